Source: an optimization exercise on an open RTL-to-GDS flow (aim: small area). Production flows keep margins and buffers that such runs may drop.
In this exercise RTL edits were held to simulation tests only and were not proved equivalent to the original.
Order is by start time. A run may have started before the one above it ended, and the first run may already hold edits.
Some runs may be left out. An edit can pass the tests and still lose a function that they never use.

<file path="design/flow/config.mk">
export PLATFORM = sky130hd
export DESIGN_NAME = router_top
export DESIGN_NICKNAME = router_top
export VERILOG_FILES = /design/flow/design.v
export SDC_FILE = /design/flow/constraint.sdc
export NUM_CORES = 4
export LEC_CHECK = 0
export CAP_MARGIN = 20
export CORE_MARGIN = 2
export CORE_UTILIZATION = 40
export SLEW_MARGIN = 20
</file>
<file path="design/flow/constraint.sdc">
create_clock -name core_clock -period 4.0 [get_ports {clk}]
set_input_delay 0.8000 -clock core_clock [delete_from_list [all_inputs] [get_ports {clk}]]
set_output_delay 0.8000 -clock core_clock [all_outputs]
set_load 0.01 [all_outputs]
</file>
<file path="design/flow/design.v">
module router_fifo(clk,rst,rd_en,we,din,dout,full,empty,sft_rst,lfd_state);
input clk,rst,rd_en,we,sft_rst,lfd_state;
input [7:0]din;
output reg [7:0]dout;
output full,empty;
reg [8:0]mem[15:0];
reg [4:0]wrp,rdp;
reg [6:0]count;
reg lfd_state_t;
always@(posedge clk)
begin
	if(!rst)
		lfd_state_t<=0;
	else
		lfd_state_t<=lfd_state;
end
always@(posedge clk)
begin
	if(!rst)
		count<=7'h0;
	else if(sft_rst)
		count<=7'h0;
	else if(rd_en && !empty)
		begin
			if(mem[rdp[3:0]][8]==1)
				count<=mem[rdp[3:0]][7:2]+1'b1;
		else if(count!=0)
		count<=count-1'b1;
end
end
always@(posedge clk)
begin
	if(!rst)
		dout<=8'h0;
	else if(sft_rst)
		dout<=8'h0;
	else if(rd_en&&!empty)
		dout<=mem[rdp[3:0]][7:0];
		else 
		dout<=8'h0;
end
always@(posedge clk)
begin
	if(!rst)
		mem[wrp[3:0]][8:0]<=9'h0;
	else if(sft_rst)
		mem[wrp[3:0]][8:0]<=9'h0;
	else if(we&&!full)
	begin
	if(lfd_state_t)
	begin
	mem[wrp[3:0]][8]<=1;
	mem[wrp[3:0]][7:0]<=din;
	end
	else
	begin
	mem[wrp[3:0]][8]<=0;
	mem[wrp[3:0]][7:0]<=din;
	end
	end
end
always@(posedge clk)
begin
	if(!rst)
		wrp<=5'h0;
	else if(sft_rst)
		wrp<=5'h0;
	else if(we &&!full)
		wrp<=wrp+1'b1;
end
always@(posedge clk)
begin
	if(!rst)
		rdp<=5'h0;
	else if(sft_rst)
		rdp<=5'h0;
	else if (rd_en && !empty)
		rdp<=rdp+1'b1;
end
assign full=((wrp=={~rdp[4],rdp[3:0]}))? 1'b1:1'b0;
assign empty =(wrp==rdp)||(sft_rst==1)? 1'b1:1'b0;
endmodule
module rfsm(clk,rst,parity_done,pkt_vld,sft_rst0,sft_rst1,sft_rst2,fifo_full,low_pkt_vld,fifo_empty0,fifo_empty1,fifo_empty2,din,busy,detect_add,ld_state,laf_state,full_state,write_enb_reg,rst_int_reg,lfd_state);
input clk,rst,parity_done,pkt_vld,sft_rst0,sft_rst1,sft_rst2,fifo_full,low_pkt_vld,fifo_empty0,fifo_empty1,fifo_empty2;
input [1:0]din;
output busy,detect_add,ld_state,laf_state,full_state,write_enb_reg,rst_int_reg,lfd_state;
parameter DECODE_ADDRESS = 3'b000,
	  WAIT_TILL_EMPTY=3'b001,
	  LOAD_FIRST_DATA = 3'b010,
	  LOAD_DATA = 3'b011,
	  LOAD_PARITY=3'b100,
	  FIFO_FULL_STATE=3'b101,
	  LOAD_AFTER_FULL=3'b110,
	  CHECK_PARITY_ERROR=3'b111;
reg [1:0] addr;
reg [2:0] state,next;
always @(posedge clk)
begin
	if(!rst)
		addr<=0;
	else if(state==DECODE_ADDRESS)
		addr<=din;
end
always@(posedge clk)
begin
	if(!rst)
		state<=DECODE_ADDRESS;
		else if(sft_rst0||sft_rst1||sft_rst2)
		state<=DECODE_ADDRESS;
	else
		state<=next;
end
always@(*)
begin
next=DECODE_ADDRESS;
	case(state)
		DECODE_ADDRESS:
		begin
			if((pkt_vld & din[1:0]==0 & fifo_empty0)|(pkt_vld & din[1:0]==1 & fifo_empty1)|(pkt_vld & din[1:0]==2 & fifo_empty2))
				next=LOAD_FIRST_DATA;
			else if((pkt_vld & din[1:0]==0 & ~fifo_empty0)|(pkt_vld & din[1:0]==1 & ~fifo_empty1)|(pkt_vld & din[1:0]==2 & ~fifo_empty2))
				next=WAIT_TILL_EMPTY;
			else
				next=DECODE_ADDRESS;
				end
		WAIT_TILL_EMPTY:
		begin
			if(fifo_empty0 &&(addr==2'd0)||fifo_empty1&&(addr==2'd1)||fifo_empty2&&(addr==2'd2))
				next=LOAD_FIRST_DATA;
			else
				next=WAIT_TILL_EMPTY;
				end
		LOAD_FIRST_DATA:
			next=LOAD_DATA;
		LOAD_DATA:
		begin
			if(!fifo_full && !pkt_vld)
				next=LOAD_PARITY;
			else if(fifo_full)
				next=FIFO_FULL_STATE;
			else
				next=LOAD_DATA;
				end
		LOAD_PARITY:
			next=CHECK_PARITY_ERROR;
		FIFO_FULL_STATE:
		begin
			if(fifo_full)
				next=FIFO_FULL_STATE;
			else 
				next=LOAD_AFTER_FULL;
				end
		LOAD_AFTER_FULL:
			begin
		   if(!parity_done && low_pkt_vld)
				next=LOAD_PARITY;
			else if(!parity_done && !low_pkt_vld)
				next=LOAD_DATA;
	   		else if(parity_done)
				next=DECODE_ADDRESS;
				end
		CHECK_PARITY_ERROR:
		begin
			if(fifo_full)
				next=FIFO_FULL_STATE;
			else if(!fifo_full)
				next=DECODE_ADDRESS;
				end
	endcase
end
assign lfd_state=(state==LOAD_FIRST_DATA)? 1'b1:1'b0;
assign detect_add=(state==DECODE_ADDRESS)? 1'b1:1'b0;
assign ld_state=(state==LOAD_DATA)? 1'b1:1'b0;
assign full_state=(state==FIFO_FULL_STATE)? 1'b1:1'b0;
assign laf_state=(state==LOAD_AFTER_FULL)? 1'b1:1'b0;
assign write_enb_reg=((state==LOAD_DATA)||(state==LOAD_PARITY)||(state==LOAD_AFTER_FULL))? 1'b1:1'b0;
assign rst_int_reg=(state==CHECK_PARITY_ERROR)? 1'b1:1'b0;
assign busy=((state==DECODE_ADDRESS)||(state==LOAD_DATA))? 1'b0:1'b1;
endmodule
module router_reg(clk,rst,pkt_vld,din,fifo_full,rst_int_reg,detect_add,ld_state,laf_state,full_state,lfd_state,parity_done,low_pkt_vld,err,dout);
input clk,rst,pkt_vld,fifo_full,rst_int_reg,detect_add,ld_state,laf_state,full_state,lfd_state;
input [7:0]din;
output reg parity_done,low_pkt_vld,err;
output reg [7:0]dout;
reg [7:0] packet_parity,header,internal_parity,fifo_full_state;
always@(posedge clk)
begin
	if(!rst)
		dout<=0;
	else if(lfd_state)
		dout<=header;
	else if(pkt_vld&&ld_state&&!fifo_full)
		dout<=din;
	else if(ld_state&&fifo_full)
	begin
	  fifo_full_state<=din;
	    if(laf_state)
			dout<=fifo_full_state;
			end
		else if(~pkt_vld)
	dout<=din;
	else
		dout<=dout;
end
always@(posedge clk)
begin
	if(!rst)
		header<=0;
	else if(detect_add && pkt_vld&&din[1:0]!=2'b11)
		header<=din;
	else
		header<=header;
end
always@(posedge clk)
begin
	if(!rst)
		low_pkt_vld<=0;
	else if(rst_int_reg)
		low_pkt_vld<=0;
	else if(ld_state && !pkt_vld)
		low_pkt_vld<=1;
	else
		low_pkt_vld<=low_pkt_vld;
end
always@(posedge clk)
begin
	if(!rst)
		packet_parity<=8'd0;
	else if(detect_add)
		packet_parity<=8'd0;
	else if((ld_state&&!pkt_vld&&!fifo_full)||(laf_state&&!parity_done&&low_pkt_vld))
		packet_parity<=din;
		else
		packet_parity<=packet_parity;
end
always@(posedge clk)
begin
	if(!rst)
		internal_parity<=8'd0;
	else if(detect_add)
		internal_parity<=8'd0;
	else if(lfd_state&&pkt_vld)
		internal_parity<=internal_parity^header;
	else if(ld_state && pkt_vld&&!full_state)
		internal_parity<=internal_parity^din;
        else
	 internal_parity<=internal_parity;
 end
always@(posedge clk)
begin
	if(!rst)
		parity_done<=1'b0;
	else if(detect_add)
		parity_done<=1'b0;
	else if((ld_state&&!pkt_vld&&!fifo_full)||(laf_state&&!parity_done&&low_pkt_vld))
		parity_done<=1'b1;
		else
		parity_done<=parity_done;
end
always@(posedge clk)
begin
	if(!rst)
		err<=0;
	else if(parity_done)
	begin
		if(internal_parity==packet_parity)
			err<=1'b0;
		else
			err<=1'b1;
	end
	else
		err<=0;
end
endmodule
module rsynch(detect_add,data_in,wrt_enb_reg,clk,rst,rd_en0,rd_en1,rd_en2,empty_0,empty_1,empty_2,full0,full1,full2,sft_rst0,sft_rst1,sft_rst2,vld_out0,vld_out1,vld_out2,fifo_full,wrt_enb);
input detect_add,wrt_enb_reg,clk,rst,rd_en0,rd_en1,rd_en2,empty_0,empty_1,empty_2,full0,full1,full2;
input [1:0] data_in;
output reg sft_rst0,sft_rst1,sft_rst2,fifo_full;
output vld_out0,vld_out1,vld_out2;
output reg [2:0]wrt_enb;
reg [1:0]fifo_add;
reg [4:0] count_sft_rst0,count_sft_rst1,count_sft_rst2;
wire w0,w1,w2;
always @(posedge clk)
begin
	if(!rst)
		fifo_add<=2'd0;
	else if(detect_add)
		fifo_add<=data_in;
end
always@(*)
begin
	if(wrt_enb_reg)
	begin
		case (fifo_add)
			2'b00:wrt_enb=3'b001;
			2'b01:wrt_enb=3'b010;
			2'b10:wrt_enb=3'b100;
			2'b11:wrt_enb=3'b000;
		endcase
	end
	else
		wrt_enb=3'b000;
end
always@(*)
begin
	case(fifo_add)
		2'b00:fifo_full=full0;
		2'b01:fifo_full=full1;
		2'b10:fifo_full=full2;
		2'b11:fifo_full=1'b0;
	endcase
end
assign vld_out0=!empty_0;
assign vld_out1=!empty_1;
assign vld_out2=!empty_2;
always @(posedge clk)
begin
	if(!rst)
	begin
	count_sft_rst0<=1;
	sft_rst0<=0;
        end
	else if(!vld_out0)
	begin
		count_sft_rst0<=1;
		sft_rst0<=0;
	end
	else if(rd_en0)
	begin
		count_sft_rst0<=1;
		sft_rst0<=0;
	end
        else if(w0)
	begin
		count_sft_rst0<=1;
		sft_rst0<=1;
	end
        else
	begin
		count_sft_rst0<=count_sft_rst0+1;
		sft_rst0<=0;
	end
end
always @(posedge clk)
begin
	if(!rst)
	begin
	count_sft_rst1<=1;
	sft_rst1<=0;
        end
	else if(!vld_out1)
	begin
		count_sft_rst1<=1;
		sft_rst1<=0;
	end
	else if(rd_en1)
	begin
		count_sft_rst1<=1;
		sft_rst1<=0;
	end
        else if(w1)
	begin
		count_sft_rst1<=1;
		sft_rst1<=1;
	end
        else
	begin
		count_sft_rst1<=count_sft_rst1+1;
		sft_rst1<=0;
	end
end
always @(posedge clk)
begin
	if(!rst)
	begin
	count_sft_rst2<=1;
	sft_rst2<=0;
        end
	else if(!vld_out2)
	begin
		count_sft_rst2<=1;
		sft_rst2<=0;
	end
	else if(rd_en2)
	begin
		count_sft_rst2<=1;
	sft_rst2<=0;
	end
        else if(w2)
	begin
		count_sft_rst2<=5'b1;
		sft_rst2<=1'b1;
	end
        else
	begin
		count_sft_rst2<=count_sft_rst2+1;
		sft_rst2<=1'b0;
	end
end
assign w0=(count_sft_rst0==5'd30)? 1'b1:1'b0;
assign w1=(count_sft_rst1==5'd30)? 1'b1:1'b0;
assign w2=(count_sft_rst2==5'd30)? 1'b1:1'b0;
endmodule
module router_top(clk,rst,din,rd_en0,rd_en1,rd_en2,pkt_vld,vld_out0,vld_out1,vld_out2,dout0,dout1,dout2,busy,err);
input clk,rst,rd_en0,rd_en1,rd_en2,pkt_vld;
input [7:0] din;
output vld_out0,vld_out1,vld_out2,busy,err;
output [7:0]dout0,dout1,dout2;
wire [2:0]write_enb;
wire [7:0]dout;
wire empty0,empty1,empty2,full0,full1,full2,sft_rst0,sft_rst1,sft_rst2,lfd_state,detect_add,ld_state,laf_state,full_state,write_enb_reg,rst_int_reg,low_pkt_vld,parity_done,fifo_full;
rfsm FSM(clk,rst,parity_done,pkt_vld,sft_rst0,sft_rst1,sft_rst2,fifo_full,low_pkt_vld,empty0,empty1,empty2,din[1:0],busy,detect_add,ld_state,laf_state,full_state,write_enb_reg,rst_int_reg,lfd_state);
rsynch SYN(detect_add,din[1:0],write_enb_reg,clk,rst,rd_en0,rd_en1,rd_en2,empty0,empty1,empty2,full0,full1,full2,sft_rst0,sft_rst1,sft_rst2,vld_out0,vld_out1,vld_out2,fifo_full,write_enb);
router_reg REG(clk,rst,pkt_vld,din,fifo_full,rst_int_reg,detect_add,ld_state,laf_state,full_state,lfd_state,parity_done,low_pkt_vld,err,dout);
router_fifo FIFO_0(clk,rst,rd_en0,write_enb[0],dout,dout0,full0,empty0,sft_rst0,lfd_state);
router_fifo FIFO_1(clk,rst,rd_en1,write_enb[1],dout,dout1,full1,empty1,sft_rst1,lfd_state);
router_fifo FIFO_2(clk,rst,rd_en2,write_enb[2],dout,dout2,full2,empty2,sft_rst2,lfd_state);
endmodule
</file>
<file path="design/flow/run.sh">
#!/bin/bash
# synth_recipe.tcl (not shown) runs the flow's synth.tcl, then flattens the netlist and writes it again
# the make line also repeats each setting of config.mk as NAME=value (left out here)
make -C /OpenROAD-flow-scripts/flow DESIGN_CONFIG=/design/flow/config.mk WORK_HOME=/design/flow/orfs CLKGATE_MAP_FILE= SYNTH_SCRIPT=/design/flow/synth_recipe.tcl finish
</file>
==> impl_results.md, run 1 <==
* Status: finished clean
* Synth area leaders: edfxtp_1 57%, mux4_2 13%, dfxtp_1 11%, and2_1 1.8%, xor2_1 1.6%
* Syn Nets at 1,218
* CTS tree: built
* Synthesized area at just over 20,000 sq um
* Post-synth EDFFs at between 300 and 400
* Number of global-route vias before repair at between 10,000 and 15,000
* Num CTS Buffers at 51
* Relative slew slack at 0.361
* Layout cells sized above 1 at 0.198
* Yosys warning count at 4
* Routed wire length at between 40,000 and 50,000 microns
* Min Tclk post-route at around 3.4 ns
* Top sig layer: met4
* Max-cap violations at 0
* Asr flop ratio synth at 0
* Synth top area share at 0.573
* Die H at 228 microns
* Fillers at about 4,300
* DRC Markers at 0
* Required @ worst endpoint at around 3.2 ns
* Via density per instance at roughly 5.3
* Max incr delay on CP at between 0.6 and 0.7 ns
* Number of synthesized register bits at 496
* Worst Path Max Fanout at 12
* Commonest register cell after synthesis: edfxtp_1
* Met3 WL at 2080 microns
* Post-Layout Cell Count at about 2,000
* Port Buffers at 42
* Metal-1 WL at approximately 18,000 microns
* Slowest stage cell, crit path: clkdlybuf4s50_1
* DP Cell Count at around 1,900
* I/O pin count at between 40 and 50
* Most frequent cells in the layout: 384 x edfxtp_1, 120 x mux4_2, 109 x dfxtp_1
* Antenna fix cells at 0
* CTS Hold Bufs at 0
* Slew at the pin with the worst max-slew slack at 0.956 ns
* Clock Path Buffers at 3
* Hold_ws at 0.476 ns
* Dominant cell type by area after synthesis: edfxtp_1
* Multi-input logic area at approximately 6000 sq um
* DRT iter0 DRCs at around 630
* Remaining antenna violation count at 0
* Max-slew violation count at 0
* Post-synth cell types at 60
* Crit path kind: flop to output pin
* Post-CTS sizing at 0
* Sequential fraction of the synthesis area at 0.684
* Post-CTS Setup Bufs at 0
* Final setup TNS at 0 ns
* Tot GR Track Use at 0.163
* Reg clk slew, reported paths at around 0.050 ns
* Critical Path End Type: output pin
* Metal2 WL at 20,700 microns
* First-pass GRT wire length at between 60,000 and 70,000 microns
* Dpl hpwl at 26,900 microns
* RePlAce Congestion at just under 0.8
* Layout Skew at roughly 0.012 ns
* Final setup violation count at 0
* Effective utilization at floorplan at 0.403
* Root buf cell: clkbuf_16
* Cells after Synth at roughly 1,200
* CP Cell Sequence: buf_4, xor2_1, nor4_4, a21oi_1, clkdlybuf4s50_1
* Rows at approximately 80
* Crit share post-route at 0.848
* Reg area at roughly 14,000 sq um
* Initial antenna violation count at 0
* Worst-skew pair later-pin latency at ~0.58 ns
* DIE AREA at around 52,000 sq um
* WL/cell at 21.4 microns
* CP Launch Type: flop
* Mean Syn Cell Area at roughly 17 sq um
* Pre-Repair DR Iteration Count at 5
* Hold Crit Class: flop to flop
* Arrival @ worst endpoint at around 2.6 ns
* Grt ovf at 0
* TritonCTS sink count at ~500
* Area Overhead vs Synth at 13.9%
* Peak Freq at 295 MHz
* Final design utilization at 0.459
* Most common cell after layout, fill and taps aside: edfxtp_1
* Core ar. at approximately 50,000 sq um
* DR vias at a little over 10,000
* H-tree depth at 2
* RSZ-0062 raised after global routing: false
* Largest net degree at the start of global routing at 36
* Final hold viol count at 0
* Die width at ~230 microns
* Nets at ~1,300
==> stage by stage <==
stage / worst slack (ns) / instance area (sq um)
CTS: 0.559 / 22900
finish: 0.606 / 22900
floorplan: 1.57 / 20100
global placement: 1.12 / 21300
detailed placement: 1.09 / 21300
global route: 0.457 / 22900
==> final cells by class <==
cell class / count / share of cell area
Clock buffer: 70 / 0.0605
Sequential cell: 496 / 0.601
Clock inverter: 23 / 0.00976
Tap cell: 672 / 0.0367
Inverter: 12 / 0.00196
Multi-Input combinational cell: 611 / 0.261
Timing Repair Buffer: 78 / 0.0299
==> worst paths after layout <==
kind	startpoint	endpoint	slack, ns	depth (start not counted)
worst max-delay path	FIFO_0.rdp[2]	vld_out0	0.61	5
worst max register to register	FSM.state[0]	FIFO_0.mem[4][3]	1.17	6
worst min-delay path	REG.packet_parity[5]	REG.packet_parity[5]	0.48	2
worst min register to register	REG.packet_parity[5]	REG.packet_parity[5]	0.48	2
==> per-layer routing <==
metal | GRT usage | vias up
li1 | - | 4723
met1 | 0.220 | 5329
met2 | 0.272 | 230
met3 | 0.0344 | 46
met4 | 0.0392 | 0
met5 | 0 | -
==> cells by family (layout without fill, tap and decap cells) <==
logic type / Yosys count / count (layout) / synth area share
AO/OA/AOI/OAI: 74 / 74 / 0.0239
adder cells (fa/ha/maj): 21 / 21 / 0.0130
flip-flops: 496 / 496 / 0.684
AND/OR/NAND/NOR: 311 / 311 / 0.0867
multiplexers: 147 / 147 / 0.148
buffers and inverters: 76 / 183 / 0.0193
XOR/XNOR: 58 / 58 / 0.0256
==> state kept, by name, summed over array words and instances (netlist names), 2 cells and up <==
signal and count:
REG.dout 8, FIFO_0.dout 8, REG.header 8, FIFO_0.rdp 5
FSM.addr 2, FIFO_0.mem 128, FIFO_2.dout 8, REG.internal_parity 8
FIFO_0.wrp 5, FIFO_1.dout 8, SYN.count_sft_rst1 5, FIFO_1.wrp 5
FIFO_1.mem 128, FIFO_2.mem 128, REG.packet_parity 8, FIFO_2.wrp 5
SYN.count_sft_rst0 5, SYN.count_sft_rst2 5, FSM.state 3, FIFO_1.rdp 5
FIFO_2.rdp 5
==> worst max-delay path, delay by kind of cell, from the launching register on <==
kind,cells,cell delay [ns]
buffers and inverters,2,0.91
AND/OR/NAND/NOR,1,0.10
XOR/XNOR,1,0.27
AO/OA/AOI/OAI,1,0.44
flip-flops,1,0.30
==> cells in the mapped netlist (2+ instances only) <==
cell	count
edfxtp_1	384
mux4_2	120
dfxtp_1	112
nor2_1	85
and2_1	59
xor2_1	37
a21oi_1	31
clkbuf_1	30
nand2_1	29
mux2i_1	27
ha_1	21
xnor2_1	20
or3_1	19
nand3_1	17
and3_1	16
nand4_1	15
nand2b_1	13
inv_1	12
buf_2	10
buf_4	10
nor3_1	10
o21ai_0	10
nor2b_1	9
o211ai_1	9
o21ai_1	8
buf_1	7
buf_6	7
and4_1	5
nor3b_2	5
or2_2	4
nand3b_1	3
a21o_1	2
a221oi_4	2
nand3b_2	2
nor3_2	2
nor3b_1	2
nor4_1	2
nor4b_1	2
o22ai_1	2
or2_1	2
or4_1	2
Power of run 1 is not shown: the default activity estimate is doubtful for this run.
==> run 2: changes to the inputs <==
==> design/flow/design.v (replaced) <==
module router_fifo(clk,rst,rd_en,we,din,dout,full,cnt_nz,sft_rst,rd_eff);
input clk,rst,rd_en,we,sft_rst;
input [7:0]din;
output [7:0]dout;
output full,cnt_nz,rd_eff;
reg [7:0]mem[15:0];
reg [4:0]cnt;
reg rd_q;
integer i;
wire wr_eff;
assign full=cnt[4];
assign cnt_nz=|cnt;
assign rd_eff=rd_en&cnt_nz&!sft_rst;
assign wr_eff=we&!full&!sft_rst;
always@(posedge clk)
begin
	if(wr_eff)
	begin
		mem[0]<=din;
		for(i=1;i<16;i=i+1)
			mem[i]<=mem[i-1];
	end
end
always@(posedge clk)
begin
	if(!rst||sft_rst)
		cnt<=5'd0;
	else if(wr_eff&&!rd_eff)
		cnt<=cnt+1'b1;
	else if(rd_eff&&!wr_eff)
		cnt<=cnt-1'b1;
end
always@(posedge clk)
begin
	if(!rst)
		rd_q<=1'b0;
	else
		rd_q<=rd_eff;
end
assign dout=rd_q?mem[cnt[3:0]]:8'h00;
endmodule
module rfsm(clk,rst,pkt_vld,din,sft_any,cnt_nz0,cnt_nz1,cnt_nz2,fifo_full,parity_done,low_pkt_vld,addr,busy,detect_add,lfd_state,ld_state,laf_state,cpe_state,write_enb_reg);
input clk,rst,pkt_vld,sft_any,cnt_nz0,cnt_nz1,cnt_nz2,fifo_full,parity_done,low_pkt_vld;
input [1:0]din;
output reg [1:0]addr;
output busy,detect_add,lfd_state,ld_state,laf_state,cpe_state,write_enb_reg;
parameter DECODE_ADDRESS = 3'b000,
	  WAIT_TILL_EMPTY=3'b001,
	  LOAD_FIRST_DATA = 3'b010,
	  LOAD_DATA = 3'b011,
	  LOAD_PARITY=3'b100,
	  FIFO_FULL_STATE=3'b101,
	  LOAD_AFTER_FULL=3'b110,
	  CHECK_PARITY_ERROR=3'b111;
reg [2:0] state,next;
reg din_empty,addr_empty;
always@(posedge clk)
begin
	if(!rst)
		addr<=2'd0;
	else if(state==DECODE_ADDRESS)
		addr<=din;
end
always@(posedge clk)
begin
	if(!rst||sft_any)
		state<=DECODE_ADDRESS;
	else
		state<=next;
end
always@(*)
begin
	case(din)
		2'd0:din_empty=!cnt_nz0;
		2'd1:din_empty=!cnt_nz1;
		default:din_empty=!cnt_nz2;
	endcase
	case(addr)
		2'd0:addr_empty=!cnt_nz0;
		2'd1:addr_empty=!cnt_nz1;
		2'd2:addr_empty=!cnt_nz2;
		default:addr_empty=1'b0;
	endcase
end
always@(*)
begin
	next=DECODE_ADDRESS;
	case(state)
		DECODE_ADDRESS:
			if(pkt_vld&&din!=2'd3)
				next=din_empty?LOAD_FIRST_DATA:WAIT_TILL_EMPTY;
		WAIT_TILL_EMPTY:
			next=addr_empty?LOAD_FIRST_DATA:WAIT_TILL_EMPTY;
		LOAD_FIRST_DATA:
			next=LOAD_DATA;
		LOAD_DATA:
			if(fifo_full)
				next=FIFO_FULL_STATE;
			else if(!pkt_vld)
				next=LOAD_PARITY;
			else
				next=LOAD_DATA;
		LOAD_PARITY:
			next=CHECK_PARITY_ERROR;
		FIFO_FULL_STATE:
			next=fifo_full?FIFO_FULL_STATE:LOAD_AFTER_FULL;
		LOAD_AFTER_FULL:
			if(parity_done)
				next=DECODE_ADDRESS;
			else if(low_pkt_vld)
				next=LOAD_PARITY;
			else
				next=LOAD_DATA;
		CHECK_PARITY_ERROR:
			next=fifo_full?FIFO_FULL_STATE:DECODE_ADDRESS;
	endcase
end
assign detect_add=(state==DECODE_ADDRESS);
assign lfd_state=(state==LOAD_FIRST_DATA);
assign ld_state=(state==LOAD_DATA);
assign laf_state=(state==LOAD_AFTER_FULL);
assign cpe_state=(state==CHECK_PARITY_ERROR);
assign write_enb_reg=(state==LOAD_DATA)||(state==LOAD_PARITY)||(state==LOAD_AFTER_FULL);
assign busy=!((state==DECODE_ADDRESS)||(state==LOAD_DATA));
endmodule
module router_reg(clk,rst,pkt_vld,din,addr,fifo_full,detect_add,lfd_state,ld_state,laf_state,cpe_state,parity_done,low_pkt_vld,err,dout);
input clk,rst,pkt_vld,fifo_full,detect_add,lfd_state,ld_state,laf_state,cpe_state;
input [7:0]din;
input [1:0]addr;
output reg parity_done,low_pkt_vld,err;
output reg [7:0]dout;
reg [7:2]header;
reg [7:0]par;
wire [7:0]hdr={header,addr};
wire load_parity=(ld_state&&!pkt_vld&&!fifo_full)||(laf_state&&!parity_done&&low_pkt_vld);
always@(posedge clk)
begin
	if(!rst)
		dout<=8'd0;
	else if(lfd_state)
		dout<=hdr;
	else if(ld_state&&fifo_full)
		dout<=dout;
	else if(ld_state||!pkt_vld)
		dout<=din;
end
always@(posedge clk)
begin
	if(!rst)
		header<=6'd0;
	else if(detect_add&&pkt_vld&&din[1:0]!=2'b11)
		header<=din[7:2];
end
always@(posedge clk)
begin
	if(!rst||cpe_state)
		low_pkt_vld<=1'b0;
	else if(ld_state&&!pkt_vld)
		low_pkt_vld<=1'b1;
end
always@(posedge clk)
begin
	if(!rst||detect_add)
		par<=8'd0;
	else if(lfd_state&&pkt_vld)
		par<=par^hdr;
	else if((ld_state&&pkt_vld)||load_parity)
		par<=par^din;
end
always@(posedge clk)
begin
	if(!rst||detect_add)
		parity_done<=1'b0;
	else if(load_parity)
		parity_done<=1'b1;
end
always@(posedge clk)
begin
	if(!rst)
		err<=1'b0;
	else
		err<=parity_done&&(par!=8'd0);
end
endmodule
module rsynch(clk,rst,rd_en,vld_out,sft_rst);
input clk,rst,rd_en,vld_out;
output reg sft_rst;
reg [4:0]count;
always@(posedge clk)
begin
	if(!rst||!vld_out||rd_en)
	begin
		count<=5'd1;
		sft_rst<=1'b0;
	end
	else if(count==5'd30)
	begin
		count<=5'd1;
		sft_rst<=1'b1;
	end
	else
	begin
		count<=count+1'b1;
		sft_rst<=1'b0;
	end
end
endmodule
module router_top(clk,rst,din,rd_en0,rd_en1,rd_en2,pkt_vld,vld_out0,vld_out1,vld_out2,dout0,dout1,dout2,busy,err);
input clk,rst,rd_en0,rd_en1,rd_en2,pkt_vld;
input [7:0] din;
output vld_out0,vld_out1,vld_out2,busy,err;
output [7:0]dout0,dout1,dout2;
wire [7:0]data;
wire [1:0]addr;
wire full0,full1,full2,nz0,nz1,nz2,sft_rst0,sft_rst1,sft_rst2,rde0,rde1,rde2;
wire detect_add,lfd_state,ld_state,laf_state,cpe_state,write_enb_reg,parity_done,low_pkt_vld;
reg fifo_full;
always@(*)
begin
	case(addr)
		2'd0:fifo_full=full0;
		2'd1:fifo_full=full1;
		2'd2:fifo_full=full2;
		default:fifo_full=1'b0;
	endcase
end
assign vld_out0=nz0&!sft_rst0;
assign vld_out1=nz1&!sft_rst1;
assign vld_out2=nz2&!sft_rst2;
rfsm FSM(clk,rst,pkt_vld,din[1:0],sft_rst0|sft_rst1|sft_rst2,nz0,nz1,nz2,fifo_full,parity_done,low_pkt_vld,addr,busy,detect_add,lfd_state,ld_state,laf_state,cpe_state,write_enb_reg);
router_reg REG(clk,rst,pkt_vld,din,addr,fifo_full,detect_add,lfd_state,ld_state,laf_state,cpe_state,parity_done,low_pkt_vld,err,data);
rsynch SYN0(clk,rst,rd_en0,vld_out0,sft_rst0);
rsynch SYN1(clk,rst,rd_en1,vld_out1,sft_rst1);
rsynch SYN2(clk,rst,rd_en2,vld_out2,sft_rst2);
router_fifo FIFO_0(clk,rst,rd_en0,write_enb_reg&&addr==2'd0,data,dout0,full0,nz0,sft_rst0,rde0);
router_fifo FIFO_1(clk,rst,rd_en1,write_enb_reg&&addr==2'd1,data,dout1,full1,nz1,sft_rst1,rde1);
router_fifo FIFO_2(clk,rst,rd_en2,write_enb_reg&&addr==2'd2,data,dout2,full2,nz2,sft_rst2,rde2);
endmodule
==> impl_results.md, run 2 <==
* Final worst slack at 0.129 ns
* Via density per instance at between 5 and 6
* Mean Syn Cell Area at 14.1 sq um
* Grt ovf at 0
* Worst reg2reg path depth at 5
* Synth area leaders: edfxtp_1 62%, dfxtp_1 7.1%, mux2i_1 3.5%, mux2_2 2.3%, a21oi_1 1.8%
* Max-slew violation count at 0
* CTS tree: built
* RSZ-0062 raised after global routing: false
* Synth top area share at 0.617
* Peak Freq at 258 MHz
* Most common cell after layout, fill and taps aside: edfxtp_1
* Synthesized area at around 19,000 sq um
* Most frequent cell after synthesis: edfxtp_1
* Layout Skew at 0.0204 ns
* Remaining antenna violation count at 0
* Required @ worst endpoint at between 3 and 4 ns
* Clock Path Buffers at 3
* Area Overhead vs Synth at 15.7%
* Final hold viol count at 0
* Hold Path Depth at 0
* Hold path endpoint: FIFO_0.mem[10][4]
* Most common library cells after synthesis: 384 x edfxtp_1, 72 x nor2_1, 66 x a21oi_1, 66 x dfxtp_1, 66 x mux2i_1
* Crit path kind: flop to output pin
* Layout cells sized above 1 at 0.143
* Cells after Synth at about 1,300
* Antenna fix cells at 0
* CP Launch Type: flop
* Dpl hpwl at around 27,000 microns
* Die H at approximately 220 microns
* H-tree depth at 2
* Slew at the pin with the worst max-slew slack at 0.964 ns
* Status: finished clean
* Initial antenna violation count at 0
* Min Tclk post-route at between 3 and 4 ns
* Tot GR Track Use at 0.175
* Core ar. at approximately 46,000 sq um
* Post-synth EDFFs at 384
* Hold_sp: FIFO_0.mem[9][4]
* R2R Path End: FIFO_0.mem[12][2]
* Effective utilization at floorplan at 0.403
* Nets at 1,426
* DRC Markers at 0
* Number of global-route vias before repair at 11,226
* Routed wire length at around 42,000 microns
* Worst-skew pair later-pin latency at a little under 0.6 ns
* Arrival @ worst endpoint at between 3 and 4 ns
* Post-Layout Cell Count at about 2,000
* I/O pin count at 43
* DP Cell Count at slightly below 2,000
* Crit share post-route at 0.968
* TritonCTS sink count at 450
* WL/cell at about 21 microns
* Rows at 79
* First-pass GRT wire length at between 60,000 and 70,000 microns
* Most frequent cells in the layout: 384 x edfxtp_1, 72 x nor2_1, 65 x mux2i_1
* DRT iter0 DRCs at ~1,000
* Number of synthesized register bits at 450
* Root buf cell: clkbuf_16
* Port Buffers at 42
* Worst Path Max Fanout at 25
* DR vias at 11,426
* Syn Nets at between 1,000 and 1,500
* Sequential fraction of the synthesis area at 0.688
* Asr flop ratio synth at 0
* Dpl ws at 0.596 ns
* Pre-Repair DR Iteration Count at 5
* Final setup violation count at 0
* Yosys warning count at 6
* DIE AREA at a little under 50,000 sq um
* Relative slew slack at 0.356
* Critical Path End Type: output pin
* Fillers at roughly 3,900
* Hold Crit Class: flop to flop
* Die width at ~220 microns
* Num CTS Buffers at 49
* Dominant cell type by area after synthesis: edfxtp_1
* Largest net degree at the start of global routing at roughly 130
* Max-cap violations at 0
* RePlAce Congestion at between 0.8 and 0.9
* R2R Setup Slk at about 0.6 ns
* Origin of the critical flop-to-flop path: FSM.state[2]
* Commonest register cell after synthesis: edfxtp_1
* Final design utilization at 0.466
* Reg clk slew, reported paths at about 0.060 ns
* Post-synth cell types at 71
## run 2: changes by cell type in the layout (fill, tap and decap cells not counted), sizes merged, moves of 39 or more
cell / previous run / this run
nor2b: 9 / 48
mux2i: 27 / 66
and2: 59 / 8
o21ai: 18 / 61
dfxtp: 112 / 66
mux4: 120 / 4
## run 2: repair_timing
item | 4_1_cts | 5_1_grt
resized for setup | 3 | 5
cloned | 0 | 0
hold buffers | 0 | 0
buffers inserted | 0 | 3
setup endpoints to repair | 3 | 14
## run 2: final cells by class
cell class | instances | area (sq um) | area share
clock buffer | 72 | 1410 | 0.0654
inverter | 23 | 90.1 | 0.00417
multi-input combinational | 772 | 5510 | 0.255
sequential | 450 | 12900 | 0.595
clock inverter | 19 | 123 | 0.00567
timing repair buffer | 95 | 843 | 0.0390
tap | 607 | 759 | 0.0351
## run 2: per-layer routing
layer | global-route usage | vias to the layer above | routed length, microns
li1 | - | 5282 | -
met1 | 0.255 | 5699 | 19600
met2 | 0.264 | 376 | 18900
met5 | 0 | - | 0
met4 | 0.0600 | 0 | 1120
met3 | 0.0294 | 69 | 2300
## run 2: stage by stage
step           area (sq um)  setup TNS, ns  hold WS [ns]
5_1_grt               21600              0         0.453
6_report              21600              0         0.441
2_1_floorplan         18800        -383.40         0.417
3_3_place_gp          20000              0         0.425
4_1_cts               21600              0         0.443
3_5_place_dp          20000              0         0.428
## run 2: worst max path at each step
stage / from / end / slack (ns) / cells after the start
floorplan: FSM.state[0] / FIFO_2.cnt[4] / -2.68 / 11
global placement: FIFO_0.cnt[1] / dout0[2] / 0.66 / 6
detailed placement: FSM.state[2] / FIFO_0.mem[12][2] / 0.60 / 5
CTS: FIFO_1.cnt[3] / dout1[2] / 0.004 / 6
global route: FIFO_2.cnt[1] / dout2[7] / 0.007 / 7
finish: FIFO_2.cnt[1] / dout2[7] / 0.13 / 7
## run 2: cell families (layout without fill, tap and decap cells)
kind of cell / after synthesis / after routing / synth area share
xor gates and xnor gates: 29 / 29 / 0.0136
AOI/OAI and AO/OA: 299 / 299 / 0.110
DFF: 450 / 450 / 0.688
buffers and inverters: 102 / 209 / 0.0222
and+or+nand+nor: 315 / 315 / 0.0882
adders and majority gates: 21 / 21 / 0.0153
muxes: 108 / 108 / 0.0631
## run 2: critical path, stage by stage (launching register included)
cell,delay [ns]
dfxtp_1,0.39
buf_12,0.20
nor2_1,0.50
nand2_1,0.26
o32ai_1,0.16
nor4_1,0.08
a21oi_1,0.27
clkdlybuf4s50_1,0.59
Power of run 2 is not shown: the default activity estimate is doubtful for this run.
==> run 3: changes to the inputs <==
--- a/design/flow/config.mk
+++ b/design/flow/config.mk
@@ -9,3 +9,4 @@
 export CORE_MARGIN = 2
 export CORE_UTILIZATION = 40
+export CTS_BUF_LIST = sky130_fd_sc_hd__clkbuf_4 sky130_fd_sc_hd__clkbuf_8
 export SLEW_MARGIN = 20
==> impl_results.md, run 3 <==
* CTS tree: built
* RSZ-0062 raised after global routing: false
* Core ar. at ~46,000 sq um
* Dpl hpwl at between 20,000 and 30,000 microns
* Synthesized area at about 19,000 sq um
* Multi-input logic area at 5510 sq um
* Final hold viol count at 0
* Grt ovf at 0
* Nets at around 1,500
* Hold_sp: FIFO_0.mem[9][6]
* Commonest register cell after synthesis: edfxtp_1
* H-tree depth at 3
* Rows at around 80
* Effective utilization at floorplan at 0.403
* Clock Path Buffers at 3
* Post-Layout Cell Count at 2,088
* Max-slew violation count at 0
* Root buf cell: clkbuf_8
* Remaining antenna violation count at 0
* Reg clk slew, reported paths at around 0.06 ns
* Final setup violation count at 0
* DIE AREA at around 48,000 sq um
* Required @ worst endpoint at 3.20 ns
* Syn Nets at about 1,400
* DP Cell Count at 1,944
* Via density per instance at approximately 5.5
* Number of synthesized register bits at 450
* Arrival @ worst endpoint at roughly 3.0 ns
* Asr flop ratio synth at 0
* RePlAce Congestion at ~0.84
* Post-synth EDFFs at 384
* Dominant cell type by area after synthesis: edfxtp_1
* DR vias at ~12,000
* Post-synth cell types at 71
* Status: finished clean
* Peak Freq at ~260 MHz
* Synth Area in Adders at 0.0153
* Max-cap violations at 0
* Synth Area in Simple Gates at 0.0882
* Cells after Synth at 1,324
* Number of global-route vias before repair at between 10,000 and 15,000
* Die width at approximately 220 microns
* Routed wire length at 42,200 microns
* Most frequent cell after synthesis: edfxtp_1
* R2R Setup Slk at roughly 0.60 ns
* Fillers at slightly below 4,000
* Num CTS Buffers at slightly below 80
* Largest net degree at the start of global routing at about 130
* Synth top area share at 0.617
* Area Overhead vs Synth at 15.8%
* Origin of the critical flop-to-flop path: FSM.state[2]
* Initial antenna violation count at 0
* Slew at the pin with the worst max-slew slack at roughly 1 ns
* DRC Markers at 0
* Layout cells sized above 1 at 0.174
* I/O pin count at 43
* Sequential fraction of the synthesis area at 0.688
* Worst Path Max Fanout at 17
* Synth area leaders: edfxtp_1 62%, dfxtp_1 7.1%, mux2i_1 3.5%, mux2_2 2.3%, a21oi_1 1.8%
* CP Launch Type: flop
* Critical Path Start: FIFO_1.cnt[1]
* Pre-Repair DR Iteration Count at 5
* Critical Path End Type: output pin
* Crit share post-route at 0.960
* Compound-gate portion of the synthesized area at 0.110
* Port Buffers at 42
* Layout Skew at between 0.02 and 0.025 ns
* Relative slew slack at 0.351
* Mean Syn Cell Area at 14.1 sq um
* Reg area at 12,900 sq um
* Main combinational cell family by area after synthesis: compound AO/OA/AOI/OAI gates
* Hold Crit Class: flop to flop
* XOR/XNOR share of the synthesized area at 0.0136
* Worst-skew pair later-pin latency at ~0.64 ns
* Tot GR Track Use at 0.177
* Min Tclk post-route at a little under 4 ns
* Most frequent cells in the layout: 384 x edfxtp_1, 85 x clkbuf_8, 71 x nor2_1
* First-pass GRT wire length at approximately 66,000 microns
* Antenna fix cells at 0
* Multiplexer share of the synthesized area at 0.0631
* Most common library cells after synthesis: 384 x edfxtp_1, 72 x nor2_1, 66 x a21oi_1, 66 x dfxtp_1, 66 x mux2i_1
* DRT iter0 DRCs at around 960
* WL/cell at approximately 20 microns
* Yosys warning count at 6
* TritonCTS sink count at between 400 and 500
* Most common cell after layout, fill and taps aside: edfxtp_1
* Crit path kind: flop to output pin
* Die H at around 220 microns
[run 3: changes by cell type in the layout (fill, tap and decap cells not counted), moves of 2 or more]
cell	previous run	this run
clkbuf_8	8	85
inv_8	0	2
clkinv_1	5	19
clkbuf_1	14	0
clkbuf_16	50	0
clkinv_2	10	5
clkinvlp_4	1	4
clkbuf_4	0	24
[run 3: kinds of logic (layout without fill, tap and decap cells)]
logic type,Yosys count,in the layout
buf+inv,102,259
simple gates,315,315
fa+ha+maj,21,21
flops,450,450
compound gates,299,299
mux,108,108
xor+xnor,29,29
[run 3: layout make-up]
| type | instances | area share |
|---|---|---|
| Tap cell | 607 | 0.0351 |
| Clock inverter | 32 | 0.00908 |
| Sequential cell | 450 | 0.595 |
| Inverter | 23 | 0.00417 |
| Clock buffer | 109 | 0.0624 |
| Multi-Input combinational cell | 772 | 0.255 |
| Timing Repair Buffer | 95 | 0.0390 |
[run 3: per-layer routing]
metal / wire (microns) / vias to the layer above / track usage / part of all wire
li1: - / 5357 / - / -
met1: 19700 / 5744 / 0.256 / 0.47
met2: 19000 / 395 / 0.264 / 0.45
met3: 2450 / 73 / 0.0329 / 0.058
met4: 1090 / 0 / 0.0700 / 0.026
met5: 0 / - / 0 / 0
[run 3: through the flow]
stage / utilization / cell area, sq um / hold slack, ns / worst slack (ns) / setup TNS (ns)
after global placement: 0.432 / 20000 / 0.425 / 0.658 / 0
after floorplan: - / 18800 / 0.417 / -2.68 / -383.40
after CTS: 0.466 / 21600 / 0.423 / 0.00459 / 0
after global routing: 0.466 / 21600 / 0.444 / 0.00273 / 0
final: 0.466 / 21600 / 0.426 / 0.159 / 0
after detailed placement: 0.432 / 20000 / 0.428 / 0.596 / 0
[run 3: path summary, 6_finish.rpt]
check                                          to  cells past startpoint
worst max-delay path                     dout1[0]                      7
worst min-delay path            FIFO_0.mem[10][6]                      0
worst max register to register  FIFO_0.mem[14][1]                      5
worst min register to register  FIFO_0.mem[10][6]                      0
[run 3: worst max-delay path, stage by stage (launching register included)]
cell and delay (ns):
dfxtp_1 0.40, buf_4 0.24, nor2b_1 0.36, a22oi_1 0.13, nand2_1 0.09, or4b_1 0.43
a21oi_1 0.19, clkdlybuf4s50_1 0.57
[run 3: timing repair]
| action | CTS | global route |
|---|---|---|
| gates cloned | 0 | 0 |
| setup endpoints to repair | 10 | 6 |
| hold buffers | 0 | 0 |
| setup buffers | 0 | 3 |
| resized for setup | 5 | 5 |
Power of run 3 is not shown: the default activity estimate is doubtful for this run.
==> run 4: changes to the inputs <==
--- a/design/flow/design.v
+++ b/design/flow/design.v
@@ -38,11 +38,18 @@
 		rd_q<=rd_eff;
 end
-assign dout=rd_q?mem[cnt[3:0]]:8'h00;
-endmodule
-module rfsm(clk,rst,pkt_vld,din,sft_any,cnt_nz0,cnt_nz1,cnt_nz2,fifo_full,parity_done,low_pkt_vld,addr,busy,detect_add,lfd_state,ld_state,laf_state,cpe_state,write_enb_reg);
+reg [7:0]mo;
+always@(*)
+begin
+	mo=8'h00;
+	for(i=0;i<16;i=i+1)
+		mo=mo|({8{rd_q&&cnt[3:0]==i}}&mem[i]);
+end
+assign dout=mo;
+endmodule
+module rfsm(clk,rst,pkt_vld,din,sft_any,cnt_nz0,cnt_nz1,cnt_nz2,fifo_full,parity_done,low_pkt_vld,addr,busy,detect_add,wait_state,lfd_state,ld_state,laf_state,cpe_state,write_enb_reg);
 input clk,rst,pkt_vld,sft_any,cnt_nz0,cnt_nz1,cnt_nz2,fifo_full,parity_done,low_pkt_vld;
 input [1:0]din;
 output reg [1:0]addr;
-output busy,detect_add,lfd_state,ld_state,laf_state,cpe_state,write_enb_reg;
+output busy,detect_add,wait_state,lfd_state,ld_state,laf_state,cpe_state,write_enb_reg;
 parameter DECODE_ADDRESS = 3'b000,
 	  WAIT_TILL_EMPTY=3'b001,
@@ -117,4 +124,5 @@
 end
 assign detect_add=(state==DECODE_ADDRESS);
+assign wait_state=(state==WAIT_TILL_EMPTY);
 assign lfd_state=(state==LOAD_FIRST_DATA);
 assign ld_state=(state==LOAD_DATA);
@@ -124,31 +132,15 @@
 assign busy=!((state==DECODE_ADDRESS)||(state==LOAD_DATA));
 endmodule
-module router_reg(clk,rst,pkt_vld,din,addr,fifo_full,detect_add,lfd_state,ld_state,laf_state,cpe_state,parity_done,low_pkt_vld,err,dout);
-input clk,rst,pkt_vld,fifo_full,detect_add,lfd_state,ld_state,laf_state,cpe_state;
+module router_reg(clk,rst,pkt_vld,din,fifo_full,detect_add,wait_state,lfd_state,ld_state,laf_state,cpe_state,parity_done,low_pkt_vld,err,dout);
+input clk,rst,pkt_vld,fifo_full,detect_add,wait_state,lfd_state,ld_state,laf_state,cpe_state;
 input [7:0]din;
-input [1:0]addr;
 output reg parity_done,low_pkt_vld,err;
 output reg [7:0]dout;
-reg [7:2]header;
 reg [7:0]par;
-wire [7:0]hdr={header,addr};
 wire load_parity=(ld_state&&!pkt_vld&&!fifo_full)||(laf_state&&!parity_done&&low_pkt_vld);
 always@(posedge clk)
 begin
-	if(!rst)
-		dout<=8'd0;
-	else if(lfd_state)
-		dout<=hdr;
-	else if(ld_state&&fifo_full)
-		dout<=dout;
-	else if(ld_state||!pkt_vld)
+	if(detect_add||(ld_state&&!fifo_full)||(!pkt_vld&&!ld_state&&!wait_state&&!lfd_state))
 		dout<=din;
-end
-always@(posedge clk)
-begin
-	if(!rst)
-		header<=6'd0;
-	else if(detect_add&&pkt_vld&&din[1:0]!=2'b11)
-		header<=din[7:2];
 end
 always@(posedge clk)
@@ -161,8 +153,8 @@
 always@(posedge clk)
 begin
-	if(!rst||detect_add)
+	if(detect_add)
+		par<=din;
+	else if(lfd_state&&!pkt_vld)
 		par<=8'd0;
-	else if(lfd_state&&pkt_vld)
-		par<=par^hdr;
 	else if((ld_state&&pkt_vld)||load_parity)
 		par<=par^din;
@@ -183,25 +175,16 @@
 end
 endmodule
-module rsynch(clk,rst,rd_en,vld_out,sft_rst);
-input clk,rst,rd_en,vld_out;
-output reg sft_rst;
+module rsynch(clk,rst,rd_en,cnt_nz,vld_out,sft_rst);
+input clk,rst,rd_en,cnt_nz;
+output vld_out,sft_rst;
 reg [4:0]count;
+assign sft_rst=&count;
+assign vld_out=cnt_nz&!sft_rst;
 always@(posedge clk)
 begin
 	if(!rst||!vld_out||rd_en)
-	begin
-		count<=5'd1;
-		sft_rst<=1'b0;
-	end
-	else if(count==5'd30)
-	begin
-		count<=5'd1;
-		sft_rst<=1'b1;
-	end
-	else
-	begin
-		count<=count+1'b1;
-		sft_rst<=1'b0;
-	end
+		count<=5'b11110;
+	else
+		count<={count[3:0],count[4]^count[2]};
 end
 endmodule
@@ -214,5 +197,5 @@
 wire [1:0]addr;
 wire full0,full1,full2,nz0,nz1,nz2,sft_rst0,sft_rst1,sft_rst2,rde0,rde1,rde2;
-wire detect_add,lfd_state,ld_state,laf_state,cpe_state,write_enb_reg,parity_done,low_pkt_vld;
+wire detect_add,wait_state,lfd_state,ld_state,laf_state,cpe_state,write_enb_reg,parity_done,low_pkt_vld;
 reg fifo_full;
 always@(*)
@@ -225,12 +208,9 @@
 	endcase
 end
-assign vld_out0=nz0&!sft_rst0;
-assign vld_out1=nz1&!sft_rst1;
-assign vld_out2=nz2&!sft_rst2;
-rfsm FSM(clk,rst,pkt_vld,din[1:0],sft_rst0|sft_rst1|sft_rst2,nz0,nz1,nz2,fifo_full,parity_done,low_pkt_vld,addr,busy,detect_add,lfd_state,ld_state,laf_state,cpe_state,write_enb_reg);
-router_reg REG(clk,rst,pkt_vld,din,addr,fifo_full,detect_add,lfd_state,ld_state,laf_state,cpe_state,parity_done,low_pkt_vld,err,data);
-rsynch SYN0(clk,rst,rd_en0,vld_out0,sft_rst0);
-rsynch SYN1(clk,rst,rd_en1,vld_out1,sft_rst1);
-rsynch SYN2(clk,rst,rd_en2,vld_out2,sft_rst2);
+rfsm FSM(clk,rst,pkt_vld,din[1:0],sft_rst0|sft_rst1|sft_rst2,nz0,nz1,nz2,fifo_full,parity_done,low_pkt_vld,addr,busy,detect_add,wait_state,lfd_state,ld_state,laf_state,cpe_state,write_enb_reg);
+router_reg REG(clk,rst,pkt_vld,din,fifo_full,detect_add,wait_state,lfd_state,ld_state,laf_state,cpe_state,parity_done,low_pkt_vld,err,data);
+rsynch SYN0(clk,rst,rd_en0,nz0,vld_out0,sft_rst0);
+rsynch SYN1(clk,rst,rd_en1,nz1,vld_out1,sft_rst1);
+rsynch SYN2(clk,rst,rd_en2,nz2,vld_out2,sft_rst2);
 router_fifo FIFO_0(clk,rst,rd_en0,write_enb_reg&&addr==2'd0,data,dout0,full0,nz0,sft_rst0,rde0);
 router_fifo FIFO_1(clk,rst,rd_en1,write_enb_reg&&addr==2'd1,data,dout1,full1,nz1,sft_rst1,rde1);
--- a/design/flow/config.mk
+++ b/design/flow/config.mk
@@ -9,4 +9,6 @@
 export CORE_MARGIN = 2
 export CORE_UTILIZATION = 40
-export CTS_BUF_LIST = sky130_fd_sc_hd__clkbuf_4 sky130_fd_sc_hd__clkbuf_8
+export CTS_BUF_LIST = sky130_fd_sc_hd__clkbuf_16
+export CTS_CLUSTER_DIAMETER = 80
+export CTS_CLUSTER_SIZE = 28
 export SLEW_MARGIN = 20
==> impl_results.md, run 4 <==
* Layout Skew at ~0.037 ns
* Final setup violation count at 0
* Routed wire length at about 38,000 microns
* Number of global-route vias before repair at ~9,600
* Max-cap violations at 0
* Asr flop ratio synth at 0
* Die H at around 210 microns
* CTS Hold Bufs at 0
* Arrival @ worst endpoint at ~3.1 ns
* Worst Path Max Fanout at 8
* Slew at the pin with the worst max-slew slack at about 1 ns
* Remaining antenna violation count at 0
* DR vias at between 9,000 and 10,000
* Root buf cell: clkbuf_16
* Hold Path Depth at 1
* Cells after Synth at ~1,100
* RePlAce Congestion at between 0.8 and 0.9
* Max-slew violation count at 0
* Most common library cells after synthesis: 400 x edfxtp_1, 134 x a22oi_1, 83 x nor2_1
* Min Tclk post-route at a little under 4 ns
* Post-CTS Setup Bufs at 0
* Dpl ws at roughly 0.64 ns
* Largest net degree at the start of global routing at between 80 and 90
* I/O pin count at 43
* Slowest stage cell, crit path: clkdlybuf4s50_1
* R2R Setup Slk at ~0.66 ns
* Max incr delay on CP at 0.56 ns
* CP Launch Type: flop
* Yosys warning count at 6
* Worst-skew pair later-pin latency at about 0.57 ns
* Layout cells sized above 1 at 0.101
* Tot GR Track Use at 0.170
* Dpl hpwl at between 20,000 and 30,000 microns
* Num CTS Buffers at 21
* Final hold viol count at 0
* CTS tree: built
* Relative slew slack at 0.335
* Crit share post-route at 0.980
* Hold path endpoint: SYN0.count[2]
* Sequential fraction of the synthesis area at 0.758
* Rows at 75
* Hold Crit Class: flop to flop
* Post-synth cell types at 65
* Antenna fix cells at 0
* Post-synth EDFFs at 400
* R2R Path End: FIFO_2.mem[11][4]
* Synth area leaders: edfxtp_1 71%, a22oi_1 5.9%, dfxtp_1 4.8%, nor2_1 1.8%, nand2_1 1.4%
* Mean Syn Cell Area at ~16 sq um
* Effective utilization at floorplan at 0.404
* Syn Nets at 1,095
* Most frequent cell after synthesis: edfxtp_1
* TritonCTS sink count at 441
* Peak Freq at 255 MHz
* Status: finished clean
* Port Buffers at 42
* Origin of the critical flop-to-flop path: FSM.state[2]
* Area Overhead vs Synth at 12.2%
* Worst reg2reg path depth at 5
* Pre-Repair DR Iteration Count at 5
* Most common cell after layout, fill and taps aside: edfxtp_1
* Clock Path Buffers at 3
* First-pass GRT wire length at 57,700 microns
* Dominant cell type by area after synthesis: edfxtp_1
* RSZ-0062 raised after global routing: false
* Via density per instance at between 5 and 6
* Most frequent cells in the layout: 400 x edfxtp_1, 134 x a22oi_1, 79 x nor2_1
* Required @ worst endpoint at between 3 and 4 ns
* DIE AREA at 44,000 sq um
* DRC Markers at 0
* Hold_sp: SYN0.count[1]
* Number of synthesized register bits at between 400 and 500
* Synthesized area at about 17,000 sq um
* Crit path kind: flop to output pin
* Nets at around 1,200
* Final worst slack at 0.0783 ns
* WL/cell at about 22 microns
* Initial antenna violation count at 1
* Die width at roughly 210 microns
* Reg clk slew, reported paths at approximately 0.10 ns
* Critical Path End Type: output pin
* DRT iter0 DRCs at between 900 and 1,000
* Synth top area share at 0.710
* H-tree depth at 1
* Commonest register cell after synthesis: edfxtp_1
* Core ar. at between 40,000 and 50,000 sq um
* Grt ovf at 0
* CP Cell Sequence: or3b_4, nor2_1, a22oi_1, and4_1, nand4_1, clkdlybuf4s50_1
run 4: cell count changes after synthesis, sizes merged, moves of 42 or more:
cell,before,now
o21ai,61,18
clkbuf,56,10
a21oi,66,21
a22oi,33,135
nor2b,48,6
mux2i,66,19
run 4: kinds of logic after synthesis:
group / synth area share
flops: 0.758
simple gates: 0.0906
compound gates: 0.102
buf+inv: 0.0106
xor+xnor: 0.0119
mux: 0.0146
fa+ha+maj: 0.0124
run 4: worst max-delay path by stage:
stage | start | to | slack, ns | cells past startpoint
6_report | FIFO_1.rd_q | dout1[5] | 0.08 | 6
5_1_grt | FIFO_1.rd_q | dout1[5] | 0.002 | 6
4_1_cts | FIFO_2.cnt[2] | dout2[4] | 0.05 | 7
3_5_place_dp | FIFO_0.cnt[3] | dout0[1] | 0.64 | 7
3_3_place_gp | FIFO_0.cnt[3] | dout0[1] | 0.64 | 7
2_1_floorplan | FSM.state[0] | FIFO_2.cnt[4] | -0.41 | 12
run 4: what timing repair did:
action / 4_1_cts / 5_1_grt
pin swaps: 0 / 0
resized for setup: 1 / 9
setup endpoints to repair: 1 / 10
run 4: worst max-delay path: cells and delay by family (launching register included):
family | cells | cell delay [ns]
AND/OR/NAND/NOR | 4 | 1.28
flip-flops | 1 | 0.51
AO/OA/AOI/OAI | 1 | 0.21
buffers and inverters | 1 | 0.56
run 4: layer usage:
metal	wire length, microns	global-route usage
met4	1060	0.0562
met1	17900	0.260
met3	2020	0.0220
met2	16800	0.253
met5	13	0
run 4: through the flow:
stage               instance area (sq um)  instances  setup TNS (ns)   util  hold WS (ns)
floorplan                           16900       1066          -0.946      -         0.408
global placement                    18300       1675               0  0.438         0.417
detailed placement                  18300       1675               0  0.438         0.419
CTS                                 19000       1713               0  0.453         0.444
global route                        19000       1713               0  0.454         0.451
finish                              19000       1713               0  0.454         0.443
run 4: cell type report:
class | count | area [sq um]
repair buffers | 98 | 841
clock buffers | 21 | 526
fillers | 3701 | 22900
multi-input cells | 587 | 3950
well taps | 539 | 674
clock inverters | 17 | 120
inverters | 10 | 37.5
flip-flops and latches | 441 | 12800
Power of run 4 is not shown: the default activity estimate is doubtful for this run.
==> run 5: changes to the inputs <==
--- a/design/flow/config.mk
+++ b/design/flow/config.mk
@@ -9,6 +9,6 @@
 export CORE_MARGIN = 2
 export CORE_UTILIZATION = 40
-export CTS_BUF_LIST = sky130_fd_sc_hd__clkbuf_16
+export CTS_BUF_LIST = sky130_fd_sc_hd__clkbuf_8
 export CTS_CLUSTER_DIAMETER = 80
-export CTS_CLUSTER_SIZE = 28
+export CTS_CLUSTER_SIZE = 16
 export SLEW_MARGIN = 20
==> impl_results.md, run 5 <==
* Status: finished clean
* Root buf cell: clkbuf_8
* Worst Path Max Fanout at 8
* DRT iter0 DRCs at 1,048
* Hold Crit Class: flop to flop
* Most frequent cell after synthesis: edfxtp_1
* First-pass GRT wire length at around 60,000 microns
* RePlAce Congestion at between 0.8 and 0.9
* Number of global-route vias before repair at between 9,000 and 10,000
* Multi-input logic area at between 3000 and 4000 sq um
* Yosys warning count at 6
* Relative slew slack at 0.328
* Rows at 75
* CP Launch Type: flop
* Port Buffers at 42
* Critical Path End Type: output pin
* Fillers at between 3,000 and 4,000
* Area Overhead vs Synth at 11.6%
* I/O pin count at 43
* Dpl hpwl at roughly 25,000 microns
* TritonCTS sink count at around 440
* Via density per instance at between 5 and 6
* Final setup TNS at 0 ns
* Largest net degree at the start of global routing at between 80 and 90
* Final hold viol count at 0
* Worst-skew pair later-pin latency at 0.64 ns
* Min Tclk post-route at slightly below 4 ns
* RSZ-0062 raised after global routing: false
* Die width at about 210 microns
* Post-synth EDFFs at 400
* Syn Nets at ~1,100
* Tot GR Track Use at 0.172
* Arrival @ worst endpoint at 3.06 ns
* Dominant cell type by area after synthesis: edfxtp_1
* Post-synth cell types at between 60 and 70
* Nets at roughly 1,200
* Max-cap violations at 0
* Commonest register cell after synthesis: edfxtp_1
* Remaining antenna violation count at 0
* Core ar. at roughly 42,000 sq um
* H-tree depth at 1
* Initial antenna violation count at 1
* Layout cells sized above 1 at 0.109
* CTS tree: built
* Clock Path Buffers at 3
* Cells after Synth at ~1,100
* Number of synthesized register bits at 441
* Asr flop ratio synth at 0
* DRC Markers at 0
* Post-CTS Setup Bufs at 0
* Reg area at between 10,000 and 15,000 sq um
* Most common cell after layout, fill and taps aside: edfxtp_1
* CTS Hold Bufs at 0
* Die H at between 200 and 250 microns
* Reg clk slew, reported paths at about 0.11 ns
* Mean Syn Cell Area at roughly 16 sq um
* Final setup violation count at 0
* Num CTS Buffers at 31
* Most common library cells after synthesis: 400 x edfxtp_1, 134 x a22oi_1, 83 x nor2_1
* Grt ovf at 0
* CP Cell Sequence: or3b_4, nor2_1, buf_4, a221oi_1, nand4b_1, clkdlybuf4s50_1
* Routed wire length at approximately 38,000 microns
* Antenna fix cells at 0
* R2R Setup Slk at approximately 0.63 ns
* Crit share post-route at 0.966
* Slew at the pin with the worst max-slew slack at slightly above 1 ns
* WL/cell at 21.9 microns
* Most frequent cells in the layout: 400 x edfxtp_1, 134 x a22oi_1, 76 x nor2_1
* DIE AREA at between 40,000 and 50,000 sq um
* Layout Skew at ~0.023 ns
* Sequential fraction of the synthesis area at 0.758
* Max incr delay on CP at about 0.56 ns
* Crit path kind: flop to output pin
* Effective utilization at floorplan at 0.404
* Pre-Repair DR Iteration Count at 5
* Synth top area share at 0.710
* DR vias at 9,811
* Peak Freq at 259 MHz
* Slowest stage cell, crit path: clkdlybuf4s50_1
* Synth area leaders: edfxtp_1 71%, a22oi_1 5.9%, dfxtp_1 4.8%, nor2_1 1.8%, nand2_1 1.4%
* Post-CTS sizing at 7
* Required @ worst endpoint at approximately 3.2 ns
* Synthesized area at between 15,000 and 20,000 sq um
* Max-slew violation count at 0
## run 5: cell families after synthesis
group	after synthesis	share of synthesized area
xor gates and xnor gates	23	0.0119
and+or+nand+nor	292	0.0906
muxes	23	0.0146
buffers and inverters	38	0.0106
AOI/OAI and AO/OA	234	0.102
DFF	441	0.758
adders and majority gates	15	0.0124
## run 5: final timing paths
path / start / endpoint / cells past startpoint
worst min-delay path: SYN2.count[1] / SYN2.count[2] / 1
worst min register to register: SYN2.count[1] / SYN2.count[2] / 1
worst max-delay path: FIFO_1.rd_q / dout1[6] / 6
worst max register to register: FSM.state[2] / FIFO_1.mem[11][1] / 5
## run 5: metal layers
layer	GRT usage	routed length, microns	up-vias
met5	0	13	-
met2	0.257	17000	335
li1	-	-	4468
met3	0.0257	2490	61
met1	0.260	17600	4945
met4	0.0506	874	2
## run 5: critical path: cells and delay by family, from the launching register on
family / cells / cell delay, ns
flops: 1 / 0.52
compound gates: 1 / 0.08
simple gates: 3 / 1.03
buf+inv: 2 / 0.79
## run 5: per-stage QoR
step,area [sq um],worst slack (ns),utilization,hold WS (ns),cells
floorplan,16900,-0.406,-,0.408,1066
global placement,18300,0.642,0.438,0.417,1675
detailed placement,18300,0.641,0.438,0.419,1675
CTS,18900,0.00188,0.451,0.437,1733
global route,18900,0.000206,0.452,0.446,1733
finish,18900,0.137,0.452,0.428,1733
## run 5: final cells by class
type                    count  share of cell area
clock buffers              31              0.0226
clock inverters            27             0.00583
inverters                  10             0.00199
multi-input cells         587               0.210
flip-flops and latches    441               0.679
well taps                 539              0.0357
repair buffers             98              0.0445
Power of run 5 is not shown: the default activity estimate is doubtful for this run.
==> run 6: changes to the inputs <==
--- a/design/flow/config.mk
+++ b/design/flow/config.mk
@@ -12,3 +12,4 @@
 export CTS_CLUSTER_DIAMETER = 80
 export CTS_CLUSTER_SIZE = 16
+export GPL_TIMING_DRIVEN = 0
 export SLEW_MARGIN = 20
==> impl_results.md, run 6 <==
* Final hold viol count at 0
* Num CTS Buffers at 31
* First-pass GRT wire length at 58,100 microns
* Post-synth cell types at 65
* CTS tree: built
* Peak Freq at approximately 260 MHz
* CTS Hold Bufs at 0
* Crit share post-route at 0.978
* Rows at between 70 and 80
* DR vias at slightly below 10,000
* Sequential fraction of the synthesis area at 0.758
* I/O pin count at 43
* Tot GR Track Use at 0.172
* DRC Markers at 0
* Antenna fix cells at 0
* CP Cell Sequence: nand3b_1, nor2_1, a22oi_1, nand4_1, nand4b_1, clkdlybuf4s50_1
* Dominant cell type by area after synthesis: edfxtp_1
* Core ar. at 41,900 sq um
* Reg clk slew, reported paths at 0.10 ns
* Required @ worst endpoint at between 3 and 4 ns
* RePlAce Congestion at between 0.8 and 0.9
* DIE AREA at 44,000 sq um
* Clock Path Buffers at 3
* CP Launch Type: flop
* Syn Nets at ~1,100
* Origin of the critical flop-to-flop path: FSM.state[0]
* Most common cell after layout, fill and taps aside: edfxtp_1
* Via density per instance at between 5 and 6
* Critical Path End Type: output pin
* Most frequent cells in the layout: 400 x edfxtp_1, 134 x a22oi_1, 59 x nand2_1
* Relative slew slack at 0.401
* Fillers at between 3,000 and 4,000
* Most common library cells after synthesis: 400 x edfxtp_1, 134 x a22oi_1, 83 x nor2_1
* RSZ-0062 raised after global routing: true
* Mean Syn Cell Area at between 15 and 20 sq um
* Reg area at 12,800 sq um
* Nets at between 1,000 and 1,500
* Critical Path Start: FIFO_1.cnt[3]
* Worst Path Max Fanout at 7
* TritonCTS sink count at around 440
* Worst Path Buf+Inv at 1
* Most frequent cell after synthesis: edfxtp_1
* Routed wire length at between 30,000 and 40,000 microns
* Min Tclk post-route at roughly 3.9 ns
* Top cell family by delay on the critical path: simple AND/OR/NAND/NOR gates
* Arrival @ worst endpoint at just over 3 ns
* Layout cells sized above 1 at 0.133
* Remaining antenna violation count at 0
* Number of synthesized register bits at roughly 440
* Dpl hpwl at between 20,000 and 25,000 microns
* Hold Crit Class: flop to flop
* Die H at 210 microns
* Final instance area at a little under 20,000 sq um
* Slew at the pin with the worst max-slew slack at roughly 0.9 ns
* Max-cap violations at 0
* Max incr delay on CP at between 0.6 and 0.7 ns
* Crit path kind: flop to output pin
* Final setup violation count at 0
* Cells after Synth at approximately 1,100
* Post-synth EDFFs at 400
* Pre-Repair DR Iteration Count at 5
* WL/cell at 22.4 microns
* Slowest stage cell, crit path: nor2_1
* Max-slew violation count at 0
* Root buf cell: clkbuf_8
* Yosys warning count at 6
* Port Buffers at just over 40
* Area Overhead vs Synth at 13.7%
* Hold_sp: SYN0.count[0]
* Die width at around 210 microns
* Synth top area share at 0.710
* Commonest register cell after synthesis: edfxtp_1
* Grt ovf at 0
* Status: finished clean
* Layout Skew at about 0.027 ns
* Asr flop ratio synth at 0
* Effective utilization at floorplan at 0.404
* Number of global-route vias before repair at between 9,000 and 10,000
* Worst-skew pair later-pin latency at between 0.6 and 0.7 ns
* Placed Area at 18,200 sq um
* H-tree depth at 1
* DRT iter0 DRCs at between 1,000 and 1,500
* Synthesized area at 16,900 sq um
* Largest net degree at the start of global routing at 60
* Initial antenna violation count at 1
* Multi-input logic area at 4300 sq um
* Synth area leaders: edfxtp_1 71%, a22oi_1 5.9%, dfxtp_1 4.8%, nor2_1 1.8%, nand2_1 1.4%
[run 6: kinds of logic (layout without fill, tap and decap cells)]
logic type                 Yosys count  after routing  share of synthesized area
muxes                               23             23                     0.0146
AOI/OAI and AO/OA                  234            235                      0.102
xor gates and xnor gates            23             23                     0.0119
and+or+nand+nor                    292            293                     0.0906
DFF                                441            441                      0.758
adders and majority gates           15             15                     0.0124
buffers and inverters               38            160                     0.0106
[run 6: path summary, 6_finish.rpt]
check,end,slack (ns),cells past startpoint
max,dout1[6],0.09,6
min,SYN0.count[1],0.43,1
max reg2reg,FIFO_2.cnt[4],0.27,13
min reg2reg,SYN0.count[1],0.43,1
[run 6: stage by stage]
stage	util	instances	TNS [ns]	setup slack (ns)	hold slack [ns]
after detailed placement	0.435	1652	-0.0112	-0.0112	0.423
after global routing	0.460	1729	-0.377	-0.104	0.451
after floorplan	-	1066	-0.946	-0.406	0.408
final	0.460	1729	0	0.0895	0.433
after global placement	0.431	1646	-10.24	-1.39	0.416
after CTS	0.451	1711	-0.0649	-0.0350	0.450
[run 6: what timing repair did]
action                     4_1_cts  5_1_grt
resized for setup               42       54
setup endpoints to repair       25       27
cloned                           1        1
pin swaps                        2       11
setup buffers                    0       17
[run 6: routing by layer]
layer  up-vias  wire length (microns)  track usage
met5         -                      0            0
met4         0                    839       0.0494
met3        57                   2530       0.0296
met2       375                  17600        0.260
met1      4967                  17800        0.255
li1       4483                      -            -
[run 6: layout make-up]
cell class                 count  share of cell area
clock inverter                26             0.00546
inverter                      10             0.00195
tap                          539              0.0350
timing repair buffer          64              0.0360
sequential                   441               0.667
buffer                        28             0.00813
clock buffer                  32              0.0229
multi-input combinational    589               0.223
Power of run 6 is not shown: the default activity estimate is doubtful for this run.
==> run 7: changes to the inputs <==
==> design/flow/flow/run.sh (new file) <==
#!/bin/bash
# Own layout flow: the standard layout (standard.sh) with smaller port
# buffers and a clock tree of clkbuf_8 leaves without dummy loads.
set -euo pipefail
export BUFFER_PORTS_ARGS="-buffer_cell sky130_fd_sc_hd__buf_1"
export CTS_ARGS="-sink_clustering_enable -repair_clock_nets -sink_clustering_size 16 -sink_clustering_max_diameter 80 -buf_list sky130_fd_sc_hd__clkbuf_8 -dont_use_dummy_load"
bash standard.sh finish > standard_flow.log 2>&1
==> design/flow/standard.sh (new file) <==
#!/bin/bash
# synth_recipe.tcl (not shown) runs the flow's synth.tcl, then flattens the netlist and writes it again
# the make line also repeats each setting of config.mk as NAME=value (left out here)
make -C /OpenROAD-flow-scripts/flow DESIGN_CONFIG=/design/flow/config.mk WORK_HOME=/design/flow/orfs CLKGATE_MAP_FILE= SYNTH_SCRIPT=/design/flow/synth_recipe.tcl "${@:-finish}"
--- a/design/flow/config.mk
+++ b/design/flow/config.mk
@@ -9,7 +9,3 @@
 export CORE_MARGIN = 2
 export CORE_UTILIZATION = 40
-export CTS_BUF_LIST = sky130_fd_sc_hd__clkbuf_8
-export CTS_CLUSTER_DIAMETER = 80
-export CTS_CLUSTER_SIZE = 16
-export GPL_TIMING_DRIVEN = 0
 export SLEW_MARGIN = 20
removed: design/flow/run.sh
==> impl_results.md, run 7 <==
* DR vias at around 9,700
* Final setup violation count at 0
* CP Cell Sequence: nand3_1, nor2_1, a22oi_1, and4_1, nand4_1, buf_1
* Max-slew violation count at 0
* Synthesized area at 16,900 sq um
* Min Tclk post-route at 3.79 ns
* Origin of the critical flop-to-flop path: FIFO_2.cnt[1]
* Dpl hpwl at between 20,000 and 25,000 microns
* Post-synth EDFFs at 400
* First-pass GRT wire length at 58,000 microns
* RSZ-0062 raised after global routing: false
* Final design utilization at 0.439
* Max-cap violations at 0
* Pre-Repair DR Iteration Count at 5
* Worst reg2reg path depth at 12
* Fillers at between 3,000 and 4,000
* Arrival @ worst endpoint at between 2 and 3 ns
* Most frequent cells in the layout: 400 x edfxtp_1, 134 x a22oi_1, 83 x nor2_1
* Post-CTS Setup Bufs at 0
* Most common cell after layout, fill and taps aside: edfxtp_1
* Routed wire length at ~37,000 microns
* Status: finished clean
* Top sig layer: met4
* Critical Path End Type: output pin
* Core ar. at 41,900 sq um
* Worst Path Buf+Inv at 1
* CP Depth at 6
* Final hold viol count at 0
* Hold Path Depth at 0
* Grt ovf at 0
* Worst Setup EP: dout0[5]
* Yosys warning count at 6
* Crit share post-route at 0.947
* Effective utilization at floorplan at 0.404
* Cells after Synth at ~1,100
* Reg area at around 13,000 sq um
* Die width at approximately 210 microns
* Reg clk slew, reported paths at 0.10 ns
* Hold Crit Class: flop to flop
* Multiplexer share of the synthesized area at 0.0146
* Compound-gate portion of the synthesized area at 0.102
* Peak Freq at between 200 and 300 MHz
* Crit path kind: flop to output pin
* Clock Path Buffers at 3
* Commonest register cell after synthesis: edfxtp_1
* TritonCTS sink count at ~440
* CTS tree: built
* I/O pin count at 43
* Synth top area share at 0.710
* Sequential fraction of the synthesis area at 0.758
* Most frequent cell after synthesis: edfxtp_1
* Dominant cell type by area after synthesis: edfxtp_1
* XOR/XNOR share of the synthesized area at 0.0119
* Required @ worst endpoint at around 3.2 ns
* Number of synthesized register bits at roughly 440
* Synth Area in Adders at 0.0124
* DRT iter0 DRCs at 1,142
* Metal2 WL at between 15,000 and 20,000 microns
* R2R Path End: FIFO_2.cnt[4]
* Layout cells sized above 1 at 0.0860
* Asr flop ratio synth at 0
* Slew at the pin with the worst max-slew slack at around 0.91 ns
* Syn Nets at 1,095
* Area Overhead vs Synth at 8.49%
* Post-synth cell types at between 60 and 70
* Most common library cells after synthesis: 400 x edfxtp_1, 134 x a22oi_1, 83 x nor2_1
* Largest net degree at the start of global routing at 74
* Top cell family by delay on the critical path: simple AND/OR/NAND/NOR gates
* Worst-skew pair later-pin latency at roughly 0.63 ns
* Synth area leaders: edfxtp_1 71%, a22oi_1 5.9%, dfxtp_1 4.8%, nor2_1 1.8%, nand2_1 1.4%
* Critical Path Start: FIFO_0.cnt[3]
* Met3 WL at between 2000 and 3000 microns
* H-tree depth at 1
* CP Launch Type: flop
* WL/cell at approximately 22 microns
* Number of global-route vias before repair at around 9,700
* Initial antenna violation count at 0
* Main combinational cell family by area after synthesis: compound AO/OA/AOI/OAI gates
* R2R Setup Slk at 0.74 ns
* Hold_sp: FIFO_1.mem[8][2]
* Relative slew slack at 0.396
* Tot GR Track Use at 0.170
* Num CTS Buffers at 31
* Remaining antenna violation count at 0
* Root buf cell: clkbuf_8
* Synth Area in Simple Gates at 0.0906
* Die H at 210 microns
* Slowest stage cell, crit path: dfxtp_1
* Via density per instance at roughly 5.8
* Mean Syn Cell Area at ~16 sq um
* Max incr delay on CP at between 0.7 and 0.8 ns
* Multi-input logic area at 3930 sq um
* Rows at between 70 and 80
* Hold_ws at approximately 0.43 ns
* Antenna fix cells at 0
* RePlAce Congestion at about 0.86
* Nets at ~1,200
* DRC Markers at 0
* Worst Path Max Fanout at 19
* Layout Skew at between 0.05 and 0.06 ns
* Metal-1 WL at between 15,000 and 20,000 microns
* Port Buffers at 42
* DIE AREA at 44,000 sq um
## run 7: cell counts after synthesis
No cell type changed its count.
## run 7: cells by family (layout without fill, tap and decap cells)
family / Yosys count / count (layout)
AOI/OAI and AO/OA: 234 / 234
muxes: 23 / 23
DFF: 441 / 441
and+or+nand+nor: 292 / 292
adders and majority gates: 15 / 15
xor gates and xnor gates: 23 / 23
buffers and inverters: 38 / 123
## run 7: how the worst min path moves through the flow
stage / slack, ns / to
global route: 0.42 / REG.dout[6]
floorplan: 0.41 / SYN1.count[2]
global placement: 0.42 / SYN0.count[2]
detailed placement: 0.43 / SYN0.count[2]
finish: 0.43 / FIFO_1.mem[9][2]
CTS: 0.40 / REG.dout[6]
## run 7: routing by layer
metal / up-vias / track usage
li1: 4408 / -
met1: 4843 / 0.250
met5: - / 0
met4: 0 / 0.0526
met3: 68 / 0.0263
met2: 400 / 0.262
## run 7: worst reg2reg max path, cell delays in order, from the launching register on
cell,delay [ns]
dfxtp_1,0.46
or2_1,0.38
nor4_1,0.48
nor2_1,0.16
nand2_1,0.13
ha_1,0.19
inv_1,0.11
fa_1,0.42
a21o_1,0.17
a21oi_1,0.16
xnor2_1,0.09
or3_1,0.30
a21oi_1,0.14
## run 7: timing repair
action,4_1_cts,5_1_grt
endpoints found under the setup margin,0,4
hold buffers,0,0
resized for setup,0,2
## run 7: metrics by stage
stage	worst slack, ns	instances	setup TNS (ns)	area (sq um)
6_report	0.212	1690	0	18400
5_1_grt	0.0505	1690	0	18400
4_1_cts	0.0951	1690	0	18400
3_5_place_dp	0.753	1659	0	17900
3_3_place_gp	0.825	1659	0	17900
2_1_floorplan	-0.406	1066	-0.946	16900
## run 7: layout make-up
type | count | share of cell area
Clock buffer | 31 | 0.0232
Sequential cell | 441 | 0.699
Timing Repair Buffer | 82 | 0.0249
Tap cell | 539 | 0.0367
Inverter | 10 | 0.00204
Multi-Input combinational cell | 587 | 0.214
Power of run 7 is not shown: the default activity estimate is doubtful for this run.
==> run 8: changes to the inputs <==
==> design/flow/flow/run.sh (replaced) <==
#!/bin/bash
# Own layout flow: the standard layout (standard.sh) with
#  - the standard synthesis script, but an area-oriented ABC mapping script
#    (flow/area.abc) for the combinational logic; registers are mapped by
#    dfflibmap before ABC exactly as in the standard synthesis,
#  - smaller port buffers,
#  - a clock tree of clkbuf_8 leaves without dummy loads.
set -euo pipefail
W=$PWD
sed "s#log_cmd abc {\*}\$abc_args#set abc_args [lreplace \$abc_args 1 1 $W/flow/area.abc]; log_cmd abc {*}\$abc_args#" \
  "$FLOW_HOME/scripts/synth.tcl" > "$W/synth_area.tcl"
grep -q "flow/area.abc" "$W/synth_area.tcl"
sed "s#source \$::env(SCRIPTS_DIR)/synth.tcl#source $W/synth_area.tcl#" synth_recipe.tcl > "$W/synth_recipe_area.tcl"
grep -q "synth_area.tcl" "$W/synth_recipe_area.tcl"
sed "s#SYNTH_SCRIPT=[^ ]*#SYNTH_SCRIPT=$W/synth_recipe_area.tcl#" standard.sh > "$W/standard_area.sh"
grep -q "synth_recipe_area.tcl" "$W/standard_area.sh"
export BUFFER_PORTS_ARGS="-buffer_cell sky130_fd_sc_hd__buf_1"
export CTS_ARGS="-sink_clustering_enable -repair_clock_nets -sink_clustering_size 16 -sink_clustering_max_diameter 80 -buf_list sky130_fd_sc_hd__clkbuf_8 -dont_use_dummy_load"
bash "$W/standard_area.sh" finish > standard_flow.log 2>&1
==> design/flow/flow/area.abc (new file) <==
strash
&get -n
&st
&syn2
&dch -f
&nf -a -R 100
&put
topo
stime -c
--- a/design/flow/config.mk
+++ b/design/flow/config.mk
@@ -6,6 +6,7 @@
 export NUM_CORES = 4
 export LEC_CHECK = 0
-export CAP_MARGIN = 20
+export CAP_MARGIN = 0
 export CORE_MARGIN = 2
-export CORE_UTILIZATION = 40
-export SLEW_MARGIN = 20
+export CORE_UTILIZATION = 65
+export PLACE_DENSITY = 0.75
+export SLEW_MARGIN = 0
==> impl_results.md, run 8 <==
* Reg clk slew, reported paths at ~0.1 ns
* Relative slew slack at 0.163
* Compound-gate portion of the synthesized area at 0.101
* Mean Syn Cell Area at about 17 sq um
* Routed wire length at between 30,000 and 40,000 microns
* Die width at 162 microns
* Max-cap violations at 0
* Synth area leaders: edfxtp_1 74%, dfxtp_1 5.1%, a222oi_1 4.2%, nor2_1 1.9%, a22oi_1 1.6%
* Commonest register cell after synthesis: edfxtp_1
* Pre-Repair DR Iteration Count at 8
* Synthesized area at 16,300 sq um
* Most common cell after layout, fill and taps aside: edfxtp_1
* Required @ worst endpoint at around 3.2 ns
* Worst Path Max Fanout at 8
* Root buf cell: clkbuf_8
* Synth Area in Adders at 0.0129
* Layout cells sized above 1 at 0.0847
* Via density per instance at approximately 6.7
* Syn Nets at approximately 980
* Grt ovf at 0
* Worst-skew pair later-pin latency at approximately 0.62 ns
* Multi-input logic area at about 3500 sq um
* Remaining antenna violation count at 0
* Number of synthesized register bits at 441
* Antenna fix cells at 0
* Initial antenna violation count at 1
* Crit share post-route at 0.941
* CTS tree: built
* I/O pin count at 43
* RSZ-0062 raised after global routing: false
* Sequential fraction of the synthesis area at 0.790
* Rows at 57
* Die H at 162 microns
* Status: finished clean
* Nets at approximately 1,100
* Core ar. at 24,500 sq um
* Cells after Synth at about 950
* Post-CTS Setup Bufs at 0
* Largest net degree at the start of global routing at 93
* Tot GR Track Use at 0.259
* DIE AREA at 26,300 sq um
* Number of global-route vias before repair at roughly 9,000
* First-pass GRT wire length at 51,500 microns
* Multiplexer share of the synthesized area at 0.00431
* Peak Freq at 266 MHz
* H-tree depth at 1
* Most common library cells after synthesis: 400 x edfxtp_1, 83 x nor2_1, 68 x a222oi_1
* Max incr delay on CP at slightly below 0.8 ns
* Synth Area in Simple Gates at 0.0795
* Area Overhead vs Synth at 8.38%
* Final instance area at 17,600 sq um
* Clock Path Buffers at 3
* Slowest stage cell, crit path: nor2_1
* Asr flop ratio synth at 0
* CP Cell Sequence: nand3b_1, nor2_1, a222oi_1, and3_1, nand4_1, buf_1
* CTS Hold Bufs at 0
* Max-slew violation count at 0
* Placed Area at roughly 17,000 sq um
* RePlAce Congestion at 0.853
* Critical Path End Type: output pin
* Reg area at about 13,000 sq um
* Most frequent cells in the layout: 400 x edfxtp_1, 83 x nor2_1, 68 x a222oi_1
* WL/cell at roughly 24 microns
* Post-synth EDFFs at 400
* CP Launch Type: flop
* XOR/XNOR share of the synthesized area at 0.0108
* Effective utilization at floorplan at 0.664
* DR vias at approximately 9,300
* Main combinational cell family by area after synthesis: compound AO/OA/AOI/OAI gates
* Min Tclk post-route at roughly 3.8 ns
* Final setup violation count at 0
* Dpl hpwl at ~21,000 microns
* Final hold viol count at 0
* Dominant cell type by area after synthesis: edfxtp_1
* Slew at the pin with the worst max-slew slack at 1.25 ns
* Synth top area share at 0.739
* TritonCTS sink count at roughly 440
* Most frequent cell after synthesis: edfxtp_1
* Port Buffers at 42
* DRT iter0 DRCs at 1,244
* DRC Markers at 0
* Fillers at between 1,500 and 2,000
* Post-CTS sizing at 0
* Crit path kind: flop to output pin
* Arrival @ worst endpoint at about 3 ns
* Yosys warning count at 6
* Post-synth cell types at 35
* Hold Crit Class: input port to flop
* Num CTS Buffers at 31
* Layout Skew at 0.0335 ns
==> run 8: metrics by stage <==
step / TNS [ns] / hold WS, ns / instances / utilization / setup WS (ns)
floorplan: -237.91 / 0.410 / 954 / - / -2.67
global placement: 0 / 0.415 / 1356 / 0.703 / 0.812
detailed placement: 0 / 0.429 / 1356 / 0.703 / 0.644
CTS: 0 / 0.389 / 1387 / 0.720 / 0.331
global route: 0 / 0.435 / 1387 / 0.720 / 0.153
finish: 0 / 0.415 / 1387 / 0.720 / 0.236
==> run 8: area by class of cell <==
| class | instances | area share |
|---|---|---|
| well taps | 324 | 0.0230 |
| multi-input cells | 506 | 0.197 |
| inverters | 7 | 0.00171 |
| repair buffers | 78 | 0.0243 |
| flip-flops and latches | 441 | 0.729 |
| clock buffers | 31 | 0.0242 |
==> run 8: logic make-up after synthesis <==
kind of cell | Yosys count
and+or+nand+nor | 259
buffers and inverters | 7
xor gates and xnor gates | 20
AOI/OAI and AO/OA | 205
muxes | 7
DFF | 441
adders and majority gates | 15
==> run 8: critical path: cells and delay by family (launching register included) <==
kind            cells  cell delay (ns)
compound gates      1             0.27
buf+inv             1             0.18
flops               1             0.53
simple gates        4             1.37
==> run 8: path summary, 6_finish.rpt <==
kind | start | endpoint | slack, ns | cells past startpoint
min reg2reg | FIFO_0.mem[8][6] | FIFO_0.mem[9][6] | 0.42 | 0
max | FIFO_1.cnt[0] | dout1[6] | 0.24 | 6
min | rd_en2 | FIFO_2.rd_q | 0.42 | 3
max reg2reg | FIFO_2.cnt[2] | FIFO_2.cnt[4] | 0.68 | 13
==> run 8: layer usage <==
metal,share of wire,up-vias,wire (microns),track usage
li1,-,4155,-,-
met1,0.40,4542,13500,0.380
met2,0.47,507,15600,0.404
met3,0.095,82,3210,0.0434
met4,0.036,2,1220,0.0917
met5,0.00021,-,7,0
Power of run 8 is not shown: the default activity estimate is doubtful for this run.
==> run 9: changes to the inputs <==
--- a/design/flow/config.mk
+++ b/design/flow/config.mk
@@ -6,7 +6,6 @@
 export NUM_CORES = 4
 export LEC_CHECK = 0
-export CAP_MARGIN = 0
+export CAP_MARGIN = 20
 export CORE_MARGIN = 2
-export CORE_UTILIZATION = 65
-export PLACE_DENSITY = 0.75
-export SLEW_MARGIN = 0
+export CORE_UTILIZATION = 40
+export SLEW_MARGIN = 20
==> impl_results.md, run 9 <==
* Number of synthesized register bits at 441
* Post-CTS Setup Bufs at 0
* I/O pin count at between 40 and 50
* Asr flop ratio synth at 0
* Syn Nets at 983
* Die width at ~210 microns
* DIE AREA at 42,300 sq um
* Hold_ws at around 0.43 ns
* Routed wire length at 36,000 microns
* Antenna fix cells at 0
* Hold Crit Class: input port to flop
* Grt ovf at 0
* WL/cell at about 23 microns
* Final hold viol count at 0
* Most frequent cell after synthesis: edfxtp_1
* Post-CTS sizing at 0
* Most frequent cells in the layout: 400 x edfxtp_1, 83 x nor2_1, 68 x a222oi_1
* Layout cells sized above 1 at 0.0907
* Dominant cell type by area after synthesis: edfxtp_1
* Clock Path Buffers at 3
* Worst Path Max Fanout at 8
* Required @ worst endpoint at between 3 and 4 ns
* Crit share post-route at 0.911
* DRT iter0 DRCs at ~1,200
* Tot GR Track Use at 0.170
* CTS tree: built
* CP Launch Type: flop
* Core ar. at approximately 40,000 sq um
* Synthesized area at 16,300 sq um
* Port Buffers at 42
* First-pass GRT wire length at ~54,000 microns
* Crit path kind: flop to output pin
* Synth Area in Adders at 0.0129
* Area Overhead vs Synth at 10.2%
* Largest net degree at the start of global routing at about 80
* Pre-Repair DR Iteration Count at 8
* Peak Freq at approximately 270 MHz
* Post-synth EDFFs at 400
* Final instance area at roughly 18,000 sq um
* Initial antenna violation count at 0
* Reg clk slew, reported paths at roughly 0.1 ns
* Fillers at between 3,000 and 4,000
* Rows at 73
* Cells after Synth at 954
* Min Tclk post-route at between 3 and 4 ns
* Synth top area share at 0.739
* CTS Hold Bufs at 0
* Placed Area at between 15,000 and 20,000 sq um
* Max-slew violation count at 0
* Yosys warning count at 6
* Dpl hpwl at ~22,000 microns
* Multi-input logic area at 3480 sq um
* Number of global-route vias before repair at about 9,000
* Most common cell after layout, fill and taps aside: edfxtp_1
* Status: finished clean
* Layout Skew at 0.0327 ns
* Arrival @ worst endpoint at roughly 2.8 ns
* R2R Setup Slk at 0.61 ns
* Synth Area in Simple Gates at 0.0795
* Nets at between 1,000 and 1,500
* Mean Syn Cell Area at roughly 17 sq um
* Compound-gate portion of the synthesized area at 0.101
* Critical Path End Type: output pin
* H-tree depth at 1
* Most common library cells after synthesis: 400 x edfxtp_1, 83 x nor2_1, 68 x a222oi_1
* Via density per instance at just under 6
* Main combinational cell family by area after synthesis: compound AO/OA/AOI/OAI gates
* DR vias at a little over 9,000
* Post-synth cell types at 35
* Root buf cell: clkbuf_8
* RSZ-0062 raised after global routing: false
* Synth area leaders: edfxtp_1 74%, dfxtp_1 5.1%, a222oi_1 4.2%, nor2_1 1.9%, a22oi_1 1.6%
* Effective utilization at floorplan at 0.407
* DRC Markers at 0
* Final setup violation count at 0
* RePlAce Congestion at just under 0.8
* Reg area at roughly 13,000 sq um
* Die H at slightly above 200 microns
* Relative slew slack at 0.322
* XOR/XNOR share of the synthesized area at 0.0108
* Commonest register cell after synthesis: edfxtp_1
* Num CTS Buffers at 31
* Remaining antenna violation count at 0
* Sequential fraction of the synthesis area at 0.790
* Multiplexer share of the synthesized area at 0.00431
* Max-cap violations at 0
* Worst-skew pair later-pin latency at around 0.63 ns
* Slew at the pin with the worst max-slew slack at roughly 1 ns
* TritonCTS sink count at roughly 440
-- run 9: cell counts after synthesis --
Identical to the previous run, type by type.
-- run 9: kinds of logic (layout without fill, tap and decap cells) --
group | Yosys count | after routing
xor gates and xnor gates | 20 | 20
and+or+nand+nor | 259 | 259
DFF | 441 | 441
adders and majority gates | 15 | 15
AOI/OAI and AO/OA | 205 | 205
buffers and inverters | 7 | 123
muxes | 7 | 7
-- run 9: final cells by class --
type,count,share of cell area
flip-flops and latches,441,0.717
multi-input cells,506,0.194
well taps,525,0.0367
repair buffers,85,0.0268
clock buffers,31,0.0238
inverters,7,0.00168
-- run 9: layer usage --
| layer | vias up | global-route usage | wire length (microns) |
|---|---|---|---|
| li1 | 4170 | - | - |
| met2 | 395 | 0.248 | 15900 |
| met3 | 65 | 0.0301 | 2990 |
| met4 | 0 | 0.0563 | 935 |
| met5 | - | 0 | 0 |
| met1 | 4667 | 0.256 | 16200 |
-- run 9: through the flow --
stage	setup TNS, ns	instances	util	worst slack (ns)
finish	0	1595	0.449	0.355
floorplan	-237.91	954	-	-2.67
global placement	0	1564	0.438	0.786
detailed placement	0	1564	0.438	0.673
global route	0	1595	0.449	0.157
CTS	0	1595	0.449	0.323
-- run 9: final timing paths --
| kind | startpoint | to | depth (start not counted) |
|---|---|---|---|
| setup reg to reg | FIFO_2.cnt[2] | FIFO_2.cnt[4] | 13 |
| setup / recovery | FIFO_1.cnt[1] | dout1[2] | 6 |
| hold reg to reg | FIFO_1.mem[2][6] | FIFO_1.mem[3][6] | 0 |
| hold / removal | rd_en0 | FIFO_0.rd_q | 3 |
-- run 9: worst max-delay path, cell delays in order, from the launching register on --
cell	delay, ns
dfxtp_1	0.49
nand3b_1	0.18
nor2_1	0.80
a222oi_1	0.22
and4_1	0.25
nand4_1	0.11
buf_1	0.16
Power of run 9 is not shown: the default activity estimate is doubtful for this run.
==> run 10: changes to the inputs <==
--- a/design/flow/flow/run.sh
+++ b/design/flow/flow/run.sh
@@ -5,5 +5,7 @@
 #    dfflibmap before ABC exactly as in the standard synthesis,
 #  - smaller port buffers,
-#  - a clock tree of clkbuf_8 leaves without dummy loads.
+#  - a clock tree of clkbuf_8 leaves without dummy loads,
+#  - no pre-placement upsizing (ABC buffers are removed instead) and
+#    downsizing of non-critical cells after global routing.
 set -euo pipefail
 W=$PWD
@@ -16,4 +18,6 @@
 grep -q "synth_recipe_area.tcl" "$W/standard_area.sh"
 export BUFFER_PORTS_ARGS="-buffer_cell sky130_fd_sc_hd__buf_1"
+export REMOVE_ABC_BUFFERS=1
+export RECOVER_POWER=100
 export CTS_ARGS="-sink_clustering_enable -repair_clock_nets -sink_clustering_size 16 -sink_clustering_max_diameter 80 -buf_list sky130_fd_sc_hd__clkbuf_8 -dont_use_dummy_load"
 bash "$W/standard_area.sh" finish > standard_flow.log 2>&1
==> impl_results.md, run 10 <==
* Synth top area share at 0.739
* Num CTS Buffers at 34
* Final hold viol count at 0
* Worst Path Max Fanout at 8
* Hold Path Depth at 0
* Number of global-route vias before repair at slightly below 9,000
* Die H at 206 microns
* DR vias at approximately 9,400
* Status: finished clean
* Metal-1 WL at 15,800 microns
* Peak Freq at approximately 280 MHz
* Min Tclk post-route at about 3.6 ns
* Core ar. at approximately 40,000 sq um
* H-tree depth at 2
* DP Cell Count at 1,568
* Crit share post-route at 0.898
* Slew at the pin with the worst max-slew slack at approximately 1.1 ns
* Via density per instance at about 6
* Layout cells sized above 1 at 0.0734
* Rows at 73
* Worst reg2reg path depth at 5
* Relative slew slack at 0.294
* CTS Hold Bufs at 0
* Grt ovf at 0
* XOR/XNOR share of the synthesized area at 0.0108
* Multiplexer share of the synthesized area at 0.00431
* Final setup violation count at 0
* Final setup TNS at 0 ns
* RSZ-0062 raised after global routing: false
* Hold Crit Class: flop to flop
* Commonest register cell after synthesis: edfxtp_1
* Post-CTS Setup Bufs at 0
* Dominant cell type by area after synthesis: edfxtp_1
* Top sig layer: met4
* Dpl ws at between 0.6 and 0.7 ns
* RePlAce Congestion at 0.807
* Largest net degree at the start of global routing at a little under 80
* Area Overhead vs Synth at 10.0%
* DRC Markers at 0
* CTS tree: built
* Synthesized area at between 15,000 and 20,000 sq um
* Post-synth cell types at 35
* Final worst slack at a little over 0.4 ns
* I/O pin count at 43
* Most common cell after layout, fill and taps aside: edfxtp_1
* Most common library cells after synthesis: 400 x edfxtp_1, 83 x nor2_1, 68 x a222oi_1
* Port Buffers at 42
* Main combinational cell family by area after synthesis: compound AO/OA/AOI/OAI gates
* Initial antenna violation count at 1
* Tot GR Track Use at 0.170
* Routed wire length at roughly 36,000 microns
* Die width at 206 microns
* Post-Layout Cell Count at between 1,500 and 2,000
* Effective utilization at floorplan at 0.407
* Compound-gate portion of the synthesized area at 0.101
* Layout Skew at ~0.051 ns
* Number of synthesized register bits at 441
* Max-slew violation count at 0
* Reg clk slew, reported paths at approximately 0.1 ns
* Clock Path Buffers at 3
* CP Launch Type: flop
* Critical Path End Type: output pin
* Final design utilization at 0.448
* Synth Area in Adders at 0.0129
* Post-CTS sizing at 0
* Most frequent cell after synthesis: edfxtp_1
* Post-synth EDFFs at 400
* Required @ worst endpoint at 3.20 ns
* Max-cap violations at 0
* Arrival @ worst endpoint at ~2.8 ns
* Sequential fraction of the synthesis area at 0.790
* Remaining antenna violation count at 0
* Mean Syn Cell Area at roughly 17 sq um
* Synth area leaders: edfxtp_1 74%, dfxtp_1 5.1%, a222oi_1 4.2%, nor2_1 1.9%, a22oi_1 1.6%
* Most frequent cells in the layout: 400 x edfxtp_1, 83 x nor2_1, 68 x a222oi_1
* DIE AREA at between 40,000 and 50,000 sq um
* Synth Area in Simple Gates at 0.0795
* Dpl hpwl at 22,400 microns
* Cells after Synth at approximately 950
* Nets at 1,108
* Crit path kind: flop to output pin
* Metal2 WL at roughly 16,000 microns
* Met3 WL at 3860 microns
* First-pass GRT wire length at 53,900 microns
* Pre-Repair DR Iteration Count at 8
* Worst-skew pair later-pin latency at about 0.57 ns
* Yosys warning count at 6
* DRT iter0 DRCs at between 1,500 and 2,000
* WL/cell at 22.5 microns
* Asr flop ratio synth at 0
* Root buf cell: clkbuf_8
* TritonCTS sink count at 441
-- run 10: cell families (layout without fill, tap and decap cells) --
group	Yosys count	after routing
flip-flops	441	441
AND/OR/NAND/NOR	259	259
AO/OA/AOI/OAI	205	205
XOR/XNOR	20	20
adder cells (fa/ha/maj)	15	15
multiplexers	7	7
buffers and inverters	7	130
other	0	1
-- run 10: path summary, 6_finish.rpt --
path	endpoint	startpoint	slack, ns
worst min register to register	FIFO_0.mem[14][3]	FIFO_0.mem[13][3]	0.41
worst min-delay path	FIFO_0.mem[14][3]	FIFO_0.mem[13][3]	0.41
worst max register to register	FIFO_1.mem[13][6]	FSM.state[0]	0.52
worst max-delay path	dout2[2]	FIFO_2.cnt[0]	0.41
-- run 10: final cells by class --
class	count	area, sq um
Antenna cell	1	2.50
Clock buffer	34	468
Fill cell	3465	22000
Inverter	7	26.3
Multi-Input combinational cell	506	3390
Sequential cell	441	12800
Tap cell	525	657
Timing Repair Buffer	89	503
-- run 10: layer usage --
| layer | GRT usage | vias up |
|---|---|---|
| li1 | - | 4180 |
| met5 | 0 | - |
| met2 | 0.241 | 447 |
| met1 | 0.264 | 4724 |
| met4 | 0.0465 | 0 |
| met3 | 0.0353 | 47 |
-- run 10: critical path, stage by stage (launching register included) --
cell and delay [ns]:
dfxtp_1 0.50, nand3_1 0.23, nor2_1 0.70, a222oi_1 0.21
and4_1 0.28, nand3_1 0.13, buf_1 0.17
-- run 10: per-stage QoR --
step	hold WS, ns	area (sq um)
floorplan	0.402	16300
global placement	0.416	17400
detailed placement	0.430	17400
CTS	0.420	17900
global route	0.426	17900
finish	0.413	17900
Power of run 10 is not shown: the default activity estimate is doubtful for this run.
==> run 11: changes to the inputs <==
--- a/design/flow/flow/run.sh
+++ b/design/flow/flow/run.sh
@@ -20,4 +20,5 @@
 export REMOVE_ABC_BUFFERS=1
 export RECOVER_POWER=100
+export GPL_KEEP_OVERFLOW=0
 export CTS_ARGS="-sink_clustering_enable -repair_clock_nets -sink_clustering_size 16 -sink_clustering_max_diameter 80 -buf_list sky130_fd_sc_hd__clkbuf_8 -dont_use_dummy_load"
 bash "$W/standard_area.sh" finish > standard_flow.log 2>&1
==> impl_results.md, run 11 <==
* Die width at slightly above 200 microns
* First-pass GRT wire length at about 54,000 microns
* DRC Markers at 0
* Fillers at about 3,500
* Yosys warning count at 6
* Rows at 73
* Layout cells sized above 1 at 0.0456
* Most common cell after layout, fill and taps aside: edfxtp_1
* Required @ worst endpoint at between 3 and 4 ns
* Area Overhead vs Synth at 9.11%
* Final setup violation count at 0
* Worst Path Max Fanout at 8
* Max-cap violations at 0
* GR Util met1 at 0.251
* Synth area leaders: edfxtp_1 74%, dfxtp_1 5.1%, a222oi_1 4.2%, nor2_1 1.9%, a22oi_1 1.6%
* Relative slew slack at 0.147
* Grt ovf at 0
* Sequential fraction of the synthesis area at 0.790
* Critical Path End Type: output pin
* Pre-Repair DR Iteration Count at 8
* Reg area at between 10,000 and 15,000 sq um
* Most frequent cell after synthesis: edfxtp_1
* Post-CTS Setup Bufs at 0
* Arrival @ worst endpoint at 3.01 ns
* Asr flop ratio synth at 0
* Post-synth cell types at 35
* Hold Path Depth at 1
* Dominant cell type by area after synthesis: edfxtp_1
* Met2 GRT Util at 0.240
* Hold Crit Class: input port to flop
* Routed wire length at ~36,000 microns
* Final design utilization at 0.444
* Core ar. at 39,900 sq um
* Via density per instance at just under 6
* Status: finished clean
* Final hold viol count at 0
* Min Tclk post-route at between 3 and 4 ns
* Final worst slack at approximately 0.19 ns
* Layout Skew at 0.0370 ns
* Number of synthesized register bits at approximately 440
* Hold path endpoint: REG.dout[7]
* Peak Freq at approximately 260 MHz
* WL/cell at 22.3 microns
* Remaining antenna violation count at 0
* Port Buffers at 42
* Slew at the pin with the worst max-slew slack at around 1.3 ns
* R2R Setup Slk at about 0.35 ns
* Crit share post-route at 0.953
* Tot GR Track Use at 0.168
* CTS tree: built
* Hold_sp: din[7]
* Global routing's busiest layer: met1
* Final setup TNS at 0 ns
* DR vias at 9,350
* RSZ-0062 raised after global routing: false
* Most common library cells after synthesis: 400 x edfxtp_1, 83 x nor2_1, 68 x a222oi_1
* Dpl ws at around 0.53 ns
* Root buf cell: clkbuf_8
* Nets at about 1,100
* Origin of the critical flop-to-flop path: FSM.state[0]
* Synth top area share at 0.739
* Post-synth EDFFs at 400
* DIE AREA at about 42,000 sq um
* Multi-input logic area at ~3400 sq um
* Die H at 206 microns
* Synthesized area at 16,300 sq um
* R2R Path End: FIFO_2.mem[9][6]
* I/O pin count at 43
* Crit path kind: flop to output pin
* TritonCTS sink count at approximately 440
* Worst-skew pair later-pin latency at 0.63 ns
* Reg clk slew, reported paths at 0.11 ns
* Effective utilization at floorplan at 0.407
* Dpl hpwl at ~23,000 microns
* Num CTS Buffers at 31
* H-tree depth at 1
* Clock Path Buffers at 3
* GRT met3 Usage at 0.0372
* Mean Syn Cell Area at around 17 sq um
* Most frequent cells in the layout: 400 x edfxtp_1, 82 x nor2_1, 68 x a222oi_1
* Max-slew violation count at 0
* RePlAce Congestion at approximately 0.82
* Largest net degree at the start of global routing at 19
* Worst reg2reg path depth at 7
* CP Launch Type: flop
* DRT iter0 DRCs at 1,178
* Commonest register cell after synthesis: edfxtp_1
* Initial antenna violation count at 3
* Cells after Synth at between 900 and 1,000
* Number of global-route vias before repair at 9,108
## run 11: worst max-delay path, stage by stage (launching register included)
cell and delay [ns]:
dfxtp_1 0.51, nand3_1 0.22, nor2_1 0.88, a222oi_1 0.23, and3_1 0.27, nand4_1 0.12
buf_1 0.17
## run 11: cell families (layout without fill, tap and decap cells)
logic type | after synthesis | after routing | share of synthesized area
buf+inv | 7 | 128 | 0.00162
flops | 441 | 441 | 0.790
mux | 7 | 7 | 0.00431
compound gates | 205 | 205 | 0.101
simple gates | 259 | 259 | 0.0795
xor+xnor | 20 | 20 | 0.0108
fa+ha+maj | 15 | 15 | 0.0129
other cells | 0 | 3 | 0
## run 11: worst max-delay path by stage
| stage | to | slack, ns | cells after the start | start |
|---|---|---|---|---|
| after floorplan | FIFO_1.cnt[4] | -12.06 | 11 | FSM.state[0] |
| after CTS | dout0[5] | 0.13 | 6 | FIFO_0.cnt[0] |
| final | dout0[5] | 0.19 | 6 | FIFO_0.cnt[0] |
| after global placement | FIFO_1.cnt[4] | -17.01 | 11 | FSM.state[0] |
| after detailed placement | FIFO_2.cnt[4] | 0.53 | 13 | FIFO_2.cnt[2] |
| after global routing | FIFO_2.mem[6][6] | 0.02 | 7 | FSM.state[0] |
## run 11: stage by stage
| stage | hold slack (ns) | instances | area (sq um) |
|---|---|---|---|
| 3_3_place_gp | 0.407 | 1521 | 17100 |
| 3_5_place_dp | 0.424 | 1569 | 17400 |
| 5_1_grt | 0.417 | 1603 | 17700 |
| 2_1_floorplan | 0.402 | 954 | 16300 |
| 6_report | 0.425 | 1603 | 17700 |
| 4_1_cts | 0.381 | 1600 | 17900 |
## run 11: final cells by class
cell class / count / share of cell area
diodes: 3 / 0.000423
clock buffers: 31 / 0.0241
inverters: 7 / 0.00148
multi-input cells: 506 / 0.191
flip-flops and latches: 441 / 0.724
well taps: 525 / 0.0370
repair buffers: 90 / 0.0218
## run 11: layer usage
layer | vias to the layer above | wire length (microns) | share of wire
met5 | - | 0 | 0
met3 | 60 | 3280 | 0.092
met2 | 413 | 15800 | 0.44
met1 | 4693 | 15800 | 0.44
li1 | 4184 | - | -
met4 | 0 | 897 | 0.025
## run 11: what timing repair did
item / 4_1_cts / 5_1_grt
hold buffers: 0 / 0
endpoints found under the hold margin: 0 / 0
gates resized for setup: 0 / 1
endpoints found under the setup margin: 0 / 3
Power of run 11 is not shown: the default activity estimate is doubtful for this run.
==> run 12: changes to the inputs <==
--- a/design/flow/flow/run.sh
+++ b/design/flow/flow/run.sh
@@ -6,5 +6,6 @@
 #  - smaller port buffers,
 #  - a clock tree of clkbuf_8 leaves without dummy loads,
-#  - no pre-placement upsizing (ABC buffers are removed instead) and
+#  - no pre-placement upsizing (ABC buffers are removed instead),
+#  - global placement that does not keep its timing-driven buffering, and
 #    downsizing of non-critical cells after global routing.
 set -euo pipefail
==> design/flow/flow/area.abc (replaced) <==
strash
&get -n
&st
&syn4
&dch -f
&nf -a -R 100
&put
topo
stime -c
==> impl_results.md, run 12 <==
* Num CTS Buffers at 34
* Mean Syn Cell Area at between 15 and 20 sq um
* Dpl hpwl at between 20,000 and 25,000 microns
* Dominant cell type by area after synthesis: edfxtp_1
* Die H at between 200 and 250 microns
* Most frequent cells in the layout: 400 x edfxtp_1, 72 x a222oi_1, 64 x nor2_1
* Via density per instance at ~6
* Port Buffers at 42
* Layout Skew at 0.0748 ns
* H-tree depth at 2
* Routed wire length at between 30,000 and 40,000 microns
* Initial antenna violation count at 1
* Worst Path Buf+Inv at 1
* Tot GR Track Use at 0.173
* DR vias at slightly above 9,000
* Max incr delay on CP at between 0.7 and 0.8 ns
* DIE AREA at between 40,000 and 50,000 sq um
* Synth area leaders: edfxtp_1 74%, dfxtp_1 5.1%, a222oi_1 4.5%, a22oi_1 1.8%, a22o_1 1.5%
* Commonest register cell after synthesis: edfxtp_1
* Max-slew violation count at 0
* I/O pin count at 43
* Clock Path Buffers at 3
* Fillers at 3,542
* Final design utilization at 0.445
* Die width at roughly 200 microns
* Most common cell after layout, fill and taps aside: edfxtp_1
* Crit path kind: flop to output pin
* Root buf cell: clkbuf_8
* CP Launch Type: flop
* Min Tclk post-route at ~3.8 ns
* Relative slew slack at 0.0452
* R2R Setup Slk at 0.37 ns
* CP Depth at 6
* TritonCTS sink count at about 440
* DRC Markers at 0
* Multi-input logic area at ~3300 sq um
* Number of synthesized register bits at about 440
* Hold Crit Class: flop to flop
* Status: finished clean
* Pre-Repair DR Iteration Count at 9
* Core ar. at between 30,000 and 40,000 sq um
* Rows at 73
* Top cell family by delay on the critical path: simple AND/OR/NAND/NOR gates
* Worst-skew pair later-pin latency at around 0.6 ns
* Reg clk slew, reported paths at 0.10 ns
* Effective utilization at floorplan at 0.406
* Area Overhead vs Synth at 9.38%
* WL/cell at around 23 microns
* Remaining antenna violation count at 0
* Reg area at between 10,000 and 15,000 sq um
* Max-cap violations at 0
* Synth Area in Adders at 0.0130
* CTS tree: built
* Synthesized area at between 15,000 and 20,000 sq um
* Layout cells sized above 1 at 0.0526
* Crit share post-route at 0.951
* Number of global-route vias before repair at 9,225
* RePlAce Congestion at ~0.82
* RSZ-0062 raised after global routing: false
* Hold Path Depth at 0
* CP Cell Sequence: or3b_1, nor2_1, a222oi_1, and4_1, nand4_1, buf_1
* Final hold viol count at 0
* Yosys warning count at 6
* Multiplexer share of the synthesized area at 0.00271
* Hold_sp: FIFO_1.mem[9][3]
* Worst Path Max Fanout at 8
* Slowest stage cell, crit path: nor2_1
* Slew at the pin with the worst max-slew slack at approximately 1.4 ns
* Post-synth EDFFs at 400
* Critical Path End Type: output pin
* Nets at around 1,100
* Post-CTS Setup Bufs at 0
* XOR/XNOR share of the synthesized area at 0.00487
* Most frequent cell after synthesis: edfxtp_1
* Asr flop ratio synth at 0
* Sequential fraction of the synthesis area at 0.793
* Post-synth cell types at 40
* R2R Path End: FIFO_1.mem[13][7]
* Final setup violation count at 0
* Largest net degree at the start of global routing at 20
* Most common library cells after synthesis: 400 x edfxtp_1, 72 x a222oi_1, 64 x nor2_1
* Origin of the critical flop-to-flop path: FSM.state[1]
* Main combinational cell family by area after synthesis: compound AO/OA/AOI/OAI gates
* Synth Area in Simple Gates at 0.0755
* Compound-gate portion of the synthesized area at 0.109
* Arrival @ worst endpoint at 3.00 ns
* Synth top area share at 0.742
* Hold_ws at about 0.4 ns
* Grt ovf at 0
* Peak Freq at 263 MHz
* DRT iter0 DRCs at approximately 1,300
* First-pass GRT wire length at around 55,000 microns
* Required @ worst endpoint at about 3.2 ns
* Hold path endpoint: FIFO_1.mem[10][3]
* Worst reg2reg path depth at 9
* Cells after Synth at approximately 930
## run 12: changes by cell type in the layout (fill, tap and decap cells not counted), moves of 8 or more
cell / previous run / this run
nand2b_1: 18 / 8
nor2_1: 82 / 64
o21ai_0: 23 / 5
nand3_1: 10 / 21
clkbuf_1: 36 / 25
a311oi_1: 1 / 9
## run 12: per-layer routing
metal  up-vias  GRT usage  routed length [microns]
li1       4152          -                        -
met1      4648      0.253                    16000
met2       482      0.256                    16100
met3        69     0.0377                     3510
met4         2     0.0604                      936
met5         -          0                       16
## run 12: stage by stage
stage / cells / setup TNS, ns / instance area [sq um] / setup WS, ns
6_report: 1571 / 0 / 17700 / 0.197
5_1_grt: 1570 / 0 / 17700 / 0.0535
4_1_cts: 1570 / 0 / 17800 / 0.200
3_5_place_dp: 1536 / 0 / 17400 / 0.587
3_3_place_gp: 1494 / -3871.18 / 17000 / -11.85
2_1_floorplan: 927 / -2573.41 / 16200 / -8.25
## run 12: worst max path at each step
stage,endpoint,slack (ns),start
floorplan,FIFO_0.cnt[4],-8.25,FSM.state[1]
global placement,FIFO_0.cnt[4],-11.85,FSM.state[1]
finish,dout0[5],0.20,FIFO_0.cnt[2]
CTS,dout0[5],0.20,FIFO_0.cnt[2]
detailed placement,FIFO_0.cnt[4],0.59,FSM.state[0]
global route,FIFO_2.mem[4][5],0.05,FSM.state[1]
## run 12: kinds of logic after synthesis
family,after synthesis
buffers and inverters,8
AND/OR/NAND/NOR,238
AO/OA/AOI/OAI,212
multiplexers,4
flip-flops,441
XOR/XNOR,9
adder cells (fa/ha/maj),15
## run 12: timing repair
action	CTS	global route
hold endpoints to repair	0	0
hold buffers	0	0
setup endpoints to repair	0	1
resized for setup	0	1
## run 12: area by class of cell
class,instances,share of cell area
Sequential cell,441,0.725
Inverter,8,0.00170
Multi-Input combinational cell,478,0.188
Tap cell,525,0.0371
Timing Repair Buffer,84,0.0218
Clock buffer,34,0.0264
Antenna cell,1,0.000141
## run 12: worst reg2reg max path, stage by stage (launching register included)
cell and delay [ns]:
dfxtp_1 0.49, nand2_1 0.12, nor2_1 0.22, a21oi_1 0.14, nor3_1 0.51, buf_4 0.28
clkbuf_1 0.49, clkbuf_1 0.33, clkbuf_1 0.50, buf_4 0.31
Power of run 12 is not shown: the default activity estimate is doubtful for this run.
==> run 13: changes to the inputs <==
--- a/design/flow/flow/run.sh
+++ b/design/flow/flow/run.sh
@@ -22,4 +22,4 @@
 export RECOVER_POWER=100
 export GPL_KEEP_OVERFLOW=0
-export CTS_ARGS="-sink_clustering_enable -repair_clock_nets -sink_clustering_size 16 -sink_clustering_max_diameter 80 -buf_list sky130_fd_sc_hd__clkbuf_8 -dont_use_dummy_load"
+export CTS_ARGS="-sink_clustering_enable -repair_clock_nets -sink_clustering_size 22 -sink_clustering_max_diameter 60 -buf_list sky130_fd_sc_hd__clkbuf_8 -dont_use_dummy_load"
 bash "$W/standard_area.sh" finish > standard_flow.log 2>&1
--- a/design/flow/config.mk
+++ b/design/flow/config.mk
@@ -8,4 +8,4 @@
 export CAP_MARGIN = 20
 export CORE_MARGIN = 2
-export CORE_UTILIZATION = 40
+export CORE_UTILIZATION = 60
 export SLEW_MARGIN = 20
==> impl_results.md, run 13 <==
* Critical Path End Type: output pin
* Effective utilization at floorplan at 0.606
* I/O pin count at 43
* Layout cells sized above 1 at 0.0509
* Num CTS Buffers at 36
* RePlAce Congestion at ~0.83
* Slew at the pin with the worst max-slew slack at around 1.4 ns
* WL/cell at around 26 microns
* DR vias at about 9,400
* Pre-Repair DR Iteration Count at 9
* Initial antenna violation count at 0
* Tot GR Track Use at 0.254
* CP Launch Type: flop
* Number of synthesized register bits at between 400 and 500
* Grt ovf at 0
* Max-slew violation count at 0
* Dominant cell type by area after synthesis: edfxtp_1
* Post-synth cell types at 40
* Root buf cell: clkbuf_8
* Reg area at 12,800 sq um
* Antenna fix cells at 0
* Post-synth EDFFs at 400
* Peak Freq at around 270 MHz
* Worst-skew pair later-pin latency at ~0.58 ns
* Asr flop ratio synth at 0
* Final design utilization at 0.654
* Status: finished clean
* Min Tclk post-route at ~3.7 ns
* Reg clk slew, reported paths at around 0.12 ns
* CTS tree: built
* First-pass GRT wire length at 54,300 microns
* Most frequent cells in the layout: 400 x edfxtp_1, 72 x a222oi_1, 64 x nor2_1
* Core ar. at around 27,000 sq um
* Final instance area at approximately 17,000 sq um
* Port Buffers at 42
* Remaining antenna violation count at 0
* Crit path kind: flop to output pin
* Synth area leaders: edfxtp_1 74%, dfxtp_1 5.1%, a222oi_1 4.5%, a22oi_1 1.8%, a22o_1 1.5%
* TritonCTS sink count at approximately 440
* Final setup violation count at 0
* Mean Syn Cell Area at approximately 17 sq um
* Post-CTS sizing at 0
* DRT iter0 DRCs at ~1,300
* Rows at 60
* Placed Area at ~17,000 sq um
* Crit share post-route at 0.930
* Number of global-route vias before repair at around 9,400
* Arrival @ worst endpoint at between 2 and 3 ns
* Nets at between 1,000 and 1,500
* Largest net degree at the start of global routing at 23
* Post-CTS Setup Bufs at 0
* Hold Crit Class: flop to flop
* Most common cell after layout, fill and taps aside: edfxtp_1
* Die H at 168 microns
* Dpl hpwl at around 23,000 microns
* Yosys warning count at 6
* Final hold viol count at 0
* Area Overhead vs Synth at 7.98%
* Die width at approximately 170 microns
* Sequential fraction of the synthesis area at 0.793
* Layout Skew at 0.0791 ns
* Routed wire length at ~36,000 microns
* Most common library cells after synthesis: 400 x edfxtp_1, 72 x a222oi_1, 64 x nor2_1
* Synthesized area at 16,200 sq um
* Relative slew slack at 0.0827
* Fillers at ~1,900
* DIE AREA at between 20,000 and 30,000 sq um
* Commonest register cell after synthesis: edfxtp_1
* DRC Markers at 0
* RSZ-0062 raised after global routing: false
* Max-cap violations at 0
* Via density per instance at between 6 and 7
* Required @ worst endpoint at 3.20 ns
* Most frequent cell after synthesis: edfxtp_1
* Multi-input logic area at roughly 3300 sq um
* Worst Path Max Fanout at 8
* H-tree depth at 2
* CTS Hold Bufs at 0
* Clock Path Buffers at 3
* Cells after Synth at 927
* Synth top area share at 0.742
[run 13: metrics by stage]
stage	hold slack (ns)	instances	worst slack, ns	TNS (ns)
after floorplan	0.418	927	-8.25	-2573.41
after global placement	0.426	1310	-11.00	-3551.48
after detailed placement	0.432	1347	0.409	0
after CTS	0.389	1383	0.279	0
after global routing	0.405	1383	0.0652	0
final	0.379	1383	0.280	0
[run 13: routing by layer]
layer  up-vias  track usage  wire length (microns)
met5         -            0                      0
met4         0       0.0866                   1090
met3        89       0.0484                   3470
met2       574        0.407                  17300
met1      4637        0.356                  14200
li1       4138            -                      -
[run 13: area by class of cell]
cell class	instances	area share
tap	341	0.0244
multi-input combinational	478	0.191
inverter	8	0.00172
clock buffer	36	0.0284
timing repair buffer	79	0.0203
sequential	441	0.734
[run 13: cell families after synthesis]
kind of cell	synth area share
flops	0.793
simple gates	0.0755
compound gates	0.109
fa+ha+maj	0.0130
xor+xnor	0.00487
buf+inv	0.00186
mux	0.00271
[run 13: path summary, 6_finish.rpt]
path / from / to / slack, ns / cells after the start
setup / recovery: FIFO_0.cnt[3] / dout0[5] / 0.28 / 6
hold / removal: FIFO_1.mem[9][7] / FIFO_1.mem[10][7] / 0.38 / 0
setup reg to reg: FSM.state[0] / FIFO_0.mem[3][3] / 0.36 / 9
hold reg to reg: FIFO_1.mem[9][7] / FIFO_1.mem[10][7] / 0.38 / 0
[run 13: worst max-delay path, stage by stage, from the launching register on]
cell	delay, ns
dfxtp_1	0.38
or3b_1	0.43
nor2_1	0.76
a222oi_1	0.26
and4_1	0.26
nand4_1	0.10
buf_1	0.17
Power of run 13 is not shown: the default activity estimate is doubtful for this run.
==> run 14: changes to the inputs <==
--- a/design/flow/flow/run.sh
+++ b/design/flow/flow/run.sh
@@ -22,4 +22,4 @@
 export RECOVER_POWER=100
 export GPL_KEEP_OVERFLOW=0
-export CTS_ARGS="-sink_clustering_enable -repair_clock_nets -sink_clustering_size 22 -sink_clustering_max_diameter 60 -buf_list sky130_fd_sc_hd__clkbuf_8 -dont_use_dummy_load"
+export CTS_ARGS="-sink_clustering_enable -repair_clock_nets -sink_clustering_size 32 -sink_clustering_max_diameter 60 -buf_list sky130_fd_sc_hd__clkbuf_16 -dont_use_dummy_load"
 bash "$W/standard_area.sh" finish > standard_flow.log 2>&1
==> impl_results.md, run 14 <==
* Arrival @ worst endpoint at 2.92 ns
* Final hold viol count at 0
* Synth area leaders: edfxtp_1 74%, dfxtp_1 5.1%, a222oi_1 4.5%, a22oi_1 1.8%, a22o_1 1.5%
* Nets at approximately 1,100
* Min Tclk post-route at approximately 3.7 ns
* Status: finished clean
* I/O pin count at 43
* Post-synth EDFFs at 400
* RSZ-0062 raised after global routing: false
* Tot GR Track Use at 0.256
* Dpl hpwl at 23,000 microns
* Relative slew slack at 0.101
* Largest net degree at the start of global routing at 20
* Final setup violation count at 0
* Critical Path End Type: output pin
* Post-CTS Setup Bufs at 0
* Root buf cell: clkbuf_16
* Most frequent cell after synthesis: edfxtp_1
* Critical Path Start: FIFO_0.cnt[2]
* Yosys warning count at 6
* Peak Freq at between 200 and 300 MHz
* Max-slew violation count at 0
* Global routing's busiest layer: met2
* Max incr delay on CP at between 0.7 and 0.8 ns
* Pre-Repair DR Iteration Count at 5
* Number of global-route vias before repair at approximately 9,400
* Worst reg2reg path depth at 9
* Die width at 168 microns
* DRT iter0 DRCs at around 1,300
* Worst-skew pair later-pin latency at ~0.53 ns
* Remaining antenna violation count at 0
* WL/cell at 26.2 microns
* CP Cell Sequence: or3b_1, nor2_1, a222oi_1, and4_1, nand4_1, buf_1
* Most common library cells after synthesis: 400 x edfxtp_1, 72 x a222oi_1, 64 x nor2_1
* Core ar. at between 20,000 and 30,000 sq um
* Crit path kind: flop to output pin
* DRC Markers at 0
* Number of synthesized register bits at about 440
* Area Overhead vs Synth at 10.5%
* Post-synth cell types at 40
* Die H at between 150 and 200 microns
* Hold_ws at approximately 0.44 ns
* Post-Layout Cell Count at around 1,400
* DP Cell Count at ~1,300
* H-tree depth at 2
* Met2 GRT Util at 0.412
* Num CTS Buffers at 36
* Hold Crit Class: flop to flop
* Slew at the pin with the worst max-slew slack at 1.34 ns
* CTS Hold Bufs at 0
* Initial antenna violation count at 0
* Crit share post-route at 0.929
* TritonCTS sink count at 441
* Reg clk slew, reported paths at 0.06 ns
* Clock Path Buffers at 3
* Rows at 60
* DIE AREA at 28,300 sq um
* Most common cell after layout, fill and taps aside: edfxtp_1
* Antenna fix cells at 0
* Commonest register cell after synthesis: edfxtp_1
* Post-CTS sizing at 0
* Grt ovf at 0
* CP Launch Type: flop
* Layout cells sized above 1 at 0.0509
* Asr flop ratio synth at 0
* Most frequent cells in the layout: 400 x edfxtp_1, 72 x a222oi_1, 64 x nor2_1
* Synth top area share at 0.742
* DR vias at roughly 9,500
* First-pass GRT wire length at 54,700 microns
* Max-cap violations at 0
* Mean Syn Cell Area at around 17 sq um
* Layout Skew at 0.0498 ns
* Origin of the critical flop-to-flop path: FSM.state[0]
* Effective utilization at floorplan at 0.606
* Hold Path Depth at 0
* Via density per instance at just under 7
* Hold_sp: FIFO_2.mem[5][6]
* Port Buffers at 42
* GR Util met1 at 0.356
* Cells after Synth at around 900
* Final setup TNS at 0 ns
* RePlAce Congestion at roughly 0.83
* Slowest stage cell, crit path: nor2_1
* Dominant cell type by area after synthesis: edfxtp_1
* Required @ worst endpoint at ~3.2 ns
* CTS tree: built
* GRT met3 Usage at 0.0487
* R2R Setup Slk at approximately 0.38 ns
* Fillers at between 1,500 and 2,000
* Sequential fraction of the synthesis area at 0.793
* Routed wire length at around 36,000 microns
* Synthesized area at 16,200 sq um
* Worst Path Max Fanout at 8
-- run 14: per-layer routing --
layer | up-vias | part of all wire
met5 | - | 0
met4 | 0 | 0.029
met3 | 81 | 0.084
met2 | 516 | 0.48
met1 | 4724 | 0.40
li1 | 4147 | -
-- run 14: cells by family after synthesis --
group,count (synthesis),synth area share
xor+xnor,9,0.00487
flops,441,0.793
compound gates,212,0.109
simple gates,238,0.0755
buf+inv,8,0.00186
mux,4,0.00271
fa+ha+maj,15,0.0130
-- run 14: worst paths after layout --
check,endpoint
worst max-delay path,dout0[5]
worst min-delay path,FIFO_2.mem[6][6]
worst max register to register,FIFO_0.mem[3][3]
worst min register to register,FIFO_2.mem[6][6]
-- run 14: critical path, delay by kind of cell, from the launching register on --
family / cells / cell delay, ns
simple gates: 4 / 1.61
flops: 1 / 0.37
compound gates: 1 / 0.26
buf+inv: 1 / 0.17
-- run 14: stage by stage --
stage | worst slack [ns] | cell area [sq um] | util
after global routing | 0.0800 | 17900 | 0.669
after global placement | -11.00 | 16800 | 0.627
final | 0.283 | 17900 | 0.669
after CTS | 0.322 | 18000 | 0.673
after floorplan | -8.25 | 16200 | -
after detailed placement | 0.409 | 17100 | 0.639
-- run 14: cell type report --
| cell class | count | area, sq um | share of cell area |
|---|---|---|---|
| Sequential cell | 441 | 12800 | 0.718 |
| Multi-Input combinational cell | 478 | 3340 | 0.187 |
| Clock buffer | 36 | 901 | 0.0504 |
| Tap cell | 341 | 427 | 0.0239 |
| Timing Repair Buffer | 79 | 354 | 0.0198 |
| Inverter | 8 | 30.0 | 0.00168 |
Power of run 14 is not shown: the default activity estimate is doubtful for this run.
==> run 15: changes to the inputs <==
--- a/design/flow/flow/run.sh
+++ b/design/flow/flow/run.sh
@@ -22,4 +22,4 @@
 export RECOVER_POWER=100
 export GPL_KEEP_OVERFLOW=0
-export CTS_ARGS="-sink_clustering_enable -repair_clock_nets -sink_clustering_size 32 -sink_clustering_max_diameter 60 -buf_list sky130_fd_sc_hd__clkbuf_16 -dont_use_dummy_load"
+export CTS_ARGS="-sink_clustering_enable -repair_clock_nets -sink_clustering_size 16 -sink_clustering_max_diameter 80 -buf_list sky130_fd_sc_hd__clkbuf_8 -dont_use_dummy_load"
 bash "$W/standard_area.sh" finish > standard_flow.log 2>&1
--- a/design/flow/config.mk
+++ b/design/flow/config.mk
@@ -8,4 +8,4 @@
 export CAP_MARGIN = 20
 export CORE_MARGIN = 2
-export CORE_UTILIZATION = 60
+export CORE_UTILIZATION = 70
 export SLEW_MARGIN = 20
==> impl_results.md, run 15 <==
* I/O pin count at 43
* Post-CTS Setup Bufs at 0
* Rows at 55
* Tot GR Track Use at 0.288
* Final setup violation count at 0
* CTS Hold Bufs at 0
* WL/cell at roughly 26 microns
* Final design utilization at 0.766
* DRT iter0 DRCs at 1,336
* Cells after Synth at roughly 930
* Yosys warning count at 6
* DIE AREA at 24,400 sq um
* Max-cap violations at 0
* H-tree depth at 1
* Peak Freq at about 260 MHz
* Synth area leaders: edfxtp_1 74%, dfxtp_1 5.1%, a222oi_1 4.5%, a22oi_1 1.8%, a22o_1 1.5%
* Worst-skew pair later-pin latency at about 0.60 ns
* Most common library cells after synthesis: 400 x edfxtp_1, 72 x a222oi_1, 64 x nor2_1
* Dominant cell type by area after synthesis: edfxtp_1
* Layout cells sized above 1 at 0.0482
* Number of global-route vias before repair at ~9,500
* Slew at the pin with the worst max-slew slack at 1.26 ns
* Largest net degree at the start of global routing at 20
* Area Overhead vs Synth at 7.14%
* Core ar. at between 20,000 and 25,000 sq um
* Pre-Repair DR Iteration Count at 6
* CTS tree: built
* Crit share post-route at 0.962
* Post-synth EDFFs at 400
* Root buf cell: clkbuf_8
* Hold Crit Class: flop to flop
* Initial antenna violation count at 2
* Relative slew slack at 0.156
* Routed wire length at ~35,000 microns
* RSZ-0062 raised after global routing: false
* Commonest register cell after synthesis: edfxtp_1
* Post-synth cell types at 40
* DR vias at around 9,600
* Critical Path End Type: output pin
* Status: finished clean
* Dpl hpwl at about 22,000 microns
* Die H at around 160 microns
* Die width at 156 microns
* Final hold viol count at 0
* R2R Setup Slk at roughly 0.30 ns
* Min Tclk post-route at approximately 3.8 ns
* Layout Skew at 0.0338 ns
* Max-slew violation count at 0
* Most frequent cells in the layout: 400 x edfxtp_1, 72 x a222oi_1, 64 x nor2_1
* RePlAce Congestion at between 0.8 and 0.9
* Most frequent cell after synthesis: edfxtp_1
* Num CTS Buffers at 31
* Effective utilization at floorplan at 0.715
* Most common cell after layout, fill and taps aside: edfxtp_1
* Sequential fraction of the synthesis area at 0.793
* Max incr delay on CP at 0.80 ns
* Worst Path Max Fanout at 8
* Remaining antenna violation count at 0
* Slowest stage cell, crit path: nor2_1
* CP Launch Type: flop
* Synth top area share at 0.742
* Grt ovf at 0
* Crit path kind: flop to output pin
* Port Buffers at 42
* Post-CTS sizing at 0
* Clock Path Buffers at 3
* Fillers at around 1,300
* Required @ worst endpoint at 3.20 ns
* Nets at 1,068
* Reg clk slew, reported paths at 0.10 ns
* Arrival @ worst endpoint at about 3.1 ns
* Synthesized area at about 16,000 sq um
* Via density per instance at around 7.2
* Mean Syn Cell Area at 17.5 sq um
* Number of synthesized register bits at ~440
* CP Cell Sequence: or2_0, nor2_1, a22o_1, a221oi_1, and4_1, nand3_1, buf_1
* First-pass GRT wire length at approximately 53,000 microns
* DRC Markers at 0
* TritonCTS sink count at about 440
* Asr flop ratio synth at 0
-- run 15: cell families (layout without fill, tap and decap cells) --
group | after synthesis | count (layout) | share of synthesized area
AOI/OAI and AO/OA | 212 | 212 | 0.109
xor gates and xnor gates | 9 | 9 | 0.00487
adders and majority gates | 15 | 15 | 0.0130
buffers and inverters | 8 | 118 | 0.00186
DFF | 441 | 441 | 0.793
muxes | 4 | 4 | 0.00271
other | 0 | 1 | 0
and+or+nand+nor | 238 | 238 | 0.0755
-- run 15: through the flow --
step / hold slack [ns] / setup slack (ns) / cell area (sq um) / setup TNS, ns / instances
global placement: 0.429 / -10.94 / 16700 / -3518.91 / 1254
finish: 0.425 / 0.151 / 17300 / 0 / 1323
CTS: 0.427 / 0.221 / 17400 / 0 / 1322
global route: 0.426 / 0.0517 / 17300 / 0 / 1322
detailed placement: 0.435 / 0.401 / 17000 / 0 / 1291
floorplan: 0.418 / -8.25 / 16200 / -2573.41 / 927
-- run 15: layer usage --
metal | track usage | part of all wire | vias to the layer above
met2 | 0.458 | 0.47 | 635
met4 | 0.104 | 0.035 | 2
li1 | - | - | 4128
met3 | 0.0561 | 0.11 | 115
met1 | 0.408 | 0.38 | 4692
met5 | 0 | 0.00032 | -
-- run 15: worst paths after layout --
path	endpoint	startpoint	cells past startpoint
setup / recovery	dout1[5]	FIFO_1.cnt[0]	7
hold / removal	FIFO_1.mem[13][7]	FIFO_1.mem[12][7]	0
setup reg to reg	FIFO_0.mem[6][2]	FSM.state[1]	10
hold reg to reg	FIFO_1.mem[13][7]	FIFO_1.mem[12][7]	0
-- run 15: final cells by class --
class	instances	area, sq um	share of cell area
clock buffer	31	427	0.0246
tap	285	357	0.0206
antenna	1	2.50	0.000144
timing repair buffer	79	359	0.0207
sequential	441	12800	0.740
inverter	8	30.0	0.00173
multi-input combinational	478	3330	0.192
-- run 15: worst max-delay path: cells and delay by family, from the launching register on --
| kind | cells | cell delay (ns) |
|---|---|---|
| simple gates | 4 | 1.52 |
| flops | 1 | 0.39 |
| compound gates | 2 | 0.35 |
| buf+inv | 1 | 0.19 |
Power of run 15 is not shown: the default activity estimate is doubtful for this run.
==> run 16: changes to the inputs <==
--- a/design/flow/config.mk
+++ b/design/flow/config.mk
@@ -8,4 +8,4 @@
 export CAP_MARGIN = 20
 export CORE_MARGIN = 2
-export CORE_UTILIZATION = 70
+export CORE_UTILIZATION = 60
 export SLEW_MARGIN = 20
==> impl_results.md, run 16 <==
* Status: finished clean
* Effective utilization at floorplan at 0.606
* I/O pin count at 43
* Largest net degree at the start of global routing at 20
* Initial antenna violation count at 0
* DRC Markers at 0
* Dominant cell type by area after synthesis: edfxtp_1
* Required @ worst endpoint at about 3.2 ns
* Post-CTS sizing at 0
* Sequential fraction of the synthesis area at 0.793
* Dpl hpwl at 23,000 microns
* Area Overhead vs Synth at 7.55%
* Layout Skew at 0.0339 ns
* Reg area at around 13,000 sq um
* Number of global-route vias before repair at between 9,000 and 10,000
* Max-cap violations at 0
* TritonCTS sink count at roughly 440
* Root buf cell: clkbuf_8
* First-pass GRT wire length at 53,900 microns
* Synth top area share at 0.742
* WL/cell at between 20 and 30 microns
* Hold_sp: din[4]
* RSZ-0062 raised after global routing: false
* Layout cells sized above 1 at 0.0463
* Crit share post-route at 0.952
* Peak Freq at about 260 MHz
* Min Tclk post-route at 3.81 ns
* Max incr delay on CP at ~0.8 ns
* Critical Path Start: FIFO_0.cnt[2]
* Most common cell after layout, fill and taps aside: edfxtp_1
* Critical Path End Type: output pin
* Number of synthesized register bits at roughly 440
* Mean Syn Cell Area at between 15 and 20 sq um
* Final hold viol count at 0
* Rows at 60
* Final design utilization at 0.651
* CTS tree: built
* Via density per instance at approximately 6.8
* Remaining antenna violation count at 0
* Final setup violation count at 0
* DR vias at ~9,400
* Slew at the pin with the worst max-slew slack at around 1.4 ns
* CP Cell Sequence: or3b_1, nor2_1, a22oi_1, and3_1, nand4_1, buf_1
* Routed wire length at 35,800 microns
* Synthesized area at roughly 16,000 sq um
* Commonest register cell after synthesis: edfxtp_1
* Synth area leaders: edfxtp_1 74%, dfxtp_1 5.1%, a222oi_1 4.5%, a22oi_1 1.8%, a22o_1 1.5%
* Asr flop ratio synth at 0
* RePlAce Congestion at ~0.83
* Most frequent cells in the layout: 400 x edfxtp_1, 72 x a222oi_1, 64 x nor2_1
* Pre-Repair DR Iteration Count at 8
* Post-CTS Setup Bufs at 0
* Post-synth EDFFs at 400
* CTS Hold Bufs at 0
* Cells after Synth at 927
* Fillers at 1,910
* Slowest stage cell, crit path: nor2_1
* Tot GR Track Use at 0.251
* Post-synth cell types at 40
* Core ar. at around 27,000 sq um
* Arrival @ worst endpoint at between 3 and 4 ns
* Multi-input logic area at roughly 3300 sq um
* Hold Crit Class: input port to flop
* Most common library cells after synthesis: 400 x edfxtp_1, 72 x a222oi_1, 64 x nor2_1
* Die width at 168 microns
* Worst Path Max Fanout at 8
* DIE AREA at ~28,000 sq um
* H-tree depth at 1
* Grt ovf at 0
* Port Buffers at between 40 and 50
* Crit path kind: flop to output pin
* Worst-skew pair later-pin latency at about 0.62 ns
* Relative slew slack at 0.0753
* Yosys warning count at 6
* Nets at 1,068
* Reg clk slew, reported paths at around 0.10 ns
* Clock Path Buffers at 3
* DRT iter0 DRCs at 1,386
* Max-slew violation count at 0
* Antenna fix cells at 0
* Num CTS Buffers at 31
* Origin of the critical flop-to-flop path: FSM.state[0]
* Most frequent cell after synthesis: edfxtp_1
* Die H at 168 microns
* CP Launch Type: flop
run 16: layout make-up:
class | instances | area share
Multi-Input combinational cell | 478 | 0.192
Tap cell | 341 | 0.0245
Inverter | 8 | 0.00173
Clock buffer | 31 | 0.0245
Timing Repair Buffer | 79 | 0.0203
Sequential cell | 441 | 0.737
run 16: final timing paths:
path / to / slack, ns / cells past startpoint
worst min-delay path: REG.dout[4] / 0.42 / 1
worst max-delay path: dout0[0] / 0.19 / 6
worst max register to register: FIFO_0.mem[5][3] / 0.32 / 9
worst min register to register: FIFO_1.mem[12][5] / 0.43 / 0
run 16: metrics by stage:
| stage | setup slack, ns | setup TNS, ns | cells | hold WS, ns | instance area, sq um |
|---|---|---|---|---|---|
| after floorplan | -8.25 | -2573.41 | 927 | 0.418 | 16200 |
| after global placement | -11.00 | -3551.48 | 1310 | 0.426 | 16800 |
| after detailed placement | 0.409 | 0 | 1347 | 0.432 | 17100 |
| after CTS | 0.225 | 0 | 1378 | 0.396 | 17500 |
| after global routing | 0.0597 | 0 | 1378 | 0.413 | 17400 |
| final | 0.192 | 0 | 1378 | 0.423 | 17400 |
run 16: logic make-up (layout without fill, tap and decap cells):
kind of cell / count (synthesis) / count (layout) / share of synthesized area
DFF: 441 / 441 / 0.793
and+or+nand+nor: 238 / 238 / 0.0755
AOI/OAI and AO/OA: 212 / 212 / 0.109
adders and majority gates: 15 / 15 / 0.0130
xor gates and xnor gates: 9 / 9 / 0.00487
buffers and inverters: 8 / 118 / 0.00186
muxes: 4 / 4 / 0.00271
run 16: critical path: cells and delay by family, from the launching register on:
kind                   cells  cell delay (ns)
DFF                        1             0.38
buffers and inverters      1             0.18
AOI/OAI and AO/OA          1             0.24
and+or+nand+nor            4             1.62
run 16: per-layer routing:
| layer | vias to the layer above | GRT usage | wire, microns |
|---|---|---|---|
| met1 | 4626 | 0.355 | 14400 |
| met2 | 526 | 0.404 | 17100 |
| met5 | - | 0 | 0 |
| met4 | 0 | 0.0832 | 1230 |
| met3 | 91 | 0.0435 | 3100 |
| li1 | 4132 | - | - |
Power of run 16 is not shown: the default activity estimate is doubtful for this run.
==> run 17: changes to the inputs <==
--- a/design/flow/flow/run.sh
+++ b/design/flow/flow/run.sh
@@ -22,4 +22,4 @@
 export RECOVER_POWER=100
 export GPL_KEEP_OVERFLOW=0
-export CTS_ARGS="-sink_clustering_enable -repair_clock_nets -sink_clustering_size 16 -sink_clustering_max_diameter 80 -buf_list sky130_fd_sc_hd__clkbuf_8 -dont_use_dummy_load"
+export CTS_ARGS="-sink_clustering_enable -repair_clock_nets -sink_clustering_size 18 -sink_clustering_max_diameter 100 -buf_list sky130_fd_sc_hd__clkbuf_8 -dont_use_dummy_load"
 bash "$W/standard_area.sh" finish > standard_flow.log 2>&1
==> impl_results.md, run 17 <==
* Min Tclk post-route at ~3.8 ns
* Antenna fix cells at 0
* Core ar. at 26,700 sq um
* Worst reg2reg path depth at 9
* Final instance area at approximately 17,000 sq um
* Final worst slack at just under 0.2 ns
* Slew at the pin with the worst max-slew slack at approximately 1.3 ns
* RSZ-0062 raised after global routing: false
* Yosys warning count at 6
* Final setup violation count at 0
* Asr flop ratio synth at 0
* Critical Path End Type: output pin
* Synth Area in Simple Gates at 0.0755
* I/O pin count at 43
* Number of synthesized register bits at between 400 and 500
* Grt ovf at 0
* Commonest register cell after synthesis: edfxtp_1
* Port Buffers at 42
* Fillers at 1,909
* Largest net degree at the start of global routing at 20
* Post-synth cell types at 40
* Most common cell after layout, fill and taps aside: edfxtp_1
* Crit share post-route at 0.951
* CP Cell Sequence: or2_0, nor2_1, a22o_1, a221oi_1, and4_1, nand3_1, buf_1
* Pre-Repair DR Iteration Count at 6
* Worst-skew pair later-pin latency at between 0.6 and 0.7 ns
* Reg clk slew, reported paths at 0.11 ns
* Main combinational cell family by area after synthesis: compound AO/OA/AOI/OAI gates
* Root buf cell: clkbuf_8
* Hold Path Depth at 0
* Post-CTS sizing at 0
* Multiplexer share of the synthesized area at 0.00271
* Final setup TNS at 0 ns
* Post-synth EDFFs at 400
* Mean Syn Cell Area at 17.5 sq um
* Dpl hpwl at about 23,000 microns
* DP Cell Count at between 1,000 and 1,500
* H-tree depth at 1
* WL/cell at roughly 26 microns
* Initial antenna violation count at 0
* Dpl ws at 0.409 ns
* R2R Path End: FIFO_0.mem[15][3]
* Slowest stage cell, crit path: nor2_1
* Layout Skew at 0.0463 ns
* Routed wire length at ~36,000 microns
* Final hold viol count at 0
* Cells after Synth at 927
* Clock Path Buffers at 3
* Arrival @ worst endpoint at ~3.0 ns
* DR vias at approximately 9,400
* Max-slew violation count at 0
* Nets at approximately 1,100
* Max incr delay on CP at 0.81 ns
* Hold Crit Class: flop to flop
* Worst Path Max Fanout at 8
* Placed Area at ~17,000 sq um
* Synth top area share at 0.742
* Synth Area in Adders at 0.0130
* Crit path kind: flop to output pin
* Peak Freq at roughly 260 MHz
* Die width at around 170 microns
* Sequential fraction of the synthesis area at 0.793
* Required @ worst endpoint at 3.20 ns
* Status: finished clean
* Area Overhead vs Synth at 7.30%
* First-pass GRT wire length at roughly 54,000 microns
* RePlAce Congestion at about 0.83
* Number of global-route vias before repair at 9,229
* Post-Layout Cell Count at approximately 1,400
* Multi-input logic area at ~3300 sq um
* Compound-gate portion of the synthesized area at 0.109
* CTS tree: built
* XOR/XNOR share of the synthesized area at 0.00487
* CP Launch Type: flop
* Reg area at 12,800 sq um
* Layout cells sized above 1 at 0.0435
* Synthesized area at about 16,000 sq um
* Post-CTS Setup Bufs at 0
* DRC Markers at 0
* Origin of the critical flop-to-flop path: FSM.state[0]
* R2R Setup Slk at 0.33 ns
* Tot GR Track Use at 0.251
* Most frequent cells in the layout: 400 x edfxtp_1, 72 x a222oi_1, 64 x nor2_1
* DIE AREA at roughly 28,000 sq um
* TritonCTS sink count at about 440
* Max-cap violations at 0
* Hold path endpoint: FIFO_1.mem[4][7]
* DRT iter0 DRCs at roughly 1,400
* Die H at 168 microns
* Relative slew slack at 0.0944
* Remaining antenna violation count at 0
* Hold_sp: FIFO_1.mem[3][7]
* Most frequent cell after synthesis: edfxtp_1
* CTS Hold Bufs at 0
* Num CTS Buffers at 28
* Most common library cells after synthesis: 400 x edfxtp_1, 72 x a222oi_1, 64 x nor2_1
* Synth area leaders: edfxtp_1 74%, dfxtp_1 5.1%, a222oi_1 4.5%, a22oi_1 1.8%, a22o_1 1.5%
* Via density per instance at 6.83
* Rows at 60
* Dominant cell type by area after synthesis: edfxtp_1
* Effective utilization at floorplan at 0.606
-- run 17: cell counts after synthesis --
No cell type changed its count.
-- run 17: worst max-delay path by stage --
stage,to,startpoint
CTS,dout2[6],FIFO_2.cnt[2]
global placement,FIFO_0.cnt[4],FSM.state[1]
floorplan,FIFO_0.cnt[4],FSM.state[1]
detailed placement,FIFO_0.cnt[4],FSM.state[0]
global route,FIFO_0.mem[15][3],FSM.state[0]
finish,dout1[5],FIFO_1.cnt[0]
-- run 17: cell families (layout without fill, tap and decap cells) --
family          after synthesis  in the layout
xor+xnor                      9              9
simple gates                238            238
fa+ha+maj                    15             15
flops                       441            441
mux                           4              4
compound gates              212            212
buf+inv                       8            115
-- run 17: critical path: cells and delay by family, from the launching register on --
family | cells | cell delay [ns]
AND/OR/NAND/NOR | 4 | 1.50
flip-flops | 1 | 0.40
AO/OA/AOI/OAI | 2 | 0.31
buffers and inverters | 1 | 0.16
-- run 17: stage by stage --
step	hold slack, ns	utilization
2_1_floorplan	0.418	-
3_3_place_gp	0.426	0.627
3_5_place_dp	0.432	0.639
4_1_cts	0.400	0.654
5_1_grt	0.407	0.650
6_report	0.406	0.650
-- run 17: final cells by class --
class,count,area share
clock buffers,28,0.0222
inverters,8,0.00173
multi-input cells,478,0.192
flip-flops and latches,441,0.739
well taps,341,0.0246
repair buffers,79,0.0204
-- run 17: routing by layer --
metal,GRT usage,vias to the layer above,share of wire
met1,0.355,4662,0.40
met5,0,-,0
met4,0.0783,0,0.031
met2,0.404,514,0.48
met3,0.0463,87,0.089
li1,-,4122,-
Power of run 17 is not shown: the default activity estimate is doubtful for this run.
==> run 18: changes to the inputs <==
--- a/design/flow/flow/run.sh
+++ b/design/flow/flow/run.sh
@@ -22,4 +22,4 @@
 export RECOVER_POWER=100
 export GPL_KEEP_OVERFLOW=0
-export CTS_ARGS="-sink_clustering_enable -repair_clock_nets -sink_clustering_size 18 -sink_clustering_max_diameter 100 -buf_list sky130_fd_sc_hd__clkbuf_8 -dont_use_dummy_load"
+export CTS_ARGS="-sink_clustering_enable -repair_clock_nets -sink_clustering_size 16 -sink_clustering_max_diameter 80 -buf_list sky130_fd_sc_hd__clkbuf_8 -dont_use_dummy_load"
 bash "$W/standard_area.sh" finish > standard_flow.log 2>&1
--- a/design/flow/config.mk
+++ b/design/flow/config.mk
@@ -6,6 +6,6 @@
 export NUM_CORES = 4
 export LEC_CHECK = 0
-export CAP_MARGIN = 20
+export CAP_MARGIN = 0
 export CORE_MARGIN = 2
 export CORE_UTILIZATION = 60
-export SLEW_MARGIN = 20
+export SLEW_MARGIN = 0
==> impl_results.md, run 18 <==
* Most frequent cell after synthesis: edfxtp_1
* Required @ worst endpoint at ~3.2 ns
* Num CTS Buffers at 31
* Layout cells sized above 1 at 0.0398
* Origin of the critical flop-to-flop path: FIFO_0.cnt[0]
* Post-synth EDFFs at 400
* Critical Path End Type: output pin
* Antenna fix cells at 0
* CP Cell Sequence: or2_0, nor2_1, a22oi_1, and4_1, nand3_1, buf_1
* RSZ-0062 raised after global routing: false
* Number of global-route vias before repair at between 9,000 and 10,000
* Clock Path Buffers at 3
* Most frequent cells in the layout: 400 x edfxtp_1, 72 x a222oi_1, 64 x nor2_1
* Hold_ws at around 0.43 ns
* Post-synth cell types at 40
* DIE AREA at ~28,000 sq um
* Routed wire length at 35,800 microns
* Area Overhead vs Synth at 7.24%
* Asr flop ratio synth at 0
* Worst Path Max Fanout at 8
* Die H at around 170 microns
* Sequential fraction of the synthesis area at 0.793
* WL/cell at around 26 microns
* Effective utilization at floorplan at 0.606
* Slowest stage cell, crit path: nor2_1
* Tot GR Track Use at 0.249
* Final design utilization at 0.649
* Dominant cell type by area after synthesis: edfxtp_1
* Final setup TNS at 0 ns
* Worst reg2reg path depth at 12
* Max-cap violations at 0
* Synth top area share at 0.742
* Crit share post-route at 0.947
* Hold path endpoint: FIFO_1.mem[5][5]
* Grt ovf at 0
* Post-CTS Setup Bufs at 0
* Mean Syn Cell Area at about 17 sq um
* DR vias at 9,383
* Relative slew slack at 0.0531
* Commonest register cell after synthesis: edfxtp_1
* Final setup violation count at 0
* Largest net degree at the start of global routing at 20
* Yosys warning count at 6
* Final hold viol count at 0
* Slew at the pin with the worst max-slew slack at ~1.4 ns
* Core ar. at between 20,000 and 30,000 sq um
* Crit path kind: flop to output pin
* RePlAce Congestion at roughly 0.83
* Layout Skew at a little under 0.04 ns
* Nets at 1,061
* DRC Markers at 0
* Root buf cell: clkbuf_8
* Worst-skew pair later-pin latency at ~0.62 ns
* Most common cell after layout, fill and taps aside: edfxtp_1
* Dpl hpwl at 22,800 microns
* First-pass GRT wire length at 53,600 microns
* Reg clk slew, reported paths at ~0.10 ns
* R2R Setup Slk at ~0.4 ns
* Initial antenna violation count at 0
* CTS tree: built
* Synth area leaders: edfxtp_1 74%, dfxtp_1 5.1%, a222oi_1 4.5%, a22oi_1 1.8%, a22o_1 1.5%
* I/O pin count at between 40 and 50
* Max-slew violation count at 0
* Number of synthesized register bits at 441
* Arrival @ worst endpoint at approximately 3 ns
* Remaining antenna violation count at 0
* Min Tclk post-route at 3.79 ns
* Hold Path Depth at 0
* Hold_sp: FIFO_1.mem[4][5]
* R2R Path End: FIFO_0.cnt[4]
* Cells after Synth at slightly above 900
* Critical Path Start: FIFO_1.cnt[0]
* CP Launch Type: flop
* Rows at 60
* Hold Crit Class: flop to flop
* Die width at roughly 170 microns
* TritonCTS sink count at about 440
* Port Buffers at 42
* Max incr delay on CP at between 0.8 and 0.9 ns
* Pre-Repair DR Iteration Count at 6
* Synthesized area at 16,200 sq um
* Via density per instance at about 6.8
* H-tree depth at 1
* Status: finished clean
* Peak Freq at 264 MHz
* Most common library cells after synthesis: 400 x edfxtp_1, 72 x a222oi_1, 64 x nor2_1
* DRT iter0 DRCs at roughly 1,400
==> run 18: cell counts after synthesis <==
No cell type changed its count.
==> run 18: area by class of cell <==
cell class                      instances  area (sq um)
Clock buffer                           31           427
Fill cell                            1901          9370
Inverter                                8          30.0
Multi-Input combinational cell        478          3340
Sequential cell                       441         12800
Tap cell                              341           427
Timing Repair Buffer                   72           298
==> run 18: timing repair <==
| item | 4_1_cts | 5_1_grt |
|---|---|---|
| hold buffers | 0 | 0 |
| endpoints found under the setup margin | 0 | 1 |
| resized for setup | 0 | 1 |
==> run 18: cells by family after synthesis <==
| group | count (synthesis) | share of synthesized area |
|---|---|---|
| mux | 4 | 0.00271 |
| simple gates | 238 | 0.0755 |
| buf+inv | 8 | 0.00186 |
| fa+ha+maj | 15 | 0.0130 |
| flops | 441 | 0.793 |
| xor+xnor | 9 | 0.00487 |
| compound gates | 212 | 0.109 |
==> run 18: how the worst max path moves through the flow <==
stage	to	slack (ns)	depth (start not counted)
after CTS	dout0[5]	0.24	6
after global placement	FIFO_0.cnt[4]	-11.00	12
after floorplan	FIFO_0.cnt[4]	-8.25	12
final	dout1[0]	0.21	6
after detailed placement	FIFO_1.cnt[4]	0.32	13
after global routing	dout0[3]	0.11	6
==> run 18: worst max-delay path: cells and delay by family, from the launching register on <==
| kind | cells | cell delay, ns |
|---|---|---|
| buf+inv | 1 | 0.24 |
| flops | 1 | 0.40 |
| simple gates | 4 | 1.54 |
| compound gates | 1 | 0.23 |
==> run 18: metal layers <==
layer  share of wire  global-route usage  up-vias
met5               0                   0        -
met4           0.031              0.0881        0
met3           0.091              0.0447       89
met2            0.47               0.390      520
met1            0.41               0.360     4655
li1                -                   -     4119
==> run 18: per-stage QoR <==
stage,area [sq um],instances,worst slack (ns)
global route,17400,1371,0.109
finish,17400,1371,0.211
global placement,16800,1310,-11.00
floorplan,16200,927,-8.25
CTS,17500,1371,0.242
detailed placement,17100,1340,0.317
Power of run 18 is not shown: the default activity estimate is doubtful for this run.
==> run 19: changes to the inputs <==
--- a/design/flow/flow/run.sh
+++ b/design/flow/flow/run.sh
@@ -22,4 +22,4 @@
 export RECOVER_POWER=100
 export GPL_KEEP_OVERFLOW=0
-export CTS_ARGS="-sink_clustering_enable -repair_clock_nets -sink_clustering_size 16 -sink_clustering_max_diameter 80 -buf_list sky130_fd_sc_hd__clkbuf_8 -dont_use_dummy_load"
+export CTS_ARGS="-sink_clustering_enable -repair_clock_nets -sink_clustering_size 18 -sink_clustering_max_diameter 100 -buf_list sky130_fd_sc_hd__clkbuf_8 -dont_use_dummy_load"
 bash "$W/standard_area.sh" finish > standard_flow.log 2>&1
==> design/flow/flow/area.abc (replaced) <==
strash
dc2
drw
drf
dc2
&get -n
&st
&dch -f
&nf -a -R 100
&put
topo
stime -c
==> impl_results.md, run 19 <==
* Reg clk slew, reported paths at 0.11 ns
* CP dominant cell by count: nand3_1
* Most common library cells after synthesis: 400 x edfxtp_1, 91 x a222oi_1, 76 x nor2_1
* Critical Path End Type: output pin
* Crit path kind: flop to output pin
* DRT iter0 DRCs at approximately 1,800
* Die H at ~170 microns
* Via density per instance at slightly below 7
* Asr flop ratio synth at 0
* Initial antenna violation count at 0
* R2R Setup Slk at between 0.2 and 0.3 ns
* DIE AREA at 28,300 sq um
* First-pass GRT wire length at around 55,000 microns
* Synth area leaders: edfxtp_1 74%, a222oi_1 5.6%, dfxtp_1 5.1%, nor2_1 1.8%, nand2_1 1.3%
* Multi-input logic area at roughly 3400 sq um
* CTS tree: built
* Dominant cell type by area after synthesis: edfxtp_1
* Most common cell after layout, fill and taps aside: edfxtp_1
* Slew at the pin with the worst max-slew slack at approximately 1.2 ns
* Number of global-route vias before repair at 9,394
* Worst reg2reg path depth at 9
* Commonest register cell after synthesis: edfxtp_1
* Core ar. at 26,700 sq um
* Sequential fraction of the synthesis area at 0.792
* Remaining antenna violation count at 0
* Most frequent cell after synthesis: edfxtp_1
* Area Overhead vs Synth at 8.02%
* Hold_ws at 0.452 ns
* Post-CTS sizing at 0
* Synth top area share at 0.741
* Origin of the critical flop-to-flop path: FSM.state[1]
* Post-Layout Cell Count at about 1,400
* Rows at 60
* CTS Hold Bufs at 0
* TritonCTS sink count at ~440
* DR vias at ~9,600
* Worst-skew pair later-pin latency at about 0.60 ns
* Dpl hpwl at between 20,000 and 25,000 microns
* Max-slew violation count at 0
* Die width at about 170 microns
* Effective utilization at floorplan at 0.606
* Nets at 1,089
* Reg area at about 13,000 sq um
* Mean Syn Cell Area at approximately 17 sq um
* Crit share post-route at 0.974
* Num CTS Buffers at 28
* Port Buffers at 42
* Root buf cell: clkbuf_8
* Tot GR Track Use at 0.257
* Largest net degree at the start of global routing at 20
* Worst Path Max Fanout at 12
* I/O pin count at between 40 and 50
* Arrival @ worst endpoint at slightly above 3 ns
* Layout Skew at 0.0459 ns
* Status: finished clean
* Post-synth cell types at 39
* RePlAce Congestion at between 0.8 and 0.9
* DRC Markers at 0
* Post-synth EDFFs at 400
* Required @ worst endpoint at ~3.2 ns
* Hold Crit Class: flop to flop
* Routed wire length at 36,600 microns
* Slowest stage cell, crit path: nor2_1
* Peak Freq at between 200 and 300 MHz
* Critical Path Start: FIFO_2.cnt[0]
* Final hold viol count at 0
* Layout cells sized above 1 at 0.0652
* Number of synthesized register bits at about 440
* Min Tclk post-route at a little under 4 ns
* Max-cap violations at 0
* CP Launch Type: flop
* WL/cell at roughly 26 microns
* H-tree depth at 1
* DP Cell Count at approximately 1,400
* Most frequent cells in the layout: 400 x edfxtp_1, 91 x a222oi_1, 70 x nor2_1
* Synthesized area at 16,200 sq um
* Post-CTS Setup Bufs at 0
* Grt ovf at 0
* Relative slew slack at 0.160
* Worst Setup EP: dout2[5]
* Hold_sp: FIFO_2.mem[7][5]
* Max incr delay on CP at 0.86 ns
* Yosys warning count at 6
* Clock Path Buffers at 3
* R2R Path End: FIFO_1.mem[10][6]
* Pre-Repair DR Iteration Count at 7
* CP Cell Sequence: nand3_1, nor2_1, a222oi_1, and4_1, nand3_1, buf_1
* Antenna fix cells at 0
* Fillers at approximately 1,900
* Final setup violation count at 0
* Cells after Synth at about 940
run 19: logic make-up after synthesis:
logic type,Yosys count,share of synthesized area
DFF,441,0.792
and+or+nand+nor,261,0.0808
AOI/OAI and AO/OA,199,0.102
adders and majority gates,15,0.0130
buffers and inverters,11,0.00255
xor gates and xnor gates,9,0.00487
muxes,7,0.00433
run 19: area by class of cell:
type,count,share of cell area
flip-flops and latches,441,0.733
multi-input cells,491,0.195
well taps,341,0.0244
repair buffers,87,0.0228
clock buffers,28,0.0220
inverters,11,0.00236
run 19: metrics by stage:
stage	util	TNS [ns]	instance area [sq um]	worst slack [ns]
2_1_floorplan	-	-4254.08	16200	-12.93
3_3_place_gp	0.628	-5674.16	16800	-16.91
3_5_place_dp	0.644	0	17200	0.229
4_1_cts	0.658	0	17600	0.114
5_1_grt	0.655	-0.00480	17500	-0.00480
6_report	0.655	0	17500	0.104
run 19: worst max-delay path, delay by kind of cell, from the launching register on:
kind,cells,cell delay [ns]
flip-flops,1,0.62
AO/OA/AOI/OAI,1,0.20
AND/OR/NAND/NOR,4,1.50
buffers and inverters,1,0.17
run 19: worst min path at each step:
| stage | endpoint | slack (ns) | cells past startpoint |
|---|---|---|---|
| finish | FIFO_2.mem[8][5] | 0.45 | 0 |
| global route | REG.dout[4] | 0.43 | 1 |
| CTS | REG.dout[4] | 0.41 | 1 |
| detailed placement | FIFO_1.mem[2][0] | 0.43 | 0 |
| global placement | SYN0.count[1] | 0.42 | 1 |
| floorplan | SYN0.count[2] | 0.40 | 1 |
run 19: routing by layer:
metal  part of all wire  GRT usage  vias up  routed length, microns
met5                  0          0        -                       0
met4              0.036     0.0945        0                    1310
met3               0.10     0.0505       99                    3640
met2               0.45      0.391      556                   16600
met1               0.41      0.376     4721                   15000
li1                   -          -     4182                       -
Power of run 19 is not shown: the default activity estimate is doubtful for this run.
==> run 20: changes to the inputs <==
==> design/flow/flow/area.abc (replaced) <==
strash
&get -n
&st
&syn4
&dch -f
&nf -a -R 100
&put
topo
stime -c
--- a/design/flow/config.mk
+++ b/design/flow/config.mk
@@ -6,5 +6,5 @@
 export NUM_CORES = 4
 export LEC_CHECK = 0
-export CAP_MARGIN = 0
+export CAP_MARGIN = 10
 export CORE_MARGIN = 2
 export CORE_UTILIZATION = 60
==> impl_results.md, run 20 <==
* CTS tree: built
* Remaining antenna violation count at 0
* Post-synth cell types at 40
* Critical Path End Type: output pin
* Crit path kind: flop to output pin
* TritonCTS sink count at ~440
* Fillers at about 1,900
* Max-cap violations at 0
* Most common cell after layout, fill and taps aside: edfxtp_1
* Final design utilization at 0.649
* Hold_ws at ~0.42 ns
* First-pass GRT wire length at approximately 54,000 microns
* DRT iter0 DRCs at between 1,000 and 1,500
* Worst Path Max Fanout at 8
* Reg area at ~13,000 sq um
* Number of synthesized register bits at about 440
* I/O pin count at between 40 and 50
* Commonest register cell after synthesis: edfxtp_1
* Hold Crit Class: flop to flop
* Slew at the pin with the worst max-slew slack at around 1.2 ns
* Mean Syn Cell Area at 17.5 sq um
* Post-CTS Setup Bufs at 0
* DIE AREA at 28,300 sq um
* Asr flop ratio synth at 0
* Synth area leaders: edfxtp_1 74%, dfxtp_1 5.1%, a222oi_1 4.5%, a22oi_1 1.8%, a22o_1 1.5%
* Core ar. at 26,700 sq um
* Placed Area at roughly 17,000 sq um
* Crit share post-route at 0.956
* Die H at around 170 microns
* Status: finished clean
* Synthesized area at 16,200 sq um
* Antenna fix cells at 0
* Most frequent cells in the layout: 400 x edfxtp_1, 72 x a222oi_1, 64 x nor2_1
* CP Launch Type: flop
* Most frequent cell after synthesis: edfxtp_1
* Routed wire length at between 30,000 and 40,000 microns
* Largest net degree at the start of global routing at 20
* Final instance area at roughly 17,000 sq um
* Die width at 168 microns
* Rows at 60
* DR vias at around 9,400
* Dominant cell type by area after synthesis: edfxtp_1
* Layout cells sized above 1 at 0.0398
* CTS Hold Bufs at 0
* WL/cell at about 26 microns
* Pre-Repair DR Iteration Count at 6
* Tot GR Track Use at 0.252
* Num CTS Buffers at 28
* H-tree depth at 1
* Dpl hpwl at 22,900 microns
* Grt ovf at 0
* Via density per instance at 6.85
* Synth top area share at 0.742
* Relative slew slack at 0.226
* Layout Skew at approximately 0.042 ns
* Nets at around 1,100
* Most common library cells after synthesis: 400 x edfxtp_1, 72 x a222oi_1, 64 x nor2_1
* RSZ-0062 raised after global routing: false
* Area Overhead vs Synth at 7.15%
* DRC Markers at 0
* Max-slew violation count at 0
* Min Tclk post-route at between 3 and 4 ns
* Clock Path Buffers at 3
* Sequential fraction of the synthesis area at 0.793
* Reg clk slew, reported paths at 0.11 ns
* Port Buffers at 42
* Worst-skew pair later-pin latency at between 0.5 and 0.6 ns
* Effective utilization at floorplan at 0.606
* Root buf cell: clkbuf_8
* Cells after Synth at between 900 and 1,000
* Final hold viol count at 0
* Number of global-route vias before repair at 9,326
* Peak Freq at 262 MHz
* RePlAce Congestion at 0.833
* Final setup violation count at 0
* Final setup TNS at 0 ns
* Arrival @ worst endpoint at about 3.0 ns
* Post-CTS sizing at 0
* Yosys warning count at 6
* Initial antenna violation count at 0
* Required @ worst endpoint at between 3 and 4 ns
* Multi-input logic area at 3340 sq um
* Post-synth EDFFs at 400
==> run 20: metal layers <==
layer  vias up  track usage  wire length, microns
li1       4111            -                     -
met1      4668        0.365                 14700
met2       521        0.396                 17100
met3        80       0.0454                  3170
met4         0       0.0806                  1090
met5         -            0                     0
==> run 20: cells by family after synthesis <==
group                    Yosys count  share of synthesized area
AO/OA/AOI/OAI                    212                      0.109
flip-flops                       441                      0.793
XOR/XNOR                           9                    0.00487
buffers and inverters              8                    0.00186
multiplexers                       4                    0.00271
AND/OR/NAND/NOR                  238                     0.0755
adder cells (fa/ha/maj)           15                     0.0130
==> run 20: stage by stage <==
| step | cells | worst slack (ns) |
|---|---|---|
| 4_1_cts | 1369 | 0.225 |
| 6_report | 1370 | 0.178 |
| 3_5_place_dp | 1341 | 0.242 |
| 3_3_place_gp | 1310 | -11.00 |
| 5_1_grt | 1370 | 0.0609 |
| 2_1_floorplan | 927 | -8.25 |
==> run 20: final cells by class <==
| cell class | instances | share of cell area |
|---|---|---|
| well taps | 341 | 0.0246 |
| clock buffers | 28 | 0.0222 |
| repair buffers | 74 | 0.0187 |
| multi-input cells | 478 | 0.193 |
| flip-flops and latches | 441 | 0.740 |
| inverters | 8 | 0.00173 |
==> run 20: critical path: stages, from the launching register on <==
cell and delay, ns:
dfxtp_1 0.38, or3b_1 0.46, nor2_1 0.81, a222oi_1 0.26, and4_1 0.26, nand4_1 0.09, buf_1 0.16
==> run 20: path summary, 6_finish.rpt <==
check | start | end | slack [ns] | cells after the start
min | FIFO_1.mem[1][5] | FIFO_1.mem[2][5] | 0.42 | 0
max reg2reg | FSM.state[1] | FIFO_0.mem[6][5] | 0.31 | 8
min reg2reg | FIFO_1.mem[1][5] | FIFO_1.mem[2][5] | 0.42 | 0
max | FIFO_0.cnt[2] | dout0[3] | 0.18 | 6
Power of run 20 is not shown: the default activity estimate is doubtful for this run.
==> run 21: changes to the inputs <==
--- a/design/flow/config.mk
+++ b/design/flow/config.mk
@@ -6,6 +6,6 @@
 export NUM_CORES = 4
 export LEC_CHECK = 0
-export CAP_MARGIN = 10
+export CAP_MARGIN = 5
 export CORE_MARGIN = 2
 export CORE_UTILIZATION = 60
-export SLEW_MARGIN = 0
+export SLEW_MARGIN = 5
==> impl_results.md, run 21 <==
* H-tree depth at 1
* Slowest stage cell, crit path: nor2_1
* I/O pin count at 43
* DIE AREA at 28,300 sq um
* DRC Markers at 0
* DR vias at approximately 9,500
* Hold Crit Class: flop to flop
* Pre-Repair DR Iteration Count at 5
* R2R Setup Slk at just under 0.3 ns
* Max-cap violations at 0
* Die width at approximately 170 microns
* Tot GR Track Use at 0.248
* CP Depth at 6
* RSZ-0062 raised after global routing: false
* Worst Setup EP: dout0[5]
* Cells after Synth at 927
* Peak Freq at ~270 MHz
* Clock Path Buffers at 3
* Most frequent cell after synthesis: edfxtp_1
* Die H at roughly 170 microns
* Initial antenna violation count at 0
* Post-CTS Setup Bufs at 0
* Synthesized area at roughly 16,000 sq um
* Grt ovf at 0
* Top cell family by delay on the critical path: simple AND/OR/NAND/NOR gates
* CP Cell Sequence: or3b_1, nor2_1, a222oi_1, and4_1, nand4_1, buf_1
* Reg clk slew, reported paths at 0.11 ns
* Post-Layout Cell Count at ~1,400
* Layout Skew at ~0.046 ns
* Most frequent cells in the layout: 400 x edfxtp_1, 72 x a222oi_1, 64 x nor2_1
* CP Launch Type: flop
* Main combinational cell family by area after synthesis: compound AO/OA/AOI/OAI gates
* Final hold viol count at 0
* Crit share post-route at 0.941
* XOR/XNOR share of the synthesized area at 0.00487
* Critical Path End Type: output pin
* Remaining antenna violation count at 0
* Worst-skew pair later-pin latency at slightly below 0.6 ns
* Layout cells sized above 1 at 0.0438
* Root buf cell: clkbuf_8
* Fillers at between 1,500 and 2,000
* Required @ worst endpoint at 3.20 ns
* Final design utilization at 0.649
* Number of global-route vias before repair at roughly 9,300
* Arrival @ worst endpoint at between 2 and 3 ns
* Multiplexer share of the synthesized area at 0.00271
* Post-CTS sizing at 0
* Core ar. at ~27,000 sq um
* CTS Hold Bufs at 0
* Largest net degree at the start of global routing at 20
* Post-synth EDFFs at 400
* Nets at between 1,000 and 1,500
* Dpl hpwl at about 23,000 microns
* RePlAce Congestion at 0.833
* Yosys warning count at 6
* Dominant cell type by area after synthesis: edfxtp_1
* Max incr delay on CP at about 0.75 ns
* R2R Path End: FIFO_0.mem[6][5]
* Asr flop ratio synth at 0
* Min Tclk post-route at 3.76 ns
* DP Cell Count at 1,341
* Critical Path Start: FIFO_0.cnt[3]
* WL/cell at 26.2 microns
* Post-synth cell types at 40
* Synth Area in Adders at 0.0130
* Antenna fix cells at 0
* Relative slew slack at 0.0679
* Crit path kind: flop to output pin
* First-pass GRT wire length at between 50,000 and 60,000 microns
* Number of synthesized register bits at roughly 440
* Worst Path Max Fanout at 8
* Via density per instance at ~7
* Compound-gate portion of the synthesized area at 0.109
* Synth top area share at 0.742
* CTS tree: built
* Sequential fraction of the synthesis area at 0.793
* Routed wire length at approximately 36,000 microns
* Final setup violation count at 0
* Hold Path Depth at 0
* Synth Area in Simple Gates at 0.0755
* Synth area leaders: edfxtp_1 74%, dfxtp_1 5.1%, a222oi_1 4.5%, a22oi_1 1.8%, a22o_1 1.5%
* Final instance area at 17,300 sq um
* Origin of the critical flop-to-flop path: FSM.state[1]
* Mean Syn Cell Area at 17.5 sq um
* Worst Path Buf+Inv at 1
* DRT iter0 DRCs at 1,294
* Port Buffers at 42
* Hold_ws at 0.420 ns
* Effective utilization at floorplan at 0.606
* Status: finished clean
* Num CTS Buffers at 28
* Commonest register cell after synthesis: edfxtp_1
* Slew at the pin with the worst max-slew slack at ~1.4 ns
* Max-slew violation count at 0
* Worst reg2reg path depth at 8
* Most common library cells after synthesis: 400 x edfxtp_1, 72 x a222oi_1, 64 x nor2_1
* Most common cell after layout, fill and taps aside: edfxtp_1
* Placed Area at 17,100 sq um
* Area Overhead vs Synth at 7.10%
* TritonCTS sink count at between 400 and 500
* Rows at 60
==> run 21: layout make-up <==
| class | count | area, sq um | area share |
|---|---|---|---|
| flip-flops and latches | 441 | 12800 | 0.740 |
| multi-input cells | 478 | 3340 | 0.193 |
| well taps | 341 | 427 | 0.0246 |
| clock buffers | 28 | 385 | 0.0222 |
| repair buffers | 73 | 323 | 0.0186 |
| inverters | 8 | 30.0 | 0.00173 |
==> run 21: worst register-to-register path, delay by kind of cell, from the launching register on <==
kind	cells	cell delay [ns]
buffers and inverters	4	1.78
flip-flops	1	0.50
AO/OA/AOI/OAI	1	0.16
AND/OR/NAND/NOR	3	0.96
==> run 21: metrics by stage <==
| stage | TNS (ns) | setup WS [ns] |
|---|---|---|
| 6_report | 0 | 0.236 |
| 5_1_grt | 0 | 0.0268 |
| 4_1_cts | 0 | 0.223 |
| 3_5_place_dp | 0 | 0.395 |
| 3_3_place_gp | -3551.48 | -11.00 |
| 2_1_floorplan | -2573.41 | -8.25 |
==> run 21: how the worst min path moves through the flow <==
stage                     startpoint               end  slack (ns)
CTS                           din[6]       REG.dout[6]        0.41
detailed placement  FIFO_0.mem[4][7]  FIFO_0.mem[5][7]        0.43
finish              FIFO_1.mem[7][7]  FIFO_1.mem[8][7]        0.42
global route        FIFO_1.mem[7][7]  FIFO_1.mem[8][7]        0.43
floorplan              SYN0.count[1]     SYN0.count[2]        0.42
global placement    FIFO_0.mem[3][5]  FIFO_0.mem[4][5]        0.43
==> run 21: logic make-up (layout without fill, tap and decap cells) <==
logic type	count (synthesis)	count (layout)
and+or+nand+nor	238	238
adders and majority gates	15	15
AOI/OAI and AO/OA	212	212
xor gates and xnor gates	9	9
muxes	4	4
buffers and inverters	8	109
DFF	441	441
==> run 21: routing by layer <==
metal	up-vias	wire, microns	track usage
met5	-	0	0
met4	0	1210	0.0821
met3	95	3280	0.0447
met2	534	16800	0.394
met1	4717	14600	0.355
li1	4106	-	-
Power of run 21 is not shown: the default activity estimate is doubtful for this run.
==> run 22: changes to the inputs <==
--- a/design/flow/flow/run.sh
+++ b/design/flow/flow/run.sh
@@ -5,5 +5,5 @@
 #    dfflibmap before ABC exactly as in the standard synthesis,
 #  - smaller port buffers,
-#  - a clock tree of clkbuf_8 leaves without dummy loads,
+#  - a clock tree of clkbuf_8 leaves (up to 18 sinks each) without dummy loads,
 #  - no pre-placement upsizing (ABC buffers are removed instead),
 #  - global placement that does not keep its timing-driven buffering, and
==> impl_results.md, run 22 <==
* Most common library cells after synthesis: 400 x edfxtp_1, 72 x a222oi_1, 64 x nor2_1
* Met3 WL at between 3000 and 4000 microns
* Die width at about 170 microns
* Hold Path Depth at 0
* Layout cells sized above 1 at 0.0438
* TritonCTS sink count at approximately 440
* Antenna fix cells at 0
* Slew at the pin with the worst max-slew slack at roughly 1.4 ns
* Metal2 WL at around 17,000 microns
* Worst-skew pair later-pin latency at 0.59 ns
* Final hold viol count at 0
* Peak Freq at around 270 MHz
* Core ar. at between 20,000 and 30,000 sq um
* Top cell family by delay on the critical path: simple AND/OR/NAND/NOR gates
* DRT iter0 DRCs at around 1,300
* Hold_sp: FIFO_1.mem[7][7]
* DP Cell Count at about 1,300
* Die H at between 150 and 200 microns
* Post-Layout Cell Count at around 1,400
* DRC Markers at 0
* R2R Setup Slk at just under 0.3 ns
* Post-synth cell types at 40
* Post-CTS Setup Bufs at 0
* RePlAce Congestion at around 0.83
* Most frequent cells in the layout: 400 x edfxtp_1, 72 x a222oi_1, 64 x nor2_1
* CP Cell Sequence: or3b_1, nor2_1, a222oi_1, and4_1, nand4_1, buf_1
* Reg clk slew, reported paths at about 0.11 ns
* Multi-input logic area at 3340 sq um
* Final worst slack at roughly 0.24 ns
* Sequential fraction of the synthesis area at 0.793
* Mean Syn Cell Area at about 17 sq um
* Routed wire length at approximately 36,000 microns
* Nets at between 1,000 and 1,500
* Dpl hpwl at 22,700 microns
* CP Launch Type: flop
* Number of synthesized register bits at approximately 440
* Commonest register cell after synthesis: edfxtp_1
* Asr flop ratio synth at 0
* Remaining antenna violation count at 0
* CTS tree: built
* Final setup TNS at 0 ns
* Pre-Repair DR Iteration Count at 5
* Status: finished clean
* Metal-1 WL at ~15,000 microns
* Yosys warning count at 6
* Synth top area share at 0.742
* Final setup violation count at 0
* Arrival @ worst endpoint at just under 3 ns
* Root buf cell: clkbuf_8
* Slowest stage cell, crit path: nor2_1
* Initial antenna violation count at 0
* Worst Path Buf+Inv at 1
* Number of global-route vias before repair at a little over 9,000
* Most common cell after layout, fill and taps aside: edfxtp_1
* H-tree depth at 1
* Reg area at around 13,000 sq um
* Cells after Synth at approximately 900
* Max-cap violations at 0
* Dpl ws at 0.395 ns
* Hold path endpoint: FIFO_1.mem[8][7]
* Hold Crit Class: flop to flop
* DIE AREA at 28,300 sq um
* Port Buffers at 42
* Layout Skew at between 0.04 and 0.05 ns
* Worst reg2reg path depth at 8
* Fillers at 1,885
* Top sig layer: met4
* Dominant cell type by area after synthesis: edfxtp_1
* Most frequent cell after synthesis: edfxtp_1
* Largest net degree at the start of global routing at 20
* Area Overhead vs Synth at 7.10%
* Clock Path Buffers at 3
* Max-slew violation count at 0
* Effective utilization at floorplan at 0.606
* Worst Path Max Fanout at 8
* Origin of the critical flop-to-flop path: FSM.state[1]
* Grt ovf at 0
* WL/cell at 26.2 microns
* Max incr delay on CP at around 0.75 ns
* Synthesized area at ~16,000 sq um
* First-pass GRT wire length at about 53,000 microns
* Critical Path End Type: output pin
* Tot GR Track Use at 0.248
* Post-CTS sizing at 0
* R2R Path End: FIFO_0.mem[6][5]
* CTS Hold Bufs at 0
* Crit share post-route at 0.941
* RSZ-0062 raised after global routing: false
* Rows at 60
* Min Tclk post-route at around 3.8 ns
* Num CTS Buffers at 28
* Relative slew slack at 0.0679
* I/O pin count at 43
* Required @ worst endpoint at 3.20 ns
* DR vias at approximately 9,500
* Synth area leaders: edfxtp_1 74%, dfxtp_1 5.1%, a222oi_1 4.5%, a22oi_1 1.8%, a22o_1 1.5%
* Crit path kind: flop to output pin
* Via density per instance at roughly 6.9
* Post-synth EDFFs at 400
-- run 22: cell counts in the layout (fill, tap and decap cells not counted) --
Identical to the previous run, type by type.
-- run 22: final cells by class --
type                    instances  share of cell area
repair buffers                 73              0.0186
multi-input cells             478               0.193
inverters                       8             0.00173
well taps                     341              0.0246
clock buffers                  28              0.0222
flip-flops and latches        441               0.740
-- run 22: metal layers --
layer  vias up  GRT usage
li1       4106          -
met5         -          0
met3        95     0.0447
met2       534      0.394
met4         0     0.0821
met1      4717      0.355
-- run 22: worst max-delay path by stage --
stage,startpoint,end,slack (ns),depth (start not counted)
2_1_floorplan,FSM.state[1],FIFO_0.cnt[4],-8.25,12
3_3_place_gp,FSM.state[1],FIFO_0.cnt[4],-11.00,12
3_5_place_dp,FSM.state[0],FIFO_1.cnt[4],0.39,12
4_1_cts,FIFO_0.cnt[2],dout0[5],0.22,6
5_1_grt,FSM.state[0],FIFO_0.mem[6][5],0.03,8
6_report,FIFO_0.cnt[3],dout0[5],0.24,6
-- run 22: kinds of logic after synthesis --
group / Yosys count / synth area share
compound gates: 212 / 0.109
xor+xnor: 9 / 0.00487
fa+ha+maj: 15 / 0.0130
buf+inv: 8 / 0.00186
flops: 441 / 0.793
mux: 4 / 0.00271
simple gates: 238 / 0.0755
-- run 22: stage by stage --
stage	cell area (sq um)	hold slack (ns)	utilization
6_report	17300	0.420	0.649
3_5_place_dp	17100	0.430	0.638
5_1_grt	17300	0.430	0.649
3_3_place_gp	16800	0.426	0.627
2_1_floorplan	16200	0.418	-
4_1_cts	17400	0.409	0.653
Power of run 22 is not shown: the default activity estimate is doubtful for this run.
==> run 23: changes to the inputs <==
==> design/flow/flow/area.abc (replaced) <==
strash
&get -n
&st
&syn2
&dch -f
&nf -a -R 100
&put
strash
&get -n
&st
&dch -f
&nf -a -R 100
&put
topo
stime -c
==> impl_results.md, run 23 <==
* Status: finished clean
* CTS Hold Bufs at 0
* Rows at 60
* Crit path kind: flop to output pin
* H-tree depth at 1
* Arrival @ worst endpoint at around 3.1 ns
* First-pass GRT wire length at around 54,000 microns
* Final setup violation count at 0
* Antenna fix cells at 0
* Worst Path Max Fanout at 8
* Cells after Synth at about 960
* R2R Path End: FIFO_2.cnt[4]
* Most frequent cells in the layout: 400 x edfxtp_1, 86 x nor2_1, 63 x a222oi_1
* Worst Path Buf+Inv at 1
* Most common library cells after synthesis: 400 x edfxtp_1, 89 x nor2_1, 63 x a222oi_1
* Multi-input logic area at between 3000 and 4000 sq um
* Hold Crit Class: flop to flop
* Most frequent cell after synthesis: edfxtp_1
* Port Buffers at 42
* I/O pin count at 43
* R2R Setup Slk at approximately 0.22 ns
* CP Cell Sequence: or2_0, nor2_1, a222oi_1, nand4_1, a21oi_1, nand3_1, buf_1
* Dpl hpwl at 23,300 microns
* Nets at between 1,000 and 1,500
* WL/cell at approximately 26 microns
* Synthesized area at 16,200 sq um
* Crit share post-route at 0.975
* Die width at around 170 microns
* Reg clk slew, reported paths at 0.11 ns
* Post-CTS Setup Bufs at 0
* Hold path endpoint: SYN0.count[0]
* Slew at the pin with the worst max-slew slack at around 1.2 ns
* Min Tclk post-route at roughly 3.9 ns
* Core ar. at about 27,000 sq um
* Synth area leaders: edfxtp_1 74%, dfxtp_1 5.1%, a222oi_1 3.9%, a22oi_1 2.5%, nor2_1 2.1%
* Initial antenna violation count at 2
* DR vias at between 9,000 and 10,000
* Mean Syn Cell Area at ~17 sq um
* DRC Markers at 0
* Fillers at about 1,900
* Worst reg2reg path depth at 10
* Tot GR Track Use at 0.254
* Clock Path Buffers at 3
* Layout cells sized above 1 at 0.0675
* Effective utilization at floorplan at 0.607
* TritonCTS sink count at ~440
* Max incr delay on CP at slightly above 0.9 ns
* Pre-Repair DR Iteration Count at 8
* Root buf cell: clkbuf_8
* DRT iter0 DRCs at ~1,500
* Routed wire length at around 36,000 microns
* Post-Layout Cell Count at about 1,400
* Post-CTS sizing at 0
* Post-synth cell types at 37
* Area Overhead vs Synth at 8.17%
* Top cell family by delay on the critical path: simple AND/OR/NAND/NOR gates
* DIE AREA at around 28,000 sq um
* Remaining antenna violation count at 0
* Dominant cell type by area after synthesis: edfxtp_1
* Peak Freq at around 260 MHz
* Num CTS Buffers at 28
* DP Cell Count at between 1,000 and 1,500
* Post-synth EDFFs at 400
* Origin of the critical flop-to-flop path: FSM.state[2]
* RSZ-0062 raised after global routing: true
* Hold_sp: SYN0.count[4]
* Number of global-route vias before repair at between 9,000 and 10,000
* Hold Path Depth at 1
* Required @ worst endpoint at roughly 3.2 ns
* Via density per instance at between 6 and 7
* Largest net degree at the start of global routing at 19
* Commonest register cell after synthesis: edfxtp_1
* Worst-skew pair later-pin latency at 0.61 ns
* Relative slew slack at 0.226
* Critical Path End Type: output pin
* Grt ovf at 0
* Reg area at 12,800 sq um
* Yosys warning count at 6
* Asr flop ratio synth at 0
* CTS tree: built
* Final design utilization at 0.656
* Max-slew violation count at 0
* Die H at around 170 microns
* Number of synthesized register bits at 441
* Synth top area share at 0.741
* Final setup TNS at 0 ns
* Final hold viol count at 0
* Slowest stage cell, crit path: nor2_1
* Most common cell after layout, fill and taps aside: edfxtp_1
* Layout Skew at approximately 0.061 ns
* CP Launch Type: flop
* RePlAce Congestion at 0.848
* Max-cap violations at 0
* Sequential fraction of the synthesis area at 0.791
==> run 23: worst reg2reg max path, stage by stage (launching register included) <==
cell and delay (ns):
dfxtp_1 0.64, o21ai_0 0.40, nor3_2 0.86, ha_1 0.33, clkinv_1 0.17, fa_1 0.45, a21o_1 0.17, a21oi_1 0.16
xnor2_1 0.09, or3_1 0.31, a21oi_1 0.14
==> run 23: layer usage <==
layer,GRT usage,vias up,wire length (microns),share of wire
met1,0.372,4758,15200,0.42
li1,-,4174,-,-
met4,0.0787,2,1150,0.032
met5,0,-,15,0.00041
met2,0.394,556,16500,0.46
met3,0.0472,97,3440,0.095
==> run 23: cells by family after synthesis <==
logic type	synth area share
muxes	0.00432
DFF	0.791
xor gates and xnor gates	0.00756
buffers and inverters	0.000926
AOI/OAI and AO/OA	0.110
and+or+nand+nor	0.0729
adders and majority gates	0.0130
==> run 23: final cells by class <==
type,count,share of cell area
tap,341,0.0243
clock buffer,28,0.0220
timing repair buffer,78,0.0274
multi-input combinational,516,0.194
sequential,441,0.732
inverter,4,0.000856
==> run 23: how the worst max path moves through the flow <==
stage                        from            end  slack, ns  cells after the start
global route         FSM.state[2]  FIFO_2.cnt[4]      -0.04                     10
floorplan            FSM.state[1]  FIFO_1.cnt[4]     -12.09                     11
global placement     FSM.state[1]  FIFO_1.cnt[4]     -15.73                     11
CTS                  FSM.state[1]  FIFO_0.cnt[4]       0.01                     12
finish              FIFO_0.cnt[2]       dout0[1]        0.1                      7
detailed placement   FSM.state[0]  FIFO_0.cnt[4]       0.04                     12
==> run 23: metrics by stage <==
step | hold slack [ns] | cell area (sq um) | setup slack (ns)
floorplan | 0.410 | 16200 | -12.09
detailed placement | 0.436 | 17100 | 0.0445
finish | 0.410 | 17500 | 0.0987
global placement | 0.420 | 16800 | -15.73
CTS | 0.402 | 17500 | 0.0145
global route | 0.440 | 17500 | -0.0376
Power of run 23 is not shown: the default activity estimate is doubtful for this run.
==> run 24: changes to the inputs <==
==> design/flow/flow/area.abc (replaced) <==
strash
&get -n
&st
&syn2
&dch -f
&nf -a -R 100
&put
topo
stime -c
==> impl_results.md, run 24 <==
* Status: finished clean
* DP Cell Count at about 1,400
* CTS Hold Bufs at 0
* Commonest register cell after synthesis: edfxtp_1
* Post-synth cell types at 35
* Arrival @ worst endpoint at ~3.0 ns
* DRT iter0 DRCs at approximately 1,200
* Max-slew violation count at 0
* Worst-skew pair later-pin latency at 0.61 ns
* Hold Path Depth at 0
* CP Launch Type: flop
* RePlAce Congestion at 0.833
* Final setup TNS at 0 ns
* I/O pin count at 43
* Worst Path Max Fanout at 8
* Effective utilization at floorplan at 0.606
* Sequential fraction of the synthesis area at 0.790
* Worst reg2reg path depth at 13
* Area Overhead vs Synth at 7.20%
* Placed Area at between 15,000 and 20,000 sq um
* Metal2 WL at 16,900 microns
* Max-cap violations at 0
* R2R Setup Slk at roughly 0.38 ns
* Rows at 60
* Synthesized area at roughly 16,000 sq um
* RSZ-0062 raised after global routing: false
* Port Buffers at between 40 and 50
* Dominant cell type by area after synthesis: edfxtp_1
* Initial antenna violation count at 0
* Min Tclk post-route at around 3.8 ns
* Reg clk slew, reported paths at about 0.11 ns
* Hold_sp: FIFO_0.mem[12][1]
* Clock Path Buffers at 3
* Slew at the pin with the worst max-slew slack at 1.17 ns
* Post-synth EDFFs at 400
* Crit path kind: flop to output pin
* Met3 WL at between 3000 and 4000 microns
* Tot GR Track Use at 0.252
* Hold path endpoint: FIFO_0.mem[13][1]
* Dpl hpwl at 23,300 microns
* H-tree depth at 1
* Crit share post-route at 0.941
* Origin of the critical flop-to-flop path: FIFO_2.cnt[2]
* Mean Syn Cell Area at roughly 17 sq um
* Number of global-route vias before repair at about 9,300
* R2R Path End: FIFO_2.cnt[4]
* Routed wire length at approximately 36,000 microns
* Largest net degree at the start of global routing at 19
* Layout Skew at 0.0377 ns
* Final hold viol count at 0
* Final instance area at between 15,000 and 20,000 sq um
* First-pass GRT wire length at about 54,000 microns
* DRC Markers at 0
* Most frequent cell after synthesis: edfxtp_1
* Yosys warning count at 6
* Pre-Repair DR Iteration Count at 6
* Critical Path End Type: output pin
* Antenna fix cells at 0
* Most common library cells after synthesis: 400 x edfxtp_1, 83 x nor2_1, 68 x a222oi_1
* Hold Crit Class: flop to flop
* Relative slew slack at 0.212
* Most frequent cells in the layout: 400 x edfxtp_1, 83 x nor2_1, 68 x a222oi_1
* Cells after Synth at about 950
* WL/cell at between 20 and 30 microns
* Peak Freq at around 270 MHz
* Root buf cell: clkbuf_8
* Top sig layer: met4
* Number of synthesized register bits at 441
* Post-Layout Cell Count at ~1,400
* Die width at ~170 microns
* Num CTS Buffers at 28
* Final setup violation count at 0
* Remaining antenna violation count at 0
* Layout cells sized above 1 at 0.0434
* Asr flop ratio synth at 0
* DIE AREA at 28,400 sq um
* Synth area leaders: edfxtp_1 74%, dfxtp_1 5.1%, a222oi_1 4.2%, nor2_1 1.9%, a22oi_1 1.6%
* Required @ worst endpoint at between 3 and 4 ns
* Die H at between 150 and 200 microns
* Grt ovf at 0
* Core ar. at 26,800 sq um
* Metal-1 WL at around 15,000 microns
* CTS tree: built
* DR vias at roughly 9,500
* Fillers at about 1,900
* TritonCTS sink count at 441
* Most common cell after layout, fill and taps aside: edfxtp_1
* Nets at about 1,100
* Via density per instance at between 6 and 7
* Synth top area share at 0.739
-- run 24: area by class of cell --
class / count / area, sq um / share of cell area
well taps: 341 / 427 / 0.0245
flip-flops and latches: 441 / 12800 / 0.737
repair buffers: 79 / 340 / 0.0195
inverters: 7 / 26.3 / 0.00151
multi-input cells: 506 / 3410 / 0.196
clock buffers: 28 / 385 / 0.0221
-- run 24: worst max path at each step --
stage / startpoint / end / slack [ns] / cells past startpoint
4_1_cts: FIFO_2.cnt[0] / dout2[6] / 0.25 / 6
3_3_place_gp: FSM.state[0] / FIFO_1.cnt[4] / -15.69 / 11
3_5_place_dp: FSM.state[0] / FIFO_2.cnt[4] / 0.33 / 11
2_1_floorplan: FSM.state[0] / FIFO_1.cnt[4] / -12.06 / 11
5_1_grt: FSM.state[0] / FIFO_2.mem[7][2] / 0.04 / 7
6_report: FIFO_2.cnt[0] / dout2[6] / 0.24 / 6
-- run 24: what timing repair did --
| action | CTS | global route |
|---|---|---|
| endpoints found under the hold margin | 0 | 0 |
| gates resized for setup | 0 | 1 |
| buffers inserted | 0 | 0 |
| setup endpoints to repair | 0 | 1 |
-- run 24: per-layer routing --
layer  vias to the layer above  track usage
li1                       4145            -
met2                       528        0.389
met4                         0       0.0802
met5                         -            0
met1                      4778        0.372
met3                        68       0.0451
-- run 24: logic make-up (layout without fill, tap and decap cells) --
logic type	Yosys count	after routing	synth area share
simple gates	259	259	0.0795
flops	441	441	0.790
compound gates	205	205	0.101
xor+xnor	20	20	0.0108
fa+ha+maj	15	15	0.0129
buf+inv	7	114	0.00162
mux	7	7	0.00431
-- run 24: per-stage QoR --
step / setup slack (ns) / hold slack [ns] / util
floorplan: -12.06 / 0.402 / -
global placement: -15.69 / 0.416 / 0.628
detailed placement: 0.331 / 0.426 / 0.640
CTS: 0.247 / 0.425 / 0.654
global route: 0.0396 / 0.423 / 0.650
finish: 0.236 / 0.422 / 0.650
-- run 24: critical path, stage by stage (launching register included) --
cell	delay, ns
dfxtp_1	0.53
nand3_1	0.20
nor2_1	0.83
a222oi_1	0.28
and4_1	0.28
nand3_1	0.09
buf_1	0.17
Power of run 24 is not shown: the default activity estimate is doubtful for this run.
==> run 25: changes to the inputs <==
==> design/flow/flow/area.abc (replaced) <==
strash
&get -n
&st
&syn4
&dch -f
&nf -a -R 100
&put
topo
stime -c
--- a/design/flow/config.mk
+++ b/design/flow/config.mk
@@ -8,4 +8,4 @@
 export CAP_MARGIN = 5
 export CORE_MARGIN = 2
-export CORE_UTILIZATION = 60
+export CORE_UTILIZATION = 70
 export SLEW_MARGIN = 5
==> impl_results.md, run 25 <==
* Multi-input logic area at 3320 sq um
* Slowest stage cell, crit path: nor2_1
* Most common library cells after synthesis: 400 x edfxtp_1, 72 x a222oi_1, 64 x nor2_1
* Largest net degree at the start of global routing at 20
* Required @ worst endpoint at 3.20 ns
* Die width at around 160 microns
* Arrival @ worst endpoint at between 3 and 4 ns
* XOR/XNOR share of the synthesized area at 0.00487
* Relative slew slack at 0.246
* Routed wire length at around 35,000 microns
* Asr flop ratio synth at 0
* Post-synth cell types at 40
* Mean Syn Cell Area at roughly 17 sq um
* Worst reg2reg path depth at 9
* Slew at the pin with the worst max-slew slack at 1.12 ns
* Port Buffers at 42
* Effective utilization at floorplan at 0.715
* DIE AREA at roughly 24,000 sq um
* Dominant cell type by area after synthesis: edfxtp_1
* Max-slew violation count at 0
* Synth area leaders: edfxtp_1 74%, dfxtp_1 5.1%, a222oi_1 4.5%, a22oi_1 1.8%, a22o_1 1.5%
* Remaining antenna violation count at 0
* Worst Path Max Fanout at 8
* Final setup violation count at 0
* Reg area at 12,800 sq um
* Dpl ws at 0.515 ns
* Max incr delay on CP at ~0.76 ns
* Hold Crit Class: flop to flop
* I/O pin count at 43
* Most frequent cell after synthesis: edfxtp_1
* DRT iter0 DRCs at ~1,300
* Post-CTS sizing at 0
* Synth Area in Simple Gates at 0.0755
* Layout Skew at ~0.04 ns
* RSZ-0062 raised after global routing: false
* Tot GR Track Use at 0.289
* Status: finished clean
* Layout cells sized above 1 at 0.0427
* Compound-gate portion of the synthesized area at 0.109
* Post-Layout Cell Count at ~1,300
* Commonest register cell after synthesis: edfxtp_1
* Post-synth EDFFs at 400
* Hold_ws at 0.410 ns
* Nets at 1,061
* Most frequent cells in the layout: 400 x edfxtp_1, 72 x a222oi_1, 64 x nor2_1
* Num CTS Buffers at 28
* Origin of the critical flop-to-flop path: FSM.state[0]
* WL/cell at roughly 26 microns
* DR vias at about 9,500
* Max-cap violations at 0
* CP Cell Sequence: or3b_1, nor2_1, a222oi_1, and4_1, nand4_1, buf_1
* Synth top area share at 0.742
* Yosys warning count at 6
* Most common cell after layout, fill and taps aside: edfxtp_1
* Peak Freq at between 200 and 300 MHz
* Critical Path End Type: output pin
* Main combinational cell family by area after synthesis: compound AO/OA/AOI/OAI gates
* Synthesized area at about 16,000 sq um
* CP Launch Type: flop
* Number of global-route vias before repair at about 9,500
* Die H at between 150 and 200 microns
* Pre-Repair DR Iteration Count at 10
* Min Tclk post-route at between 3 and 4 ns
* Area Overhead vs Synth at 6.75%
* Multiplexer share of the synthesized area at 0.00271
* Critical Path Start: FIFO_0.cnt[2]
* RePlAce Congestion at between 0.8 and 0.9
* Post-CTS Setup Bufs at 0
* DRC Markers at 0
* TritonCTS sink count at between 400 and 500
* Grt ovf at 0
* Core ar. at 22,600 sq um
* Initial antenna violation count at 2
* Worst Setup EP: dout0[3]
* First-pass GRT wire length at roughly 53,000 microns
* Sequential fraction of the synthesis area at 0.793
* Final worst slack at between 0.15 and 0.2 ns
* Rows at between 50 and 60
* Dpl hpwl at 22,600 microns
* CTS Hold Bufs at 0
* Cells after Synth at slightly above 900
* Number of synthesized register bits at between 400 and 500
* R2R Setup Slk at ~0.35 ns
* Crit path kind: flop to output pin
* Via density per instance at 7.20
* DP Cell Count at roughly 1,300
* Final hold viol count at 0
* Reg clk slew, reported paths at roughly 0.12 ns
* R2R Path End: FIFO_2.mem[13][5]
* Clock Path Buffers at 3
* Worst-skew pair later-pin latency at 0.60 ns
* H-tree depth at 1
* Fillers at between 1,000 and 1,500
* Synth Area in Adders at 0.0130
* Root buf cell: clkbuf_8
* CTS tree: built
* Crit share post-route at 0.956
-- run 25: logic make-up (layout without fill, tap and decap cells) --
kind of cell / after synthesis / after routing
flops: 441 / 441
simple gates: 238 / 238
mux: 4 / 4
other cells: 0 / 1
buf+inv: 8 / 111
fa+ha+maj: 15 / 15
xor+xnor: 9 / 9
compound gates: 212 / 212
-- run 25: cell type report --
type                            instances  share of cell area
Sequential cell                       441               0.743
Tap cell                              285              0.0206
Antenna cell                            1            0.000145
Multi-Input combinational cell        478               0.192
Clock buffer                           28              0.0223
Timing Repair Buffer                   75              0.0201
Inverter                                8             0.00174
-- run 25: through the flow --
step | setup TNS [ns] | utilization | cell area, sq um
after floorplan | -2573.41 | - | 16200
after global placement | -3518.91 | 0.738 | 16700
after detailed placement | 0 | 0.752 | 17000
after CTS | 0 | 0.769 | 17400
after global routing | 0 | 0.763 | 17300
final | 0 | 0.763 | 17300
-- run 25: per-layer routing --
layer,global-route usage,vias up,part of all wire
met3,0.0533,93,0.11
li1,-,4112,-
met5,0,-,0.00032
met1,0.423,4633,0.39
met4,0.112,2,0.031
met2,0.444,641,0.47
-- run 25: how the worst min path moves through the flow --
stage	from	endpoint	slack [ns]	depth (start not counted)
floorplan	SYN0.count[1]	SYN0.count[2]	0.42	1
detailed placement	FIFO_0.mem[9][4]	FIFO_0.mem[10][4]	0.43	0
global route	FIFO_1.mem[0][7]	FIFO_1.mem[1][7]	0.42	0
CTS	FIFO_1.mem[0][7]	FIFO_1.mem[1][7]	0.42	0
finish	FIFO_1.mem[0][7]	FIFO_1.mem[1][7]	0.41	0
global placement	SYN0.count[0]	SYN0.count[1]	0.43	1
-- run 25: critical path: cells and delay by family (launching register included) --
family          cells  cell delay, ns
compound gates      1            0.29
buf+inv             1            0.17
simple gates        4            1.60
flops               1            0.39
Power of run 25 is not shown: the default activity estimate is doubtful for this run.
==> run 26: changes to the inputs <==
--- a/design/flow/config.mk
+++ b/design/flow/config.mk
@@ -8,4 +8,5 @@
 export CAP_MARGIN = 5
 export CORE_MARGIN = 2
-export CORE_UTILIZATION = 70
+export CORE_UTILIZATION = 60
+export PLACE_DENSITY = 0.8
 export SLEW_MARGIN = 5
==> impl_results.md, run 26 <==
* Global routing's busiest layer: met2
* Root buf cell: clkbuf_8
* Arrival @ worst endpoint at 3.01 ns
* Max incr delay on CP at ~0.83 ns
* Number of global-route vias before repair at approximately 9,000
* Post-synth cell types at 40
* Grt ovf at 0
* Final instance area at between 15,000 and 20,000 sq um
* RSZ-0062 raised after global routing: false
* DIE AREA at about 28,000 sq um
* Pre-Repair DR Iteration Count at 8
* Clock Path Buffers at 3
* Num CTS Buffers at 28
* Cells after Synth at around 930
* Largest net degree at the start of global routing at 20
* Crit path kind: flop to output pin
* Most common library cells after synthesis: 400 x edfxtp_1, 72 x a222oi_1, 64 x nor2_1
* Post-CTS Setup Bufs at 0
* Top cell family by delay on the critical path: simple AND/OR/NAND/NOR gates
* Max-slew violation count at 0
* Slew at the pin with the worst max-slew slack at approximately 1.4 ns
* Peak Freq at roughly 260 MHz
* Nets at between 1,000 and 1,500
* Most common cell after layout, fill and taps aside: edfxtp_1
* Slowest stage cell, crit path: nor2_1
* Routed wire length at about 34,000 microns
* Final setup TNS at 0 ns
* Met2 GRT Util at 0.365
* Commonest register cell after synthesis: edfxtp_1
* Mean Syn Cell Area at between 15 and 20 sq um
* Worst Path Buf+Inv at 1
* Final worst slack at 0.193 ns
* Synth top area share at 0.742
* Port Buffers at between 40 and 50
* Critical Path End Type: output pin
* Area Overhead vs Synth at 7.34%
* Number of synthesized register bits at approximately 440
* Tot GR Track Use at 0.240
* DRC Markers at 0
* Hold Crit Class: flop to flop
* Required @ worst endpoint at approximately 3.2 ns
* I/O pin count at 43
* Layout cells sized above 1 at 0.0427
* Dpl hpwl at between 20,000 and 25,000 microns
* Post-CTS sizing at 0
* Final hold viol count at 0
* Die width at 168 microns
* Post-Layout Cell Count at roughly 1,400
* Via density per instance at a little under 7
* Most frequent cell after synthesis: edfxtp_1
* CP Cell Sequence: or3b_1, nor2_1, a22oi_1, and3_1, nand4_1, buf_1
* Asr flop ratio synth at 0
* Final setup violation count at 0
* DR vias at around 9,400
* First-pass GRT wire length at between 50,000 and 60,000 microns
* Antenna fix cells at 0
* Yosys warning count at 6
* GRT met3 Usage at 0.0569
* Die H at approximately 170 microns
* H-tree depth at 1
* Synthesized area at approximately 16,000 sq um
* Sequential fraction of the synthesis area at 0.793
* Crit share post-route at 0.952
* Max-cap violations at 0
* Initial antenna violation count at 1
* Effective utilization at floorplan at 0.606
* CTS Hold Bufs at 0
* Status: finished clean
* Dominant cell type by area after synthesis: edfxtp_1
* Rows at 60
* Placed Area at 17,100 sq um
* Relative slew slack at 0.0876
* Worst Path Max Fanout at 8
* CP Launch Type: flop
* Reg clk slew, reported paths at approximately 0.11 ns
* Most frequent cells in the layout: 400 x edfxtp_1, 72 x a222oi_1, 64 x nor2_1
* Core ar. at 26,700 sq um
* Min Tclk post-route at 3.81 ns
* Layout Skew at ~0.038 ns
* WL/cell at between 20 and 30 microns
* DRT iter0 DRCs at around 1,400
* Synth area leaders: edfxtp_1 74%, dfxtp_1 5.1%, a222oi_1 4.5%, a22oi_1 1.8%, a22o_1 1.5%
* Worst-skew pair later-pin latency at around 0.60 ns
* Post-synth EDFFs at 400
* Dpl ws at 0.189 ns
* RePlAce Congestion at about 0.8
* TritonCTS sink count at ~440
* CTS tree: built
* Remaining antenna violation count at 0
* DP Cell Count at 1,344
* GR Util met1 at 0.345
run 26: path summary, 6_finish.rpt:
| path | startpoint | to | slack, ns | cells past startpoint |
|---|---|---|---|---|
| max | FIFO_2.cnt[2] | dout2[0] | 0.19 | 6 |
| min | FIFO_1.mem[13][7] | FIFO_1.mem[14][7] | 0.42 | 0 |
| max reg2reg | FSM.state[0] | FIFO_0.mem[15][2] | 0.29 | 9 |
| min reg2reg | FIFO_1.mem[13][7] | FIFO_1.mem[14][7] | 0.42 | 0 |
run 26: logic make-up (layout without fill, tap and decap cells):
kind of cell	after synthesis	count (layout)	synth area share
adder cells (fa/ha/maj)	15	15	0.0130
AND/OR/NAND/NOR	238	238	0.0755
flip-flops	441	441	0.793
multiplexers	4	4	0.00271
AO/OA/AOI/OAI	212	212	0.109
buffers and inverters	8	112	0.00186
XOR/XNOR	9	9	0.00487
run 26: layout make-up:
type                       count  area, sq um
fill                        1847         9350
tap                          341          427
sequential                   441        12800
multi-input combinational    478         3340
clock buffer                  28          385
timing repair buffer          76          360
inverter                       8         30.0
run 26: metal layers:
metal | routed length (microns) | vias to the layer above
li1 | - | 4117
met1 | 13600 | 4583
met2 | 15600 | 627
met3 | 4100 | 100
met4 | 1120 | 2
met5 | 11 | -
run 26: metrics by stage:
step	util	hold slack [ns]
2_1_floorplan	-	0.418
3_3_place_gp	0.627	0.427
3_5_place_dp	0.640	0.434
4_1_cts	0.655	0.425
5_1_grt	0.650	0.434
6_report	0.650	0.425
Power of run 26 is not shown: the default activity estimate is doubtful for this run.

[afterwards: timing with drivers on the ports]
In the flow no input, the clock included, has a driving cell. The finished layouts below were timed again as built, in two steps.
Step 1 (the two cells are an assumption about what drives the block):
set clk [get_ports {clk}]
set_driving_cell -lib_cell sky130_fd_sc_hd__clkbuf_16 $clk
set_driving_cell -lib_cell sky130_fd_sc_hd__buf_2 [delete_from_list [all_inputs] $clk]
Step 2 times the ports against the registers' clock, not the clock port: input delays grow and output delays shrink by t, the midpoint of the rising clock arrivals with the driver on.
Slacks: no drivers / after step 1 / after step 2; pairs: no drivers / after step 1.
| run | t (ns) | slack for setup (ns) | worst setup path after step 2 | worst data-port slew with drivers (ns) |
|---|---|---|---|---|
| run 1 | 0.623 | 0.606 / 0.555 / 1.095 | input to register | 0.06 |
| run 2 | 0.639 | 0.129 / 0.074 / 0.602 | register to register | 0.04 |
| run 3 | 0.674 | 0.159 / 0.107 / 0.603 | register to register | 0.04 |
| run 4 | 0.601 | 0.078 / 0.027 / 0.627 | register to output | 0.08 |
| run 5 | 0.685 | 0.137 / 0.087 / 0.628 | register to register | 0.08 |
| run 6 | 0.683 | 0.090 / 0.039 / 0.269 | register to register | 0.03 |
| run 7 | 0.656 | 0.212 / 0.162 / 0.744 | register to register | 0.08 |
| run 8 | 0.649 | 0.236 / 0.188 / 0.684 | register to register | 0.06 |
| run 9 | 0.674 | 0.355 / 0.309 / 0.610 | register to register | 0.08 |
| run 10 | 0.595 | 0.407 / 0.361 / 0.516 | register to register | 0.09 |
| run 11 | 0.659 | 0.189 / 0.142 / 0.351 | register to register | 0.11 |
| run 12 | 0.611 | 0.197 / 0.153 / 0.366 | register to register | 0.08 |
| run 13 | 0.589 | 0.280 / 0.234 / 0.359 | register to register | 0.07 |
| run 14 | 0.558 | 0.283 / 0.230 / 0.382 | register to register | 0.07 |
| run 15 | 0.635 | 0.151 / 0.107 / 0.303 | register to register | 0.07 |
| run 16 | 0.649 | 0.192 / 0.148 / 0.318 | register to register | 0.07 |
| run 17 | 0.652 | 0.196 / 0.149 / 0.326 | register to register | 0.07 |
| run 18 | 0.644 | 0.211 / 0.163 / 0.397 | register to register | 0.06 |
| run 19 | 0.622 | 0.104 / 0.057 / 0.254 | register to register | 0.07 |
| run 20 | 0.625 | 0.178 / 0.132 / 0.306 | register to register | 0.06 |
| run 21 | 0.621 | 0.236 / 0.188 / 0.292 | register to register | 0.07 |
| run 22 | 0.621 | 0.236 / 0.188 / 0.292 | register to register | 0.07 |
| run 23 | 0.629 | 0.099 / 0.052 / 0.220 | register to register | 0.06 |
| run 24 | 0.641 | 0.236 / 0.189 / 0.381 | register to register | 0.06 |
| run 25 | 0.621 | 0.175 / 0.130 / 0.347 | register to register | 0.08 |
| run 26 | 0.633 | 0.193 / 0.148 / 0.287 | register to register | 0.07 |
After both steps setup and hold are still met in every run listed.
